Background: an optimization exercise with open tools, aiming at small area, a short achievable clock period and few clock cycles. Do not read the settings as production practice.
At most, simulation tests tie the RTL to the original design; equivalence was not proved.
Order is by start time. A run may have started before the one above it ended, and the first run may already hold edits.
Some runs may be left out. An edit can pass the tests and still lose a function that they never use.
Only the layout flow was run in runs 3 to 5 and 13; the RTL was not checked for function there.
Power and IR drop assume default switching activity.

==> design/flow/design.v <==
`timescale 1ns / 1ps
module spm (input wire clk, input wire  rst, input wire clr, input wire  y, input wire [7:0]   x, output wire p);
    wire[7:1] pp;
    genvar i;
    CSADD csa0 (clk, rst, clr, (x[0]&y), (pp[1]), (p));
    generate 
        for(i=1; i<7; i=i+1) begin
            CSADD csa (.clk(clk), .rst(rst), .clr(clr), .x(x[i]&y), .y(pp[i+1]), .sum(pp[i]));
        end 
    endgenerate
    TCMP tcmp (.clk(clk), .rst(rst), .clr(clr), .a(x[7]&y), .s(pp[7]));
endmodule
module CSADD(input wire clk, input wire rst, input wire clr, input wire x, input wire y,output reg  sum);
    reg sc;
    wire hsum1, hco1;
    wire hsum2, hco2;
    assign hsum1 = y ^ sc;
    assign hco1 = y & sc;
    assign hsum2 = x ^ hsum1;
    assign hco2 = x & hsum1;
    always @(posedge clk or posedge rst) begin
        if (rst) begin
            sum <= 1'b0;
            sc <= 1'b0;
        end
        else if (clr) begin
            sum <= 1'b0;
            sc <= 1'b0;
        end
        else begin
            sum <= hsum2;
            sc <= hco1 ^ hco2;
        end
    end
endmodule
module TCMP (input wire clk, input wire rst, input wire clr, input wire a, output reg  s);
    reg z;
    always @(posedge clk or posedge rst) begin
        if (rst) begin
            s <= 1'b0; z <= 1'b0;
        end
        else if (clr) begin
            s <= 1'b0; z <= 1'b0;
        end
        else begin
            z <= a | z; s <= a ^ z;
        end
    end
endmodule
`timescale 1ns / 1ps
module fsm(input wire clk, input wire  rst, input wire start, input wire  [7:0]   mc, input wire  [7:0]   mp, output reg  [15:0]  pro, output wire done);
    wire        pp;
    reg [7:0]   Y;
    reg         sign_mp;   
    reg [4:0]   iter, nextiter;
    reg [1:0]   state, next;
    localparam  INACTIVE=0, MULTIPLY=1, DONE=2;
    always @(posedge clk or posedge rst)
        if(rst)
            state  <= INACTIVE;
        else 
            state <= next;
    always @*
        case(state)
            INACTIVE    :   if(start) next = MULTIPLY; else next = INACTIVE;
            MULTIPLY :   if(iter == 16) next = DONE; else next = MULTIPLY; 
            DONE    :   if(start) next = MULTIPLY; else next = DONE;
            default :   next = INACTIVE;
        endcase
    always @(posedge clk)
        iter <= nextiter;
    always @*
        case(state)
            INACTIVE:   nextiter = 0;
            MULTIPLY:   nextiter = iter + 1;
            DONE:   nextiter = 0;
            default:   nextiter = 0;
        endcase
    always @(posedge clk or posedge rst)
        if(rst)
            sign_mp <= 1'b0;
        else if(start)
            sign_mp <= mp[7];   
    always @(posedge clk or posedge rst)
        if(rst)
            Y <= 8'b0;
        else if(start)
            Y <= mp;
        else if(state==MULTIPLY) begin
            if(iter >= 7)
                Y <= {sign_mp, Y[7:1]};
            else
                Y <= {Y[7], Y[7:1]};   
        end
    always @(posedge clk)
        if(start | rst)
            pro <= 16'b0;
        else if(state==MULTIPLY)
            pro <= {pp, pro[15:1]};
    wire si = (state==MULTIPLY) ? Y[0] : 1'b0;
    spm spm8(.clk(clk),.rst(rst),.clr(start),.x(mc),.y(si),.p(pp));
    assign done = (state == DONE);
endmodule
`timescale 1ns / 1ps
module twos_complement(
    input [14:0] in,
    output [14:0] out);
        assign out = ~in + 1 ;
endmodule
`timescale 1ns / 1ps
module BCD #(parameter p = 18)(input[14:0] in,output reg [19:0] bcd);
    integer i;
    always @(in) begin
        bcd = 20'b0;
        for (i = 14; i >= 0; i = i - 1) begin
            if (bcd[3:0] > 4) begin
                bcd[3:0] = bcd[3:0] + 3;
            end if (bcd[7:4] > 4) begin
                bcd[7:4] = bcd[7:4] + 3;
            end if (bcd[11:8] > 4) begin
                bcd[11:8] = bcd[11:8] + 3;
            end if (bcd[15:12] > 4) begin
                bcd[15:12] = bcd[15:12] + 3;
            end if (bcd[19:16] > 4) begin
                bcd[19:16] = bcd[19:16] + 3;
            end
            bcd = {bcd[18:0], in[i]};
        end
    end
endmodule
`timescale 1ns / 1ps
module spm_mul_bcd(
    input  wire        clk,
    input  wire        rst,
    input  wire        start,
    input  wire [7:0]  mc,
    input  wire [7:0]  mp,
    output wire [15:0] product,
    output wire [19:0] bcd,
    output wire        done
);
    wire        sign = product[15];
    wire [14:0] mag;
    fsm sm(.clk(clk), .rst(rst), .start(start), .mc(mc), .mp(mp), .pro(product), .done(done));
    twos_complement tc(.in(product[14:0]), .out(mag));
    BCD binary_bcd(.in(sign ? mag : product[14:0]), .bcd(bcd));
endmodule
==> design/flow/run.sh <==
#!/bin/bash
# synth_recipe.tcl (not shown) runs the flow's synth.tcl, then flattens the netlist and writes it again
# the make line also repeats each setting of config.mk as NAME=value (left out here)
make -C /OpenROAD-flow-scripts/flow DESIGN_CONFIG=/design/flow/config.mk WORK_HOME=/design/flow/orfs CLKGATE_MAP_FILE= SYNTH_SCRIPT=/design/flow/synth_recipe.tcl finish
==> design/flow/config.mk <==
export PLATFORM = sky130hd
export DESIGN_NAME = spm_mul_bcd
export DESIGN_NICKNAME = spm_mul_bcd
export VERILOG_FILES = /design/flow/design.v
export SDC_FILE = /design/flow/constraint.sdc
export NUM_CORES = 4
export LEC_CHECK = 0
export CAP_MARGIN = 20
export CORE_MARGIN = 2
export CORE_UTILIZATION = 40
export SLEW_MARGIN = 20
==> design/flow/constraint.sdc <==
create_clock -name core_clock -period 18.0 [get_ports {clk}]
set_input_delay 3.6000 -clock core_clock [delete_from_list [all_inputs] [get_ports {clk}]]
set_output_delay 3.6000 -clock core_clock [all_outputs]
set_load 0.01 [all_outputs]
==> summary.txt, run 1 <==
Path depth of the worst reg2reg path: 3
Die Area: 0.0190 mm²
Startpoint of the worst setup timing path: sm.pro[6]
Synthesized-area fraction occupied by xor and xnor cells: 6.85%
TritonCTS clock tree: done
Number of DRC violations after detailed-routing iteration 0: 514
PortBufs: 54
Asr flop ratio synth: 56.3%
Critical path arrival: 12.59 ns
Critical Path Sink: bcd[6]
First-pass GRT wire length: 30100 µm
Fraction of synthesized area in multiplexers: 6.29%
Synth-to-Final Area Change: 11.2%
Antenna cell count: 0
Category of the critical setup timing path: flop to output pin
Most used cell along the critical path: ha_1
Maximum level of the CTS H-tree: 2
Adder and majority gate portion of the synthesized area: 8.88%
Per-cell routed wire length: 14.9 µm
Maximum clock frequency: 61.8 MHz
Kind of capture point of the worst setup path: output pin
Total count of max-transition violations in the final report: 0
Post-synthesis share of cell area spent on and, or, nand and nor gates: 25.6%
Share of the synthesized area in the top cell type: 9.41%
Count of max-cap constraint violations: 0
Fraction of the cycle the final worst path needs: 89.9%
Pin slew with the least headroom to its limit: 1.08 ns
Average footprint of a synthesized cell: 7.72 µm²
Setup-violating endpoint count in the final report: 0
Synth Warn #: 4
Post-DRT Antenna Nets: 0
Clock latency reported for the late side of the worst-skew pair: 0.29 ns
Number of global-route vias before repair: 6327
Number of enable-type register cells in the synthesized netlist: 0
Post-layout instance area: 0.00799 mm²
Class of the most critical hold timing path: flop to flop
Quantity of hold-fixing buffers added after cts: 0
Critical Path Max Stage Delay: 0.70 ns
Worst Skew: 0.00416 ns
Final #Nets: 1018
Total clock sinks: 48
Initial antenna violation count: 0
Leakage: 3.23 nW
Synth Area in Compound Gates: 31.2%
Number of CTS-inserted buffers: 5
DR vias/cell: 5.90
Required time of the critical path: 14.40 ns
Overall die height: 138 µm
Number of standard-cell rows in the floorplan: 49
Initial core utilization: 40.4%
Total via count after detailed routing: 6979
Sum of negative setup slack: 0 ns
Unrepaired setup endpoints after global routing: false
Number of remaining DRC errors: 0
Largest fanout on the critical path: 15
Cell variety after synth: 122
Final hold violations: 0
Area of the core: 0.0178 mm²
Instance count of the mapped netlist: 931
Max Buffers Root-to-Sink: 2
R2r setup slk: 16.33 ns
Postcts setup bufs: 0
Share of layout cells above drive strength 1: 9.96%
Detailed Routing Iterations Pass 1: 4
Result of the run: finished clean
Top flip-flop cell by instance count after synthesis: dfrtp_1
Most frequent standard cell in the layout excluding fill and tap cells: nand2_1
Routed WL: 17600 µm
Total placed instance area: 0.00784 mm²
Clock transition at the registers of the reported paths: 0.06 ns
Fraction of the yosys area taken by sequential cells: 15.3%
Worst supply voltage drop on vdd: 0.0834 mV
Maximum number of pins on one net before global-route repair: 34
Sort of element at the start of the critical path: flop
Cell type with the largest total area after synthesis: dfrtp_1
Critical R2R Launch: sm.state[1]
Cell area after synthesis: 0.00718 mm²
Cell area power density: 70.0 mW/mm²
GRT Overall Usage: 17.9%
Root buffer selected by CTS: clkbuf_16
Cell with the biggest individual delay on the critical path: or4_1
Largest cells by area after synthesis: dfrtp_1 (9.4%), ha_1 (6.8%), nand2_1 (6.3%)
Most used cells in the layout excluding fill and tap cells: nand2_1 (120), nor2_1 (72), a21oi_1 (57)
Die X-Extent: 138 µm
Total congestion overflow after global routing: 0
Number of storage elements in the synthesis netlist: 48
Final weighted congestion in routability-driven placement: 0.839
Max-Slew Margin vs Limit: 27.8%
Main combinational cell family by area after synthesis: compound AO/OA/AOI/OAI gates
Dpl hpwl: 13100 µm
Final critical path time including I/O delays and setup: 16.19 ns
Critical R2R Capture: sm.Y[4]
I/O pin total: 56
Count of cells resized by post-cts repair: 0
[logic make-up (layout without fill, tap and decap cells)]
family                   after synthesis  after routing
AO/OA/AOI/OAI                        284            284
other                                  1              1
buffers and inverters                 97            120
multiplexers                          42             42
flip-flops                            48             48
adder cells (fa/ha/maj)               47             47
AND/OR/NAND/NOR                      366            366
XOR/XNOR                              46             46
[power by group]
| part | internal, W | switching, W | total (W) | leakage, nW |
|---|---|---|---|---|
| Clock | 0.0000548 | 0.0000396 | 0.0000944 | 0.0766 |
| Combinational | 0.000152 | 0.000174 | 0.000326 | 2.63 |
| Sequential | 0.000124 | 0.0000143 | 0.000139 | 0.521 |
| Total | 0.000331 | 0.000228 | 0.000559 | 3.23 |
[worst max-delay path, delay by kind of cell (launching register included)]
| kind | cells | cell delay [ns] |
|---|---|---|
| compound gates | 15 | 3.17 |
| xor+xnor | 5 | 1.50 |
| fa+ha+maj | 8 | 2.52 |
| buf+inv | 4 | 0.91 |
| flops | 1 | 0.36 |
| mux | 2 | 0.39 |
| simple gates | 15 | 3.40 |
[cell type report]
cell class                      count  area (µm²)
Fill cell                        1800        9790
Multi-Input combinational cell    786        5670
Sequential cell                    48        1100
Timing Repair Buffer               62         601
Tap cell                          229         287
Inverter                           50         188
Clock buffer                        6         139
Clock inverter                      2        10.0
[Yosys cell counts, drive strengths merged (4+ instances only)]
cell type / n
o221ai: 4
o22ai: 6
a31oi: 17
nor3: 35
ha: 39
o21ai: 47
a21oi: 61
o31ai: 13
or4: 5
fa: 7
mux2: 13
dfrtp: 27
nand4: 9
nand3: 32
buf: 23
nor2b: 21
nor2: 74
o21a: 4
o32ai: 4
a211oi: 19
a21boi: 6
o2111ai: 9
nor4: 16
o31a: 4
or3: 5
xor2: 17
o22a: 5
o311ai: 4
o211ai: 18
mux2i: 29
a211o: 8
or2: 6
o2bb2ai: 5
and2: 9
nand2b: 6
a221oi: 5
a21o: 4
clkbuf: 24
o41ai: 4
xnor2: 27
nand2: 122
inv: 48
dfxtp: 21
and3: 15
[worst min-delay path by stage]
| stage | depth (start not counted) | start | end | slack, ns |
|---|---|---|---|---|
| floorplan | 1 | sm.iter[0] | sm.iter[0] | 0.44 |
| global placement | 1 | sm.iter[0] | sm.iter[0] | 0.46 |
| detailed placement | 1 | sm.iter[0] | sm.iter[0] | 0.48 |
| CTS | 1 | sm.iter[0] | sm.iter[0] | 0.50 |
| global route | 1 | sm.sign_mp | sm.sign_mp | 0.53 |
| finish | 1 | sm.iter[0] | sm.iter[0] | 0.50 |
[sequential cells by signal, indices dropped and copies added (netlist names)]
register,cells
sm.spm8.tcmp.s,1
sm.spm8.csa0.sc,1
sm.spm8.genblk1.csa.sum,6
sm.state,2
sm.Y,8
sm.pro,16
sm.spm8.tcmp.z,1
sm.spm8.csa0.sum,1
sm.spm8.genblk1.csa.sc,6
sm.iter,5
sm.sign_mp,1
[stage by stage]
| stage | hold WS [ns] | total power, W | instances | setup slack [ns] | utilization, % |
|---|---|---|---|---|---|
| 2_1_floorplan | 0.441 | 0.000371 | 931 | 3.89 | - |
| 3_3_place_gp | 0.463 | 0.000466 | 1175 | 2.40 | 44.1 |
| 5_1_grt | 0.531 | 0.000605 | 1183 | 0.759 | 44.9 |
| 3_5_place_dp | 0.481 | 0.000466 | 1175 | 2.24 | 44.1 |
| 6_report | 0.495 | 0.000559 | 1183 | 1.81 | 44.9 |
| 4_1_cts | 0.497 | 0.000564 | 1183 | 1.89 | 44.9 |
[routing by layer]
metal  wire length (µm)  part of all wire [%]  up-vias  GRT usage [%]
met1               8360                    47     3270           24.5
met3                821                   4.7       17           2.36
met2               8210                    47      182           30.0
met4                240                   1.4        0           4.08
met5                  0                     0        -              0
li1                   -                     -     3510              -
Testbench counts, summed over its fixed seeds: cycles 57,600.
==> run 2, diff against run 1 <==
==> design/flow/design.v (replaced) <==
`timescale 1ns / 1ps
module spm_mul_bcd(
    input  wire        clk,
    input  wire        rst,
    input  wire        start,
    input  wire [7:0]  mc,
    input  wire [7:0]  mp,
    output wire [15:0] product,
    output reg  [19:0] bcd,
    output reg         done
);
    reg  [15:0] pro;
    wire signed [7:0]  a = mc;
    wire signed [7:0]  b = mp;
    wire signed [15:0] mul = a * b;
    always @(posedge clk)
        if (start)
            pro <= mul;
    always @(posedge clk or posedge rst)
        if (rst)
            done <= 1'b0;
        else if (start)
            done <= 1'b1;
    assign product = pro;
    wire [14:0] mag = pro[15] ? (~pro[14:0] + 15'd1) : pro[14:0];
    integer i;
    always @* begin
        bcd = 20'b0;
        for (i = 14; i >= 0; i = i - 1) begin
            if (bcd[3:0]   > 4) bcd[3:0]   = bcd[3:0]   + 3;
            if (bcd[7:4]   > 4) bcd[7:4]   = bcd[7:4]   + 3;
            if (bcd[11:8]  > 4) bcd[11:8]  = bcd[11:8]  + 3;
            if (bcd[15:12] > 4) bcd[15:12] = bcd[15:12] + 3;
            if (bcd[19:16] > 4) bcd[19:16] = bcd[19:16] + 3;
            bcd = {bcd[18:0], mag[i]};
        end
    end
endmodule
==> summary.txt, run 2 <==
Critical Path Max Stage Delay: 0.66 ns (-0.04 ns)
Fraction of the yosys area taken by sequential cells: 6.63% (-8.6 points)
Most used cells in the layout excluding fill and tap cells: inv_1 (89), nand2_1 (62), nor2_1 (58)
Total clock sinks: 17 (-65%)
Antenna cell count: 0 (unchanged)
Final hold violations: 0 (unchanged)
Top flip-flop cell by instance count after synthesis: edfxtp_1
Registers with the most flip-flops: pro (16), done (1)
DR vias/cell: 5.86 (-0.64%)
Number of remaining DRC errors: 0 (unchanged)
Initial antenna violation count: 0 (unchanged)
Setup-violating endpoint count in the final report: 0 (unchanged)
Fraction of the cycle the final worst path needs: 94.8% (+4.8 points)
Top cells by count, synth: inv_1 (89), nand2_1 (63), nor2_1 (61)
Sum of negative setup slack: 0 ns (unchanged)
Cell type with the largest total area after synthesis: fa_1
Per-cell routed wire length: 15.0 µm (+0.50%)
Startpoint of the worst setup timing path: pro[3]
Total count of max-transition violations in the final report: 0 (unchanged)
GRT Overall Usage: 17.8% (-0.063 points)
First-pass GRT wire length: 30700 µm (+2.0%)
Asr flop ratio synth: 5.88% (-50 points)
Area of the core: 0.0187 mm² (+5.2%)
Max-Slew Margin vs Limit: 39.6% (+12 points)
Number of CTS-inserted buffers: 3 (-2)
Final weighted congestion in routability-driven placement: 0.917 (+9.3%)
Register bank with the most flops: pro
Final #Nets: 1119 (+9.9%)
Share of the synthesized area in the top cell type: 14.5% (+5.0 points)
Maximum number of pins on one net before global-route repair: 25 (-26%)
Clock latency reported for the late side of the worst-skew pair: 0.25 ns (-0.04 ns)
Synth Warn #: 1 (-3)
Most used cell along the critical path: ha_1
Root buffer selected by CTS: clkbuf_16
Max Buffers Root-to-Sink: 2 (unchanged)
Number of DRC violations after detailed-routing iteration 0: 414 (-19%)
Most frequent standard cell in the layout excluding fill and tap cells: inv_1
PortBufs: 54 (unchanged)
Result of the run: finished clean
Number of global-route vias before repair: 6540 (+3.4%)
Critical R2R Launch: done
Maximum clock frequency: 58.6 MHz (-5.1%)
Initial core utilization: 40.7% (+0.33 points)
Instance count of the mapped netlist: 939 (+0.86%)
Number of flip-flops in the largest register: 16 (unchanged)
Unrepaired setup endpoints after global routing: false
Required time of the critical path: 14.40 ns (about the same)
Kind of capture point of the worst setup path: output pin
Sort of element at the start of the critical path: flop
Final critical path time including I/O delays and setup: 17.06 ns (+0.870 ns)
Largest fanout on the critical path: 8 (-7)
Total via count after detailed routing: 7145 (+2.4%)
Worst Skew: 0 ns (-0.00416 ns)
Pin slew with the least headroom to its limit: 0.902 ns (-0.177 ns)
Hold Startpoint: done
Number of storage elements in the synthesis netlist: 17 (-65%)
Class of the most critical hold timing path: flop to flop
Die X-Extent: 142 µm (+2.9%)
Maximum level of the CTS H-tree: 1 (-1)
Cell area after synthesis: 0.00762 mm² (+6.1%)
Number of enable-type register cells in the synthesized netlist: 16 (+16)
Clock transition at the registers of the reported paths: 0.05 ns (about the same)
Dpl hpwl: 14700 µm (+12%)
Die Area: 0.0202 mm² (+5.9%)
Share of layout cells above drive strength 1: 11.2% (+1.2 points)
Cell with the biggest individual delay on the critical path: or4_4
Detailed Routing Iterations Pass 1: 5 (+1)
Synth-to-Final Area Change: 13.5%
Post-DRT Antenna Nets: 0 (unchanged)
TritonCTS clock tree: done
Count of max-cap constraint violations: 0 (unchanged)
I/O pin total: 56 (unchanged)
Number of filler instances in the final layout: 1857 (+3.2%)
Largest cells by area after synthesis: fa_1 (14%), ha_1 (9.7%), edfxtp_1 (6.3%)
Overall die height: 142 µm (+2.9%)
Dominant cell by count in the synthesized netlist: inv_1
Average footprint of a synthesized cell: 8.11 µm² (+5.2%)
Category of the critical setup timing path: flop to output pin
Critical path arrival: 13.46 ns (+0.87 ns)
Total congestion overflow after global routing: 0 (unchanged)
Number of standard-cell rows in the floorplan: 50 (+2.0%)
Routed WL: 18300 µm (+3.6%)
Cell variety after synth: 108 (-11%)
## run 2: cell count changes in the layout (fill, tap and decap cells not counted), sizes merged, moves of 11 or more
cell,before,now
nand2,122,63
fa,7,55
inv,48,90
and2,9,44
dfrtp,27,1
dfxtp,21,0
ha,39,59
nor2b,21,4
edfxtp,0,16
xnor2,27,42
a21oi,61,48
nor2,74,61
buf,8,20
o21bai,1,12
## run 2: metal layers
metal / global-route usage, % / part of all wire [%] / vias up
met1: 23.2 / 45 / 3402
met4: 3.21 / 1.2 / 0
met3: 1.45 / 3.8 / 20
met2: 32.4 / 50 / 172
met5: 0 / 0 / -
li1: - / - / 3551
## run 2: kinds of logic after synthesis
| kind of cell | share of synthesized area, % |
|---|---|
| buffers and inverters | 6.31 |
| adders and majority gates | 24.1 |
| xor gates and xnor gates | 7.46 |
| DFF | 6.63 |
| and+or+nand+nor | 22.2 |
| muxes | 7.65 |
| AOI/OAI and AO/OA | 25.6 |
| other | 0.0492 |
## run 2: worst paths after layout
check                               to  slack, ns  cells past startpoint
worst max register to register    done      17.22                      1
worst max-delay path            bcd[6]       0.94                     57
max in group asynchronous         done      14.43                      2
min in group asynchronous         done       3.48                      2
worst min register to register    done       0.48                      1
worst min-delay path              done       0.48                      1
## run 2: metrics by stage
stage	setup WS (ns)	util, %	instances	instance area (µm²)	hold slack [ns]
finish	0.940	46.2	1219	8640	0.475
global route	0.000723	46.2	1219	8640	0.528
CTS	0.00616	45.3	1209	8460	0.483
detailed placement	0.280	44.8	1205	8380	0.472
global placement	0.600	44.8	1205	8380	0.459
floorplan	2.03	-	939	7620	0.512
## run 2: what timing repair did
item	CTS	global route
pin swaps	0	4
buffers inserted	0	10
resized for setup	1	26
hold buffers	0	0
setup endpoints to repair	1	12
## run 2: worst max-delay path, delay by kind of cell (launching register included)
| kind | cells | cell delay (ns) |
|---|---|---|
| flops | 1 | 0.46 |
| mux | 1 | 0.20 |
| simple gates | 20 | 5.28 |
| buf+inv | 6 | 1.07 |
| fa+ha+maj | 8 | 1.91 |
| xor+xnor | 4 | 0.82 |
| compound gates | 18 | 3.47 |
## run 2: layout make-up
type / instances / area, µm² / area share [%]
Multi-Input combinational cell: 800 / 6740 / 78.0
Tap cell: 234 / 293 / 3.39
Clock buffer: 4 / 78.8 / 0.912
Inverter: 90 / 338 / 3.91
Sequential cell: 17 / 505 / 5.85
Timing Repair Buffer: 74 / 691 / 7.99
Testbench counts for the RTL of run 2, summed over its fixed seeds: cycles 3,200.
Power of run 2 is not shown: default switching activity piles up to over one toggle a cycle in this logic, so the estimate is an artifact.
==> run 3, diff against run 2 <==
--- a/design/flow/design.v
+++ b/design/flow/design.v
@@ -23,14 +23,32 @@
             done <= 1'b1;
     assign product = pro;
-    wire [14:0] mag = pro[15] ? (~pro[14:0] + 15'd1) : pro[14:0];
+    reg [14:0] mag;
+    reg        below;
+    integer k;
+    always @* begin
+        below = 1'b0;
+        for (k = 0; k < 15; k = k + 1) begin
+            mag[k] = pro[k] ^ (pro[15] & below);
+            below  = below | pro[k];
+        end
+    end
+    function [3:0] add3(input [3:0] d);
+        reg s;
+        begin
+            s = d[3] | (d[2] & (d[1] | d[0]));
+            add3[3] = s;
+            add3[2] = (d[3] & d[0]) | (d[2] & ~d[1] & ~d[0]);
+            add3[1] = (d[1] & d[0]) | (d[1] & ~d[2] & ~d[3]) | (d[3] & ~d[0]);
+            add3[0] = s ^ d[0];
+        end
+    endfunction
     integer i;
     always @* begin
         bcd = 20'b0;
         for (i = 14; i >= 0; i = i - 1) begin
-            if (bcd[3:0]   > 4) bcd[3:0]   = bcd[3:0]   + 3;
-            if (bcd[7:4]   > 4) bcd[7:4]   = bcd[7:4]   + 3;
-            if (bcd[11:8]  > 4) bcd[11:8]  = bcd[11:8]  + 3;
-            if (bcd[15:12] > 4) bcd[15:12] = bcd[15:12] + 3;
-            if (bcd[19:16] > 4) bcd[19:16] = bcd[19:16] + 3;
+            bcd[3:0]   = add3(bcd[3:0]);
+            bcd[7:4]   = add3(bcd[7:4]);
+            bcd[11:8]  = add3(bcd[11:8]);
+            bcd[15:12] = add3(bcd[15:12]);
             bcd = {bcd[18:0], mag[i]};
         end
--- a/design/flow/config.mk
+++ b/design/flow/config.mk
@@ -6,6 +6,7 @@
 export NUM_CORES = 4
 export LEC_CHECK = 0
+export ABC_AREA = 1
 export CAP_MARGIN = 20
 export CORE_MARGIN = 2
-export CORE_UTILIZATION = 40
+export CORE_UTILIZATION = 65
 export SLEW_MARGIN = 20
==> summary.txt, run 3 <==
Critical Path Max Stage Delay: 0.55 ns (-0.11 ns)
Dominant cell by count in the synthesized netlist: inv_1
Routed WL: 10100 µm (-45%)
Initial antenna violation count: 0 (unchanged)
Cell with the biggest individual delay on the critical path: clkdlybuf4s50_1
Maximum level of the CTS H-tree: 1 (unchanged)
Maximum number of pins on one net before global-route repair: 18 (-28%)
Antenna cell count: 0 (unchanged)
Adder and majority gate portion of the synthesized area: 29.1% (+4.9 points)
Maximum clock frequency: 104 MHz (+78%)
TritonCTS clock tree: done
Synth Area in Compound Gates: 11.9% (-14 points)
Fraction of the cycle the final worst path needs: 53.3% (-41 points)
Hold Startpoint: done
Postcts setup bufs: 0 (unchanged)
Registers with the most flip-flops: pro (16), done (1)
Average footprint of a synthesized cell: 7.00 µm² (-14%)
Family with the most delay on the worst path: simple AND/OR/NAND/NOR gates
Quantity of hold-fixing buffers added after cts: 0 (unchanged)
Number of standard-cell rows in the floorplan: 32 (-36%)
Most used cells in the layout excluding fill and tap cells: inv_1 (165), nand2_1 (149), fa_1 (55)
Number of gates on the worst path with buffers counted: 49 (-14%)
Top flip-flop cell by instance count after synthesis: edfxtp_1
Post-synthesis share of cell area spent on and, or, nand and nor gates: 28.3% (+6.1 points)
Startpoint of the worst setup timing path: pro[1]
Initial core utilization: 66.2% (+25 points)
Register bank with the most flops: pro
Top cells by count, synth: inv_1 (165), nand2_1 (149), fa_1 (55)
Class of the most critical hold timing path: flop to flop
Total count of max-transition violations in the final report: 0 (unchanged)
Max Buffers Root-to-Sink: 2 (unchanged)
Detailed Routing Iterations Pass 1: 4 (-1)
Path depth of the worst reg2reg path: 1 (unchanged)
Number of enable-type register cells in the synthesized netlist: 16 (unchanged)
WHS Path Cells: 1 (unchanged)
Dpl hpwl: 8800 µm (-40%)
Area of the core: 0.00761 mm² (-59%)
Pin slew with the least headroom to its limit: 0.707 ns (-0.194 ns)
Sum of met2 wire segment lengths after detailed routing: 5640 µm (-38%)
Critical R2R Capture: done
Final weighted congestion in routability-driven placement: 0.880 (-4.1%)
Number of CTS-inserted buffers: 3 (unchanged)
PortBufs: 53 (-1.9%)
Share of the synthesized area in the top cell type: 21.9% (+7.4 points)
Sort of element at the start of the critical path: flop
Cell area after synthesis: 0.00504 mm² (-34%)
Overall die height: 92.0 µm (-35%)
Synth Warn #: 1 (unchanged)
Most used cell along the critical path: nand2_2
Number of flip-flops in the largest register: 16 (unchanged)
Most frequent standard cell in the layout excluding fill and tap cells: inv_1
Category of the critical setup timing path: flop to output pin
Share of layout cells above drive strength 1: 13.3% (+2.1 points)
Final hold violations: 0 (unchanged)
Endpoint of the worst hold path: done
Result of the run: finished clean
Main combinational cell family by area after synthesis: adder cells
Total clock sinks: 17 (unchanged)
Critical R2R Launch: done
Unrepaired setup endpoints after global routing: false
Detailed-routing wirelength on met1: 4100 µm (-50%)
Cell variety after synth: 42 (-61%)
Kind of capture point of the worst setup path: output pin
Top layer in use: met4
Fraction of the yosys area taken by sequential cells: 10.0% (+3.4 points)
Count of cells resized by post-cts repair: 0 (-1)
Per-cell routed wire length: 11.7 µm (-22%)
Sum of negative setup slack: 0 ns (unchanged)
First-pass GRT wire length: 18200 µm (-41%)
DR vias/cell: 5.22 (-11%)
Critical path arrival: 6.00 ns (-7.46 ns)
Post-DRT Antenna Nets: 0 (unchanged)
Total congestion overflow after global routing: 0 (unchanged)
Root buffer selected by CTS: clkbuf_8
GRT Overall Usage: 25.6% (+7.8 points)
Number of remaining DRC errors: 0 (unchanged)
Instance count of the mapped netlist: 720 (-23%)
Total via count after detailed routing: 4494 (-37%)
Setup-violating endpoint count in the final report: 0 (unchanged)
Max-Slew Margin vs Limit: 52.7% (+13 points)
Synth-to-Final Area Change: 12.4%
Clock transition at the registers of the reported paths: 0.06 ns (about the same)
Cell type with the largest total area after synthesis: fa_1
Die X-Extent: 92.0 µm (-35%)
Final critical path time including I/O delays and setup: 9.60 ns (-7.46 ns)
Largest cells by area after synthesis: fa_1 (22%), inv_1 (12%), nand2_1 (11%)
Required time of the critical path: 14.40 ns (about the same)
Asr flop ratio synth: 5.88% (unchanged)
Synthesized-area fraction occupied by xor and xnor cells: 5.37% (-2.1 points)
Buffer and inverter count on the worst path: 5 (-1)
Count of max-cap constraint violations: 0 (unchanged)
Number of storage elements in the synthesis netlist: 17 (unchanged)
Final #Nets: 863 (-23%)
Met3 routed wirelength: 200 µm (-71%)
I/O pin total: 56 (unchanged)
Number of global-route vias before repair: 4553 (-30%)
Number of DRC violations after detailed-routing iteration 0: 96 (-77%)
Fraction of synthesized area in multiplexers: 0% (-7.7 points)
Clock latency reported for the late side of the worst-skew pair: 0.25 ns (about the same)
Worst Skew: 0 ns (unchanged)
R2r setup slk: 17.22 ns (about the same)
Largest fanout on the critical path: 7 (-1)
Die Area: 0.00847 mm² (-58%)
-- run 3: cell types whose count changed after synthesis, moves of 30 or more --
cell and delta:
and2_1 -42, nand2_2 +41, ha_1 -30, mux2i_1 -30
nor2_1 -33, xnor2_1 -33, nand2_1 +86, inv_1 +76
-- run 3: final cells by class --
type,count,area [µm²]
Fill cell,602,1950
Clock buffer,4,45.0
Inverter,182,688
Timing Repair Buffer,53,531
Multi-Input combinational cell,503,3760
Sequential cell,17,505
Tap cell,102,128
-- run 3: worst max path at each step --
stage	to	slack, ns
final	bcd[13]	8.40
after global routing	bcd[1]	7.59
after CTS	bcd[13]	8.40
after detailed placement	bcd[9]	8.66
after global placement	bcd[13]	8.89
after floorplan	bcd[13]	9.62
-- run 3: metrics by stage --
| step | area (µm²) | util, % | setup WS, ns | cells | hold slack [ns] |
|---|---|---|---|---|---|
| CTS | 5660 | 74.4 | 8.40 | 861 | 0.476 |
| finish | 5660 | 74.4 | 8.40 | 861 | 0.477 |
| global placement | 5620 | 73.8 | 8.89 | 857 | 0.452 |
| floorplan | 5040 | - | 9.62 | 721 | 0.512 |
| detailed placement | 5620 | 73.8 | 8.66 | 857 | 0.460 |
| global route | 5660 | 74.4 | 7.59 | 861 | 0.498 |
-- run 3: metal layers --
metal | GRT usage, % | vias up
li1 | - | 2282
met1 | 28.0 | 2122
met2 | 52.9 | 75
met3 | 1.07 | 15
met4 | 6.47 | 0
met5 | 0 | -
-- run 3: cells by family (layout without fill, tap and decap cells) --
group                      count (synthesis)  after routing
AOI/OAI and AO/OA                         93             93
and+or+nand+nor                          294            294
DFF                                       17             17
other                                      1              2
xor gates and xnor gates                  30             30
buffers and inverters                    201            239
adders and majority gates                 84             84
Power of run 3 is left out for the same reason.
==> run 4, diff against run 3 <==
--- a/design/flow/config.mk
+++ b/design/flow/config.mk
@@ -9,4 +9,4 @@
 export CAP_MARGIN = 20
 export CORE_MARGIN = 2
-export CORE_UTILIZATION = 65
+export CORE_UTILIZATION = 40
 export SLEW_MARGIN = 20
==> summary.txt, run 4 <==
Share of the synthesized area in the top cell type: 21.9% (unchanged)
GRT Overall Usage: 15.3% (-10 points)
Number of DRC violations after detailed-routing iteration 0: 200 (+110%)
Cell area after synthesis: 0.00504 mm² (unchanged)
DR vias/cell: 4.73 (-9.3%)
Detailed Routing Iterations Pass 1: 4 (unchanged)
Largest fanout on the critical path: 7 (unchanged)
Total congestion overflow after global routing: 0 (unchanged)
Met2 Track Usage GR: 29.8% (-23 points)
Path depth of the worst reg2reg path: 1 (unchanged)
Area of the core: 0.0122 mm² (+60%)
Most used cell along the critical path: nand2_2
Global routing usage on met1: 17.9% (-10 points)
Number of enable-type register cells in the synthesized netlist: 16 (unchanged)
Footprint of the multi-input gates: 0.00376 mm² (unchanged)
Pin slew with the least headroom to its limit: 0.699 ns (-0.00878 ns)
Overall die height: 116 µm (+26%)
Clock transition at the registers of the reported paths: 0.05 ns (about the same)
Critical R2R Launch: done
Buffer and inverter count on the worst path: 3 (-2)
Maximum level of the CTS H-tree: 1 (unchanged)
Class of the most critical hold timing path: flop to flop
Critical path arrival: 6.04 ns (+0.04 ns)
Number of storage elements in the synthesis netlist: 17 (unchanged)
Maximum number of pins on one net before global-route repair: 18 (unchanged)
Initial antenna violation count: 0 (unchanged)
Antenna cell count: 0 (unchanged)
Number of global-route vias before repair: 4281 (-6.0%)
Dpl hpwl: 8800 µm (about the same)
Maximum clock frequency: 104 MHz (-0.42%)
Die X-Extent: 116 µm (+26%)
TritonCTS clock tree: done
First-pass GRT wire length: 17300 µm (-5.2%)
Fraction of the cycle the final worst path needs: 53.5% (+0.23 points)
Cell with the biggest individual delay on the critical path: clkdlybuf4s50_1
Sum of negative setup slack: 0 ns (unchanged)
Cell type with the largest total area after synthesis: fa_1
Kind of capture point of the worst setup path: output pin
Count of cells resized by post-cts repair: 0 (unchanged)
Number of CTS-inserted buffers: 3 (unchanged)
Final weighted congestion in routability-driven placement: 0.873 (-0.73%)
Synth Warn #: 1 (unchanged)
Critical Path Max Stage Delay: 0.53 ns (-0.02 ns)
Initial core utilization: 41.4% (-25 points)
Cell variety after synth: 42 (unchanged)
Largest cells by area after synthesis: fa_1 (22%), inv_1 (12%), nand2_1 (11%)
Number of filler instances in the final layout: 1200 (+99%)
Final hold violations: 0 (unchanged)
Register bank with the most flops: pro
Total clock sinks: 17 (unchanged)
Top cells by count, synth: inv_1 (165), nand2_1 (149), fa_1 (55)
Synth-to-Final Area Change: 14.7%
Sort of element at the start of the critical path: flop
Result of the run: finished clean
Total via count after detailed routing: 4387 (-2.4%)
Setup-violating endpoint count in the final report: 0 (unchanged)
Max Buffers Root-to-Sink: 2 (unchanged)
Average footprint of a synthesized cell: 7.00 µm² (unchanged)
Setup slack at placement: 8.62 ns (-0.0430 ns)
Count of max-cap constraint violations: 0 (unchanged)
Top flip-flop cell by instance count after synthesis: edfxtp_1
Category of the critical setup timing path: flop to output pin
Final #Nets: 863 (unchanged)
Asr flop ratio synth: 5.88% (unchanged)
Number of gates on the worst path with buffers counted: 52 (+6.1%)
Post-DRT Antenna Nets: 0 (unchanged)
Required time of the critical path: 14.40 ns (about the same)
R2r setup slk: 17.23 ns (about the same)
Routed WL: 9790 µm (-2.9%)
Startpoint of the worst setup timing path: pro[1]
Number of flip-flops in the largest register: 16 (unchanged)
Family with the most delay on the worst path: simple AND/OR/NAND/NOR gates
Critical Path Sink: bcd[5]
Clock latency reported for the late side of the worst-skew pair: 0.25 ns (about the same)
GRT Max-Usage Layer: met2
Per-cell routed wire length: 10.6 µm (-9.8%)
Share of layout cells above drive strength 1: 13.3% (unchanged)
Post-layout utilization of the core: 47.5% (-27 points)
Unrepaired setup endpoints after global routing: false
Quantity of hold-fixing buffers added after cts: 0 (unchanged)
Number of standard-cell rows in the floorplan: 40 (+25%)
Die Area: 0.0135 mm² (+59%)
Postcts setup bufs: 0 (unchanged)
Total count of max-transition violations in the final report: 0 (unchanged)
PortBufs: 53 (unchanged)
Most frequent standard cell in the layout excluding fill and tap cells: inv_1
Smallest setup slack after layout: 8.36 ns (-0.0406 ns)
Root buffer selected by CTS: clkbuf_16
Total area of sequential cells: 505 µm² (unchanged)
WHS Path Cells: 1 (unchanged)
Worst Skew: 0 ns (unchanged)
Instance count of the mapped netlist: 720 (unchanged)
I/O pin total: 56 (unchanged)
Global routing usage on met3: 0.623% (-0.45 points)
Registers with the most flip-flops: pro (16), done (1)
Critical R2R Capture: done
Dominant cell by count in the synthesized netlist: inv_1
Fraction of the yosys area taken by sequential cells: 10.0% (unchanged)
Max-Slew Margin vs Limit: 53.3% (+0.59 points)
Final critical path time including I/O delays and setup: 9.64 ns (+0.0406 ns)
Number of remaining DRC errors: 0 (unchanged)
Most used cells in the layout excluding fill and tap cells: inv_1 (165), nand2_1 (149), fa_1 (55)
[run 4: cell counts after synthesis]
Identical to the previous run, type by type.
[run 4: logic make-up (layout without fill, tap and decap cells)]
logic type	Yosys count	count (layout)	synth area share (%)
DFF	17	17	10.0
AOI/OAI and AO/OA	93	93	11.9
adders and majority gates	84	84	29.1
other	1	2	0.0744
xor gates and xnor gates	30	30	5.37
buffers and inverters	201	239	15.3
and+or+nand+nor	294	294	28.3
[run 4: layer usage]
layer,vias to the layer above,share of wire [%]
met2,60,53
met4,0,1.7
met3,11,1.7
met5,-,0
li1,2281,-
met1,2035,43
[run 4: worst min-delay path by stage]
stage                     slack (ns)  start   end
after global routing            0.50   done  done
after detailed placement        0.46   done  done
final                           0.46   done  done
after global placement          0.45   done  done
after floorplan                 0.51   done  done
after CTS                       0.47   done  done
[run 4: layout make-up]
class,instances,share of cell area [%]
timing repair buffer,53,9.18
multi-input combinational,503,65.2
clock buffer,4,1.36
sequential,17,8.75
inverter,182,11.9
tap,168,3.64
[run 4: through the flow]
stage,hold WS [ns],instance area [µm²],cells
4_1_cts,0.467,5780,927
3_5_place_dp,0.455,5700,923
5_1_grt,0.497,5780,927
3_3_place_gp,0.452,5700,923
6_report,0.462,5780,927
2_1_floorplan,0.512,5040,721
Power of run 4 is left out for the same reason.
==> run 5, diff against run 4 <==
--- a/design/flow/design.v
+++ b/design/flow/design.v
@@ -1,2 +1,163 @@
+module mul8s(input [7:0] a, input [7:0] b, output [15:0] p);
+    wire pp0_0 = (a[0] & b[0]);
+    wire pp0_1 = (a[0] & b[1]);
+    wire pp0_2 = (a[0] & b[2]);
+    wire pp0_3 = (a[0] & b[3]);
+    wire pp0_4 = (a[0] & b[4]);
+    wire pp0_5 = (a[0] & b[5]);
+    wire pp0_6 = (a[0] & b[6]);
+    wire pp0_7 = ~(a[0] & b[7]);
+    wire pp1_0 = (a[1] & b[0]);
+    wire pp1_1 = (a[1] & b[1]);
+    wire pp1_2 = (a[1] & b[2]);
+    wire pp1_3 = (a[1] & b[3]);
+    wire pp1_4 = (a[1] & b[4]);
+    wire pp1_5 = (a[1] & b[5]);
+    wire pp1_6 = (a[1] & b[6]);
+    wire pp1_7 = ~(a[1] & b[7]);
+    wire pp2_0 = (a[2] & b[0]);
+    wire pp2_1 = (a[2] & b[1]);
+    wire pp2_2 = (a[2] & b[2]);
+    wire pp2_3 = (a[2] & b[3]);
+    wire pp2_4 = (a[2] & b[4]);
+    wire pp2_5 = (a[2] & b[5]);
+    wire pp2_6 = (a[2] & b[6]);
+    wire pp2_7 = ~(a[2] & b[7]);
+    wire pp3_0 = (a[3] & b[0]);
+    wire pp3_1 = (a[3] & b[1]);
+    wire pp3_2 = (a[3] & b[2]);
+    wire pp3_3 = (a[3] & b[3]);
+    wire pp3_4 = (a[3] & b[4]);
+    wire pp3_5 = (a[3] & b[5]);
+    wire pp3_6 = (a[3] & b[6]);
+    wire pp3_7 = ~(a[3] & b[7]);
+    wire pp4_0 = (a[4] & b[0]);
+    wire pp4_1 = (a[4] & b[1]);
+    wire pp4_2 = (a[4] & b[2]);
+    wire pp4_3 = (a[4] & b[3]);
+    wire pp4_4 = (a[4] & b[4]);
+    wire pp4_5 = (a[4] & b[5]);
+    wire pp4_6 = (a[4] & b[6]);
+    wire pp4_7 = ~(a[4] & b[7]);
+    wire pp5_0 = (a[5] & b[0]);
+    wire pp5_1 = (a[5] & b[1]);
+    wire pp5_2 = (a[5] & b[2]);
+    wire pp5_3 = (a[5] & b[3]);
+    wire pp5_4 = (a[5] & b[4]);
+    wire pp5_5 = (a[5] & b[5]);
+    wire pp5_6 = (a[5] & b[6]);
+    wire pp5_7 = ~(a[5] & b[7]);
+    wire pp6_0 = (a[6] & b[0]);
+    wire pp6_1 = (a[6] & b[1]);
+    wire pp6_2 = (a[6] & b[2]);
+    wire pp6_3 = (a[6] & b[3]);
+    wire pp6_4 = (a[6] & b[4]);
+    wire pp6_5 = (a[6] & b[5]);
+    wire pp6_6 = (a[6] & b[6]);
+    wire pp6_7 = ~(a[6] & b[7]);
+    wire pp7_0 = ~(a[7] & b[0]);
+    wire pp7_1 = ~(a[7] & b[1]);
+    wire pp7_2 = ~(a[7] & b[2]);
+    wire pp7_3 = ~(a[7] & b[3]);
+    wire pp7_4 = ~(a[7] & b[4]);
+    wire pp7_5 = ~(a[7] & b[5]);
+    wire pp7_6 = ~(a[7] & b[6]);
+    wire pp7_7 = (a[7] & b[7]);
+    wire s1 = pp0_6 ^ pp1_5;
+    wire c1 = pp0_6 & pp1_5;
+    wire s2 = pp0_7 ^ pp1_6 ^ pp2_5;
+    wire c2 = (pp0_7 & pp1_6) | (pp0_7 & pp2_5) | (pp1_6 & pp2_5);
+    wire s3 = pp3_4 ^ pp4_3;
+    wire c3 = pp3_4 & pp4_3;
+    wire s4 = pp1_7 ^ pp2_6 ^ pp3_5;
+    wire c4 = (pp1_7 & pp2_6) | (pp1_7 & pp3_5) | (pp2_6 & pp3_5);
+    wire s5 = pp4_4 ^ pp5_3 ^ pp6_2;
+    wire c5 = (pp4_4 & pp5_3) | (pp4_4 & pp6_2) | (pp5_3 & pp6_2);
+    wire s6 = pp2_7 ^ pp3_6 ^ pp4_5;
+    wire c6 = (pp2_7 & pp3_6) | (pp2_7 & pp4_5) | (pp3_6 & pp4_5);
+    wire s7 = pp0_4 ^ pp1_3;
+    wire c7 = pp0_4 & pp1_3;
+    wire s8 = pp0_5 ^ pp1_4 ^ pp2_3;
+    wire c8 = (pp0_5 & pp1_4) | (pp0_5 & pp2_3) | (pp1_4 & pp2_3);
+    wire s9 = pp3_2 ^ pp4_1;
+    wire c9 = pp3_2 & pp4_1;
+    wire s10 = s1 ^ pp2_4 ^ pp3_3;
+    wire c10 = (s1 & pp2_4) | (s1 & pp3_3) | (pp2_4 & pp3_3);
+    wire s11 = pp4_2 ^ pp5_1 ^ pp6_0;
+    wire c11 = (pp4_2 & pp5_1) | (pp4_2 & pp6_0) | (pp5_1 & pp6_0);
+    wire s12 = c1 ^ s2 ^ s3;
+    wire c12 = (c1 & s2) | (c1 & s3) | (s2 & s3);
+    wire s13 = pp5_2 ^ pp6_1 ^ pp7_0;
+    wire c13 = (pp5_2 & pp6_1) | (pp5_2 & pp7_0) | (pp6_1 & pp7_0);
+    wire s14 = c2 ^ c3 ^ s4;
+    wire c14 = (c2 & c3) | (c2 & s4) | (c3 & s4);
+    wire s15 = s5 ^ pp7_1 ^ 1'b1;
+    wire c15 = (s5 & pp7_1) | (s5 & 1'b1) | (pp7_1 & 1'b1);
+    wire s16 = c4 ^ c5 ^ s6;
+    wire c16 = (c4 & c5) | (c4 & s6) | (c5 & s6);
+    wire s17 = pp5_4 ^ pp6_3 ^ pp7_2;
+    wire c17 = (pp5_4 & pp6_3) | (pp5_4 & pp7_2) | (pp6_3 & pp7_2);
+    wire s18 = c6 ^ pp3_7 ^ pp4_6;
+    wire c18 = (c6 & pp3_7) | (c6 & pp4_6) | (pp3_7 & pp4_6);
+    wire s19 = pp5_5 ^ pp6_4 ^ pp7_3;
+    wire c19 = (pp5_5 & pp6_4) | (pp5_5 & pp7_3) | (pp6_4 & pp7_3);
+    wire s20 = pp4_7 ^ pp5_6 ^ pp6_5;
+    wire c20 = (pp4_7 & pp5_6) | (pp4_7 & pp6_5) | (pp5_6 & pp6_5);
+    wire s21 = pp0_3 ^ pp1_2;
+    wire c21 = pp0_3 & pp1_2;
+    wire s22 = s7 ^ pp2_2 ^ pp3_1;
+    wire c22 = (s7 & pp2_2) | (s7 & pp3_1) | (pp2_2 & pp3_1);
+    wire s23 = c7 ^ s8 ^ s9;
+    wire c23 = (c7 & s8) | (c7 & s9) | (s8 & s9);
+    wire s24 = c8 ^ c9 ^ s10;
+    wire c24 = (c8 & c9) | (c8 & s10) | (c9 & s10);
+    wire s25 = c10 ^ c11 ^ s12;
+    wire c25 = (c10 & c11) | (c10 & s12) | (c11 & s12);
+    wire s26 = c12 ^ c13 ^ s14;
+    wire c26 = (c12 & c13) | (c12 & s14) | (c13 & s14);
+    wire s27 = c14 ^ c15 ^ s16;
+    wire c27 = (c14 & c15) | (c14 & s16) | (c15 & s16);
+    wire s28 = c16 ^ c17 ^ s18;
+    wire c28 = (c16 & c17) | (c16 & s18) | (c17 & s18);
+    wire s29 = c18 ^ c19 ^ s20;
+    wire c29 = (c18 & c19) | (c18 & s20) | (c19 & s20);
+    wire s30 = c20 ^ pp5_7 ^ pp6_6;
+    wire c30 = (c20 & pp5_7) | (c20 & pp6_6) | (pp5_7 & pp6_6);
+    wire s31 = pp0_2 ^ pp1_1;
+    wire c31 = pp0_2 & pp1_1;
+    wire s32 = s21 ^ pp2_1 ^ pp3_0;
+    wire c32 = (s21 & pp2_1) | (s21 & pp3_0) | (pp2_1 & pp3_0);
+    wire s33 = c21 ^ s22 ^ pp4_0;
+    wire c33 = (c21 & s22) | (c21 & pp4_0) | (s22 & pp4_0);
+    wire s34 = c22 ^ s23 ^ pp5_0;
+    wire c34 = (c22 & s23) | (c22 & pp5_0) | (s23 & pp5_0);
+    wire s35 = c23 ^ s24 ^ s11;
+    wire c35 = (c23 & s24) | (c23 & s11) | (s24 & s11);
+    wire s36 = c24 ^ s25 ^ s13;
+    wire c36 = (c24 & s25) | (c24 & s13) | (s25 & s13);
+    wire s37 = c25 ^ s26 ^ s15;
+    wire c37 = (c25 & s26) | (c25 & s15) | (s26 & s15);
+    wire s38 = c26 ^ s27 ^ s17;
+    wire c38 = (c26 & s27) | (c26 & s17) | (s27 & s17);
+    wire s39 = c27 ^ s28 ^ s19;
+    wire c39 = (c27 & s28) | (c27 & s19) | (s28 & s19);
+    wire s40 = c28 ^ s29 ^ pp7_4;
+    wire c40 = (c28 & s29) | (c28 & pp7_4) | (s29 & pp7_4);
+    wire s41 = c29 ^ s30 ^ pp7_5;
+    wire c41 = (c29 & s30) | (c29 & pp7_5) | (s30 & pp7_5);
+    wire s42 = c30 ^ pp6_7 ^ pp7_6;
+    wire c42 = (c30 & pp6_7) | (c30 & pp7_6) | (pp6_7 & pp7_6);
+    wire [15:0] r0 = {1'b1, c42, c41, c40, c39, c38, c37, c36, c35, c34, c33, c32, c31, s31, pp0_1, pp0_0};
+    wire [15:0] r1 = {1'b0, pp7_7, s42, s41, s40, s39, s38, s37, s36, s35, s34, s33, s32, pp2_0, pp1_0, 1'b0};
+    wire [15:0] g = r0 & r1;
+    wire [15:0] t = r0 ^ r1;
+    reg [15:0] G, P; integer i, l;
+    always @* begin G = g; P = t;
+        for (l = 0; l < 4; l = l + 1)
+            for (i = 15; i >= 0; i = i - 1)
+                if (i[l]) begin G[i] = G[i] | (P[i] & G[((i >> l) << l) - 1]); P[i] = P[i] & P[((i >> l) << l) - 1]; end
+    end
+    assign p = t ^ {G[14:0], 1'b0};
+endmodule
 `timescale 1ns / 1ps
 module spm_mul_bcd(
@@ -11,7 +172,6 @@
 );
     reg  [15:0] pro;
-    wire signed [7:0]  a = mc;
-    wire signed [7:0]  b = mp;
-    wire signed [15:0] mul = a * b;
+    wire [15:0] mul;
+    mul8s mult(.a(mc), .b(mp), .p(mul));
     always @(posedge clk)
         if (start)
@@ -46,5 +206,5 @@
     always @* begin
         bcd = 20'b0;
-        for (i = 14; i >= 0; i = i - 1) begin
+        for (i = 13; i >= 0; i = i - 1) begin
             bcd[3:0]   = add3(bcd[3:0]);
             bcd[7:4]   = add3(bcd[7:4]);
@@ -53,4 +213,6 @@
             bcd = {bcd[18:0], mag[i]};
         end
+        if (mag[14])
+            bcd = bcd | 20'h16384;
     end
 endmodule
==> summary.txt, run 5 <==
Registers with the most flip-flops: pro (16), done (1)
Synth-to-Final Area Change: 15.5%
Quantity of hold-fixing buffers added after cts: 0 (unchanged)
Number of remaining DRC errors: 0 (unchanged)
Largest cells by area after synthesis: fa_1 (18%), nand2_1 (16%), inv_1 (14%)
Unrepaired setup endpoints after global routing: false
WHS Path Cells: 1 (unchanged)
PortBufs: 52 (-1.9%)
Final hold violations: 0 (unchanged)
Number of standard-cell rows in the floorplan: 37 (-7.5%)
First-pass GRT wire length: 15300 µm (-11%)
Count of max-cap constraint violations: 0 (unchanged)
Routed WL: 8500 µm (-13%)
Sum of negative setup slack: 0 ns (unchanged)
Dominant cell by count in the synthesized netlist: nand2_1
Overall die height: 106 µm (-8.7%)
Maximum level of the CTS H-tree: 1 (unchanged)
Register bank with the most flops: pro
Total placed instance area: 0.00478 mm² (-16%)
Critical Path Max Stage Delay: 0.52 ns (about the same)
Antenna cell count: 0 (unchanged)
Post-layout instance area: 0.00482 mm² (-17%)
Share of the synthesized area in the top cell type: 18.2% (-3.6 points)
Per-cell routed wire length: 10.3 µm (-2.1%)
Fraction of the cycle the final worst path needs: 52.1% (-1.5 points)
Max-Slew Margin vs Limit: 45.8% (-7.5 points)
Postcts setup bufs: 0 (unchanged)
Total area of sequential cells: 505 µm² (unchanged)
Die X-Extent: 106 µm (-8.7%)
Cell with the biggest individual delay on the critical path: clkdlybuf4s50_1
Clock latency reported for the late side of the worst-skew pair: 0.24 ns (about the same)
Total clock sinks: 17 (unchanged)
Critical R2R Launch: done
Cell area after synthesis: 0.00418 mm² (-17%)
GRT Overall Usage: 15.8% (+0.52 points)
Critical R2R Capture: done
Share of layout cells above drive strength 1: 8.02% (-5.3 points)
Clock transition at the registers of the reported paths: 0.06 ns (about the same)
Number of storage elements in the synthesis netlist: 17 (unchanged)
Number of filler instances in the final layout: 1057 (-12%)
Average footprint of a synthesized cell: 6.42 µm² (-8.2%)
Critical path arrival: 5.77 ns (-0.27 ns)
Total congestion overflow after global routing: 0 (unchanged)
Number of global-route vias before repair: 3796 (-11%)
R2r setup slk: 17.22 ns (about the same)
Final #Nets: 765 (-11%)
Class of the most critical hold timing path: flop to flop
Total count of max-transition violations in the final report: 0 (unchanged)
Count of cells resized by post-cts repair: 0 (unchanged)
Largest fanout on the critical path: 7 (unchanged)
Number of flip-flops in the largest register: 16 (unchanged)
Fraction of the yosys area taken by sequential cells: 12.1% (+2.1 points)
Most used cell along the critical path: nand2_1
Most used cells in the layout excluding fill and tap cells: nand2_1 (174), inv_1 (161), clkdlybuf4s50_1 (52)
Result of the run: finished clean
Category of the critical setup timing path: flop to output pin
Root buffer selected by CTS: clkbuf_8
DR vias/cell: 4.73 (about the same)
Final weighted congestion in routability-driven placement: 0.834 (-4.5%)
Top cells by count, synth: nand2_1 (174), inv_1 (161), nand3_1 (45)
Number of CTS-inserted buffers: 3 (unchanged)
Post-DRT Antenna Nets: 0 (unchanged)
TritonCTS clock tree: done
Number of DRC violations after detailed-routing iteration 0: 130 (-35%)
Final critical path time including I/O delays and setup: 9.37 ns (-0.262 ns)
Footprint of the multi-input gates: 0.00293 mm² (-22%)
Required time of the critical path: 14.40 ns (about the same)
Synth Warn #: 2 (+1)
Maximum number of pins on one net before global-route repair: 19 (+1)
Instance count of the mapped netlist: 650 (-9.7%)
Max Buffers Root-to-Sink: 2 (unchanged)
Endpoint of the worst hold path: done
Area of the core: 0.0102 mm² (-16%)
Initial antenna violation count: 0 (unchanged)
Worst Skew: 0 ns (unchanged)
Top flip-flop cell by instance count after synthesis: edfxtp_1
Number of enable-type register cells in the synthesized netlist: 16 (unchanged)
Initial core utilization: 40.8% (-0.61 points)
Cell variety after synth: 35 (-17%)
Hold Startpoint: done
Startpoint of the worst setup timing path: pro[0]
Die Area: 0.0113 mm² (-17%)
Cell type with the largest total area after synthesis: fa_1
Dpl hpwl: 7420 µm (-16%)
Path depth of the worst reg2reg path: 1 (unchanged)
Setup-violating endpoint count in the final report: 0 (unchanged)
Pin slew with the least headroom to its limit: 0.811 ns (+0.112 ns)
I/O pin total: 56 (unchanged)
Detailed Routing Iterations Pass 1: 5 (+1)
Most frequent standard cell in the layout excluding fill and tap cells: nand2_1
Sort of element at the start of the critical path: flop
Asr flop ratio synth: 5.88% (unchanged)
Kind of capture point of the worst setup path: output pin
Total via count after detailed routing: 3889 (-11%)
Maximum clock frequency: 107 MHz (+2.8%)
## run 5: changes by cell type after synthesis, sizes merged, moves of 9 or more
| cell | delta |
|---|---|
| a21oi | -11 |
| o22ai | -11 |
| o21ai | +11 |
| xnor2 | -9 |
| fa | -17 |
## run 5: critical path: cells and delay by family, from the launching register on
kind	cells	cell delay (ns)
flops	1	0.45
simple gates	49	4.53
buf+inv	1	0.52
## run 5: cells by family after synthesis
group	count (synthesis)	share of synthesized area [%]
AO/OA/AOI/OAI	78	11.2
adder cells (fa/ha/maj)	59	24.5
AND/OR/NAND/NOR	279	29.7
buffers and inverters	196	18.0
other	1	0.0898
flip-flops	17	12.1
XOR/XNOR	20	4.38
## run 5: metal layers
metal | GRT usage, % | vias to the layer above | routed length [µm]
li1 | - | 2037 | -
met1 | 18.0 | 1791 | 3710
met2 | 31.8 | 53 | 4470
met3 | 0.307 | 8 | 149
met4 | 4.61 | 0 | 165
met5 | 0 | - | 0
## run 5: area by class of cell
class | count | area share, %
multi-input combinational | 439 | 60.7
inverter | 174 | 13.5
timing repair buffer | 52 | 10.8
sequential | 17 | 10.5
tap | 136 | 3.53
clock buffer | 4 | 0.934
## run 5: stage by stage
step	util (%)	instances	setup slack, ns	hold slack, ns
3_5_place_dp	46.7	818	8.88	0.472
6_report	47.1	822	8.63	0.476
5_1_grt	47.1	822	7.88	0.513
2_1_floorplan	-	652	9.93	0.512
4_1_cts	47.1	822	8.60	0.487
3_3_place_gp	46.7	818	9.12	0.454
## run 5: how the worst max path moves through the flow
| stage | cells after the start | endpoint |
|---|---|---|
| 6_report | 50 | bcd[1] |
| 3_3_place_gp | 50 | bcd[1] |
| 3_5_place_dp | 50 | bcd[1] |
| 5_1_grt | 50 | bcd[1] |
| 2_1_floorplan | 50 | bcd[1] |
| 4_1_cts | 50 | bcd[1] |
Power of run 5 is left out for the same reason.
==> run 6, diff against run 5 <==
==> design/flow/design.v (replaced) <==
module mul7u(input [6:0] a, input [6:0] b, output [13:0] p);
    wire pp0_0 = a[0] & b[0];
    wire pp0_1 = a[0] & b[1];
    wire pp0_2 = a[0] & b[2];
    wire pp0_3 = a[0] & b[3];
    wire pp0_4 = a[0] & b[4];
    wire pp0_5 = a[0] & b[5];
    wire pp0_6 = a[0] & b[6];
    wire pp1_0 = a[1] & b[0];
    wire pp1_1 = a[1] & b[1];
    wire pp1_2 = a[1] & b[2];
    wire pp1_3 = a[1] & b[3];
    wire pp1_4 = a[1] & b[4];
    wire pp1_5 = a[1] & b[5];
    wire pp1_6 = a[1] & b[6];
    wire pp2_0 = a[2] & b[0];
    wire pp2_1 = a[2] & b[1];
    wire pp2_2 = a[2] & b[2];
    wire pp2_3 = a[2] & b[3];
    wire pp2_4 = a[2] & b[4];
    wire pp2_5 = a[2] & b[5];
    wire pp2_6 = a[2] & b[6];
    wire pp3_0 = a[3] & b[0];
    wire pp3_1 = a[3] & b[1];
    wire pp3_2 = a[3] & b[2];
    wire pp3_3 = a[3] & b[3];
    wire pp3_4 = a[3] & b[4];
    wire pp3_5 = a[3] & b[5];
    wire pp3_6 = a[3] & b[6];
    wire pp4_0 = a[4] & b[0];
    wire pp4_1 = a[4] & b[1];
    wire pp4_2 = a[4] & b[2];
    wire pp4_3 = a[4] & b[3];
    wire pp4_4 = a[4] & b[4];
    wire pp4_5 = a[4] & b[5];
    wire pp4_6 = a[4] & b[6];
    wire pp5_0 = a[5] & b[0];
    wire pp5_1 = a[5] & b[1];
    wire pp5_2 = a[5] & b[2];
    wire pp5_3 = a[5] & b[3];
    wire pp5_4 = a[5] & b[4];
    wire pp5_5 = a[5] & b[5];
    wire pp5_6 = a[5] & b[6];
    wire pp6_0 = a[6] & b[0];
    wire pp6_1 = a[6] & b[1];
    wire pp6_2 = a[6] & b[2];
    wire pp6_3 = a[6] & b[3];
    wire pp6_4 = a[6] & b[4];
    wire pp6_5 = a[6] & b[5];
    wire pp6_6 = a[6] & b[6];
    wire s1 = pp0_6 ^ pp1_5;
    wire c1 = pp0_6 & pp1_5;
    wire s2 = pp1_6 ^ pp2_5;
    wire c2 = pp1_6 & pp2_5;
    wire s3 = pp0_4 ^ pp1_3;
    wire c3 = pp0_4 & pp1_3;
    wire s4 = pp0_5 ^ pp1_4 ^ pp2_3;
    wire c4 = (pp0_5 & pp1_4) | (pp0_5 & pp2_3) | (pp1_4 & pp2_3);
    wire s5 = pp3_2 ^ pp4_1;
    wire c5 = pp3_2 & pp4_1;
    wire s6 = s1 ^ pp2_4 ^ pp3_3;
    wire c6 = (s1 & pp2_4) | (s1 & pp3_3) | (pp2_4 & pp3_3);
    wire s7 = pp4_2 ^ pp5_1 ^ pp6_0;
    wire c7 = (pp4_2 & pp5_1) | (pp4_2 & pp6_0) | (pp5_1 & pp6_0);
    wire s8 = c1 ^ s2 ^ pp3_4;
    wire c8 = (c1 & s2) | (c1 & pp3_4) | (s2 & pp3_4);
    wire s9 = pp4_3 ^ pp5_2 ^ pp6_1;
    wire c9 = (pp4_3 & pp5_2) | (pp4_3 & pp6_1) | (pp5_2 & pp6_1);
    wire s10 = c2 ^ pp2_6 ^ pp3_5;
    wire c10 = (c2 & pp2_6) | (c2 & pp3_5) | (pp2_6 & pp3_5);
    wire s11 = pp4_4 ^ pp5_3 ^ pp6_2;
    wire c11 = (pp4_4 & pp5_3) | (pp4_4 & pp6_2) | (pp5_3 & pp6_2);
    wire s12 = pp3_6 ^ pp4_5 ^ pp5_4;
    wire c12 = (pp3_6 & pp4_5) | (pp3_6 & pp5_4) | (pp4_5 & pp5_4);
    wire s13 = pp0_3 ^ pp1_2;
    wire c13 = pp0_3 & pp1_2;
    wire s14 = s3 ^ pp2_2 ^ pp3_1;
    wire c14 = (s3 & pp2_2) | (s3 & pp3_1) | (pp2_2 & pp3_1);
    wire s15 = c3 ^ s4 ^ s5;
    wire c15 = (c3 & s4) | (c3 & s5) | (s4 & s5);
    wire s16 = c4 ^ c5 ^ s6;
    wire c16 = (c4 & c5) | (c4 & s6) | (c5 & s6);
    wire s17 = c6 ^ c7 ^ s8;
    wire c17 = (c6 & c7) | (c6 & s8) | (c7 & s8);
    wire s18 = c8 ^ c9 ^ s10;
    wire c18 = (c8 & c9) | (c8 & s10) | (c9 & s10);
    wire s19 = c10 ^ c11 ^ s12;
    wire c19 = (c10 & c11) | (c10 & s12) | (c11 & s12);
    wire s20 = c12 ^ pp4_6 ^ pp5_5;
    wire c20 = (c12 & pp4_6) | (c12 & pp5_5) | (pp4_6 & pp5_5);
    wire s21 = pp0_2 ^ pp1_1;
    wire c21 = pp0_2 & pp1_1;
    wire s22 = s13 ^ pp2_1 ^ pp3_0;
    wire c22 = (s13 & pp2_1) | (s13 & pp3_0) | (pp2_1 & pp3_0);
    wire s23 = c13 ^ s14 ^ pp4_0;
    wire c23 = (c13 & s14) | (c13 & pp4_0) | (s14 & pp4_0);
    wire s24 = c14 ^ s15 ^ pp5_0;
    wire c24 = (c14 & s15) | (c14 & pp5_0) | (s15 & pp5_0);
    wire s25 = c15 ^ s16 ^ s7;
    wire c25 = (c15 & s16) | (c15 & s7) | (s16 & s7);
    wire s26 = c16 ^ s17 ^ s9;
    wire c26 = (c16 & s17) | (c16 & s9) | (s17 & s9);
    wire s27 = c17 ^ s18 ^ s11;
    wire c27 = (c17 & s18) | (c17 & s11) | (s18 & s11);
    wire s28 = c18 ^ s19 ^ pp6_3;
    wire c28 = (c18 & s19) | (c18 & pp6_3) | (s19 & pp6_3);
    wire s29 = c19 ^ s20 ^ pp6_4;
    wire c29 = (c19 & s20) | (c19 & pp6_4) | (s20 & pp6_4);
    wire s30 = c20 ^ pp5_6 ^ pp6_5;
    wire c30 = (c20 & pp5_6) | (c20 & pp6_5) | (pp5_6 & pp6_5);
    wire [13:0] r0 = {1'b0, c30, c29, c28, c27, c26, c25, c24, c23, c22, c21, s21, pp0_1, pp0_0};
    wire [13:0] r1 = {1'b0, pp6_6, s30, s29, s28, s27, s26, s25, s24, s23, s22, pp2_0, pp1_0, 1'b0};
    wire [13:0] g = r0 & r1;
    wire [13:0] t = r0 ^ r1;
    reg [13:0] G, P;
    integer i, l;
    always @* begin
        G = g;
        P = t;
        for (l = 0; l < 4; l = l + 1)
            for (i = 13; i >= 0; i = i - 1)
                if (i[l]) begin
                    G[i] = G[i] | (P[i] & G[((i >> l) << l) - 1]);
                    P[i] = P[i] & P[((i >> l) << l) - 1];
                end
    end
    assign p = t ^ {G[12:0], 1'b0};
endmodule
`timescale 1ns / 1ps
module BCD(input [14:0] in, output reg [19:0] bcd);
    function [3:0] add3(input [3:0] d);
        reg s;
        begin
            s = d[3] | (d[2] & (d[1] | d[0]));
            add3[3] = s;
            add3[2] = (d[3] & d[0]) | (d[2] & ~d[1] & ~d[0]);
            add3[1] = (d[1] & d[0]) | (d[1] & ~d[2] & ~d[3]) | (d[3] & ~d[0]);
            add3[0] = s ^ d[0];
        end
    endfunction
    integer i;
    always @* begin
        bcd = 20'b0;
        for (i = 13; i >= 0; i = i - 1) begin
            bcd[3:0]   = add3(bcd[3:0]);
            bcd[7:4]   = add3(bcd[7:4]);
            bcd[11:8]  = add3(bcd[11:8]);
            bcd[15:12] = add3(bcd[15:12]);
            bcd = {bcd[18:0], in[i]};
        end
        if (in[14])
            bcd = bcd | 20'h16384;
    end
endmodule
`timescale 1ns / 1ps
module spm_mul_bcd(
    input  wire        clk,
    input  wire        rst,
    input  wire        start,
    input  wire [7:0]  mc,
    input  wire [7:0]  mp,
    output reg  [15:0] product,
    output wire [19:0] bcd,
    output reg         done
);
    reg  [7:0] am, bm;
    reg        ba, bb;
    integer k;
    always @* begin
        ba = 1'b0;
        bb = 1'b0;
        for (k = 0; k < 7; k = k + 1) begin
            am[k] = mc[k] ^ (mc[7] & ba);
            bm[k] = mp[k] ^ (mp[7] & bb);
            ba = ba | mc[k];
            bb = bb | mp[k];
        end
        am[7] = mc[7] & ~ba;
        bm[7] = mp[7] & ~bb;
    end
    wire [13:0] p77;
    mul7u mult(.a(am[6:0]), .b(bm[6:0]), .p(p77));
    wire [14:0] mul = {1'b0, p77} | ({15{am[7]}} & {bm, 7'b0}) | ({15{bm[7]}} & {1'b0, am[6:0], 7'b0});
    wire neg = (mc[7] ^ mp[7]) & (mc[7] | ba) & (mp[7] | bb);
    reg [14:0] mag;
    reg        sgn;
    always @(posedge clk)
        if (start) begin
            mag <= mul;
            sgn <= neg;
        end
    always @(posedge clk or posedge rst)
        if (rst)
            done <= 1'b0;
        else if (start)
            done <= 1'b1;
    reg below;
    always @* begin
        below = 1'b0;
        for (k = 0; k < 15; k = k + 1) begin
            product[k] = mag[k] ^ (sgn & below);
            below = below | mag[k];
        end
        product[15] = sgn;
    end
    BCD binary_bcd(.in(mag), .bcd(bcd));
endmodule
==> design/flow/flow/run.sh (new file) <==
#!/bin/bash
# Pass-through flow: the standard layout, with its output logged here.
bash standard.sh > standard.log 2>&1
==> design/flow/standard.sh (new file) <==
#!/bin/bash
# synth_recipe.tcl (not shown) runs the flow's synth.tcl, then flattens the netlist and writes it again
# the make line also repeats each setting of config.mk as NAME=value (left out here)
make -C /OpenROAD-flow-scripts/flow DESIGN_CONFIG=/design/flow/config.mk WORK_HOME=/design/flow/orfs CLKGATE_MAP_FILE= SYNTH_SCRIPT=/design/flow/synth_recipe.tcl "${@:-finish}"
removed: design/flow/run.sh
==> summary.txt, run 6 <==
Pin slew with the least headroom to its limit: 0.769 ns (-0.0420 ns)
Kind of capture point of the worst setup path: flop
Ordered list of cells on the worst path: clkdlybuf4s50_1 -> or3_1 -> nor2_1 -> inv_1 -> nor2_1 -> inv_1 -> nand2_1 -> xor2_1 -> nor2_1 -> ha_1 -> fa_1 -> fa_1 -> inv_1 -> fa_1 -> inv_1 -> ha_1 -> a21o_1 -> a21o_1 -> nand3_1 -> nand2_1 -> a21o_1 -> a21o_1 -> xnor2_1 -> o221ai_1
Required time of the critical path: 17.97 ns (+3.57 ns)
Sum of negative setup slack: 0 ns (unchanged)
Class of the most critical hold timing path: flop to flop
GRT Overall Usage: 16.5% (+0.66 points)
Most used cells in the layout excluding fill and tap cells: inv_1 (110), nand2_1 (106), nor2_1 (73)
Antenna cell count: 0 (unchanged)
Post-DRT Antenna Nets: 0 (unchanged)
Count of cells resized by post-cts repair: 0 (unchanged)
Max Buffers Root-to-Sink: 2 (unchanged)
Maximum number of pins on one net before global-route repair: 18 (-1)
Total via count after detailed routing: 3750 (-3.6%)
Die Area: 0.0107 mm² (-4.7%)
Initial core utilization: 41.0% (+0.19 points)
I/O pin total: 56 (unchanged)
Max-Slew Margin vs Limit: 48.6% (+2.8 points)
Share of layout cells above drive strength 1: 13.4% (+5.4 points)
Share of the synthesized area in the top cell type: 13.6% (-4.6 points)
Number of CTS-inserted buffers: 3 (unchanged)
Dpl hpwl: 7660 µm (+3.2%)
TritonCTS clock tree: done
Fraction of the cycle the final worst path needs: 48.9% (-3.1 points)
Number of gates on the worst path with buffers counted: 24 (-52%)
Clock latency reported for the late side of the worst-skew pair: 0.25 ns (about the same)
Cell type with the largest total area after synthesis: fa_1
Clock transition at the registers of the reported paths: 0.06 ns (about the same)
Asr flop ratio synth: 5.88% (unchanged)
Maximum level of the CTS H-tree: 1 (unchanged)
Number of DRC violations after detailed-routing iteration 0: 117 (-10%)
PortBufs: 52 (unchanged)
Path depth of the worst reg2reg path: 1 (unchanged)
Number of global-route vias before repair: 3572 (-5.9%)
Initial antenna violation count: 0 (unchanged)
Postcts setup bufs: 0 (unchanged)
Detailed Routing Iterations Pass 1: 4 (-1)
Overall die height: 104 µm (-2.4%)
Category of the critical setup timing path: input port to flop
Largest cells by area after synthesis: fa_1 (14%), edfxtp_1 (12%), inv_1 (10%)
Register bank with the most flops: mag
Routed WL: 8740 µm (+2.8%)
Average footprint of a synthesized cell: 6.73 µm² (+4.8%)
Hold Startpoint: done
Registers with the most flip-flops: mag (15), done (1), sgn (1)
Synth Warn #: 3 (+1)
Maximum clock frequency: 114 MHz (+6.4%)
Critical path arrival: 8.77 ns (+3.00 ns)
Worst Skew: 0 ns (unchanged)
Number of enable-type register cells in the synthesized netlist: 16 (unchanged)
Unrepaired setup endpoints after global routing: false
Final hold violations: 0 (unchanged)
Critical R2R Launch: done
Critical R2R Capture: done
Number of flip-flops in the largest register: 15 (-1)
Cell variety after synth: 39 (+11%)
Number of remaining DRC errors: 0 (unchanged)
Final critical path time including I/O delays and setup: 8.81 ns (-0.566 ns)
Final #Nets: 706 (-7.7%)
Top cells by count, synth: inv_1 (110), nand2_1 (106), nor2_1 (73)
Number of storage elements in the synthesis netlist: 17 (unchanged)
Cell area after synthesis: 0.00397 mm² (-4.9%)
Critical Path Max Stage Delay: 0.52 ns (about the same)
First-pass GRT wire length: 15200 µm (-0.72%)
Sort of element at the start of the critical path: input port
Number of standard-cell rows in the floorplan: 36 (-2.7%)
Endpoint of the worst hold path: done
Root buffer selected by CTS: clkbuf_8
Total congestion overflow after global routing: 0 (unchanged)
Per-cell routed wire length: 11.3 µm (+9.2%)
Dominant cell by count in the synthesized netlist: inv_1
Synth-to-Final Area Change: 17.4%
DR vias/cell: 4.84 (+2.4%)
Count of max-cap constraint violations: 0 (unchanged)
Top flip-flop cell by instance count after synthesis: edfxtp_1
R2r setup slk: 17.23 ns (about the same)
Largest fanout on the critical path: 8 (+1)
Total clock sinks: 17 (unchanged)
Total count of max-transition violations in the final report: 0 (unchanged)
Most frequent standard cell in the layout excluding fill and tap cells: inv_1
Fraction of the yosys area taken by sequential cells: 12.7% (+0.63 points)
Family with the most delay on the worst path: adder cells
Setup-violating endpoint count in the final report: 0 (unchanged)
Die X-Extent: 104 µm (-2.4%)
Area of the core: 0.00968 mm² (-5.3%)
WHS Path Cells: 1 (unchanged)
Final weighted congestion in routability-driven placement: 0.885 (+6.2%)
Result of the run: finished clean
Quantity of hold-fixing buffers added after cts: 0 (unchanged)
Cell with the biggest individual delay on the critical path: clkdlybuf4s50_1
Instance count of the mapped netlist: 590 (-9.2%)
Buffer and inverter count on the worst path: 5 (+4)
-- run 6: area by class of cell --
class	instances	area (µm²)
Inverter	125	469
Tap cell	133	166
Clock buffer	4	45.0
Timing Repair Buffer	52	520
Multi-Input combinational cell	443	2950
Sequential cell	17	505
Fill cell	994	5020
-- run 6: how the worst max path moves through the flow --
stage / startpoint / endpoint
2_1_floorplan: mp[1] / mag[12]
3_3_place_gp: mp[0] / mag[12]
3_5_place_dp: mp[0] / mag[12]
4_1_cts: mp[0] / mag[12]
5_1_grt: mp[0] / mag[12]
6_report: mp[0] / mag[12]
-- run 6: kinds of logic after synthesis --
logic type                 Yosys count  share of synthesized area (%)
and+or+nand+nor                    279                           33.3
DFF                                 17                           12.7
adders and majority gates           45                           19.3
other                                1                         0.0945
xor gates and xnor gates            33                           7.28
AOI/OAI and AO/OA                   83                           14.2
buffers and inverters              132                           13.0
-- run 6: per-stage QoR --
| step | std cells | setup slack, ns | cell area (µm²) | util [%] | hold WS [ns] |
|---|---|---|---|---|---|
| 6_report | 774 | 9.19 | 4660 | 48.1 | 0.469 |
| 5_1_grt | 774 | 8.85 | 4660 | 48.1 | 0.501 |
| 4_1_cts | 774 | 9.18 | 4660 | 48.1 | 0.475 |
| 3_5_place_dp | 770 | 8.94 | 4620 | 47.7 | 0.458 |
| 3_3_place_gp | 770 | 9.02 | 4620 | 47.7 | 0.453 |
| 2_1_floorplan | 592 | 9.85 | 3980 | - | 0.512 |
-- run 6: layer usage --
layer | share of wire (%) | up-vias | track usage, %
met1 | 44 | 1715 | 19.8
met3 | 2.2 | 9 | 0.126
met5 | 0 | - | 0
met2 | 52 | 63 | 32.1
met4 | 1.9 | 0 | 4.92
li1 | - | 1963 | -
Testbench counts for the RTL of run 6, summed over its fixed seeds: cycles 3,200.
Power of run 6 is left out for the same reason.
==> run 7, diff against run 6 <==
==> design/flow/run.sh (new file) <==
#!/bin/bash
# synth_recipe.tcl (not shown) runs the flow's synth.tcl, then flattens the netlist and writes it again
# the make line also repeats each setting of config.mk as NAME=value (left out here)
make -C /OpenROAD-flow-scripts/flow DESIGN_CONFIG=/design/flow/config.mk WORK_HOME=/design/flow/orfs CLKGATE_MAP_FILE= SYNTH_SCRIPT=/design/flow/synth_recipe.tcl finish
removed: design/flow/flow/run.sh
removed: design/flow/standard.sh
==> summary.txt, run 7 <==
Initial antenna violation count: 0 (unchanged)
Setup slack at placement: 8.94 ns (unchanged)
Hold Startpoint: done
Number of global-route vias before repair: 3572 (unchanged)
Path depth of the worst reg2reg path: 1 (unchanged)
Overall die height: 104 µm (unchanged)
Cell variety after synth: 39 (unchanged)
Max Buffers Root-to-Sink: 2 (unchanged)
DR vias/cell: 4.84 (unchanged)
Largest fanout on the critical path: 8 (unchanged)
Share of layout cells above drive strength 1: 13.4% (unchanged)
Required time of the critical path: 17.97 ns (about the same)
Synth-to-Final Area Change: 17.4% (unchanged)
Max-Slew Margin vs Limit: 48.6% (unchanged)
Critical R2R Launch: done
Category of the critical setup timing path: input port to flop
Detailed Routing Iterations Pass 1: 4 (unchanged)
Number of standard-cell rows in the floorplan: 36 (unchanged)
R2r setup slk: 17.23 ns (about the same)
Per-cell routed wire length: 11.3 µm (unchanged)
Number of storage elements in the synthesis netlist: 17 (unchanged)
Class of the most critical hold timing path: flop to flop
Post-synthesis share of cell area spent on and, or, nand and nor gates: 33.3% (unchanged)
Initial core utilization: 41.0% (unchanged)
Instance count of the mapped netlist: 590 (unchanged)
Total clock sinks: 17 (unchanged)
Area of the core: 0.00968 mm² (unchanged)
Dominant cell by count in the synthesized netlist: inv_1
Synth Area in Compound Gates: 14.2% (unchanged)
Number of CTS-inserted buffers: 3 (unchanged)
Sort of element at the start of the critical path: input port
Fraction of synthesized area in multiplexers: 0% (unchanged)
Clock latency reported for the late side of the worst-skew pair: 0.25 ns (about the same)
Kind of capture point of the worst setup path: flop
Hold WS: 0.469 ns (unchanged)
Result of the run: finished clean
Average footprint of a synthesized cell: 6.73 µm² (unchanged)
Number of enable-type register cells in the synthesized netlist: 16 (unchanged)
First-pass GRT wire length: 15200 µm (unchanged)
Cell with the biggest individual delay on the critical path: clkdlybuf4s50_1
Final hold violations: 0 (unchanged)
Cell type with the largest total area after synthesis: fa_1
Total congestion overflow after global routing: 0 (unchanged)
Final critical path time including I/O delays and setup: 8.81 ns (unchanged)
Root buffer selected by CTS: clkbuf_8
Post-DRT Antenna Nets: 0 (unchanged)
Number of DRC violations after detailed-routing iteration 0: 117 (unchanged)
Pin slew with the least headroom to its limit: 0.769 ns (unchanged)
Setup-violating endpoint count in the final report: 0 (unchanged)
Most frequent standard cell in the layout excluding fill and tap cells: inv_1
Maximum number of pins on one net before global-route repair: 18 (unchanged)
Main combinational cell family by area after synthesis: simple AND/OR/NAND/NOR gates
Maximum level of the CTS H-tree: 1 (unchanged)
Critical Path Max Stage Delay: 0.52 ns (about the same)
Register bank with the most flops: mag
Total count of max-transition violations in the final report: 0 (unchanged)
Quantity of hold-fixing buffers added after cts: 0 (unchanged)
Post-layout instance area: 0.00466 mm² (unchanged)
WHS Path Cells: 1 (unchanged)
I/O pin total: 56 (unchanged)
Final weighted congestion in routability-driven placement: 0.885 (unchanged)
Top cells by count, synth: inv_1 (110), nand2_1 (106), nor2_1 (73)
Sum of negative setup slack: 0 ns (unchanged)
Worst Skew: 0 ns (unchanged)
Share of the synthesized area in the top cell type: 13.6% (unchanged)
Critical path arrival: 8.77 ns (about the same)
Cell area after synthesis: 0.00397 mm² (unchanged)
Unrepaired setup endpoints after global routing: false
Dpl hpwl: 7660 µm (unchanged)
Endpoint of the worst hold path: done
Top flip-flop cell by instance count after synthesis: edfxtp_1
Adder and majority gate portion of the synthesized area: 19.3% (unchanged)
Total placed instance area: 0.00462 mm² (unchanged)
Die Area: 0.0107 mm² (unchanged)
Maximum clock frequency: 114 MHz (unchanged)
Total via count after detailed routing: 3750 (unchanged)
Synth Warn #: 3 (unchanged)
TritonCTS clock tree: done
Routed WL: 8740 µm (unchanged)
Fraction of the cycle the final worst path needs: 48.9% (unchanged)
Clock transition at the registers of the reported paths: 0.06 ns (about the same)
Final #Nets: 706 (unchanged)
Largest cells by area after synthesis: fa_1 (14%), edfxtp_1 (12%), inv_1 (10%)
Ordered list of cells on the worst path: clkdlybuf4s50_1 -> or3_1 -> nor2_1 -> inv_1 -> nor2_1 -> inv_1 -> nand2_1 -> xor2_1 -> nor2_1 -> ha_1 -> fa_1 -> fa_1 -> inv_1 -> fa_1 -> inv_1 -> ha_1 -> a21o_1 -> a21o_1 -> nand3_1 -> nand2_1 -> a21o_1 -> a21o_1 -> xnor2_1 -> o221ai_1
GRT Overall Usage: 16.5% (unchanged)
Registers with the most flip-flops: mag (15), done (1), sgn (1)
Critical R2R Capture: done
Number of remaining DRC errors: 0 (unchanged)
PortBufs: 52 (unchanged)
Fraction of the yosys area taken by sequential cells: 12.7% (unchanged)
Antenna cell count: 0 (unchanged)
Synthesized-area fraction occupied by xor and xnor cells: 7.28% (unchanged)
Smallest setup slack after layout: 9.19 ns (unchanged)
Die X-Extent: 104 µm (unchanged)
Postcts setup bufs: 0 (unchanged)
Asr flop ratio synth: 5.88% (unchanged)
Count of max-cap constraint violations: 0 (unchanged)
Count of cells resized by post-cts repair: 0 (unchanged)
Number of flip-flops in the largest register: 15 (unchanged)
Most used cells in the layout excluding fill and tap cells: inv_1 (110), nand2_1 (106), nor2_1 (73)
run 7: cell counts after synthesis:
No cell type changed its count.
run 7: critical path, delay by kind of cell:
kind	cells	cell delay [ns]
simple gates	7	0.89
xor+xnor	2	0.57
buf+inv	5	0.72
fa+ha+maj	5	2.12
compound gates	5	0.88
run 7: layout make-up:
class	count	area (µm²)
sequential	17	505
timing repair buffer	52	520
fill	994	5020
multi-input combinational	443	2950
tap	133	166
inverter	125	469
clock buffer	4	45.0
run 7: per-stage QoR:
stage / utilization, % / std cells
final: 48.1 / 774
after global routing: 48.1 / 774
after CTS: 48.1 / 774
after detailed placement: 47.7 / 770
after global placement: 47.7 / 770
after floorplan: - / 592
run 7: worst max-delay path by stage:
stage | startpoint | to | slack [ns] | depth (start not counted)
finish | mp[0] | mag[12] | 9.19 | 24
floorplan | mp[1] | mag[12] | 9.85 | 23
CTS | mp[0] | mag[12] | 9.18 | 24
detailed placement | mp[0] | mag[12] | 8.94 | 24
global route | mp[0] | mag[12] | 8.85 | 27
global placement | mp[0] | mag[12] | 9.02 | 24
run 7: routing by layer:
layer / share of wire, % / GRT usage [%]
met4: 1.9 / 4.92
met2: 52 / 32.1
met1: 44 / 19.8
met3: 2.2 / 0.126
met5: 0 / 0
run 7: cells by family (layout without fill, tap and decap cells):
logic type      after synthesis  after routing
compound gates               83             83
xor+xnor                     33             33
fa+ha+maj                    45             45
buf+inv                     132            181
flops                        17             17
other cells                   1              3
simple gates                279            279
Power of run 7 is left out for the same reason.
==> run 8, diff against run 7 <==
==> design/flow/flow/run.sh (new file) <==
#!/bin/bash
# The standard layout, except that the port buffers are buf_1 cells instead
# of the buffer buffer_ports picks by default. Each tool's output is logged
# in this folder (standard.log holds the whole ORFS make run).
export BUFFER_PORTS_ARGS="-buffer_cell sky130_fd_sc_hd__buf_1"
bash standard.sh > standard.log 2>&1
==> design/flow/standard.sh (new file) <==
#!/bin/bash
# synth_recipe.tcl (not shown) runs the flow's synth.tcl, then flattens the netlist and writes it again
# the make line also repeats each setting of config.mk as NAME=value (left out here)
make -C /OpenROAD-flow-scripts/flow DESIGN_CONFIG=/design/flow/config.mk WORK_HOME=/design/flow/orfs CLKGATE_MAP_FILE= SYNTH_SCRIPT=/design/flow/synth_recipe.tcl "${@:-finish}"
removed: design/flow/run.sh
==> summary.txt, run 8 <==
Count of max-cap constraint violations: 0 (unchanged)
Dpl hpwl: 7510 µm (-2.1%)
Share of layout cells above drive strength 1: 13.6% (+0.16 points)
Number of filler instances in the final layout: 1007 (+1.3%)
Postcts setup bufs: 0 (unchanged)
Number of DRC violations after detailed-routing iteration 0: 159 (+36%)
TritonCTS clock tree: done
Clock transition at the registers of the reported paths: 0.06 ns (about the same)
Cell variety after synth: 39 (unchanged)
Ordered list of cells on the worst path: buf_1 -> or3_1 -> nor2_1 -> inv_1 -> nor2_1 -> inv_1 -> nand2_1 -> xor2_1 -> nor2_1 -> ha_1 -> fa_1 -> fa_1 -> inv_1 -> fa_1 -> inv_1 -> ha_1 -> a21o_1 -> a21o_1 -> nand3_1 -> nand2_1 -> a21o_1 -> a21o_1 -> xnor2_1 -> o221ai_1
Post-DRT Antenna Nets: 0 (unchanged)
Kind of capture point of the worst setup path: flop
Most frequent standard cell in the layout excluding fill and tap cells: inv_1
Detailed Routing Iterations Pass 1: 4 (unchanged)
Die Area: 0.0107 mm² (unchanged)
Unrepaired setup endpoints after global routing: false
Maximum clock frequency: 118 MHz (+4.0%)
Setup-violating endpoint count in the final report: 0 (unchanged)
Family with the most delay on the worst path: adder cells
Die X-Extent: 104 µm (unchanged)
Sum of negative setup slack: 0 ns (unchanged)
Max-Slew Margin vs Limit: 44.2% (-4.4 points)
Cell type with the largest total area after synthesis: fa_1
Maximum number of pins on one net before global-route repair: 18 (unchanged)
Total congestion overflow after global routing: 0 (unchanged)
Top flip-flop cell by instance count after synthesis: edfxtp_1
Count of cells resized by post-cts repair: 0 (unchanged)
Asr flop ratio synth: 5.88% (unchanged)
Initial core utilization: 41.0% (unchanged)
Synth-to-Final Area Change: 9.23%
Number of remaining DRC errors: 0 (unchanged)
Final hold violations: 0 (unchanged)
Max Buffers Root-to-Sink: 2 (unchanged)
Per-cell routed wire length: 11.1 µm (-1.2%)
Fraction of the cycle the final worst path needs: 47.0% (-1.9 points)
Required time of the critical path: 17.96 ns (about the same)
DR vias/cell: 4.84 (about the same)
Number of enable-type register cells in the synthesized netlist: 16 (unchanged)
Largest fanout on the critical path: 8 (unchanged)
Final weighted congestion in routability-driven placement: 0.870 (-1.8%)
Class of the most critical hold timing path: flop to flop
Most used cells in the layout excluding fill and tap cells: inv_1 (110), nand2_1 (106), nor2_1 (73)
Registers with the most flip-flops: mag (15), done (1), sgn (1)
Instance count of the mapped netlist: 590 (unchanged)
Number of CTS-inserted buffers: 3 (unchanged)
Top cells by count, synth: inv_1 (110), nand2_1 (106), nor2_1 (73)
Number of flip-flops in the largest register: 15 (unchanged)
Critical Path Max Stage Delay: 0.50 ns (-0.02 ns)
PortBufs: 52 (unchanged)
Number of global-route vias before repair: 3489 (-2.3%)
Critical path arrival: 8.43 ns (-0.34 ns)
Maximum level of the CTS H-tree: 1 (unchanged)
Cell with the biggest individual delay on the critical path: fa_1
Final critical path time including I/O delays and setup: 8.47 ns (-0.339 ns)
Total via count after detailed routing: 3748 (-0.053%)
Pin slew with the least headroom to its limit: 0.837 ns (+0.0679 ns)
Share of the synthesized area in the top cell type: 13.6% (unchanged)
Area of the core: 0.00968 mm² (unchanged)
Fraction of the yosys area taken by sequential cells: 12.7% (unchanged)
Overall die height: 104 µm (unchanged)
Total clock sinks: 17 (unchanged)
Cell area after synthesis: 0.00397 mm² (unchanged)
Synth Warn #: 3 (unchanged)
Initial antenna violation count: 0 (unchanged)
Register bank with the most flops: mag
Sort of element at the start of the critical path: input port
Antenna cell count: 0 (unchanged)
Hold WS: 0.474 ns (+0.00491 ns)
Result of the run: finished clean
Total count of max-transition violations in the final report: 0 (unchanged)
First-pass GRT wire length: 15000 µm (-1.1%)
Number of standard-cell rows in the floorplan: 36 (unchanged)
Largest cells by area after synthesis: fa_1 (14%), edfxtp_1 (12%), inv_1 (10%)
Buffer and inverter count on the worst path: 5 (unchanged)
Category of the critical setup timing path: input port to flop
I/O pin total: 56 (unchanged)
Root buffer selected by CTS: clkbuf_8
Clock latency reported for the late side of the worst-skew pair: 0.25 ns (about the same)
GRT Overall Usage: 16.3% (-0.24 points)
Routed WL: 8630 µm (-1.2%)
Final #Nets: 706 (unchanged)
Number of storage elements in the synthesis netlist: 17 (unchanged)
Dominant cell by count in the synthesized netlist: inv_1
Average footprint of a synthesized cell: 6.73 µm² (unchanged)
Worst Skew: 0 ns (unchanged)
Quantity of hold-fixing buffers added after cts: 0 (unchanged)
## run 8: cell type report
| type | instances | area (µm²) | area share (%) |
|---|---|---|---|
| clock buffer | 3 | 41.3 | 0.952 |
| clock inverter | 1 | 5.00 | 0.115 |
| inverter | 125 | 469 | 10.8 |
| multi-input combinational | 443 | 2950 | 68.1 |
| sequential | 17 | 505 | 11.7 |
| tap | 133 | 166 | 3.84 |
| timing repair buffer | 52 | 195 | 4.50 |
## run 8: routing by layer
metal / global-route usage [%] / vias to the layer above / wire length [µm]
li1: - / 1949 / -
met1: 19.9 / 1719 / 3770
met2: 31.5 / 73 / 4500
met3: 0.818 / 7 / 272
met4: 3.28 / 0 / 76
met5: 0 / - / 0
## run 8: cell families (layout without fill, tap and decap cells)
logic type                 count (synthesis)  count (layout)  share of synthesized area, %
and+or+nand+nor                          279             279                          33.3
buffers and inverters                    132             181                          13.0
AOI/OAI and AO/OA                         83              83                          14.2
adders and majority gates                 45              45                          19.3
xor gates and xnor gates                  33              33                          7.28
DFF                                       17              17                          12.7
other                                      1               3                        0.0945
## run 8: path summary, 6_finish.rpt
| kind | from | end | slack (ns) | cells after the start |
|---|---|---|---|---|
| max in group asynchronous | rst | done | 14.77 | 2 |
| max reg2reg | done | done | 17.22 | 1 |
| max | mp[0] | mag[12] | 9.53 | 24 |
| min reg2reg | done | done | 0.47 | 1 |
| min in group asynchronous | rst | done | 3.15 | 2 |
| min | done | done | 0.47 | 1 |
## run 8: stage by stage
stage | std cells | setup slack (ns) | cell area, µm² | utilization [%]
after floorplan | 592 | 9.85 | 3980 | -
after CTS | 774 | 9.57 | 4340 | 44.8
after detailed placement | 770 | 9.30 | 4290 | 44.3
after global placement | 770 | 9.40 | 4290 | 44.3
after global routing | 774 | 9.36 | 4340 | 44.8
final | 774 | 9.53 | 4340 | 44.8
Power of run 8 is left out for the same reason.
==> run 9, diff against run 8 <==
==> design/flow/flow/run.sh (replaced) <==
#!/bin/bash
# The standard layout, except that the port buffers are buf_2 cells instead
# of the buffer buffer_ports picks by default. Each tool's output is logged
# in this folder (standard.log holds the whole ORFS make run).
export BUFFER_PORTS_ARGS="-buffer_cell sky130_fd_sc_hd__buf_2"
bash standard.sh > standard.log 2>&1
==> summary.txt, run 9 <==
Routed WL: 8560 µm (-0.82%)
Register bank with the most flops: mag
Count of max-cap constraint violations: 0 (unchanged)
Kind of capture point of the worst setup path: flop
Post-synthesis share of cell area spent on and, or, nand and nor gates: 33.3% (unchanged)
Initial core utilization: 41.0% (unchanged)
Sum of negative setup slack: 0 ns (unchanged)
Post-DRT Antenna Nets: 0 (unchanged)
Synth Warn #: 3 (unchanged)
Die X-Extent: 104 µm (unchanged)
TritonCTS clock tree: done
Dpl hpwl: 7560 µm (+0.73%)
Unrepaired setup endpoints after global routing: false
DR vias/cell: 4.79 (-1.1%)
Post-layout utilization of the core: 45.5% (+0.67 points)
Most frequent standard cell in the layout excluding fill and tap cells: inv_1
Total clock sinks: 17 (unchanged)
Cell variety after synth: 39 (unchanged)
Initial antenna violation count: 0 (unchanged)
Dominant cell by count in the synthesized netlist: inv_1
Number of DRC violations after detailed-routing iteration 0: 124 (-22%)
PortBufs: 52 (unchanged)
Registers with the most flip-flops: mag (15), done (1), sgn (1)
Worst Skew: 0 ns (unchanged)
Share of layout cells above drive strength 1: 21.7% (+8.1 points)
Total congestion overflow after global routing: 0 (unchanged)
Setup slack at placement: 9.37 ns (+0.0756 ns)
Number of storage elements in the synthesis netlist: 17 (unchanged)
Adder and majority gate portion of the synthesized area: 19.3% (unchanged)
Top flip-flop cell by instance count after synthesis: edfxtp_1
Fraction of the cycle the final worst path needs: 46.5% (-0.50 points)
Synth Area in Compound Gates: 14.2% (unchanged)
Sort of element at the start of the critical path: input port
Instance count of the mapped netlist: 590 (unchanged)
Number of global-route vias before repair: 3536 (+1.3%)
Average footprint of a synthesized cell: 6.73 µm² (unchanged)
GRT Overall Usage: 16.3% (+0.053 points)
Quantity of hold-fixing buffers added after cts: 0 (unchanged)
Category of the critical setup timing path: input port to flop
Pin slew with the least headroom to its limit: 0.706 ns (-0.130 ns)
Largest fanout on the critical path: 8 (unchanged)
Max-Slew Margin vs Limit: 52.8% (+8.5 points)
Total count of max-transition violations in the final report: 0 (unchanged)
Number of CTS-inserted buffers: 3 (unchanged)
Overall die height: 104 µm (unchanged)
Clock latency reported for the late side of the worst-skew pair: 0.25 ns (about the same)
Maximum level of the CTS H-tree: 1 (unchanged)
Top cells by count, synth: inv_1 (110), nand2_1 (106), nor2_1 (73)
Most used cells in the layout excluding fill and tap cells: inv_1 (110), nand2_1 (106), nor2_1 (73)
Number of flip-flops in the largest register: 15 (unchanged)
Per-cell routed wire length: 11.1 µm (-0.82%)
Number of standard-cell rows in the floorplan: 36 (unchanged)
Critical path arrival: 8.34 ns (-0.09 ns)
Number of filler instances in the final layout: 1009 (+0.20%)
Area of the core: 0.00968 mm² (unchanged)
Asr flop ratio synth: 5.88% (unchanged)
Final hold violations: 0 (unchanged)
Fraction of the yosys area taken by sequential cells: 12.7% (unchanged)
Antenna cell count: 0 (unchanged)
First-pass GRT wire length: 15000 µm (-0.46%)
Number of remaining DRC errors: 0 (unchanged)
Synthesized-area fraction occupied by xor and xnor cells: 7.28% (unchanged)
Maximum number of pins on one net before global-route repair: 18 (unchanged)
R2r setup slk: 17.23 ns (about the same)
Share of the synthesized area in the top cell type: 13.6% (unchanged)
Root buffer selected by CTS: clkbuf_8
Required time of the critical path: 17.96 ns (about the same)
Maximum clock frequency: 119 MHz (+1.1%)
Result of the run: finished clean
Final #Nets: 706 (unchanged)
Final weighted congestion in routability-driven placement: 0.872 (+0.24%)
Largest cells by area after synthesis: fa_1 (14%), edfxtp_1 (12%), inv_1 (10%)
Cell type with the largest total area after synthesis: fa_1
I/O pin total: 56 (unchanged)
Cell area after synthesis: 0.00397 mm² (unchanged)
Class of the most critical hold timing path: flop to flop
Smallest setup slack after layout: 9.62 ns (+0.0907 ns)
Clock transition at the registers of the reported paths: 0.06 ns (about the same)
Synth-to-Final Area Change: 10.9%
Final critical path time including I/O delays and setup: 8.38 ns (-0.0907 ns)
Setup-violating endpoint count in the final report: 0 (unchanged)
Number of enable-type register cells in the synthesized netlist: 16 (unchanged)
Main combinational cell family by area after synthesis: simple AND/OR/NAND/NOR gates
Count of cells resized by post-cts repair: 0 (unchanged)
Detailed Routing Iterations Pass 1: 7 (+3)
Total via count after detailed routing: 3705 (-1.1%)
Max Buffers Root-to-Sink: 2 (unchanged)
Die Area: 0.0107 mm² (unchanged)
Fraction of synthesized area in multiplexers: 0% (unchanged)
Postcts setup bufs: 0 (unchanged)
-- run 9: cell counts after synthesis --
Identical to the previous run, type by type.
-- run 9: logic make-up after synthesis --
kind of cell / after synthesis
buf+inv: 132
simple gates: 279
fa+ha+maj: 45
compound gates: 83
flops: 17
other cells: 1
xor+xnor: 33
-- run 9: worst max-delay path: stages --
cell	delay, ns
buf_2	0.14
or3_1	0.36
nor2_1	0.09
inv_1	0.05
nor2_1	0.08
inv_1	0.05
nand2_1	0.06
xor2_1	0.42
nor2_1	0.09
ha_1	0.33
fa_1	0.50
fa_1	0.49
inv_1	0.05
fa_1	0.50
inv_1	0.04
ha_1	0.29
a21o_1	0.21
a21o_1	0.18
nand3_1	0.07
nand2_1	0.09
a21o_1	0.19
a21o_1	0.18
xnor2_1	0.14
o221ai_1	0.13
-- run 9: final cells by class --
cell class | count | area, µm² | area share, %
Timing Repair Buffer | 52 | 260 | 5.91
Multi-Input combinational cell | 443 | 2950 | 67.1
Inverter | 125 | 469 | 10.7
Clock buffer | 3 | 41.3 | 0.938
Sequential cell | 17 | 505 | 11.5
Clock inverter | 1 | 5.00 | 0.114
Tap cell | 133 | 166 | 3.78
-- run 9: final timing paths --
kind,depth (start not counted),endpoint,start
setup / recovery,24,mag[12],mp[0]
hold / removal,1,done,done
setup reg to reg,1,done,done
hold reg to reg,1,done,done
max in group asynchronous,2,done,rst
min in group asynchronous,2,done,rst
-- run 9: metal layers --
| metal | routed length, µm | vias to the layer above | global-route usage (%) | share of wire (%) |
|---|---|---|---|---|
| met4 | 59 | 0 | 3.86 | 0.69 |
| met3 | 254 | 4 | 0.441 | 3.0 |
| met1 | 3690 | 1687 | 19.5 | 43 |
| met5 | 0 | - | 0 | 0 |
| met2 | 4550 | 57 | 32.2 | 53 |
| li1 | - | 1957 | - | - |
-- run 9: per-stage QoR --
stage | instance area (µm²) | cells | hold slack (ns)
2_1_floorplan | 3980 | 592 | 0.512
3_3_place_gp | 4360 | 770 | 0.447
3_5_place_dp | 4360 | 770 | 0.452
4_1_cts | 4400 | 774 | 0.468
5_1_grt | 4400 | 774 | 0.498
6_report | 4400 | 774 | 0.461
Power of run 9 is left out for the same reason.
==> run 10, diff against run 9 <==
==> design/flow/flow/run.sh (replaced) <==
#!/bin/bash
# The standard layout with buf_1 port buffers and repair_timing aiming at
# a setup slack margin of 10 ns. standard.log holds the whole ORFS run.
export BUFFER_PORTS_ARGS="-buffer_cell sky130_fd_sc_hd__buf_1"
export SETUP_SLACK_MARGIN=10
bash standard.sh > standard.log 2>&1
==> summary.txt, run 10 <==
Synth Area in Compound Gates: 14.2% (unchanged)
Adder and majority gate portion of the synthesized area: 19.3% (unchanged)
Number of DRC violations after detailed-routing iteration 0: 121 (-2.4%)
Setup-violating endpoint count in the final report: 0 (unchanged)
Die Area: 0.0107 mm² (unchanged)
Critical Path Max Stage Delay: 0.48 ns (-0.02 ns)
Largest cells by area after synthesis: fa_1 (14%), edfxtp_1 (12%), inv_1 (10%)
Maximum clock frequency: 124 MHz (+3.8%)
Area of the core: 0.00968 mm² (unchanged)
Quantity of hold-fixing buffers added after cts: 0 (unchanged)
Instance count of the mapped netlist: 590 (unchanged)
Fraction of the cycle the final worst path needs: 44.8% (-1.7 points)
Dominant cell by count in the synthesized netlist: inv_1
Top cells by count, synth: inv_1 (110), nand2_1 (106), nor2_1 (73)
Pin slew with the least headroom to its limit: 0.899 ns (+0.193 ns)
Registers with the most flip-flops: mag (15), done (1), sgn (1)
Number of storage elements in the synthesis netlist: 17 (unchanged)
Register bank with the most flops: mag
Asr flop ratio synth: 5.88% (unchanged)
Synth Warn #: 3 (unchanged)
Synthesized-area fraction occupied by xor and xnor cells: 7.28% (unchanged)
Result of the run: finished clean
Average footprint of a synthesized cell: 6.73 µm² (unchanged)
Critical path arrival: 4.47 ns (-3.87 ns)
Synth-to-Final Area Change: 34.6%
Number of global-route vias before repair: 3624 (+2.5%)
Cell variety after synth: 39 (unchanged)
First-pass GRT wire length: 15600 µm (+4.2%)
Sum of negative setup slack: 0 ns (unchanged)
Maximum number of pins on one net before global-route repair: 18 (unchanged)
Final #Nets: 752 (+6.5%)
Share of layout cells above drive strength 1: 35.4% (+14 points)
Count of max-cap constraint violations: 0 (unchanged)
Hold WS: 0.470 ns (+0.00921 ns)
TritonCTS clock tree: done
Antenna cell count: 0 (unchanged)
Clock transition at the registers of the reported paths: 0.07 ns (about the same)
Initial antenna violation count: 0 (unchanged)
Fraction of the yosys area taken by sequential cells: 12.7% (unchanged)
Most used cells in the layout excluding fill and tap cells: inv_1 (96), nand2_1 (79), nor2_1 (68)
Required time of the critical path: 14.40 ns (-3.56 ns)
Root buffer selected by CTS: clkbuf_8
GRT Overall Usage: 17.0% (+0.69 points)
Final critical path time including I/O delays and setup: 8.07 ns (-0.305 ns)
Main combinational cell family by area after synthesis: simple AND/OR/NAND/NOR gates
Unrepaired setup endpoints after global routing: true
Initial core utilization: 41.0% (unchanged)
Category of the critical setup timing path: flop to output pin
Detailed Routing Iterations Pass 1: 4 (-3)
Max-Slew Margin vs Limit: 40.1% (-13 points)
Max Buffers Root-to-Sink: 2 (unchanged)
Class of the most critical hold timing path: flop to flop
Die X-Extent: 104 µm (unchanged)
Most used cell along the critical path: nand2_4
Top flip-flop cell by instance count after synthesis: edfxtp_1
Cell area after synthesis: 0.00397 mm² (unchanged)
Number of enable-type register cells in the synthesized netlist: 16 (unchanged)
Number of remaining DRC errors: 0 (unchanged)
Post-DRT Antenna Nets: 0 (unchanged)
Per-cell routed wire length: 12.7 µm (+15%)
Dpl hpwl: 7510 µm (-0.67%)
Final weighted congestion in routability-driven placement: 0.856 (-1.8%)
Total via count after detailed routing: 4029 (+8.7%)
Cell type with the largest total area after synthesis: fa_1
Number of standard-cell rows in the floorplan: 36 (unchanged)
Fraction of synthesized area in multiplexers: 0% (unchanged)
Clock latency reported for the late side of the worst-skew pair: 0.25 ns (about the same)
Maximum level of the CTS H-tree: 1 (unchanged)
Overall die height: 104 µm (unchanged)
Routed WL: 10400 µm (+22%)
Final hold violations: 0 (unchanged)
PortBufs: 52 (unchanged)
Share of the synthesized area in the top cell type: 13.6% (unchanged)
Total congestion overflow after global routing: 0 (unchanged)
Worst Skew: 0 ns (unchanged)
Largest fanout on the critical path: 5 (-3)
Kind of capture point of the worst setup path: output pin
DR vias/cell: 4.91 (+2.6%)
Number of filler instances in the final layout: 923 (-8.5%)
Most frequent standard cell in the layout excluding fill and tap cells: inv_1
Total count of max-transition violations in the final report: 0 (unchanged)
Number of CTS-inserted buffers: 3 (unchanged)
Cell with the biggest individual delay on the critical path: edfxtp_1
Sort of element at the start of the critical path: flop
I/O pin total: 56 (unchanged)
Number of flip-flops in the largest register: 15 (unchanged)
Total clock sinks: 17 (unchanged)
Post-synthesis share of cell area spent on and, or, nand and nor gates: 33.3% (unchanged)
run 10: cells by family (layout without fill, tap and decap cells):
kind of cell,count (synthesis),count (layout)
AOI/OAI and AO/OA,83,83
DFF,17,17
buffers and inverters,132,227
other,1,3
and+or+nand+nor,279,279
adders and majority gates,45,45
xor gates and xnor gates,33,33
run 10: per-layer routing:
| layer | vias up | share of wire, % | global-route usage, % |
|---|---|---|---|
| met5 | - | 0 | 0 |
| met4 | 0 | 1.7 | 5.12 |
| met3 | 13 | 2.0 | 0.755 |
| met2 | 72 | 56 | 33.0 |
| met1 | 1907 | 41 | 20.1 |
| li1 | 2037 | - | - |
run 10: final cells by class:
| cell class | instances | area [µm²] | area share, % |
|---|---|---|---|
| clock inverters | 1 | 7.51 | 0.140 |
| repair buffers | 98 | 609 | 11.4 |
| clock buffers | 3 | 41.3 | 0.772 |
| inverters | 125 | 479 | 8.97 |
| well taps | 133 | 166 | 3.11 |
| flip-flops and latches | 17 | 505 | 9.46 |
| multi-input cells | 443 | 3540 | 66.2 |
run 10: worst paths after layout:
| check | start | endpoint | slack (ns) | depth (start not counted) |
|---|---|---|---|---|
| min in group asynchronous | rst | done | 3.14 | 2 |
| setup / recovery | mag[13] | bcd[9] | 9.93 | 42 |
| hold reg to reg | done | done | 0.47 | 1 |
| hold / removal | done | done | 0.47 | 1 |
| setup reg to reg | done | done | 17.23 | 1 |
| max in group asynchronous | rst | done | 14.77 | 2 |
run 10: timing repair:
| action | 4_1_cts | 5_1_grt |
|---|---|---|
| hold endpoints to repair | 0 | 0 |
| gates resized for setup | 15 | 152 |
| pin swaps | 13 | 50 |
| setup endpoints to repair | 14 | 22 |
| setup buffers | 9 | 37 |
run 10: critical path: cells and delay by family (launching register included):
kind | cells | cell delay (ns)
flops | 1 | 0.48
buf+inv | 3 | 0.36
compound gates | 3 | 0.52
simple gates | 36 | 2.85
run 10: stage by stage:
stage | utilization, % | instances | setup WS [ns] | instance area [µm²]
global placement | 44.6 | 770 | 9.59 | 4320
global route | 55.2 | 820 | 9.57 | 5350
finish | 55.2 | 820 | 9.93 | 5350
detailed placement | 44.6 | 770 | 9.47 | 4320
CTS | 46.5 | 783 | 9.90 | 4500
floorplan | - | 592 | 9.98 | 4000
Power of run 10 is left out for the same reason.
==> run 11, diff against run 10 <==
==> design/flow/flow/run.sh (replaced) <==
#!/bin/bash
# The standard layout with buf_1 port buffers and repair_timing aiming at
# a setup slack margin of 9.7 ns. standard.log holds the whole ORFS run.
export BUFFER_PORTS_ARGS="-buffer_cell sky130_fd_sc_hd__buf_1"
export SETUP_SLACK_MARGIN=9.7
bash standard.sh > standard.log 2>&1
--- a/design/flow/config.mk
+++ b/design/flow/config.mk
@@ -9,4 +9,4 @@
 export CAP_MARGIN = 20
 export CORE_MARGIN = 2
-export CORE_UTILIZATION = 40
+export CORE_UTILIZATION = 70
 export SLEW_MARGIN = 20
==> summary.txt, run 11 <==
Footprint of the multi-input gates: 0.00336 mm² (-4.9%)
Average footprint of a synthesized cell: 6.73 µm² (unchanged)
Number of storage elements in the synthesis netlist: 17 (unchanged)
Fraction of the cycle the final worst path needs: 48.4% (+3.5 points)
Per-cell routed wire length: 18.3 µm (+44%)
Total congestion overflow after global routing: 0 (unchanged)
Most used cells in the layout excluding fill and tap cells: inv_1 (103), nand2_1 (84), nor2_1 (71)
Fraction of the yosys area taken by sequential cells: 12.7% (unchanged)
Number of flip-flops in the largest register: 15 (unchanged)
Cell with the biggest individual delay on the critical path: edfxtp_1
Total clock sinks: 17 (unchanged)
Sum of negative setup slack: 0 ns (unchanged)
Most used cell along the critical path: nand2_2
Cell area after synthesis: 0.00397 mm² (unchanged)
Worst Skew: 0 ns (unchanged)
Class of the most critical hold timing path: flop to flop
Synth Warn #: 3 (unchanged)
Number of CTS-inserted buffers: 3 (unchanged)
Total via count after detailed routing: 4683 (+16%)
Most frequent standard cell in the layout excluding fill and tap cells: inv_1
PortBufs: 52 (unchanged)
Overall die height: 79.3 µm (-23%)
Final critical path time including I/O delays and setup: 8.71 ns (+0.635 ns)
Path depth of the worst reg2reg path: 1 (unchanged)
Share of layout cells above drive strength 1: 28.2% (-7.2 points)
Number of filler instances in the final layout: 262 (-72%)
Dpl hpwl: 7620 µm (+1.5%)
Cell variety after synth: 39 (unchanged)
Asr flop ratio synth: 5.88% (unchanged)
Largest fanout on the critical path: 5 (unchanged)
Antenna cell count: 0 (unchanged)
Dominant cell by count in the synthesized netlist: inv_1
Final hold violations: 0 (unchanged)
Result of the run: finished clean
TritonCTS clock tree: done
Number of global-route vias before repair: 3708 (+2.3%)
Clock transition at the registers of the reported paths: 0.07 ns (about the same)
Root buffer selected by CTS: clkbuf_8
Required time of the critical path: 14.40 ns (about the same)
GRT Overall Usage: 29.3% (+12 points)
Clock latency reported for the late side of the worst-skew pair: 0.25 ns (about the same)
Maximum clock frequency: 115 MHz (-7.3%)
Pin slew with the least headroom to its limit: 1.02 ns (+0.119 ns)
Share of the synthesized area in the top cell type: 13.6% (unchanged)
Routed WL: 13500 µm (+30%)
Number of standard-cell rows in the floorplan: 27 (-25%)
Number of enable-type register cells in the synthesized netlist: 16 (unchanged)
Critical R2R Launch: done
Critical R2R Capture: done
Setup-violating endpoint count in the final report: 0 (unchanged)
Final weighted congestion in routability-driven placement: 0.958 (+12%)
Max-Slew Margin vs Limit: 32.1% (-7.9 points)
DR vias/cell: 6.34 (+29%)
Maximum level of the CTS H-tree: 1 (unchanged)
Total count of max-transition violations in the final report: 0 (unchanged)
Die X-Extent: 79.3 µm (-23%)
Area of the core: 0.00551 mm² (-43%)
Sort of element at the start of the critical path: flop
Top flip-flop cell by instance count after synthesis: edfxtp_1
Initial core utilization: 72.1% (+31 points)
WHS Path Cells: 1 (unchanged)
Register bank with the most flops: mag
I/O pin total: 56 (unchanged)
R2r setup slk: 17.22 ns (about the same)
Cell type with the largest total area after synthesis: fa_1
Synth-to-Final Area Change: 23.7%
Hold Startpoint: done
Detailed Routing Iterations Pass 1: 5 (+1)
Instance count of the mapped netlist: 590 (unchanged)
Critical Path Max Stage Delay: 0.49 ns (about the same)
First-pass GRT wire length: 15000 µm (-4.2%)
Die Area: 0.00629 mm² (-41%)
Top cells by count, synth: inv_1 (110), nand2_1 (106), nor2_1 (73)
Unrepaired setup endpoints after global routing: true
Max Buffers Root-to-Sink: 2 (unchanged)
Critical path arrival: 5.11 ns (+0.64 ns)
Number of remaining DRC errors: 0 (unchanged)
Registers with the most flip-flops: mag (15), done (1), sgn (1)
Kind of capture point of the worst setup path: output pin
Total area of sequential cells: 505 µm² (unchanged)
Post-DRT Antenna Nets: 0 (unchanged)
Final #Nets: 732 (-2.7%)
Initial antenna violation count: 0 (unchanged)
Maximum number of pins on one net before global-route repair: 18 (unchanged)
Count of max-cap constraint violations: 0 (unchanged)
Endpoint of the worst hold path: done
Category of the critical setup timing path: flop to output pin
Largest cells by area after synthesis: fa_1 (14%), edfxtp_1 (12%), inv_1 (10%)
Number of DRC violations after detailed-routing iteration 0: 456 (+280%)
[run 11: cell counts after synthesis]
No cell type changed its count.
[run 11: cell type report]
type | instances | share of cell area [%]
inverter | 125 | 9.76
timing repair buffer | 78 | 8.71
clock inverter | 1 | 0.102
tap | 72 | 1.83
sequential | 17 | 10.3
multi-input combinational | 443 | 68.5
clock buffer | 3 | 0.841
[run 11: layer usage]
| layer | part of all wire [%] | vias to the layer above | global-route usage [%] |
|---|---|---|---|
| li1 | - | 2000 | - |
| met1 | 32 | 2086 | 32.8 |
| met2 | 49 | 441 | 58.2 |
| met3 | 9.7 | 156 | 2.16 |
| met4 | 9.2 | 0 | 8.97 |
| met5 | 0 | - | 0 |
[run 11: metrics by stage]
step                std cells  hold slack, ns  worst slack (ns)  area [µm²]  utilization (%)
global route              739           0.485              9.13        4910             89.2
CTS                       715           0.477              9.71        4280             77.8
floorplan                 592           0.512              9.85        3980                -
finish                    739           0.472              9.29        4910             89.2
global placement          709           0.449              9.45        4210             76.5
detailed placement        709           0.465              9.35        4210             76.5
[run 11: worst max path at each step]
| stage | start | endpoint | depth (start not counted) |
|---|---|---|---|
| after floorplan | mp[1] | mag[12] | 23 |
| after global placement | mp[0] | mag[12] | 24 |
| after detailed placement | mp[0] | mag[12] | 24 |
| after CTS | mp[0] | mag[12] | 24 |
| after global routing | mag[13] | bcd[7] | 41 |
| final | mag[13] | bcd[7] | 41 |
[run 11: cells by family (layout without fill, tap and decap cells)]
group	Yosys count	after routing	synth area share, %
simple gates	279	279	33.3
fa+ha+maj	45	45	19.3
flops	17	17	12.7
other cells	1	3	0.0945
xor+xnor	33	33	7.28
compound gates	83	83	14.2
buf+inv	132	207	13.0
[run 11: timing repair]
item,in CTS,in global routing
endpoints found under the setup margin,1,21
setup buffers,2,24
resized for setup,1,104
pin swaps,1,34
hold buffers,0,0
[run 11: worst max-delay path: cells and delay by family (launching register included)]
| kind | cells | cell delay, ns |
|---|---|---|
| buf+inv | 7 | 0.89 |
| compound gates | 3 | 0.63 |
| simple gates | 31 | 2.82 |
| flops | 1 | 0.49 |
Power of run 11 is left out for the same reason.
==> run 12, diff against run 11 <==
==> design/flow/flow/run.sh (replaced) <==
#!/bin/bash
# The standard layout with buf_1 port buffers and repair_timing aiming at
# a setup slack margin of 0 ns. standard.log holds the whole ORFS run.
export BUFFER_PORTS_ARGS="-buffer_cell sky130_fd_sc_hd__buf_1"
bash standard.sh > standard.log 2>&1
==> summary.txt, run 12 <==
Die X-Extent: 79.3 µm (unchanged)
Most used cells in the layout excluding fill and tap cells: inv_1 (110), nand2_1 (106), nor2_1 (73)
Total clock sinks: 17 (unchanged)
Number of CTS-inserted buffers: 3 (unchanged)
Number of standard-cell rows in the floorplan: 27 (unchanged)
Antenna cell count: 0 (unchanged)
Setup-violating endpoint count in the final report: 0 (unchanged)
Maximum number of pins on one net before global-route repair: 18 (unchanged)
R2r setup slk: 17.22 ns (about the same)
Maximum clock frequency: 119 MHz (+3.7%)
Count of cells resized by post-cts repair: 0 (-1)
GRT Overall Usage: 29.2% (-0.12 points)
Total count of max-transition violations in the final report: 0 (unchanged)
Number of DRC violations after detailed-routing iteration 0: 158 (-65%)
Pin slew with the least headroom to its limit: 0.965 ns (-0.0536 ns)
Area of the core: 0.00551 mm² (unchanged)
Sort of element at the start of the critical path: input port
Number of remaining DRC errors: 0 (unchanged)
Instance count of the mapped netlist: 590 (unchanged)
Sum of negative setup slack: 0 ns (unchanged)
Most frequent standard cell in the layout excluding fill and tap cells: inv_1
Required time of the critical path: 17.97 ns (+3.57 ns)
Routed WL: 8870 µm (-34%)
First-pass GRT wire length: 14900 µm (-0.46%)
Class of the most critical hold timing path: flop to flop
Root buffer selected by CTS: clkbuf_8
Critical path arrival: 8.37 ns (+3.26 ns)
Result of the run: finished clean
Final hold violations: 0 (unchanged)
Count of max-cap constraint violations: 0 (unchanged)
Unrepaired setup endpoints after global routing: false
Top cells by count, synth: inv_1 (110), nand2_1 (106), nor2_1 (73)
Post-DRT Antenna Nets: 0 (unchanged)
Asr flop ratio synth: 5.88% (unchanged)
Number of global-route vias before repair: 3685 (-0.62%)
Max-Slew Margin vs Limit: 35.7% (+3.6 points)
Cell type with the largest total area after synthesis: fa_1
Average footprint of a synthesized cell: 6.73 µm² (unchanged)
Clock latency reported for the late side of the worst-skew pair: 0.25 ns (about the same)
Max Buffers Root-to-Sink: 2 (unchanged)
Dominant cell by count in the synthesized netlist: inv_1
Register bank with the most flops: mag
Final weighted congestion in routability-driven placement: 0.958 (unchanged)
Synth Warn #: 3 (unchanged)
Initial core utilization: 72.1% (unchanged)
Maximum level of the CTS H-tree: 1 (unchanged)
Fraction of the yosys area taken by sequential cells: 12.7% (unchanged)
Cell area after synthesis: 0.00397 mm² (unchanged)
Clock transition at the registers of the reported paths: 0.07 ns (about the same)
Per-cell routed wire length: 12.4 µm (-32%)
Quantity of hold-fixing buffers added after cts: 0 (unchanged)
Postcts setup bufs: 0 (-2)
Kind of capture point of the worst setup path: flop
Share of layout cells above drive strength 1: 13.6% (-15 points)
Overall die height: 79.3 µm (unchanged)
Number of storage elements in the synthesis netlist: 17 (unchanged)
PortBufs: 52 (unchanged)
Detailed Routing Iterations Pass 1: 5 (unchanged)
Cell variety after synth: 39 (unchanged)
Final #Nets: 706 (-3.6%)
Registers with the most flip-flops: mag (15), done (1), sgn (1)
Fraction of the cycle the final worst path needs: 46.7% (-1.7 points)
Dpl hpwl: 7620 µm (unchanged)
Largest fanout on the critical path: 8 (+3)
Total congestion overflow after global routing: 0 (unchanged)
Synth-to-Final Area Change: 7.31%
Number of enable-type register cells in the synthesized netlist: 16 (unchanged)
Final critical path time including I/O delays and setup: 8.40 ns (-0.308 ns)
DR vias/cell: 5.38 (-15%)
Share of the synthesized area in the top cell type: 13.6% (unchanged)
Category of the critical setup timing path: input port to flop
Number of flip-flops in the largest register: 15 (unchanged)
I/O pin total: 56 (unchanged)
Die Area: 0.00629 mm² (unchanged)
Initial antenna violation count: 0 (unchanged)
Worst Skew: 0 ns (unchanged)
Top flip-flop cell by instance count after synthesis: edfxtp_1
Largest cells by area after synthesis: fa_1 (14%), edfxtp_1 (12%), inv_1 (10%)
TritonCTS clock tree: done
Total via count after detailed routing: 3836 (-18%)
run 12: area by class of cell:
type | instances | area (µm²)
Clock inverter | 1 | 5.00
Sequential cell | 17 | 505
Inverter | 125 | 469
Timing Repair Buffer | 52 | 195
Clock buffer | 3 | 41.3
Multi-Input combinational cell | 443 | 2950
Tap cell | 72 | 90.1
Fill cell | 433 | 1250
run 12: per-stage QoR:
step           hold slack (ns)  utilization, %  instances  worst slack, ns  cell area [µm²]
2_1_floorplan            0.512               -        592             9.85             3980
3_3_place_gp             0.449            76.5        709             9.45             4210
3_5_place_dp             0.465            76.5        709             9.35             4210
4_1_cts                  0.477            77.4        713             9.61             4260
5_1_grt                  0.485            77.4        713             9.25             4260
6_report                 0.472            77.4        713             9.60             4260
run 12: cell families (layout without fill, tap and decap cells):
| group | Yosys count | count (layout) | share of synthesized area, % |
|---|---|---|---|
| other cells | 1 | 3 | 0.0945 |
| simple gates | 279 | 279 | 33.3 |
| xor+xnor | 33 | 33 | 7.28 |
| flops | 17 | 17 | 12.7 |
| fa+ha+maj | 45 | 45 | 19.3 |
| compound gates | 83 | 83 | 14.2 |
| buf+inv | 132 | 181 | 13.0 |
run 12: worst max-delay path: stages:
cell and delay (ns):
buf_1 0.15, or3_1 0.38, nor2_1 0.10, inv_1 0.06, nor2_1 0.08, inv_1 0.06
nand2_1 0.06, xor2_1 0.38, nor2_1 0.08, ha_1 0.33, fa_1 0.51, fa_1 0.49
inv_1 0.05, fa_1 0.50, inv_1 0.04, ha_1 0.29, a21o_1 0.21, a21o_1 0.19
nand3_1 0.07, nand2_1 0.09, a21o_1 0.19, a21o_1 0.19, xnor2_1 0.13, o221ai_1 0.12
run 12: per-layer routing:
layer / track usage, % / wire length (µm) / up-vias
met5: 0 / 0 / -
met4: 8.97 / 214 / 0
met3: 2.16 / 401 / 21
met2: 57.7 / 4600 / 109
met1: 32.9 / 3660 / 1751
li1: - / - / 1955
run 12: final timing paths:
kind / start / endpoint / cells after the start
setup / recovery: mp[0] / mag[12] / 24
hold / removal: done / done / 1
setup reg to reg: done / done / 1
hold reg to reg: done / done / 1
max in group asynchronous: rst / done / 2
min in group asynchronous: rst / done / 2
Power of run 12 is left out for the same reason.
==> run 13, diff against run 12 <==
==> design/flow/design.v (replaced) <==
module mul7u(input [6:0] a, input [6:0] b, output [13:0] p);
    wire pp0_0 = a[0] & b[0];
    wire pp0_1 = a[0] & b[1];
    wire pp0_2 = a[0] & b[2];
    wire pp0_3 = a[0] & b[3];
    wire pp0_4 = a[0] & b[4];
    wire pp0_5 = a[0] & b[5];
    wire pp0_6 = a[0] & b[6];
    wire pp1_0 = a[1] & b[0];
    wire pp1_1 = a[1] & b[1];
    wire pp1_2 = a[1] & b[2];
    wire pp1_3 = a[1] & b[3];
    wire pp1_4 = a[1] & b[4];
    wire pp1_5 = a[1] & b[5];
    wire pp1_6 = a[1] & b[6];
    wire pp2_0 = a[2] & b[0];
    wire pp2_1 = a[2] & b[1];
    wire pp2_2 = a[2] & b[2];
    wire pp2_3 = a[2] & b[3];
    wire pp2_4 = a[2] & b[4];
    wire pp2_5 = a[2] & b[5];
    wire pp2_6 = a[2] & b[6];
    wire pp3_0 = a[3] & b[0];
    wire pp3_1 = a[3] & b[1];
    wire pp3_2 = a[3] & b[2];
    wire pp3_3 = a[3] & b[3];
    wire pp3_4 = a[3] & b[4];
    wire pp3_5 = a[3] & b[5];
    wire pp3_6 = a[3] & b[6];
    wire pp4_0 = a[4] & b[0];
    wire pp4_1 = a[4] & b[1];
    wire pp4_2 = a[4] & b[2];
    wire pp4_3 = a[4] & b[3];
    wire pp4_4 = a[4] & b[4];
    wire pp4_5 = a[4] & b[5];
    wire pp4_6 = a[4] & b[6];
    wire pp5_0 = a[5] & b[0];
    wire pp5_1 = a[5] & b[1];
    wire pp5_2 = a[5] & b[2];
    wire pp5_3 = a[5] & b[3];
    wire pp5_4 = a[5] & b[4];
    wire pp5_5 = a[5] & b[5];
    wire pp5_6 = a[5] & b[6];
    wire pp6_0 = a[6] & b[0];
    wire pp6_1 = a[6] & b[1];
    wire pp6_2 = a[6] & b[2];
    wire pp6_3 = a[6] & b[3];
    wire pp6_4 = a[6] & b[4];
    wire pp6_5 = a[6] & b[5];
    wire pp6_6 = a[6] & b[6];
    wire s1 = pp1_1 ^ pp0_2 ^ pp2_0;
    wire c1 = (pp1_1 & pp0_2) | (pp1_1 & pp2_0) | (pp0_2 & pp2_0);
    wire s2 = pp0_3 ^ pp1_2 ^ pp2_1;
    wire c2 = (pp0_3 & pp1_2) | (pp0_3 & pp2_1) | (pp1_2 & pp2_1);
    wire s3 = pp3_0 ^ c1 ^ s2;
    wire c3 = (pp3_0 & c1) | (pp3_0 & s2) | (c1 & s2);
    wire s4 = pp1_3 ^ pp2_2 ^ pp3_1;
    wire c4 = (pp1_3 & pp2_2) | (pp1_3 & pp3_1) | (pp2_2 & pp3_1);
    wire s5 = pp0_4 ^ pp4_0 ^ c2;
    wire c5 = (pp0_4 & pp4_0) | (pp0_4 & c2) | (pp4_0 & c2);
    wire s6 = s4 ^ c3 ^ s5;
    wire c6 = (s4 & c3) | (s4 & s5) | (c3 & s5);
    wire s7 = pp2_3 ^ pp3_2 ^ pp0_5;
    wire c7 = (pp2_3 & pp3_2) | (pp2_3 & pp0_5) | (pp3_2 & pp0_5);
    wire s8 = pp1_4 ^ pp4_1 ^ pp5_0;
    wire c8 = (pp1_4 & pp4_1) | (pp1_4 & pp5_0) | (pp4_1 & pp5_0);
    wire s9 = c4 ^ s7 ^ s8;
    wire c9 = (c4 & s7) | (c4 & s8) | (s7 & s8);
    wire s10 = c5 ^ s9 ^ c6;
    wire c10 = (c5 & s9) | (c5 & c6) | (s9 & c6);
    wire s11 = pp3_3 ^ pp0_6 ^ pp1_5;
    wire c11 = (pp3_3 & pp0_6) | (pp3_3 & pp1_5) | (pp0_6 & pp1_5);
    wire s12 = pp2_4 ^ pp4_2 ^ pp5_1;
    wire c12 = (pp2_4 & pp4_2) | (pp2_4 & pp5_1) | (pp4_2 & pp5_1);
    wire s13 = pp6_0 ^ c7 ^ c8;
    wire c13 = (pp6_0 & c7) | (pp6_0 & c8) | (c7 & c8);
    wire s14 = s11 ^ s12 ^ c9;
    wire c14 = (s11 & s12) | (s11 & c9) | (s12 & c9);
    wire s15 = s13 ^ s14 ^ c10;
    wire c15 = (s13 & s14) | (s13 & c10) | (s14 & c10);
    wire s16 = pp1_6 ^ pp2_5 ^ pp3_4;
    wire c16 = (pp1_6 & pp2_5) | (pp1_6 & pp3_4) | (pp2_5 & pp3_4);
    wire s17 = pp4_3 ^ pp5_2 ^ pp6_1;
    wire c17 = (pp4_3 & pp5_2) | (pp4_3 & pp6_1) | (pp5_2 & pp6_1);
    wire s18 = c11 ^ c12 ^ s16;
    wire c18 = (c11 & c12) | (c11 & s16) | (c12 & s16);
    wire s19 = s17 ^ c13 ^ s18;
    wire c19 = (s17 & c13) | (s17 & s18) | (c13 & s18);
    wire s20 = c14 ^ s19;
    wire c20 = c14 & s19;
    wire s21 = pp2_6 ^ pp3_5 ^ pp4_4;
    wire c21 = (pp2_6 & pp3_5) | (pp2_6 & pp4_4) | (pp3_5 & pp4_4);
    wire s22 = pp5_3 ^ pp6_2 ^ c16;
    wire c22 = (pp5_3 & pp6_2) | (pp5_3 & c16) | (pp6_2 & c16);
    wire s23 = c17 ^ s21 ^ c18;
    wire c23 = (c17 & s21) | (c17 & c18) | (s21 & c18);
    wire s24 = s22 ^ c19 ^ s23;
    wire c24 = (s22 & c19) | (s22 & s23) | (c19 & s23);
    wire s25 = pp3_6 ^ pp4_5 ^ pp5_4;
    wire c25 = (pp3_6 & pp4_5) | (pp3_6 & pp5_4) | (pp4_5 & pp5_4);
    wire s26 = pp6_3 ^ c21 ^ s25;
    wire c26 = (pp6_3 & c21) | (pp6_3 & s25) | (c21 & s25);
    wire s27 = c22 ^ s26 ^ c23;
    wire c27 = (c22 & s26) | (c22 & c23) | (s26 & c23);
    wire s28 = pp4_6 ^ pp5_5 ^ pp6_4;
    wire c28 = (pp4_6 & pp5_5) | (pp4_6 & pp6_4) | (pp5_5 & pp6_4);
    wire s29 = c25 ^ s28 ^ c26;
    wire c29 = (c25 & s28) | (c25 & c26) | (s28 & c26);
    wire s30 = pp5_6 ^ pp6_5 ^ c28;
    wire c30 = (pp5_6 & pp6_5) | (pp5_6 & c28) | (pp6_5 & c28);
    wire [13:0] r0 = {1'b0, pp6_6, s30, s29, c24, c20, s20, s15, s10, s6, s3, s1, pp0_1, pp0_0};
    wire [13:0] r1 = {1'b0, c30, c29, c27, s27, s24, c15, 1'b0, 1'b0, 1'b0, 1'b0, 1'b0, pp1_0, 1'b0};
    assign p = r0 + r1;
endmodule
`timescale 1ns / 1ps
module BCD(input [14:0] in, output reg [19:0] bcd);
    function [3:0] add3(input [3:0] d);
        reg s;
        begin
            s = d[3] | (d[2] & (d[1] | d[0]));
            add3[3] = s;
            add3[2] = (d[3] & d[0]) | (d[2] & ~d[1] & ~d[0]);
            add3[1] = (d[1] & d[0]) | (d[1] & ~d[2] & ~d[3]) | (d[3] & ~d[0]);
            add3[0] = s ^ d[0];
        end
    endfunction
    integer i;
    always @* begin
        bcd = 20'b0;
        for (i = 13; i >= 0; i = i - 1) begin
            bcd[3:0]   = add3(bcd[3:0]);
            bcd[7:4]   = add3(bcd[7:4]);
            bcd[11:8]  = add3(bcd[11:8]);
            bcd[15:12] = add3(bcd[15:12]);
            bcd = {bcd[18:0], in[i]};
        end
        if (in[14])
            bcd = bcd | 20'h16384;
    end
endmodule
`timescale 1ns / 1ps
module spm_mul_bcd(
    input  wire        clk,
    input  wire        rst,
    input  wire        start,
    input  wire [7:0]  mc,
    input  wire [7:0]  mp,
    output reg  [15:0] product,
    output wire [19:0] bcd,
    output reg         done
);
    wire [7:1] oa, ob;
    assign oa[1] = mc[0];
    assign oa[2] = mc[0] | mc[1];
    assign oa[3] = oa[2] | mc[2];
    assign oa[4] = oa[2] | (mc[2] | mc[3]);
    assign oa[5] = oa[4] | mc[4];
    assign oa[6] = oa[4] | (mc[4] | mc[5]);
    assign oa[7] = oa[4] | (mc[4] | mc[5] | mc[6]);
    assign ob[1] = mp[0];
    assign ob[2] = mp[0] | mp[1];
    assign ob[3] = ob[2] | mp[2];
    assign ob[4] = ob[2] | (mp[2] | mp[3]);
    assign ob[5] = ob[4] | mp[4];
    assign ob[6] = ob[4] | (mp[4] | mp[5]);
    assign ob[7] = ob[4] | (mp[4] | mp[5] | mp[6]);
    wire [7:0] am = {mc[7] & ~oa[7], mc[6:1] ^ ({6{mc[7]}} & oa[6:1]), mc[0]};
    wire [7:0] bm = {mp[7] & ~ob[7], mp[6:1] ^ ({6{mp[7]}} & ob[6:1]), mp[0]};
    wire [13:0] p77;
    mul7u mult(.a(am[6:0]), .b(bm[6:0]), .p(p77));
    wire [14:0] mul = {1'b0, p77} | ({15{am[7]}} & {bm, 7'b0}) | ({15{bm[7]}} & {1'b0, am[6:0], 7'b0});
    wire neg = (mc[7] ^ mp[7]) & (mc[7] | oa[7]) & (mp[7] | ob[7]);
    reg [14:0] mag;
    reg        sgn;
    always @(posedge clk)
        if (start) begin
            mag <= mul;
            sgn <= neg;
        end
    always @(posedge clk or posedge rst)
        if (rst)
            done <= 1'b0;
        else if (start)
            done <= 1'b1;
    reg below;
    integer k;
    always @* begin
        below = 1'b0;
        for (k = 0; k < 15; k = k + 1) begin
            product[k] = mag[k] ^ (sgn & below);
            below = below | mag[k];
        end
        product[15] = sgn;
    end
    BCD binary_bcd(.in(mag), .bcd(bcd));
endmodule
==> summary.txt, run 13 <==
Average footprint of a synthesized cell: 6.65 µm² (-1.2%)
Cell area after synthesis: 0.00383 mm² (-3.5%)
DR vias/cell: 5.62 (+4.4%)
Max Buffers Root-to-Sink: 2 (unchanged)
Total count of max-transition violations in the final report: 0 (unchanged)
Cell variety after synth: 41 (+5.1%)
Number of storage elements in the synthesis netlist: 17 (unchanged)
Largest fanout on the critical path: 7 (-1)
Routed WL: 8950 µm (+0.83%)
Top flip-flop cell by instance count after synthesis: edfxtp_1
Maximum number of pins on one net before global-route repair: 18 (unchanged)
Dpl hpwl: 7380 µm (-3.2%)
Setup-violating endpoint count in the final report: 0 (unchanged)
Maximum level of the CTS H-tree: 1 (unchanged)
TritonCTS clock tree: done
I/O pin total: 56 (unchanged)
PortBufs: 52 (unchanged)
Kind of capture point of the worst setup path: flop
Class of the most critical hold timing path: flop to flop
Fraction of the cycle the final worst path needs: 46.8% (+0.16 points)
Total placed instance area: 0.00406 mm² (-3.6%)
Pin slew with the least headroom to its limit: 0.900 ns (-0.0643 ns)
Fraction of the yosys area taken by sequential cells: 13.2% (+0.47 points)
Final weighted congestion in routability-driven placement: 0.943 (-1.6%)
Synth-to-Final Area Change: 7.29% (about the same)
Count of max-cap constraint violations: 0 (unchanged)
Area of the core: 0.00520 mm² (-5.5%)
Initial core utilization: 73.6% (+1.5 points)
Hold WS: 0.469 ns (-0.00284 ns)
Category of the critical setup timing path: input port to flop
Number of remaining DRC errors: 0 (unchanged)
Count of cells resized by post-cts repair: 0 (unchanged)
Final #Nets: 683 (-3.3%)
Sum of negative setup slack: 0 ns (unchanged)
Quantity of hold-fixing buffers added after cts: 0 (unchanged)
Critical path arrival: 8.41 ns (+0.04 ns)
Detailed Routing Iterations Pass 1: 5 (unchanged)
Postcts setup bufs: 0 (unchanged)
Clock latency reported for the late side of the worst-skew pair: 0.25 ns (about the same)
Number of global-route vias before repair: 3836 (+4.1%)
Unrepaired setup endpoints after global routing: false
Overall die height: 78.0 µm (-1.7%)
Cell type with the largest total area after synthesis: fa_1
First-pass GRT wire length: 16000 µm (+7.5%)
R2r setup slk: 17.22 ns (about the same)
Final hold violations: 0 (unchanged)
Largest cells by area after synthesis: fa_1 (15%), edfxtp_1 (13%), nand2_1 (10%)
Die Area: 0.00608 mm² (-3.4%)
Root buffer selected by CTS: clkbuf_8
Die X-Extent: 78.0 µm (-1.7%)
Number of flip-flops in the largest register: 15 (unchanged)
Number of CTS-inserted buffers: 3 (unchanged)
Share of the synthesized area in the top cell type: 15.2% (+1.5 points)
Register bank with the most flops: mag
Sort of element at the start of the critical path: input port
Post-DRT Antenna Nets: 0 (unchanged)
Per-cell routed wire length: 12.9 µm (+3.4%)
Number of DRC violations after detailed-routing iteration 0: 198 (+25%)
Total clock sinks: 17 (unchanged)
Registers with the most flip-flops: mag (15), done (1), sgn (1)
Most used cells in the layout excluding fill and tap cells: nand2_1 (102), inv_1 (95), nor2_1 (73)
Non-Filler Instances: 695 (-2.5%)
Final critical path time including I/O delays and setup: 8.43 ns (+0.0289 ns)
Result of the run: finished clean
Number of placed instances, taps included: 691 (-2.5%)
Initial antenna violation count: 0 (unchanged)
Top cells by count, synth: nand2_1 (102), inv_1 (95), nor2_1 (73)
Total via count after detailed routing: 3903 (+1.7%)
GRT Overall Usage: 32.1% (+2.9 points)
Dominant cell by count in the synthesized netlist: nand2_1
Clock transition at the registers of the reported paths: 0.06 ns (about the same)
Asr flop ratio synth: 5.88% (unchanged)
Max-Slew Margin vs Limit: 40.0% (+4.3 points)
Most frequent standard cell in the layout excluding fill and tap cells: nand2_1
Worst Skew: 0 ns (unchanged)
Synth Warn #: 2 (-1)
Share of layout cells above drive strength 1: 14.2% (+0.67 points)
Number of standard-cell rows in the floorplan: 26 (-3.7%)
Maximum clock frequency: 119 MHz (-0.34%)
Instance count of the mapped netlist: 576 (-2.4%)
Required time of the critical path: 17.98 ns (about the same)
Total congestion overflow after global routing: 0 (unchanged)
Post-layout instance area: 0.00411 mm² (-3.6%)
Number of enable-type register cells in the synthesized netlist: 16 (unchanged)
Antenna cell count: 0 (unchanged)
## run 13: cells by family after synthesis
| kind of cell | count (synthesis) | synth area share, % |
|---|---|---|
| XOR/XNOR | 32 | 7.32 |
| AND/OR/NAND/NOR | 274 | 33.3 |
| flip-flops | 17 | 13.2 |
| buffers and inverters | 123 | 12.6 |
| other | 1 | 0.0979 |
| AO/OA/AOI/OAI | 91 | 15.3 |
| adder cells (fa/ha/maj) | 38 | 18.1 |
## run 13: cell type report
class	count	area, µm²
timing repair buffer	52	195
multi-input combinational	438	2850
sequential	17	505
clock buffer	4	45.0
inverter	114	428
fill	405	1100
tap	70	87.6
## run 13: per-layer routing
layer	global-route usage [%]	part of all wire, %	vias to the layer above
met5	0	0	-
met4	12.1	2.7	0
met3	2.09	4.8	23
met2	62.3	53	132
met1	36.4	39	1828
li1	-	-	1920
## run 13: path summary, 6_finish.rpt
kind                           end   from  cells past startpoint
min reg2reg                   done   done                      1
max in group asynchronous     done    rst                      2
max reg2reg                   done   done                      1
max                        mag[11]  mp[0]                     21
min                           done   done                      1
min in group asynchronous     done    rst                      2
## run 13: stage by stage
step                      utilization [%]  setup WS, ns
after floorplan                         -         10.09
after global placement               78.1          9.58
after detailed placement             78.1          9.40
after CTS                            78.9          9.62
after global routing                 78.9          9.10
final                                78.9          9.57
## run 13: critical path, cell delays in order
cell      delay (ns)
buf_1           0.13
or3_1           0.41
nor2_1          0.10
inv_1           0.07
nand2_1         0.07
xor2_1          0.52
nor2_1          0.14
fa_1            0.47
fa_1            0.42
fa_1            0.49
inv_1           0.05
fa_1            0.48
inv_1           0.05
ha_1            0.34
inv_1           0.09
o21ai_0         0.29
a21oi_1         0.11
o21ai_0         0.27
inv_1           0.08
nor2_1          0.12
o221ai_1        0.11
Power of run 13 is left out for the same reason.
==> run 14, diff against run 13 <==
--- a/design/flow/design.v
+++ b/design/flow/design.v
@@ -49,67 +49,81 @@
     wire pp6_5 = a[6] & b[5];
     wire pp6_6 = a[6] & b[6];
-    wire s1 = pp1_1 ^ pp0_2 ^ pp2_0;
-    wire c1 = (pp1_1 & pp0_2) | (pp1_1 & pp2_0) | (pp0_2 & pp2_0);
-    wire s2 = pp0_3 ^ pp1_2 ^ pp2_1;
-    wire c2 = (pp0_3 & pp1_2) | (pp0_3 & pp2_1) | (pp1_2 & pp2_1);
-    wire s3 = pp3_0 ^ c1 ^ s2;
-    wire c3 = (pp3_0 & c1) | (pp3_0 & s2) | (c1 & s2);
-    wire s4 = pp1_3 ^ pp2_2 ^ pp3_1;
-    wire c4 = (pp1_3 & pp2_2) | (pp1_3 & pp3_1) | (pp2_2 & pp3_1);
-    wire s5 = pp0_4 ^ pp4_0 ^ c2;
-    wire c5 = (pp0_4 & pp4_0) | (pp0_4 & c2) | (pp4_0 & c2);
-    wire s6 = s4 ^ c3 ^ s5;
-    wire c6 = (s4 & c3) | (s4 & s5) | (c3 & s5);
-    wire s7 = pp2_3 ^ pp3_2 ^ pp0_5;
-    wire c7 = (pp2_3 & pp3_2) | (pp2_3 & pp0_5) | (pp3_2 & pp0_5);
-    wire s8 = pp1_4 ^ pp4_1 ^ pp5_0;
-    wire c8 = (pp1_4 & pp4_1) | (pp1_4 & pp5_0) | (pp4_1 & pp5_0);
-    wire s9 = c4 ^ s7 ^ s8;
-    wire c9 = (c4 & s7) | (c4 & s8) | (s7 & s8);
-    wire s10 = c5 ^ s9 ^ c6;
-    wire c10 = (c5 & s9) | (c5 & c6) | (s9 & c6);
-    wire s11 = pp3_3 ^ pp0_6 ^ pp1_5;
-    wire c11 = (pp3_3 & pp0_6) | (pp3_3 & pp1_5) | (pp0_6 & pp1_5);
-    wire s12 = pp2_4 ^ pp4_2 ^ pp5_1;
-    wire c12 = (pp2_4 & pp4_2) | (pp2_4 & pp5_1) | (pp4_2 & pp5_1);
-    wire s13 = pp6_0 ^ c7 ^ c8;
-    wire c13 = (pp6_0 & c7) | (pp6_0 & c8) | (c7 & c8);
-    wire s14 = s11 ^ s12 ^ c9;
-    wire c14 = (s11 & s12) | (s11 & c9) | (s12 & c9);
-    wire s15 = s13 ^ s14 ^ c10;
-    wire c15 = (s13 & s14) | (s13 & c10) | (s14 & c10);
-    wire s16 = pp1_6 ^ pp2_5 ^ pp3_4;
-    wire c16 = (pp1_6 & pp2_5) | (pp1_6 & pp3_4) | (pp2_5 & pp3_4);
-    wire s17 = pp4_3 ^ pp5_2 ^ pp6_1;
-    wire c17 = (pp4_3 & pp5_2) | (pp4_3 & pp6_1) | (pp5_2 & pp6_1);
-    wire s18 = c11 ^ c12 ^ s16;
-    wire c18 = (c11 & c12) | (c11 & s16) | (c12 & s16);
-    wire s19 = s17 ^ c13 ^ s18;
-    wire c19 = (s17 & c13) | (s17 & s18) | (c13 & s18);
-    wire s20 = c14 ^ s19;
-    wire c20 = c14 & s19;
-    wire s21 = pp2_6 ^ pp3_5 ^ pp4_4;
-    wire c21 = (pp2_6 & pp3_5) | (pp2_6 & pp4_4) | (pp3_5 & pp4_4);
-    wire s22 = pp5_3 ^ pp6_2 ^ c16;
-    wire c22 = (pp5_3 & pp6_2) | (pp5_3 & c16) | (pp6_2 & c16);
-    wire s23 = c17 ^ s21 ^ c18;
-    wire c23 = (c17 & s21) | (c17 & c18) | (s21 & c18);
-    wire s24 = s22 ^ c19 ^ s23;
-    wire c24 = (s22 & c19) | (s22 & s23) | (c19 & s23);
-    wire s25 = pp3_6 ^ pp4_5 ^ pp5_4;
-    wire c25 = (pp3_6 & pp4_5) | (pp3_6 & pp5_4) | (pp4_5 & pp5_4);
-    wire s26 = pp6_3 ^ c21 ^ s25;
-    wire c26 = (pp6_3 & c21) | (pp6_3 & s25) | (c21 & s25);
-    wire s27 = c22 ^ s26 ^ c23;
-    wire c27 = (c22 & s26) | (c22 & c23) | (s26 & c23);
-    wire s28 = pp4_6 ^ pp5_5 ^ pp6_4;
-    wire c28 = (pp4_6 & pp5_5) | (pp4_6 & pp6_4) | (pp5_5 & pp6_4);
-    wire s29 = c25 ^ s28 ^ c26;
-    wire c29 = (c25 & s28) | (c25 & c26) | (s28 & c26);
-    wire s30 = pp5_6 ^ pp6_5 ^ c28;
-    wire c30 = (pp5_6 & pp6_5) | (pp5_6 & c28) | (pp6_5 & c28);
-    wire [13:0] r0 = {1'b0, pp6_6, s30, s29, c24, c20, s20, s15, s10, s6, s3, s1, pp0_1, pp0_0};
-    wire [13:0] r1 = {1'b0, c30, c29, c27, s27, s24, c15, 1'b0, 1'b0, 1'b0, 1'b0, 1'b0, pp1_0, 1'b0};
-    assign p = r0 + r1;
+    wire s1 = pp0_6 ^ pp1_5;
+    wire c1 = pp0_6 & pp1_5;
+    wire s2 = pp1_6 ^ pp2_5;
+    wire c2 = pp1_6 & pp2_5;
+    wire s3 = pp0_4 ^ pp1_3;
+    wire c3 = pp0_4 & pp1_3;
+    wire s4 = pp0_5 ^ pp1_4 ^ pp2_3;
+    wire c4 = (pp0_5 & pp1_4) | (pp0_5 & pp2_3) | (pp1_4 & pp2_3);
+    wire s5 = pp3_2 ^ pp4_1;
+    wire c5 = pp3_2 & pp4_1;
+    wire s6 = s1 ^ pp2_4 ^ pp3_3;
+    wire c6 = (s1 & pp2_4) | (s1 & pp3_3) | (pp2_4 & pp3_3);
+    wire s7 = pp4_2 ^ pp5_1 ^ pp6_0;
+    wire c7 = (pp4_2 & pp5_1) | (pp4_2 & pp6_0) | (pp5_1 & pp6_0);
+    wire s8 = c1 ^ s2 ^ pp3_4;
+    wire c8 = (c1 & s2) | (c1 & pp3_4) | (s2 & pp3_4);
+    wire s9 = pp4_3 ^ pp5_2 ^ pp6_1;
+    wire c9 = (pp4_3 & pp5_2) | (pp4_3 & pp6_1) | (pp5_2 & pp6_1);
+    wire s10 = c2 ^ pp2_6 ^ pp3_5;
+    wire c10 = (c2 & pp2_6) | (c2 & pp3_5) | (pp2_6 & pp3_5);
+    wire s11 = pp4_4 ^ pp5_3 ^ pp6_2;
+    wire c11 = (pp4_4 & pp5_3) | (pp4_4 & pp6_2) | (pp5_3 & pp6_2);
+    wire s12 = pp3_6 ^ pp4_5 ^ pp5_4;
+    wire c12 = (pp3_6 & pp4_5) | (pp3_6 & pp5_4) | (pp4_5 & pp5_4);
+    wire s13 = pp0_3 ^ pp1_2;
+    wire c13 = pp0_3 & pp1_2;
+    wire s14 = s3 ^ pp2_2 ^ pp3_1;
+    wire c14 = (s3 & pp2_2) | (s3 & pp3_1) | (pp2_2 & pp3_1);
+    wire s15 = c3 ^ s4 ^ s5;
+    wire c15 = (c3 & s4) | (c3 & s5) | (s4 & s5);
+    wire s16 = c4 ^ c5 ^ s6;
+    wire c16 = (c4 & c5) | (c4 & s6) | (c5 & s6);
+    wire s17 = c6 ^ c7 ^ s8;
+    wire c17 = (c6 & c7) | (c6 & s8) | (c7 & s8);
+    wire s18 = c8 ^ c9 ^ s10;
+    wire c18 = (c8 & c9) | (c8 & s10) | (c9 & s10);
+    wire s19 = c10 ^ c11 ^ s12;
+    wire c19 = (c10 & c11) | (c10 & s12) | (c11 & s12);
+    wire s20 = c12 ^ pp4_6 ^ pp5_5;
+    wire c20 = (c12 & pp4_6) | (c12 & pp5_5) | (pp4_6 & pp5_5);
+    wire s21 = pp0_2 ^ pp1_1;
+    wire c21 = pp0_2 & pp1_1;
+    wire s22 = s13 ^ pp2_1 ^ pp3_0;
+    wire c22 = (s13 & pp2_1) | (s13 & pp3_0) | (pp2_1 & pp3_0);
+    wire s23 = c13 ^ s14 ^ pp4_0;
+    wire c23 = (c13 & s14) | (c13 & pp4_0) | (s14 & pp4_0);
+    wire s24 = c14 ^ s15 ^ pp5_0;
+    wire c24 = (c14 & s15) | (c14 & pp5_0) | (s15 & pp5_0);
+    wire s25 = c15 ^ s16 ^ s7;
+    wire c25 = (c15 & s16) | (c15 & s7) | (s16 & s7);
+    wire s26 = c16 ^ s17 ^ s9;
+    wire c26 = (c16 & s17) | (c16 & s9) | (s17 & s9);
+    wire s27 = c17 ^ s18 ^ s11;
+    wire c27 = (c17 & s18) | (c17 & s11) | (s18 & s11);
+    wire s28 = c18 ^ s19 ^ pp6_3;
+    wire c28 = (c18 & s19) | (c18 & pp6_3) | (s19 & pp6_3);
+    wire s29 = c19 ^ s20 ^ pp6_4;
+    wire c29 = (c19 & s20) | (c19 & pp6_4) | (s20 & pp6_4);
+    wire s30 = c20 ^ pp5_6 ^ pp6_5;
+    wire c30 = (c20 & pp5_6) | (c20 & pp6_5) | (pp5_6 & pp6_5);
+    wire [13:0] r0 = {1'b0, c30, c29, c28, c27, c26, c25, c24, c23, c22, c21, s21, pp0_1, pp0_0};
+    wire [13:0] r1 = {1'b0, pp6_6, s30, s29, s28, s27, s26, s25, s24, s23, s22, pp2_0, pp1_0, 1'b0};
+    wire [13:0] g = r0 & r1;
+    wire [13:0] t = r0 ^ r1;
+    reg [13:0] G, P;
+    integer i, l;
+    always @* begin
+        G = g;
+        P = t;
+        for (l = 0; l < 4; l = l + 1)
+            for (i = 13; i >= 0; i = i - 1)
+                if (i[l]) begin
+                    G[i] = G[i] | (P[i] & G[((i >> l) << l) - 1]);
+                    P[i] = P[i] & P[((i >> l) << l) - 1];
+                end
+    end
+    assign p = t ^ {G[12:0], 1'b0};
 endmodule
 `timescale 1ns / 1ps
==> summary.txt, run 14 <==
Result of the run: finished clean
Most used cells in the layout excluding fill and tap cells: inv_1 (110), nand2_1 (101), nor2_1 (69)
Total count of max-transition violations in the final report: 0 (unchanged)
Die X-Extent: 78.7 µm (+0.98%)
Dpl hpwl: 7260 µm (-1.6%)
First-pass GRT wire length: 15300 µm (-4.5%)
Total clock sinks: 17 (unchanged)
Total placed instance area: 0.00415 mm² (+2.0%)
Category of the critical setup timing path: input port to flop
Routed WL: 8640 µm (-3.4%)
Antenna cell count: 0 (unchanged)
Largest fanout on the critical path: 7 (unchanged)
Share of layout cells above drive strength 1: 12.8% (-1.5 points)
Final hold violations: 0 (unchanged)
Synth-to-Final Area Change: 7.20% (about the same)
Pin slew with the least headroom to its limit: 0.993 ns (+0.0924 ns)
Area of the core: 0.00544 mm² (+4.5%)
Dominant cell by count in the synthesized netlist: inv_1
Largest cells by area after synthesis: fa_1 (14%), edfxtp_1 (12%), inv_1 (11%)
DR vias/cell: 5.38 (-4.2%)
Cell variety after synth: 40 (-2.4%)
Clock latency reported for the late side of the worst-skew pair: 0.26 ns (about the same)
Max-Slew Margin vs Limit: 33.8% (-6.2 points)
Per-cell routed wire length: 12.2 µm (-4.9%)
GRT Overall Usage: 30.3% (-1.8 points)
Asr flop ratio synth: 5.88% (unchanged)
Number of storage elements in the synthesis netlist: 17 (unchanged)
Required time of the critical path: 17.97 ns (about the same)
PortBufs: 52 (unchanged)
Initial antenna violation count: 0 (unchanged)
Final weighted congestion in routability-driven placement: 0.928 (-1.5%)
Fraction of the yosys area taken by sequential cells: 12.9% (-0.27 points)
Overall die height: 78.7 µm (+0.98%)
Number of standard-cell rows in the floorplan: 27 (+3.8%)
Post-layout instance area: 0.00419 mm² (+2.0%)
Die Area: 0.00620 mm² (+2.0%)
TritonCTS clock tree: done
Most frequent standard cell in the layout excluding fill and tap cells: inv_1
Maximum clock frequency: 121 MHz (+2.0%)
Number of global-route vias before repair: 3676 (-4.2%)
Share of the synthesized area in the top cell type: 13.8% (-1.3 points)
Final #Nets: 699 (+2.3%)
Clock transition at the registers of the reported paths: 0.07 ns (about the same)
Kind of capture point of the worst setup path: flop
Class of the most critical hold timing path: flop to flop
Post-DRT Antenna Nets: 0 (unchanged)
Cell type with the largest total area after synthesis: fa_1
Fraction of the cycle the final worst path needs: 45.9% (-0.93 points)
Root buffer selected by CTS: clkbuf_8
Instance count of the mapped netlist: 585 (+1.6%)
Number of enable-type register cells in the synthesized netlist: 16 (unchanged)
Critical path arrival: 8.23 ns (-0.18 ns)
Initial core utilization: 71.9% (-1.7 points)
Postcts setup bufs: 0 (unchanged)
Number of remaining DRC errors: 0 (unchanged)
Unrepaired setup endpoints after global routing: false
Final critical path time including I/O delays and setup: 8.26 ns (-0.168 ns)
Critical Path Max Stage Delay: 0.50 ns (-0.02 ns)
Detailed Routing Iterations Pass 1: 5 (unchanged)
Sort of element at the start of the critical path: input port
Top flip-flop cell by instance count after synthesis: edfxtp_1
Setup-violating endpoint count in the final report: 0 (unchanged)
Maximum number of pins on one net before global-route repair: 18 (unchanged)
Maximum level of the CTS H-tree: 1 (unchanged)
Cell with the biggest individual delay on the critical path: fa_1
Sum of negative setup slack: 0 ns (unchanged)
Number of CTS-inserted buffers: 3 (unchanged)
Synth Warn #: 3 (+1)
Top cells by count, synth: inv_1 (110), nand2_1 (101), nor2_1 (69)
Quantity of hold-fixing buffers added after cts: 0 (unchanged)
Max Buffers Root-to-Sink: 2 (unchanged)
Number of flip-flops in the largest register: 15 (unchanged)
Count of cells resized by post-cts repair: 0 (unchanged)
Total via count after detailed routing: 3800 (-2.6%)
Register bank with the most flops: mag
Ordered list of cells on the worst path: buf_1 -> nor2_1 -> nand2_1 -> or3_1 -> nor2_1 -> inv_1 -> nand3_1 -> nand2_1 -> nor2_1 -> ha_1 -> fa_1 -> fa_1 -> inv_1 -> fa_1 -> inv_1 -> ha_1 -> a21o_1 -> a21o_1 -> nand3_1 -> nand2_1 -> a21oi_1 -> o21bai_1 -> xnor2_1 -> o221ai_1
Total congestion overflow after global routing: 0 (unchanged)
Registers with the most flip-flops: mag (15), done (1), sgn (1)
Count of max-cap constraint violations: 0 (unchanged)
I/O pin total: 56 (unchanged)
Number of DRC violations after detailed-routing iteration 0: 107 (-46%)
Cell area after synthesis: 0.00391 mm² (+2.1%)
Worst Skew: 0 ns (unchanged)
Average footprint of a synthesized cell: 6.68 µm² (+0.52%)
[run 14: cell types whose count changed in the layout (fill, tap and decap cells not counted), sizes merged, moves of 4 or more]
cell   change
ha         +9
inv       +12
nand3      +6
nor2       -5
nor3       -4
or2        -4
[run 14: cells by family (layout without fill, tap and decap cells)]
logic type | count (synthesis) | after routing | synth area share, %
AO/OA/AOI/OAI | 87 | 87 | 14.4
XOR/XNOR | 32 | 32 | 7.17
adder cells (fa/ha/maj) | 45 | 45 | 19.6
buffers and inverters | 133 | 180 | 13.4
flip-flops | 17 | 17 | 12.9
other | 1 | 3 | 0.0959
AND/OR/NAND/NOR | 270 | 270 | 32.4
[run 14: worst paths after layout]
| check | start | to | slack (ns) | cells after the start |
|---|---|---|---|---|
| hold / removal | done | done | 0.47 | 1 |
| hold reg to reg | done | done | 0.47 | 1 |
| max in group asynchronous | rst | done | 14.78 | 2 |
| setup / recovery | mp[0] | mag[12] | 9.74 | 24 |
| setup reg to reg | done | done | 17.22 | 1 |
| min in group asynchronous | rst | done | 3.13 | 2 |
[run 14: per-layer routing]
layer,part of all wire (%),global-route usage (%),vias up,wire length [µm]
li1,-,-,1938,-
met2,50,54.8,94,4290
met4,1.8,11.1,0,153
met5,0,0,-,0
met1,44,37.6,1753,3810
met3,4.6,2.61,15,395
[run 14: final cells by class]
| cell class | count | area (µm²) |
|---|---|---|
| Fill cell | 443 | 1250 |
| Tap cell | 72 | 90.1 |
| Clock buffer | 4 | 45.0 |
| Sequential cell | 17 | 505 |
| Inverter | 124 | 468 |
| Timing Repair Buffer | 52 | 195 |
| Multi-Input combinational cell | 437 | 2890 |
[run 14: worst max-delay path: cells and delay by family]
kind	cells	cell delay, ns
adders and majority gates	5	2.03
and+or+nand+nor	9	1.24
AOI/OAI and AO/OA	5	0.87
buffers and inverters	4	0.31
xor gates and xnor gates	1	0.16
[run 14: metrics by stage]
step,util (%),setup WS [ns],hold slack [ns],std cells
2_1_floorplan,-,10.02,0.512,587
3_3_place_gp,76.2,9.61,0.452,702
3_5_place_dp,76.2,9.46,0.461,702
4_1_cts,77.1,9.74,0.478,706
5_1_grt,77.1,9.31,0.501,706
6_report,77.1,9.74,0.474,706
Testbench counts for the RTL of run 14, summed over its fixed seeds: cycles 3,200.
Power of run 14 is left out for the same reason.
==> run 15, diff against run 14 <==
--- a/design/flow/config.mk
+++ b/design/flow/config.mk
@@ -10,3 +10,4 @@
 export CORE_MARGIN = 2
 export CORE_UTILIZATION = 70
+export CTS_BUF_LIST = sky130_fd_sc_hd__clkbuf_4
 export SLEW_MARGIN = 20
==> summary.txt, run 15 <==
Buffer and inverter count on the worst path: 4 (unchanged)
Dpl hpwl: 7260 µm (unchanged)
Maximum number of pins on one net before global-route repair: 18 (unchanged)
Number of standard-cell rows in the floorplan: 27 (unchanged)
Synth Warn #: 3 (unchanged)
Clock transition at the registers of the reported paths: 0.10 ns (+0.03 ns)
DR vias/cell: 5.36 (-0.34%)
Number of global-route vias before repair: 3648 (-0.76%)
Largest fanout on the critical path: 7 (unchanged)
Routed WL: 8570 µm (-0.90%)
Synth-to-Final Area Change: 6.82%
Number of enable-type register cells in the synthesized netlist: 16 (unchanged)
Largest cells by area after synthesis: fa_1 (14%), edfxtp_1 (12%), inv_1 (11%)
Top flip-flop cell by instance count after synthesis: edfxtp_1
Asr flop ratio synth: 5.88% (unchanged)
Final critical path time including I/O delays and setup: 8.22 ns (-0.0442 ns)
Most frequent standard cell in the layout excluding fill and tap cells: inv_1
Result of the run: finished clean
Average footprint of a synthesized cell: 6.68 µm² (unchanged)
GRT Overall Usage: 30.1% (-0.20 points)
Die X-Extent: 78.7 µm (unchanged)
Share of layout cells above drive strength 1: 12.9% (+0.16 points)
Number of DRC violations after detailed-routing iteration 0: 127 (+19%)
Instance count of the mapped netlist: 585 (unchanged)
Final hold violations: 0 (unchanged)
Registers with the most flip-flops: mag (15), done (1), sgn (1)
Required time of the critical path: 18.03 ns (+0.06 ns)
Critical path arrival: 8.25 ns (+0.02 ns)
Sum of negative setup slack: 0 ns (unchanged)
TritonCTS clock tree: done
Quantity of hold-fixing buffers added after cts: 0 (unchanged)
Dominant cell by count in the synthesized netlist: inv_1
Number of storage elements in the synthesis netlist: 17 (unchanged)
Hold Startpoint: done
Per-cell routed wire length: 12.1 µm (-0.90%)
Die Area: 0.00620 mm² (unchanged)
Register bank with the most flops: mag
Most used cells in the layout excluding fill and tap cells: inv_1 (110), nand2_1 (101), nor2_1 (69)
Total clock sinks: 17 (unchanged)
Cell with the biggest individual delay on the critical path: fa_1
Kind of capture point of the worst setup path: flop
Setup-violating endpoint count in the final report: 0 (unchanged)
Total congestion overflow after global routing: 0 (unchanged)
Area of the core: 0.00544 mm² (unchanged)
Number of CTS-inserted buffers: 3 (unchanged)
Number of flip-flops in the largest register: 15 (unchanged)
Number of gates on the worst path with buffers counted: 24 (unchanged)
Worst Skew: 0 ns (unchanged)
Detailed Routing Iterations Pass 1: 5 (unchanged)
Number of remaining DRC errors: 0 (unchanged)
I/O pin total: 56 (unchanged)
Count of cells resized by post-cts repair: 0 (unchanged)
Count of max-cap constraint violations: 0 (unchanged)
Endpoint of the worst hold path: done
Initial core utilization: 71.9% (unchanged)
Antenna cell count: 0 (unchanged)
Critical R2R Launch: done
Total count of max-transition violations in the final report: 0 (unchanged)
Post-DRT Antenna Nets: 0 (unchanged)
Clock latency reported for the late side of the worst-skew pair: 0.31 ns (+0.05 ns)
Sort of element at the start of the critical path: input port
Maximum clock frequency: 122 MHz (+0.54%)
Final weighted congestion in routability-driven placement: 0.928 (unchanged)
Final #Nets: 699 (unchanged)
Unrepaired setup endpoints after global routing: false
WHS Path Cells: 1 (unchanged)
Category of the critical setup timing path: input port to flop
First-pass GRT wire length: 15200 µm (-0.72%)
Startpoint of the worst setup timing path: mp[0]
Cell variety after synth: 40 (unchanged)
Family with the most delay on the worst path: adder cells
Total via count after detailed routing: 3787 (-0.34%)
Max Buffers Root-to-Sink: 2 (unchanged)
Fraction of the yosys area taken by sequential cells: 12.9% (unchanged)
Critical Path Max Stage Delay: 0.50 ns (about the same)
Postcts setup bufs: 0 (unchanged)
Ordered list of cells on the worst path: buf_1 -> nor2_1 -> nand2_1 -> or3_1 -> nor2_1 -> inv_1 -> nand3_1 -> nand2_1 -> nor2_1 -> ha_1 -> fa_1 -> fa_1 -> inv_1 -> fa_1 -> inv_1 -> ha_1 -> a21o_1 -> a21o_1 -> nand3_1 -> nand2_1 -> a21oi_1 -> o21bai_1 -> xnor2_1 -> o221ai_1
Maximum level of the CTS H-tree: 1 (unchanged)
PortBufs: 52 (unchanged)
Overall die height: 78.7 µm (unchanged)
R2r setup slk: 17.22 ns (about the same)
Share of the synthesized area in the top cell type: 13.8% (unchanged)
Critical R2R Capture: done
Class of the most critical hold timing path: flop to flop
Path depth of the worst reg2reg path: 1 (unchanged)
Pin slew with the least headroom to its limit: 1.01 ns (+0.0173 ns)
Cell type with the largest total area after synthesis: fa_1
Root buffer selected by CTS: clkbuf_4
Fraction of the cycle the final worst path needs: 45.6% (-0.25 points)
Initial antenna violation count: 0 (unchanged)
Cell area after synthesis: 0.00391 mm² (unchanged)
Top cells by count, synth: inv_1 (110), nand2_1 (101), nor2_1 (69)
Max-Slew Margin vs Limit: 32.7% (-1.2 points)
Number of filler instances in the final layout: 452 (+2.0%)
run 15: cell counts after synthesis:
No cell type changed its count.
run 15: cell families after synthesis:
family	share of synthesized area, %
and+or+nand+nor	32.4
AOI/OAI and AO/OA	14.4
other	0.0959
buffers and inverters	13.4
DFF	12.9
xor gates and xnor gates	7.17
adders and majority gates	19.6
run 15: how the worst max path moves through the flow:
stage,slack [ns],endpoint
2_1_floorplan,10.02,mag[12]
3_3_place_gp,9.61,mag[12]
3_5_place_dp,9.46,mag[12]
4_1_cts,9.80,mag[12]
5_1_grt,9.29,bcd[9]
6_report,9.78,mag[12]
run 15: per-layer routing:
metal | share of wire [%] | track usage, %
met1 | 45 | 37.8
met3 | 4.0 | 2.50
met5 | 0 | 0
met2 | 49 | 53.8
met4 | 1.6 | 11.2
run 15: stage by stage:
step | utilization, % | setup WS, ns | instances | instance area [µm²] | hold slack, ns
after floorplan | - | 10.02 | 587 | 3920 | 0.512
after global placement | 76.2 | 9.61 | 702 | 4150 | 0.452
after detailed placement | 76.2 | 9.46 | 702 | 4150 | 0.461
after CTS | 76.8 | 9.80 | 706 | 4180 | 0.486
after global routing | 76.8 | 9.29 | 706 | 4180 | 0.511
final | 76.8 | 9.78 | 706 | 4180 | 0.482
run 15: cell type report:
type,instances,area [µm²],share of cell area [%]
Multi-Input combinational cell,437,2890,69.1
Sequential cell,17,505,12.1
Inverter,124,468,11.2
Timing Repair Buffer,52,195,4.67
Tap cell,72,90.1,2.16
Clock buffer,4,30.0,0.719
Power of run 15 is left out for the same reason.
==> run 16, diff against run 15 <==
==> design/flow/flow/run.sh (replaced) <==
#!/bin/bash
# Layout flow: the standard ORFS flow with two changes.
#  1. Port buffers are buf_1 cells (BUFFER_PORTS_ARGS) instead of the cell
#     buffer_ports picks by default; every input and output still gets one.
#  2. After the standard synthesis, flow/fapol.py flips full-adder cells
#     (a full adder is self-dual) to drop inverters around them. Registers and
#     all other cells are kept as synthesized.
# Each step's output is logged in this folder.
set -euo pipefail
export BUFFER_PORTS_ARGS="-buffer_cell sky130_fd_sc_hd__buf_1"
R=orfs/results/sky130hd/spm_mul_bcd/base
bash standard.sh synth > synth.log 2>&1
cp $R/1_2_yosys.v $R/1_2_yosys.standard.v
python3 flow/fapol.py $R/1_2_yosys.standard.v $R/1_2_yosys.v > fapol.log 2>&1
bash standard.sh finish > standard.log 2>&1
==> design/flow/flow/fapol.py (new file) <==
#!/usr/bin/env python3
"""Flip the polarity of full-adder cells in a mapped netlist to remove
inverters. A full adder is self-dual: inverting its three inputs inverts both
outputs. Inverters between cells are collapsed to (root net, parity) pairs,
full adders are flipped greedily while that lowers the number of inverters
needed, and one inverter per root net that still needs its complement is put
back. Registers, ports and every other cell are left as they are.
usage: fapol.py IN.v OUT.v"""
import re, sys
src = open(sys.argv[1]).read()
m = re.search(r'module\s+(\w+)\s*\((.*?)\);', src, re.S)
ports = set(p.strip() for p in m.group(2).split(','))
cell_re = re.compile(r'^\s*(sky130_fd_sc_hd__\w+)\s+(\S+)\s*\((.*?)\);', re.S | re.M)
cells = []
for cm in cell_re.finditer(src):
    pins = dict((p, n.strip()) for p, n in re.findall(r'\.(\w+)\(([^()]*)\)', cm.group(3)))
    cells.append([cm.group(1), cm.group(2), pins])
OUTP = {'X', 'Y', 'SUM', 'COUT', 'Q', 'Q_N', 'HI', 'LO'}
def is_port(net):
    base = net.lstrip('\\').split('[')[0].strip()
    return base in ports
drv = {}; loads = {}
for i, (t, n, pins) in enumerate(cells):
    for p, net in pins.items():
        if p in OUTP: drv[net] = (i, p)
        else: loads.setdefault(net, []).append((i, p))
def is_inv(i): return '__inv_' in cells[i][0]
adapter = set()
for i, (t, n, pins) in enumerate(cells):
    if is_inv(i) and not is_port(pins['A']) and not is_port(pins['Y']) and pins['A'] in drv:
        adapter.add(i)
def root(net):
    par = 0
    while net in drv and drv[net][0] in adapter:
        net = cells[drv[net][0]][2]['A']; par ^= 1
    return net, par
isfa = lambda i: '__fa_' in cells[i][0]
fa = [i for i in range(len(cells)) if isfa(i)]
# sinks: (cell, pin, root, parity) for every input pin of a non-adapter cell
sinks = []
for i, (t, n, pins) in enumerate(cells):
    if i in adapter: continue
    for p, net in pins.items():
        if p in OUTP: continue
        r, par = root(net)
        sinks.append((i, p, r, par))
# port sinks: output ports driven through adapters -> keep fixed
flip = {i: 0 for i in fa}
def froot(r):
    d = drv.get(r)
    return flip.get(d[0], 0) if d else 0
def cost():
    need = {}
    for i, p, r, par in sinks:
        inv = par ^ flip.get(i, 0) ^ froot(r)
        need.setdefault(r, set()).add(inv)
    return sum(1 for s in need.values() if 1 in s), need
base, _ = cost()
best = base
improved = True
while improved:
    improved = False
    for i in fa:
        flip[i] ^= 1
        c, _ = cost()
        if c < best:
            best = c; improved = True
        else:
            flip[i] ^= 1
print(f"// fapol: {len(adapter)} inverters before, {best} after, {sum(flip.values())} full adders flipped", file=sys.stderr)
_, need = cost()
# rebuild
# strongest inverter that fed each root before, to keep its drive
drive = {}
for i in adapter:
    r, par = root(cells[i][2]['Y'])
    t = cells[i][0]
    if r not in drive or int(t.rsplit('_', 1)[1]) > int(drive[r].rsplit('_', 1)[1]): drive[r] = t
newinv = {}
names = set(n for _, n, _ in cells)
k = 0
for r, s in need.items():
    if 1 in s:
        while f"fapol_{k}" in names: k += 1
        newinv[r] = (f"fapol_{k}", f"fapol_n{k}"); k += 1
for i, p, r, par in sinks:
    inv = par ^ flip.get(i, 0) ^ froot(r)
    cells[i][2][p] = newinv[r][1] if inv else r
esc = lambda n: n + ' ' if n.startswith('\\') else n
out = []
body_start = src.index(';', m.end() - 1) + 1
# keep header and declarations (everything before first cell)
first = cell_re.search(src)
header = src[:first.start()]
decl = ''.join(f"  wire {w};\n" for _, w in newinv.values())
out.append(header + decl)
for i, (t, n, pins) in enumerate(cells):
    if i in adapter: continue
    out.append(f"  {t} {n} (\n" + ",\n".join(f"    .{p}({esc(net)})" for p, net in pins.items()) + "\n  );\n")
for r, (n, w) in newinv.items():
    out.append(f"  {drive.get(r, 'sky130_fd_sc_hd__inv_1')} {n} (\n    .A({esc(r)}),\n    .Y({w})\n  );\n")
tail = src[src.rindex('endmodule'):]
# keep any assign statements after the cells
assigns = re.findall(r'^\s*assign .*?;\s*$', src, re.M)
out.append(''.join(a + '\n' for a in assigns))
out.append(tail)
open(sys.argv[2], 'w').write(''.join(out))
--- a/design/flow/config.mk
+++ b/design/flow/config.mk
@@ -10,4 +10,3 @@
 export CORE_MARGIN = 2
 export CORE_UTILIZATION = 70
-export CTS_BUF_LIST = sky130_fd_sc_hd__clkbuf_4
 export SLEW_MARGIN = 20
==> summary.txt, run 16 <==
Result of the run: finished clean
Class of the most critical hold timing path: flop to flop
Root buffer selected by CTS: clkbuf_8
Total clock sinks: 17 (unchanged)
Synth-to-Final Area Change: 7.30%
Largest fanout on the critical path: 7 (unchanged)
PortBufs: 52 (unchanged)
Antenna cell count: 0 (unchanged)
Sort of element at the start of the critical path: input port
Number of remaining DRC errors: 0 (unchanged)
Cell area after synthesis: 0.00382 mm² (-2.2%)
Synth Warn #: 3 (unchanged)
Number of CTS-inserted buffers: 3 (unchanged)
Maximum level of the CTS H-tree: 1 (unchanged)
I/O pin total: 56 (unchanged)
Pin slew with the least headroom to its limit: 0.947 ns (-0.0628 ns)
Setup-violating endpoint count in the final report: 0 (unchanged)
TritonCTS clock tree: done
DR vias/cell: 5.53 (+3.0%)
Final weighted congestion in routability-driven placement: 0.882 (-5.0%)
Total via count after detailed routing: 3764 (-0.61%)
Count of max-cap constraint violations: 0 (unchanged)
Required time of the critical path: 17.97 ns (-0.06 ns)
Average footprint of a synthesized cell: 6.80 µm² (+1.8%)
Postcts setup bufs: 0 (unchanged)
Register bank with the most flops: mag
First-pass GRT wire length: 15300 µm (+0.68%)
Final #Nets: 676 (-3.3%)
Kind of capture point of the worst setup path: flop
Max-Slew Margin vs Limit: 36.9% (+4.2 points)
Number of filler instances in the final layout: 413 (-8.6%)
Final critical path time including I/O delays and setup: 8.25 ns (+0.0388 ns)
GRT Overall Usage: 30.7% (+0.64 points)
Clock transition at the registers of the reported paths: 0.07 ns (-0.03 ns)
Post-DRT Antenna Nets: 0 (unchanged)
Path depth of the worst reg2reg path: 1 (unchanged)
Category of the critical setup timing path: input port to flop
Detailed Routing Iterations Pass 1: 4 (-1)
Number of flip-flops in the largest register: 15 (unchanged)
Overall die height: 77.9 µm (-1.1%)
WHS Path Cells: 1 (unchanged)
Maximum number of pins on one net before global-route repair: 18 (unchanged)
Initial antenna violation count: 0 (unchanged)
Most frequent standard cell in the layout excluding fill and tap cells: nand2_1
Registers with the most flip-flops: mag (15), done (1), sgn (1)
Total congestion overflow after global routing: 0 (unchanged)
Number of DRC violations after detailed-routing iteration 0: 211 (+66%)
Count of cells resized by post-cts repair: 0 (unchanged)
Fraction of the cycle the final worst path needs: 45.9% (+0.22 points)
Final hold violations: 0 (unchanged)
Per-cell routed wire length: 12.7 µm (+5.0%)
Maximum clock frequency: 121 MHz (-0.47%)
Clock latency reported for the late side of the worst-skew pair: 0.26 ns (-0.05 ns)
Number of standard-cell rows in the floorplan: 26 (-3.7%)
Area of the core: 0.00520 mm² (-4.3%)
Die Area: 0.00607 mm² (-2.1%)
Critical path arrival: 8.23 ns (-0.02 ns)
Die X-Extent: 77.9 µm (-1.1%)
Setup slack at placement: 9.52 ns (+0.0627 ns)
Sum of negative setup slack: 0 ns (unchanged)
Initial core utilization: 73.5% (+1.6 points)
Smallest setup slack after layout: 9.75 ns (-0.0388 ns)
Post-layout utilization of the core: 78.8% (+2.0 points)
Max Buffers Root-to-Sink: 2 (unchanged)
Total count of max-transition violations in the final report: 0 (unchanged)
Most used cells in the layout excluding fill and tap cells: nand2_1 (101), inv_1 (87), nor2_1 (69)
Dpl hpwl: 7290 µm (+0.47%)
Instance count of the mapped netlist: 562 (-3.9%)
Number of global-route vias before repair: 3649 (+0.027%)
Worst Skew: 0 ns (unchanged)
Quantity of hold-fixing buffers added after cts: 0 (unchanged)
Share of layout cells above drive strength 1: 13.3% (+0.32 points)
Unrepaired setup endpoints after global routing: false
R2r setup slk: 17.19 ns (-0.03 ns)
Routed WL: 8680 µm (+1.3%)
run 16: layout make-up:
type                    instances  area [µm²]  share of cell area [%]
well taps                      70        87.6                    2.13
flip-flops and latches         17         505                    12.3
inverters                     101         382                    9.30
repair buffers                 52         195                    4.76
multi-input cells             437        2890                    70.4
clock buffers                   4        45.0                    1.10
run 16: critical path: stages:
cell and delay (ns):
buf_1 0.14, nor2_1 0.17, nand2_1 0.09, o21ai_0 0.20, xor2_1 0.53, inv_1 0.14, nand2_1 0.13, fa_1 0.44
inv_1 0.10, fa_1 0.44, fa_1 0.48, ha_1 0.33, a21oi_1 0.15, nand2_1 0.09, a21o_1 0.19, a21o_1 0.19
nand3_1 0.09, nand2_1 0.10, a21oi_1 0.23, o21bai_1 0.14, xnor2_1 0.14, o221ai_1 0.12
run 16: metal layers:
metal	part of all wire, %	global-route usage [%]	vias to the layer above
met5	0	0	-
met4	1.8	8.77	0
met3	4.7	2.67	12
met2	51	56.1	117
met1	42	38.6	1740
li1	-	-	1895
run 16: through the flow:
step / instance area, µm² / hold WS (ns) / std cells
floorplan: 3830 / 0.512 / 564
global placement: 4060 / 0.452 / 677
detailed placement: 4060 / 0.494 / 677
CTS: 4100 / 0.508 / 681
global route: 4100 / 0.519 / 681
finish: 4100 / 0.507 / 681
run 16: final timing paths:
check | from | to
hold reg to reg | done | done
max in group asynchronous | rst | done
min in group asynchronous | rst | done
setup / recovery | mp[0] | mag[12]
hold / removal | done | done
setup reg to reg | done | done
Power of run 16 is left out for the same reason.

-- afterwards: timing with drivers on the ports --
The flow's constraints put no driver on any port. The routed layouts listed below were extracted and timed again, unchanged, in two steps.
Step 1 assumes that a clkbuf_16 drives the clock port and a buf_2 every other input.
Step 2 adds t to the input delays and takes it off the output delays; t is the mean of the earliest and latest rising clock arrival at the registers after step 1. Input paths then give back, and output paths get back, about the clock's delay inside the block.
Slacks: ideal ports / drivers / drivers and shift; pairs: ideal ports / drivers.
run	t, ns	setup slack, ns	hold slack, ns	worst setup path at the end
run 1	0.321	1.810 / 1.780 / 2.101	0.495 / 0.495 / 0.495	register to output
run 2	0.286	0.940 / 0.905 / 1.191	0.475 / 0.475 / 0.475	register to output
run 3	0.274	8.405 / 8.379 / 8.652	0.477 / 0.477 / 0.477	register to output
run 4	0.281	8.364 / 8.332 / 8.613	0.462 / 0.462 / 0.462	register to output
run 5	0.267	8.627 / 8.602 / 8.868	0.476 / 0.476 / 0.476	register to output
run 6	0.278	9.193 / 9.201 / 8.923	0.469 / 0.469 / 0.469	input to register
run 7	0.278	9.193 / 9.201 / 8.923	0.469 / 0.469 / 0.469	input to register
run 8	0.276	9.532 / 9.541 / 9.265	0.474 / 0.474 / 0.474	input to register
run 9	0.274	9.623 / 9.630 / 9.356	0.461 / 0.461 / 0.461	input to register
run 10	0.282	9.927 / 9.897 / 9.669	0.470 / 0.470 / 0.470	input to register
run 11	0.281	9.293 / 9.265 / 9.398	0.472 / 0.472 / 0.472	input to register
run 12	0.281	9.601 / 9.606 / 9.325	0.472 / 0.472 / 0.472	input to register
run 13	0.281	9.572 / 9.573 / 9.292	0.469 / 0.469 / 0.469	input to register
run 14	0.288	9.740 / 9.748 / 9.459	0.474 / 0.474 / 0.474	input to register
run 15	0.333	9.784 / 9.789 / 9.456	0.482 / 0.482 / 0.482	input to register
run 16	0.282	9.745 / 9.753 / 9.470	0.507 / 0.507 / 0.507	input to register
After both steps setup and hold are still met in every run listed. The setup slack of run 15, which loses most, moves by +0.005 ns with the drivers and by -0.328 ns with both steps.
